What follows belongs to an exercise in optimizing a design on an open flow for small area and a short achievable clock period; a production flow would make more cautious choices.
RTL that was checked went through simulation tests only; none was proved equivalent to the original.
The runs stand in the order in which they began. Some may have run side by side, so a run need not build on the results above it, and the first need not be the original design.
The series may have gaps, and a smaller design here may also do less where the tests do not look.
For run 1, only the layout was checked, not whether the RTL still works.

File: config.mk
export PLATFORM = sky130hd
export DESIGN_NAME = mips
export DESIGN_NICKNAME = mips
export VERILOG_FILES = /design/flow/design.v
export SDC_FILE = /design/flow/constraint.sdc
export NUM_CORES = 4
export LEC_CHECK = 0
export CAP_MARGIN = 35
export CORE_MARGIN = 2
export CORE_UTILIZATION = 35
export SLEW_MARGIN = 20
File: constraint.sdc
create_clock -name core_clock -period 17.0 [get_ports {clk}]
set_input_delay 3.4000 -clock core_clock [delete_from_list [all_inputs] [get_ports {clk}]]
set_output_delay 3.4000 -clock core_clock [all_outputs]
set_load 0.01 [all_outputs]
File: design.v
`timescale 1ns / 1ps
`timescale 1ns / 1ps
module pc_module(
	input clk,  
	input rst,
    input wire[5:0] control,
    input branch_flag,
    input wire[31:0] branch_target,
	output reg[31:0] pc,
	output reg ce
    );
    always @ (posedge clk) begin
        if (rst == 1)
            ce <= 0;
        else
            ce <= 1;
    end
    always @ (posedge clk) begin
        if (ce == 0)
            pc <= 0;
        else if (branch_flag == 1)
            pc <= branch_target;
        else if (control[0] == 0)
            pc <= pc + 4;
    end
endmodule
`timescale 1ns / 1ps
module insFetch2insDecode(
    input clk,
    input rst,
    input wire[31:0] insFetchPC,
    input wire[31:0] insFetchInst,
    output reg[31:0] insDecodePC,
    output reg[31:0] insDecodeInst,
    input wire[5:0] control
    );
    always @ (posedge clk) begin
        if (rst == 1) begin
            insDecodePC <= 0;
            insDecodeInst <= 0;
        end
        else if(control[1] == 0) begin
            insDecodePC <= insFetchPC;
            insDecodeInst <= insFetchInst;
        end
    end
endmodule
`timescale 1ns / 1ps
 `timescale 1ns / 1ps
module insDecode(
    input rst,
    input wire[31:0] insDecode_pc,
    input wire[31:0] insDecode_ins,
    input wire[31:0] reg1_data_input,
    input wire[31:0] reg2_data_input,
    input execute_WriteOrNot,
    input wire[4:0] execute_DestAddr,
    input wire[31:0] execute_Wdata,
    input memory_WriteOrNot,
    input wire[4:0] memory_DestAddr,
    input wire[31:0] memory_Wdata,
    output reg reg1_read_enabler,
    output reg reg2_read_enabler,
    output reg[4:0] reg1_addr_output,
    output reg[4:0] reg2_addr_output,
    output reg[7:0] aluop_output,
    output reg[2:0] alusel_output,
    output reg[31:0] regOp1,
    output reg[31:0] regOp2,
    output reg[4:0] dest_addr,
    output reg write_or_not,
    input in_delayslot,
    output reg branch_flag_output,
    output reg [31:0] branch_target_output,
    output reg in_delayslot_output,
    output reg next_delay,
    output reg [31:0] ret_addr,
    output wire[31:0] insDecode_ins_output,
    output insDecode_pause_output
    );
    reg [31:0] imm;
    wire[5:0] op1 = insDecode_ins[31:26]; 
    wire[4:0] op2 = insDecode_ins[10:6];  
    wire[5:0] op3 = insDecode_ins[5:0]; 
    wire[4:0] op4 = insDecode_ins[20:16]; 
    wire[31:0] pc_8;
    wire[31:0] pc_4;
    wire[31:0] imm_sll2_signedext;
    assign pc_8 = insDecode_pc + 8;
    assign pc_4 = insDecode_pc + 4;
    assign imm_sll2_signedext = {{14{insDecode_ins[15]}}, insDecode_ins[15:0], 2'b00};
    assign insDecode_ins_output = insDecode_ins;
    assign insDecode_pause_output = 0;
    always @ (*) begin
        if (rst == 1) begin
            aluop_output <= 0;
            alusel_output <= 0;
            dest_addr <= 0;
            write_or_not <= 0;
            reg1_read_enabler <= 0;
            reg2_read_enabler <= 0;
            reg1_addr_output <= 0;
            reg2_addr_output <= 0;
            imm <= 0;
            ret_addr <= 0;
            branch_target_output <= 0;
            branch_flag_output <= 0;            
            next_delay <= 0;
        end else if (in_delayslot == 1) begin
            aluop_output <= 0;
            alusel_output <= 0;
            dest_addr <= 0;
            write_or_not <= 0;
            reg1_read_enabler <= 0;
            reg2_read_enabler <= 0;
            reg1_addr_output <= 0;
            reg2_addr_output <= 0;
            imm <= 0;
            ret_addr <= 0;
            branch_target_output <= 0;
            branch_flag_output <= 0;            
            next_delay <= 0;
        end else begin
            aluop_output <= 0;
            alusel_output <= 0;
            dest_addr <= insDecode_ins[15:11];
            write_or_not <= 0;
            reg1_read_enabler <= 0;
            reg2_read_enabler <= 0;
            reg1_addr_output <= insDecode_ins[25:21];
            reg2_addr_output <= insDecode_ins[20:16];
            imm <= 0;
            ret_addr <= 0;
            branch_target_output <= 0;
            branch_flag_output <= 0;            
            next_delay <= 0;
            case(op1)
                6'b001101: begin
                    write_or_not <= 1;
                    aluop_output <= 8'b0101_1010;
                    alusel_output <= 3'b001;
                    reg1_read_enabler <= 1;
                    reg2_read_enabler <= 0;
                    imm <= {16'b0, insDecode_ins[15:0]};
                    dest_addr <= insDecode_ins[20:16];
                end
                6'b001100: begin
                    write_or_not <= 1;
                    aluop_output <= 8'b0101_1001;
                    alusel_output <= 3'b001;
                    reg1_read_enabler <= 1;
                    reg2_read_enabler <= 0;
                    imm <= {16'b0, insDecode_ins[15:0]};
                    dest_addr <= insDecode_ins[20:16];
                end
                6'b001110: begin
                    write_or_not <= 1;
                    aluop_output <= 8'b0101_1011;
                    alusel_output <= 3'b001;
                    reg1_read_enabler <= 1;
                    reg2_read_enabler <= 0;
                    imm <= {16'b0, insDecode_ins[15:0]};
                    dest_addr <= insDecode_ins[20:16];
                end
                6'b001111: begin
                    write_or_not <= 1;
                    aluop_output <= 8'b0101_1100;
                    alusel_output <= 3'b001;
                    reg1_read_enabler <= 1;
                    reg2_read_enabler <= 0;
                    imm <= {insDecode_ins[15:0], 16'b0};
                    dest_addr <= insDecode_ins[20:16];
                end
                6'b001000: begin
                    write_or_not <= 1;
                    aluop_output <= 8'b01010101;
                    alusel_output <= 3'b100;
                    reg1_read_enabler <= 1;
                    reg2_read_enabler <= 0;
                    if(insDecode_ins[15] == 1'b1)
                        imm <= {16'hffff, insDecode_ins[15:0]};
                    else
                        imm <= {16'b0, insDecode_ins[15:0]};
                    dest_addr <= insDecode_ins[20:16];
                end
                6'b001001: begin
                    write_or_not <= 1;
                    aluop_output <= 8'b01010110;
                    alusel_output <= 3'b100;
                    reg1_read_enabler <= 1;
                    reg2_read_enabler <= 0;
                    if(insDecode_ins[15] == 1'b1)
                        imm <= {16'hffff, insDecode_ins[15:0]};
                    else
                        imm <= {16'b0, insDecode_ins[15:0]};
                    dest_addr <= insDecode_ins[20:16];
                end
                6'b001010: begin
                    write_or_not <= 1;
                    aluop_output <= 8'b00101010;
                    alusel_output <= 3'b100;
                    reg1_read_enabler <= 1;
                    reg2_read_enabler <= 0;
                    if(insDecode_ins[15] == 1'b1)
                        imm <= {16'hffff, insDecode_ins[15:0]};
                    else
                        imm <= {16'b0, insDecode_ins[15:0]};
                    dest_addr <= insDecode_ins[20:16];
                end
                6'b001011: begin
                    write_or_not <= 1;
                    aluop_output <= 8'b00101011;
                    alusel_output <= 3'b100;
                    reg1_read_enabler <= 1;
                    reg2_read_enabler <= 0;
                    if(insDecode_ins[15] == 1'b1)
                        imm <= {16'hffff, insDecode_ins[15:0]};
                    else
                        imm <= {16'b0, insDecode_ins[15:0]};
                    dest_addr <= insDecode_ins[20:16];
                end
                6'b000010: begin
                    write_or_not <= 0;
                    aluop_output <= 8'b01001111;
                    alusel_output <= 3'b110;
                    reg1_read_enabler <= 0;
                    reg2_read_enabler <= 0;
                    ret_addr <= 0;
                    branch_flag_output <= 1;
                    next_delay <= 1;
                    branch_target_output <= {pc_4[31:28], insDecode_ins[25:0], 2'b00};
                end
                6'b000011: begin
                    write_or_not <= 1;
                    dest_addr <= 5'b11111;
                    aluop_output <= 8'b01010000;
                    alusel_output <= 3'b110;
                    reg1_read_enabler <= 0;
                    reg2_read_enabler <= 0;
                    ret_addr <= pc_4;
                    branch_flag_output <= 1;
                    next_delay <= 1;
                    branch_target_output <= {pc_4[31:28], insDecode_ins[25:0], 2'b00};
                end
                6'b000100: begin
                    write_or_not <= 0;
                    aluop_output <= 8'b01010001;
                    alusel_output <= 3'b110;
                    reg1_read_enabler <= 1;
                    reg2_read_enabler <= 1;
                    if(regOp1 == regOp2) begin
                        branch_target_output <= pc_4 + imm_sll2_signedext;
                        branch_flag_output <= 1;
                        next_delay <= 1;
                    end
                end
                6'b000111: begin
                    write_or_not <= 0;
                    aluop_output <= 8'b01010100;
                    alusel_output <= 3'b110;
                    reg1_read_enabler <= 1;
                    reg2_read_enabler <= 0;
                    if(regOp1[31] == 0 && regOp1 != 0) begin
                        branch_target_output <= pc_4 + imm_sll2_signedext;
                        branch_flag_output <= 1;
                        next_delay <= 1;
                    end
                end
                6'b000110: begin
                    write_or_not <= 0;
                    aluop_output <= 8'b01010011;
                    alusel_output <= 3'b110;
                    reg1_read_enabler <= 1;
                    reg2_read_enabler <= 0;
                    if(regOp1[31] == 1 && regOp1 == 0) begin
                        branch_target_output <= pc_4 + imm_sll2_signedext;
                        branch_flag_output <= 1;
                        next_delay <= 1;
                    end
                end
                6'b000101: begin
                    write_or_not <= 0;
                    aluop_output <= 8'b01010011;
                    alusel_output <= 3'b110;
                    reg1_read_enabler <= 1;
                    reg2_read_enabler <= 1;
                    if(regOp1 != regOp2) begin
                        branch_target_output <= pc_4 + imm_sll2_signedext;
                        branch_flag_output <= 1;
                        next_delay <= 1;
                    end
                end
                6'b100000: begin
                    write_or_not <= 1;
                    aluop_output <= 8'b11100000;
                    alusel_output <= 3'b111;
                    reg1_read_enabler <= 1;
                    reg2_read_enabler <= 0;
                    dest_addr <= insDecode_ins[20:16];
                end
                6'b100100: begin
                    write_or_not <= 1;
                    aluop_output <= 8'b11100100;
                    alusel_output <= 3'b111;
                    reg1_read_enabler <= 1;
                    reg2_read_enabler <= 0;
                    dest_addr <= insDecode_ins[20:16];
                end
                6'b100001: begin
                    write_or_not <= 1;
                    aluop_output <= 8'b11100001;
                    alusel_output <= 3'b111;
                    reg1_read_enabler <= 1;
                    reg2_read_enabler <= 0;
                    dest_addr <= insDecode_ins[20:16];
                end
                6'b100101: begin
                    write_or_not <= 1;
                    aluop_output <= 8'b11100101;
                    alusel_output <= 3'b111;
                    reg1_read_enabler <= 1;
                    reg2_read_enabler <= 0;
                    dest_addr <= insDecode_ins[20:16];
                end
                6'b100011: begin
                    write_or_not <= 1;
                    aluop_output <= 8'b11100011;
                    alusel_output <= 3'b111;
                    reg1_read_enabler <= 1;
                    reg2_read_enabler <= 0;
                    dest_addr <= insDecode_ins[20:16];
                end
                6'b100010: begin
                    write_or_not <= 1;
                    aluop_output <= 8'b11100010;
                    alusel_output <= 3'b111;
                    reg1_read_enabler <= 1;
                    reg2_read_enabler <= 1;
                    dest_addr <= insDecode_ins[20:16];
                end
                6'b100110: begin
                    write_or_not <= 1;
                    aluop_output <= 8'b11100110;
                    alusel_output <= 3'b111;
                    reg1_read_enabler <= 1;
                    reg2_read_enabler <= 1;
                    dest_addr <= insDecode_ins[20:16];
                end
                6'b101000: begin
                    write_or_not <= 0;
                    aluop_output <= 8'b11101000;
                    alusel_output <= 3'b111;
                    reg1_read_enabler <= 1;
                    reg2_read_enabler <= 1;
                end
                6'b101001: begin
                    write_or_not <= 0;
                    aluop_output <= 8'b11101001;
                    alusel_output <= 3'b111;
                    reg1_read_enabler <= 1;
                    reg2_read_enabler <= 1;
                end
                6'b101011: begin
                    write_or_not <= 0;
                    aluop_output <= 8'b11101011;
                    alusel_output <= 3'b111;
                    reg1_read_enabler <= 1;
                    reg2_read_enabler <= 1;
                end
                6'b101010: begin
                    write_or_not <= 0;
                    aluop_output <= 8'b11101010;
                    alusel_output <= 3'b111;
                    reg1_read_enabler <= 1;
                    reg2_read_enabler <= 1;
                end
                6'b101110: begin
                    write_or_not <= 0;
                    aluop_output <= 8'b11101110;
                    alusel_output <= 3'b111;
                    reg1_read_enabler <= 1;
                    reg2_read_enabler <= 1;
                end
                6'b000001: begin
                    case(op4)
                        5'b00001: begin
                            write_or_not <= 0;
                            aluop_output <= 8'b01000001;
                            alusel_output <= 3'b110;
                            reg1_read_enabler <= 1;
                            reg2_read_enabler <= 0;
                            if(regOp1[31] == 0) begin
                                branch_target_output <= pc_4 + imm_sll2_signedext;
                                branch_flag_output <= 1;
                                next_delay <= 1;
                            end
                        end
                        5'b10001: begin
                            write_or_not <= 1;
                            dest_addr <= 5'b11111;
                            aluop_output <= 8'b01001011;
                            alusel_output <= 3'b110;
                            reg1_read_enabler <= 1;
                            reg2_read_enabler <= 0;
                            ret_addr <= pc_8;
                            if(regOp1[31] == 0) begin
                                branch_target_output <= pc_4 + imm_sll2_signedext;
                                branch_flag_output <= 1;
                                next_delay <= 1;
                            end
                        end
                        5'b00000 : begin
                            write_or_not <= 0;
                            aluop_output <= 8'b01001011;
                            alusel_output <= 3'b110;
                            reg1_read_enabler <= 1;
                            reg2_read_enabler <= 0;
                            ret_addr <= pc_8;
                            if(regOp1[31] == 1) begin
                                branch_target_output <= pc_4 + imm_sll2_signedext;
                                branch_flag_output <= 1;
                                next_delay <= 1;
                            end
                        end
                        5'b10000 : begin
                            write_or_not <= 1;
                            dest_addr <= 5'b11111;
                            aluop_output <= 8'b01001011;
                            alusel_output <= 3'b110;
                            reg1_read_enabler <= 1;
                            reg2_read_enabler <= 0;
                            ret_addr <= pc_8;
                            if(regOp1[31] == 1) begin
                                branch_target_output <= pc_4 + imm_sll2_signedext;
                                branch_flag_output <= 1;
                                next_delay <= 1;
                            end
                        end
                    endcase
                end
                6'b000000: begin
                    case (op3)
                        6'b100100: begin
                            write_or_not <= 1;
                            aluop_output <= 8'b0010_0100;
                            alusel_output <= 3'b001;
                            reg1_read_enabler <= 1;
                            reg2_read_enabler <= 1;
                            dest_addr <= insDecode_ins[15:11];
                        end
                        6'b100101: begin
                            write_or_not <= 1;
                            aluop_output <= 8'b0010_0101;
                            alusel_output <= 3'b001;
                            reg1_read_enabler <= 1;
                            reg2_read_enabler <= 1;
                            dest_addr <= insDecode_ins[15:11];
                        end
                        6'b100110: begin
                            write_or_not <= 1;
                            aluop_output <= 8'b0010_0110;
                            alusel_output <= 3'b001;
                            reg1_read_enabler <= 1;
                            reg2_read_enabler <= 1;
                            dest_addr <= insDecode_ins[15:11];
                        end
                        6'b100111: begin
                            write_or_not <= 1;
                            aluop_output <= 8'b0010_0111;
                            alusel_output <= 3'b001;
                            reg1_read_enabler <= 1;
                            reg2_read_enabler <= 1;
                            dest_addr <= insDecode_ins[15:11];
                        end
                        6'b000010: begin
                            write_or_not <= 1;
                            aluop_output <= 8'b0000_0010;
                            alusel_output <= 3'b010;
                            reg1_read_enabler <= 0;
                            reg2_read_enabler <= 1;
                            dest_addr <= insDecode_ins[15:11];
                            imm <= op2;
                        end
                        6'b000011: begin
                            write_or_not <= 1;
                            aluop_output <= 8'b0000_0011;
                            alusel_output <= 3'b010;
                            reg1_read_enabler <= 0;
                            reg2_read_enabler <= 1;
                            dest_addr <= insDecode_ins[15:11];
                            imm <= op2;
                        end
                        6'b000100: begin
                            write_or_not <= 1;
                            aluop_output <= 8'b0000_0100;
                            alusel_output <= 3'b010;
                            reg1_read_enabler <= 1;
                            reg2_read_enabler <= 1;
                            dest_addr <= insDecode_ins[15:11];
                        end
                        6'b000110: begin
                            write_or_not <= 1;
                            aluop_output <= 8'b0000_0110;
                            alusel_output <= 3'b010;
                            reg1_read_enabler <= 1;
                            reg2_read_enabler <= 1;
                            imm <= insDecode_ins[15:11];
                        end
                        6'b000111: begin
                            write_or_not <= 1;
                            aluop_output <= 8'b0000_0111;
                            alusel_output <= 3'b010;
                            reg1_read_enabler <= 1;
                            reg2_read_enabler <= 1;
                            imm <= insDecode_ins[15:11];
                        end
                        6'b001111: begin
                            write_or_not <= 1;
                            aluop_output <= 8'b0000_0000;
                            alusel_output <= 3'b000;
                            reg1_read_enabler <= 0;
                            reg2_read_enabler <= 1;
                        end
                        6'b001011: begin
                            aluop_output <= 8'b00001011;
                            alusel_output <=3'b011;
                            reg1_read_enabler <= 1;
                            reg2_read_enabler <= 1;
                            if(regOp2 != 0) begin
                                write_or_not <= 1;
                            end else begin
                                write_or_not <= 0;
                            end
                        end
                        6'b001010: begin
                            aluop_output <= 8'b00001010;
                            alusel_output <=3'b011;
                            reg1_read_enabler <= 1;
                            reg2_read_enabler <= 1;
                            dest_addr <= insDecode_ins[15:11];
                            if(regOp2 == 0) begin
                                write_or_not <= 1;
                            end else begin
                                write_or_not <= 0;
                            end
                        end 
                        6'b010000:begin
                            aluop_output <= 8'b00010000;
                            alusel_output <= 3'b011;
                            reg1_read_enabler <= 0;
                            reg2_read_enabler <= 0;
                            write_or_not <= 1;
                        end
                        6'b010010:begin
                            aluop_output <= 8'b00010010;
                            alusel_output <= 3'b011;
                            reg1_read_enabler <= 0;
                            reg2_read_enabler <= 0;
                            write_or_not <= 1;
                        end
                        6'b010001:begin
                            aluop_output <= 8'b00010001;
                            alusel_output <= 3'b011;
                            reg1_read_enabler <= 1;
                            reg2_read_enabler <= 0;
                            write_or_not <= 0;
                        end
                        6'b010011:begin
                            aluop_output <= 8'b00010011;
                            alusel_output <= 3'b011;
                            reg1_read_enabler <= 1;
                            reg2_read_enabler <= 0;
                            write_or_not <= 0;
                        end
                        6'b100000:begin
                            aluop_output <= 8'b00100000;
                            alusel_output <= 3'b100;
                            reg1_read_enabler <= 1;
                            reg2_read_enabler <= 1;
                            write_or_not <= 1;
                        end
                        6'b100001: begin
                            aluop_output <= 8'b00100001;
                            alusel_output <= 3'b100;
                            reg1_read_enabler <= 1;
                            reg2_read_enabler <= 1;
                            write_or_not <= 1;
                        end 
                        6'b100010: begin
                            aluop_output <= 8'b00100010;
                            alusel_output <= 3'b100;
                            reg1_read_enabler <= 1;
                            reg2_read_enabler <= 1;
                            write_or_not <= 1;
                        end
                        6'b100011: begin
                            aluop_output <= 8'b00100011;
                            alusel_output <= 3'b100;
                            reg1_read_enabler <= 1;
                            reg2_read_enabler <= 1;
                            write_or_not <= 1;
                        end
                        6'b101010: begin
                            aluop_output <= 8'b00101010;
                            alusel_output <= 3'b100;
                            reg1_read_enabler <= 1;
                            reg2_read_enabler <= 1;
                            write_or_not <= 1;
                        end
                        6'b101011: begin
                            aluop_output <= 8'b00101011;
                            alusel_output <= 3'b100;
                            reg1_read_enabler <= 1;
                            reg2_read_enabler <= 1;
                            write_or_not <= 1;
                        end
                        6'b011000: begin
                            write_or_not <= 0;
                            reg1_read_enabler <= 1;
                            reg2_read_enabler <= 1;
                            aluop_output <= 8'b00011000;
                            alusel_output <= 3'b101;
                        end
                        6'b011001: begin
                            write_or_not <= 0;
                            reg1_read_enabler <= 1;
                            reg2_read_enabler <= 1;
                            aluop_output <= 8'b00011000;
                            alusel_output <= 3'b101;
                        end
                        6'b001000: begin
                            write_or_not <= 0;
                            aluop_output <= 8'b00001000;
                            alusel_output <= 3'b110;
                            reg1_read_enabler <= 1;
                            reg2_read_enabler <= 0;
                            ret_addr <= 0;
                            branch_target_output <= regOp1;
                            branch_flag_output <= 1;
                            next_delay <= 1;
                        end
                        6'b001001: begin
                            write_or_not <= 1;
                            aluop_output <= 8'b00001001;
                            alusel_output <= 3'b110;
                            reg1_read_enabler <= 1;
                            reg2_read_enabler <= 0;
                            dest_addr <= insDecode_ins[15:11];
                            ret_addr <= pc_4;
                            branch_target_output <= regOp1;
                            branch_flag_output <= 1;
                            next_delay <= 1;
                        end
                        6'b000000: begin
                            if (op2 == 5'b00000) begin
                                write_or_not <= 0;
                                aluop_output <= 8'b0000_0000;
                                alusel_output <= 3'b000;
                                dest_addr <= insDecode_ins[15:11];
                                reg1_read_enabler <= 0;
                                reg2_read_enabler <= 0;
                            end else begin
                                write_or_not <= 1'b1;
                                aluop_output <= 8'b0111_1100;
                                alusel_output <= 3'b010;
                                reg1_read_enabler <= 0;
                                reg2_read_enabler <= 1;
                                dest_addr <= insDecode_ins[15:11];
                                imm <= op2;
                            end
                        end
                    endcase
                end
                6'b011100: begin
                    case(op3)
                        6'b100000: begin
                            write_or_not <= 1;
                            aluop_output <= 8'b10110000;
                            alusel_output <= 3'b100;
                            reg1_read_enabler <= 1;
                            reg2_read_enabler <= 0;
                        end
                        6'b100001: begin
                            write_or_not <= 1;
                            aluop_output <= 8'b10110001;
                            alusel_output <= 3'b100;
                            reg1_read_enabler <= 1;
                            reg2_read_enabler <= 0;
                        end
                        6'b000010: begin
                            write_or_not <= 1;
                            aluop_output <= 8'b10101001;
                            alusel_output <= 3'b101;
                            reg1_read_enabler <= 1;
                            reg2_read_enabler <= 1;
                        end
                    endcase
                end
            endcase
        end
    end
    always @ (*) begin
        if (rst == 1)
            in_delayslot_output <= 0;
        else
            in_delayslot_output <= in_delayslot;
    end
    always @ (*) begin
        if (rst == 1)
            regOp1 <= 0;
        else if (reg1_read_enabler == 1 && execute_WriteOrNot == 1 && execute_DestAddr == reg1_addr_output)
            regOp1 <= execute_Wdata;
        else if (reg1_read_enabler == 1 && memory_WriteOrNot == 1 && memory_DestAddr == reg1_addr_output)
            regOp1 <= memory_Wdata;
        else if (reg1_read_enabler == 1)
            regOp1 <= reg1_data_input;
        else 
            regOp1 <= imm;
    end
    always @ (*) begin
        if (rst == 1) 
            regOp2 <= 0;
        else if (reg2_read_enabler == 1 && execute_WriteOrNot == 1 && execute_DestAddr == reg2_addr_output)
            regOp2 <= execute_Wdata;
        else if (reg2_read_enabler == 1 && memory_WriteOrNot == 1 && memory_DestAddr == reg2_addr_output)
            regOp2 <= memory_Wdata;
        else if (reg2_read_enabler == 1) 
            regOp2 <= reg2_data_input;
        else 
            regOp2 <= imm;
    end
endmodule
`timescale 1ns / 1ps
module insDecode2execute(
    input clk,
    input rst,
    input wire[7:0] aluop_input,
    input wire[2:0] alusel_input,
    input wire[31:0] regOp1,
    input wire[31:0] regOp2,
    input wire[4:0] dest_addr,
    input write_or_not,
    output reg[7:0] aluop_output,
    output reg[2:0] alusel_output,
    output reg[31:0] regOp1_output,
    output reg[31:0] regOp2_output,
    output reg[4:0] dest_addr_output,
    output reg write_or_not_output,
    input in_delayslot,
    input wire[31:0] ret_addr,
    input next_delay,
    output reg execute_in_delayslot,
    output reg[31:0] ret_addr_output,
    output reg insDecode_in_delayslot,
    input wire[31:0] insDecode_ins,
    output reg[31:0] insDecode2execute_ins,
    input wire[5:0] control
    );
    always @ (posedge clk) begin
        if(rst == 1) begin
            aluop_output <= 0;
            alusel_output <= 0;
            regOp1_output <= 0;
            regOp2_output <= 0;
            dest_addr_output <= 0;
            write_or_not_output <= 0;
            ret_addr_output <= 0;
            execute_in_delayslot <= 0;
            insDecode_in_delayslot <= 0;
            insDecode2execute_ins <= 0;
        end else if(control[2] == 0) begin
            aluop_output <= aluop_input;
            alusel_output <= alusel_input;
            regOp1_output <= regOp1;
            regOp2_output <= regOp2;
            dest_addr_output <= dest_addr;
            write_or_not_output <= write_or_not;
            ret_addr_output <= ret_addr;
            execute_in_delayslot <= in_delayslot;
            insDecode_in_delayslot <= next_delay;
            insDecode2execute_ins <= insDecode_ins;
        end
    end
endmodule
`timescale 1ns / 1ps
 `timescale 1ns / 1ps
module execute(
    input rst,
    input wire[7:0] aluop_input,
    input wire[2:0] alusel_input,
    input wire[31:0] regOp1,
    input wire[31:0] regOp2,
    input wire[4:0] dest_addr,
    input write_or_not,
    input wire memory_HILO_enabler,
    input wire[31:0] memory_HILO_HI,
    input wire[31:0] memory_HILO_LO,
    input wire memory2writeback_HILO_enabler,
    input wire[31:0] memory2writeback_HILO_HI,
    input wire[31:0] memory2writeback_HILO_LO,
    input wire [31:0] hilo0_HILO_HI,
    input wire [31:0] hilo0_HILO_LO,
    input wire[31:0] ret_addr,
    input wire in_delayslot,
    output reg[4:0] dest_addr_output,
    output reg write_or_not_output,
    output reg[31:0] wdata_output,
    output reg execute_HILO_enabler,
    output reg[31:0] execute_HILO_HI,
    output reg[31:0] execute_HILO_LO,
    input wire[31:0] insDecode2execute_ins,
    output wire[7:0] aluop_output,
    output wire[31:0] mem_addr_output,
    output wire[31:0] regOp2_output,
    output execute_pause_output
    );
    reg [31:0] opOut;
    reg [31:0] hi;
    reg [31:0] lo;
    wire overflow;
    wire reg1_eq_reg2;
    wire reg1_lt_reg2;
    reg[31:0] arch_answer;
    wire[31:0] regOp2_mux;
    wire[31:0] regOp1_not;
    wire[31:0] sum_result;
    wire[31:0] mulOp1;
    wire[31:0] mulOp2;
    wire[63:0] mul_temp;
    reg[63:0] mul_result;
    assign regOp2_mux = ((aluop_input == 8'b00100010) || (aluop_input == 8'b00100011) || (aluop_input == 8'b00101010)) ? (~regOp2) + 1 : regOp2;
    assign sum_result = regOp1 + regOp2_mux;
    assign overflow = (!regOp1[31] && !regOp2[31] && sum_result[31]) || (regOp1[31] && regOp2[31] && !sum_result[31]);
    assign reg1_lt_reg2 = (aluop_input == 8'b00101010) ? ((regOp1[31] && !regOp2[31]) || (!regOp1[31] && !regOp2[31] && sum_result[31]) || (regOp1[31] && regOp2[31] && sum_result[31])):(regOp1 < regOp2);
    assign regOp1_not = ~regOp1;
    assign mulOp1 = ((( aluop_input == 8'b10101001) || (aluop_input == 8'b00011000)) && (regOp1[31] == 1)) ? (~regOp1) + 1 : regOp1;
    assign mulOp2 = ((( aluop_input == 8'b10101001) || (aluop_input == 8'b00011000)) && (regOp2[31] == 1)) ? (~regOp2) + 1 : regOp2;
    assign mul_temp = mulOp1 * mulOp2;
    assign aluop_output = aluop_input;
    assign mem_addr_output = regOp1 + {{16{insDecode2execute_ins[15]}}, insDecode2execute_ins[15:0]};
    assign regOp2_output = regOp2;
    assign execute_pause_output = 0;
    always @ (*) begin
        if (rst == 1'b1) begin
            arch_answer <= 0;
        end else begin
            case (aluop_input)
                8'b00101010:
                    arch_answer <= reg1_lt_reg2;
                8'b00101011: 
                    arch_answer <= reg1_lt_reg2;
                8'b00100000:
                    arch_answer <= sum_result;
                8'b00100001:
                    arch_answer <= sum_result;
                8'b01010101:
                    arch_answer <= sum_result;
                8'b01010110:
                    arch_answer <= sum_result;
                8'b00100010:
                    arch_answer <= sum_result;
                8'b00100011:
                    arch_answer <= sum_result;
                8'b10110000: 
                    arch_answer <= regOp1[31] ? 0 : regOp1[30] ? 1 : regOp1[29] ? 2 :
                                                     regOp1[28] ? 3 : regOp1[27] ? 4 : regOp1[26] ? 5 :
                                                     regOp1[25] ? 6 : regOp1[24] ? 7 : regOp1[23] ? 8 : 
                                                     regOp1[22] ? 9 : regOp1[21] ? 10 : regOp1[20] ? 11 :
                                                     regOp1[19] ? 12 : regOp1[18] ? 13 : regOp1[17] ? 14 : 
                                                     regOp1[16] ? 15 : regOp1[15] ? 16 : regOp1[14] ? 17 : 
                                                     regOp1[13] ? 18 : regOp1[12] ? 19 : regOp1[11] ? 20 :
                                                     regOp1[10] ? 21 : regOp1[9] ? 22 : regOp1[8] ? 23 : 
                                                     regOp1[7] ? 24 : regOp1[6] ? 25 : regOp1[5] ? 26 : 
                                                     regOp1[4] ? 27 : regOp1[3] ? 28 : regOp1[2] ? 29 : 
                                                     regOp1[1] ? 30 : regOp1[0] ? 31 : 32 ;
                 8'b10110001:
                    arch_answer <= regOp1_not[31] ? 0 : regOp1_not[30] ? 1 : regOp1_not[29] ? 2 :
                                                     regOp1_not[28] ? 3 : regOp1_not[27] ? 4 : regOp1_not[26] ? 5 :
                                                     regOp1_not[25] ? 6 : regOp1_not[24] ? 7 : regOp1_not[23] ? 8 : 
                                                     regOp1_not[22] ? 9 : regOp1_not[21] ? 10 : regOp1_not[20] ? 11 :
                                                     regOp1_not[19] ? 12 : regOp1_not[18] ? 13 : regOp1_not[17] ? 14 : 
                                                     regOp1_not[16] ? 15 : regOp1_not[15] ? 16 : regOp1_not[14] ? 17 : 
                                                     regOp1_not[13] ? 18 : regOp1_not[12] ? 19 : regOp1_not[11] ? 20 :
                                                     regOp1_not[10] ? 21 : regOp1_not[9] ? 22 : regOp1_not[8] ? 23 : 
                                                     regOp1_not[7] ? 24 : regOp1_not[6] ? 25 : regOp1_not[5] ? 26 : 
                                                     regOp1_not[4] ? 27 : regOp1_not[3] ? 28 : regOp1_not[2] ? 29 : 
                                                     regOp1_not[1] ? 30 : regOp1_not[0] ? 31 : 32 ;
                 default:
                    arch_answer <= 0;
            endcase
        end
    end
    always @ (*) begin
        if (rst == 1) begin
            mul_result <= 0;
        end else if((aluop_input == 8'b00011000) || (aluop_input == 8'b10101001)) begin
            if (regOp1[31] ^ regOp2[31] == 1) begin
                mul_result <= ~mul_temp + 1;
            end else begin
                mul_result <= mul_temp;
            end
        end else begin
            mul_result <= mul_temp;
        end
    end
    always @ (*) begin
        if(rst == 1) begin
            opOut <= 0;
            execute_HILO_enabler <= 0;
            execute_HILO_HI <= 0;
            execute_HILO_LO <= 0;
        end else begin
            opOut <= 0;
            execute_HILO_enabler <= 0;
            execute_HILO_HI <= hi;
            execute_HILO_LO <= lo;
            case (aluop_input)
                8'b0010_0100: begin
                    opOut <= regOp1 & regOp2;
                end
                8'b0010_0101: begin
                    opOut <= regOp1 | regOp2;
                end
                8'b0010_0110: begin
                    opOut <= regOp1 ^ regOp2;
                end
                8'b0010_0111: begin
                    opOut <= ~(regOp1 | regOp2);
                end
                8'b0101_1001: begin
                    opOut <= regOp1 & regOp2;
                end
                8'b0101_1010: begin
                    opOut <= regOp1 | regOp2;
                end
                8'b0101_1011: begin
                    opOut <= regOp1 ^ regOp2;
                end
                8'b0101_1100: begin
                    opOut <= regOp2;
                end
                8'b0111_1100: begin
                    opOut <= regOp2 << regOp1;
                end
                8'b0000_0100: begin
                    opOut <= regOp2 << regOp1;
                end
                8'b0000_0010: begin
                    opOut <= regOp2 >> regOp1;
                end
                8'b0000_0110: begin
                    opOut <= regOp2 >> regOp1;
                end
                8'b0000_0011: begin
                    opOut <= $signed(regOp2) >>> regOp1;
                end
                8'b0000_0111: begin
                    opOut <= $signed(regOp2) >>> regOp1;
                end
                8'b00001011: begin
                    opOut <= regOp1;
                end
                8'b00001010: begin
                    opOut <= regOp1;
                end
                8'b00010000: begin
                    opOut <= hi;
                end
                8'b00010010: begin
                    opOut <= lo;
                end
                8'b00011000, 8'b00011001: begin
                    execute_HILO_enabler <= 1;
                    execute_HILO_HI <= mul_result[63:32];
                    execute_HILO_LO <= mul_result[31:0];
                end
                8'b00010001: begin
                    execute_HILO_enabler <= 1;
                    execute_HILO_HI <= regOp1;
                    execute_HILO_LO <= lo;
                end
                8'b00010011: begin
                    execute_HILO_enabler <= 1;
                    execute_HILO_HI <= hi;
                    execute_HILO_LO <= regOp1;
                end
                default:begin
                    opOut <= 0;
                    execute_HILO_enabler <= 0;
                end
            endcase
        end
    end
    always @ (*) begin
        dest_addr_output <= dest_addr;
        if((aluop_input == 8'b00100000 || aluop_input == 8'b01010101 || aluop_input == 8'b00100010) && overflow == 1) 
            write_or_not_output <= 0;
        else
            write_or_not_output <= write_or_not;
        case (alusel_input)
            3'b001:
                wdata_output <= opOut;
            3'b010:
                wdata_output <= opOut;
            3'b011:
                wdata_output <= opOut;
            3'b100:
                wdata_output <= arch_answer;
            3'b101:
                wdata_output <= mul_result[31:0];
            3'b110:
                wdata_output <= ret_addr;
            default:
                wdata_output <= 0;
        endcase
    end
    always @ (*) begin
        if (memory_HILO_enabler == 1) begin
            hi = memory_HILO_HI;
            lo = memory_HILO_LO;
        end else if (memory2writeback_HILO_enabler == 1) begin
            hi = memory2writeback_HILO_HI;
            lo = memory2writeback_HILO_LO;
        end else begin
            hi = hilo0_HILO_HI;
            lo = hilo0_HILO_LO;
        end
    end
endmodule
`timescale 1ns / 1ps
module execute2memory(
    input rst,
    input clk,
    input wire[4:0] dest_addr,
    input write_or_not,
    input wire[31:0] wdata,
    input execute_HILO_enabler,
    input wire[31:0] execute_HILO_HI,
    input wire[31:0] execute_HILO_LO,
    output reg[4:0] dest_addr_output,
    output reg write_or_not_output,
    output reg[31:0] wdata_output,
    output reg execute2memory_HILO_enabler,
    output reg[31:0] execute2memory_HILO_HI,
    output reg[31:0] execute2memory_HILO_LO,
    input wire[7:0] aluop,
    input wire[31:0] mem_addr,
    input wire[31:0] regOp2,
    output reg[7:0] aluop_output,
    output reg[31:0] mem_addr_output,
    output reg[31:0] regOp2_output,
    input wire[5:0] control
    );
    always @ (posedge clk) begin
        if (rst == 1) begin
            dest_addr_output <= 0;
            write_or_not_output <= 0;
            wdata_output <= 0;
            execute2memory_HILO_enabler <= 0;
            execute2memory_HILO_HI <= 0;
            execute2memory_HILO_LO <= 0;
            aluop_output <= 0;
            mem_addr_output <= 0;
            regOp2_output <= 0;
        end else if(control[3] == 0) begin
            dest_addr_output <= dest_addr;
            write_or_not_output <= write_or_not;
            wdata_output <= wdata;
            execute2memory_HILO_enabler <= execute_HILO_enabler;
            execute2memory_HILO_HI <= execute_HILO_HI;
            execute2memory_HILO_LO <= execute_HILO_LO;
            aluop_output <= aluop;
            mem_addr_output <= mem_addr;
            regOp2_output <= regOp2;
        end
    end
endmodule
`timescale 1ns / 1ps
 `timescale 1ns / 1ps
module memory(
    input rst,
    input wire[4:0] dest_addr,
    input write_or_not,
    input wire[31:0] wdata,
    input execute2memory_HILO_enabler,
    input wire[31:0] execute2memory_HILO_HI,
    input wire[31:0] execute2memory_HILO_LO,
    output reg[4:0] dest_addr_output,
    output reg write_or_not_output,
    output reg[31:0] wdata_output,
    output reg memory_HILO_enabler,
    output reg[31:0] memory_HILO_HI,
    output reg[31:0] memory_HILO_LO,
    input wire[7:0] aluop,
    input wire[31:0] mem_addr,
    input wire[31:0] regOp2,
    input wire[31:0] mem_data,
    output reg[31:0] mem_addr_output,
    output reg[31:0] mem_data_output,
    output reg mem_write_enabler_output,
    output reg[3:0] mem_select_output,
    output reg mem_enabler_output
    );
    always @ (*) begin
        if (rst == 1) begin
            dest_addr_output <= 0;
            write_or_not_output <= 0;
            wdata_output <= 0;
            memory_HILO_enabler <= 0;
            memory_HILO_HI <= 0;
            memory_HILO_LO <= 0;
            mem_write_enabler_output <= 0;
            mem_addr_output <= 0;
            mem_select_output <= 4'b1111;
            mem_enabler_output <= 0;
            mem_data_output <= 0;
        end else begin
            dest_addr_output <= dest_addr;
            write_or_not_output <= write_or_not;
            wdata_output <= wdata;
            memory_HILO_enabler <= execute2memory_HILO_enabler;
            memory_HILO_HI <= execute2memory_HILO_HI;
            memory_HILO_LO <= execute2memory_HILO_LO;
            mem_write_enabler_output <= 0;
            mem_addr_output <= 0;
            mem_select_output <= 4'b1111;
            mem_enabler_output <= 0;
            mem_data_output <= 0;
            case (aluop)
                8'b11100000: begin
                    mem_addr_output <= mem_addr;
                    mem_write_enabler_output <= 0;
                    mem_enabler_output <= 1;
                    case (mem_addr[1:0])
                        2'b00: begin
                            wdata_output <= {{24{mem_data[31]}},mem_data[31:24]};
                            mem_select_output <= 4'b1000;
                        end
                        2'b01: begin
                            wdata_output <= {{24{mem_data[23]}},mem_data[23:16]};
                            mem_select_output <= 4'b0100;
                        end
                        2'b10: begin
                            wdata_output <= {{24{mem_data[15]}},mem_data[15:8]};
                            mem_select_output <= 4'b0010;
                        end
                        2'b11: begin
                            wdata_output <= {{24{mem_data[7]}},mem_data[7:0]};
                            mem_select_output <= 4'b0001;
                        end
                        default: begin
                            wdata_output <= 0;
                        end
                    endcase
                end
                8'b11100100: begin
                    mem_addr_output <= mem_addr;
                    mem_write_enabler_output <= 0;
                    mem_enabler_output <= 1;
                    case (mem_addr[1:0])
                        2'b00: begin
                            wdata_output <= {{24{1'b0}},mem_data[31:24]};
                            mem_select_output <= 4'b1000;
                        end
                        2'b01: begin
                            wdata_output <= {{24{1'b0}},mem_data[23:16]};
                            mem_select_output <= 4'b0100;
                        end
                        2'b10: begin
                            wdata_output <= {{24{1'b0}},mem_data[15:8]};
                            mem_select_output <= 4'b0010;
                        end
                        2'b11: begin
                            wdata_output <= {{24{1'b0}},mem_data[7:0]};
                            mem_select_output <= 4'b0001;
                        end
                        default: begin
                            wdata_output <= 0;
                        end
                    endcase                
                end
                8'b11100001: begin
                    mem_addr_output <= mem_addr;
                    mem_write_enabler_output <= 0;
                    mem_enabler_output <= 1;
                    case (mem_addr[1:0])
                        2'b00: begin
                            wdata_output <= {{16{mem_data[31]}},mem_data[31:16]};
                            mem_select_output <= 4'b1100;
                        end
                        2'b10: begin
                            wdata_output <= {{16{mem_data[15]}},mem_data[15:0]};
                            mem_select_output <= 4'b0011;
                        end
                        default: begin
                            wdata_output <= 0;
                        end
                    endcase                    
                end
                8'b11100101: begin
                    mem_addr_output <= mem_addr;
                    mem_write_enabler_output <= 0;
                    mem_enabler_output <= 1;
                    case (mem_addr[1:0])
                        2'b00: begin
                            wdata_output <= {{16{1'b0}},mem_data[31:16]};
                            mem_select_output <= 4'b1100;
                        end
                        2'b10: begin
                            wdata_output <= {{16{1'b0}},mem_data[15:0]};
                            mem_select_output <= 4'b0011;
                        end
                        default: begin
                            wdata_output <= 0;
                        end
                    endcase                
                end
                8'b11100011: begin
                    mem_addr_output <= mem_addr;
                    mem_write_enabler_output <= 0;
                    wdata_output <= mem_data;
                    mem_select_output <= 4'b1111;
                    mem_enabler_output <= 1;        
                end
                8'b11100010: begin
                    mem_addr_output <= {mem_addr[31:2], 2'b00};
                    mem_write_enabler_output <= 0;
                    mem_select_output <= 4'b1111;
                    mem_enabler_output <= 1;
                    case (mem_addr[1:0])
                        2'b00: begin
                            wdata_output <= mem_data[31:0];
                        end
                        2'b01: begin
                            wdata_output <= {mem_data[23:0],regOp2[7:0]};
                        end
                        2'b10: begin
                            wdata_output <= {mem_data[15:0],regOp2[15:0]};
                        end
                        2'b11: begin
                            wdata_output <= {mem_data[7:0],regOp2[23:0]};    
                        end
                        default: begin
                            wdata_output <= 0;
                        end
                    endcase                
                end
                8'b11100110: begin
                    mem_addr_output <= {mem_addr[31:2], 2'b00};
                    mem_write_enabler_output <= 0;
                    mem_select_output <= 4'b1111;
                    mem_enabler_output <= 1;
                    case (mem_addr[1:0])
                        2'b00: begin
                            wdata_output <= {regOp2[31:8],mem_data[31:24]};
                        end
                        2'b01: begin
                            wdata_output <= {regOp2[31:16],mem_data[31:16]};
                        end
                        2'b10: begin
                            wdata_output <= {regOp2[31:24],mem_data[31:8]};
                        end
                        2'b11: begin
                            wdata_output <= mem_data;    
                        end
                        default: begin
                            wdata_output <= 0;
                        end
                    endcase                    
                end
                8'b11101000: begin
                    mem_addr_output <= mem_addr;
                    mem_write_enabler_output <= 1;
                    mem_data_output <= {regOp2[7:0],regOp2[7:0],regOp2[7:0],regOp2[7:0]};
                    mem_enabler_output <= 1;
                    case (mem_addr[1:0])
                        2'b00: begin
                            mem_select_output <= 4'b1000;
                        end
                        2'b01: begin
                            mem_select_output <= 4'b0100;
                        end
                        2'b10: begin
                            mem_select_output <= 4'b0010;
                        end
                        2'b11: begin
                            mem_select_output <= 4'b0001;    
                        end
                        default: begin
                            mem_select_output <= 4'b0000;
                        end
                    endcase                
                end
                8'b11101001: begin
                    mem_addr_output <= mem_addr;
                    mem_write_enabler_output <= 1;
                    mem_data_output <= {regOp2[15:0],regOp2[15:0]};
                    mem_enabler_output <= 1;
                    case (mem_addr[1:0])
                        2'b00: begin
                            mem_select_output <= 4'b1100;
                        end
                        2'b10: begin
                            mem_select_output <= 4'b0011;
                        end
                        default: begin
                            mem_select_output <= 4'b0000;
                        end
                    endcase                        
                end
                8'b11101011: begin
                    mem_addr_output <= mem_addr;
                    mem_write_enabler_output <= 1;
                    mem_data_output <= regOp2;
                    mem_select_output <= 4'b1111;    
                    mem_enabler_output <= 1;        
                end
                8'b11101010: begin
                    mem_addr_output <= {mem_addr[31:2], 2'b00};
                    mem_write_enabler_output <= 1;
                    mem_enabler_output <= 1;
                    case (mem_addr[1:0])
                        2'b00: begin                          
                            mem_select_output <= 4'b1111;
                            mem_data_output <= regOp2;
                        end
                        2'b01: begin
                            mem_select_output <= 4'b0111;
                            mem_data_output <= {8'b00000000,regOp2[31:8]};
                        end
                        2'b10: begin
                            mem_select_output <= 4'b0011;
                            mem_data_output <= {16'b0000000000000000,regOp2[31:16]};
                        end
                        2'b11: begin
                            mem_select_output <= 4'b0001;    
                            mem_data_output <= {24'b000000000000000000000000,regOp2[31:24]};
                        end
                        default: begin
                            mem_select_output <= 4'b0000;
                        end
                    endcase                            
                end
                8'b11101110: begin
                    mem_addr_output <= {mem_addr[31:2], 2'b00};
                    mem_write_enabler_output <= 1;
                    mem_enabler_output <= 1;
                    case (mem_addr[1:0])
                        2'b00: begin                          
                            mem_select_output <= 4'b1000;
                            mem_data_output <= {regOp2[7:0],24'b000000000000000000000000};
                        end
                        2'b01: begin
                            mem_select_output <= 4'b1100;
                            mem_data_output <= {regOp2[15:0],16'b0000000000000000};
                        end
                        2'b10: begin
                            mem_select_output <= 4'b1110;
                            mem_data_output <= {regOp2[23:0],8'b00000000};
                        end
                        2'b11: begin
                            mem_select_output <= 4'b1111;    
                            mem_data_output <= regOp2[31:0];
                        end
                        default: begin
                            mem_select_output <= 4'b0000;
                        end
                    endcase                                            
                end
            endcase
        end
    end
endmodule
`timescale 1ns / 1ps
module memory2writeback(
    input rst,
    input clk,
    input wire[4:0] dest_addr,
    input write_or_not,
    input wire[31:0] wdata,
    input memory_HILO_enabler,
    input wire[31:0] memory_HILO_HI,
    input wire[31:0] memory_HILO_LO,
    output reg[4:0] dest_addr_output,
    output reg write_or_not_output,
    output reg[31:0] wdata_output,
    output reg memory2writeback_HILO_enabler,
    output reg[31:0] memory2writeback_HILO_HI,
    output reg[31:0] memory2writeback_HILO_LO,
    input wire[5:0] control
    );
    always @ (posedge clk) begin
        if (rst == 1 || (control[4] == 1 && control[5] == 0)) begin
            dest_addr_output <= 0;
            write_or_not_output <= 0;
            wdata_output <= 0;
            memory2writeback_HILO_enabler <= 0; 
            memory2writeback_HILO_HI <= 0; 
            memory2writeback_HILO_LO <= 0;
        end else if(control[4] == 0)begin
            dest_addr_output <= dest_addr;
            write_or_not_output <= write_or_not;
            wdata_output <= wdata;
            memory2writeback_HILO_enabler <= memory_HILO_enabler;
            memory2writeback_HILO_HI <= memory_HILO_HI;
            memory2writeback_HILO_LO <= memory_HILO_LO;
        end
    end
endmodule
`timescale 1ns / 1ps
module regfile(
    input clk,
    input rst,
    input we,
    input wire[4:0] waddr,
    input wire[31:0] wdata,
    input re1,
    input wire[4:0] raddr1,
    output reg[31:0] rdata1,
    input re2,
    input wire[4:0] raddr2,
    output reg[31:0] rdata2
    );
    reg[31:0] regs[0:31];
    integer i;
    always @ (posedge clk) begin
        if(rst == 0 && we == 1 && waddr != 0)
            regs[waddr] <= wdata;
        else if (rst == 1) 
            for(i = 0; i < 32; i = i + 1)
                regs[i] <= wdata;
    end
    always @ (*) begin
        if(rst == 1)
            rdata1 <= 0;
        else if (raddr1 == 0)
            rdata1 <= 0;
        else if (raddr1 == waddr && we == 1 && re1 == 1)
            rdata1 <= wdata;
        else if (re1 == 1)
            rdata1 <= regs[raddr1];
        else
            rdata1 <= 0;
    end
    always @ (*) begin
        if(rst == 1)
            rdata2 <= 0;
        else if (raddr2 == 0)
            rdata2 <= 0;
        else if (raddr2 == waddr && we == 1 && re1 == 1)
            rdata2 <= wdata;
        else if (re2 == 1)
            rdata2 <= regs[raddr2];
        else
            rdata2 <= 0;
    end
endmodule
`timescale 1ns / 1ps
module hilo(
    input clk,
    input rst,
    input enabler,
    input wire[31:0] memory2writeback_HI,
    input wire[31:0] memory2writeback_LO,
    output reg[31:0] hilo_hi,
    output reg[31:0] hilo_lo
    );
    always @ (posedge clk) begin
        if(rst == 1) begin
            hilo_hi <= 0;
            hilo_lo <= 0;
        end else begin
            if (enabler == 1) begin
                hilo_hi <= memory2writeback_HI;
                hilo_lo <= memory2writeback_LO;
            end
        end
    end
endmodule
`timescale 1ns / 1ps
module control(
    input rst,
    input insDecode_pause,
    input execute_pause,
    output reg[5:0] control_output
    );
    always @ (*) begin
        if(rst == 1) begin
            control_output <= 0;
        end else if(execute_pause == 1)
            control_output <= 6'b001111;
        else if(insDecode_pause == 1)
            control_output <= 6'b000111;
        else
            control_output <= 0;
    end
endmodule
`timescale 1ns / 1ps
module mips(
    input rst,
    input clk,
    input wire[31:0] ins_input,
    output wire[31:0] addr_output,
    input wire[31:0] ram_data,
    output wire[31:0] ram_addr_output,
    output wire ram_write_enabler_output,
    output wire[3:0] ram_select_output,
    output wire[31:0] ram_data_output,
    output wire ram_enabler
    );
    wire [31:0] pc;
    wire [31:0] insDecode_PC;
    wire [31:0] insDecode_Inst;
    wire [7:0] insDecode_AluopOutput;
    wire [2:0] insDecode_AluselOutput;
    wire [31:0] insDecode_Reg1;
    wire [31:0] insDecode_Reg2;
    wire [4:0] insDecode_DestAddr;
    wire insDecode_WriteOrNot;
    wire reg1Enabler;
    wire reg2Enabler;
    wire [31:0] reg1Data;
    wire [31:0] reg2Data;
    wire [4:0] reg1Addr;
    wire [4:0] reg2Addr;
    wire [7:0] InsDecode_Aluop;
    wire [2:0] InsDecode_Alusel;
    wire [31:0] InsDecode_Reg1;
    wire [31:0] InsDecode_Reg2;
    wire [4:0]InsDecode_DestAddr;
    wire InsDecode_WriteOrNot;
    wire [7:0] InsDecode2execute_aluop;
    wire [2:0] InsDecode2execute_alusel;
    wire [31:0] InsDecode2execute_Reg1;
    wire [31:0] InsDecode2execute_Reg2;
    wire InsDecode2execute_WriteOrNot;
    wire [4:0] InsDecode2execute_DestAddr;
    wire execute_WriteOrNot;
    wire [4:0] execute_DestAddr;
    wire [31:0] execute_Wdata;
    wire execute_HILO_enabler;
    wire [31:0]execute_HILO_HI;
    wire [31:0]execute_HILO_LO;
    wire execute2memory_WriteOrNot;
    wire [4:0] execute2memory_DestAddr;
    wire [31:0] execute2memory_Wdata;
    wire execute2memory_HILO_enabler;
    wire [31:0] execute2memory_HILO_HI;
    wire [31:0] execute2memory_HILO_LO;
    wire memory_WriteOrNot;
    wire [4:0] memory_DestAddr;
    wire [31:0] memory_Wdata;
    wire memory_HILO_enabler;
    wire [31:0] memory_HILO_HI;
    wire [31:0] memory_HILO_LO;
    wire memory2writeback_WriteOrNot;
    wire [4:0] memory2writeback_DestAddr;
    wire [31:0] memory2writeback_Wdata;
    wire memory2writeback_HILO_enabler;
    wire [31:0] memory2writeback_HILO_HI;
    wire [31:0] memory2writeback_HILO_LO;
    wire [31:0] hilo_HI;
    wire [31:0] hilo_LO;
    wire [31:0] insDecode2pc_branchTargetAddr;
    wire insDecode2pc_branchFlag;
    wire [31:0] insDecode_retAddr;
    wire insDecode_inDelayslot;
    wire insDecode_nextDelay;
    wire insDecode2execute_executeInDelayslot;
    wire [31:0] insDecode2execute_retAddr;
    wire insDecode2execute_insDecodeInDelayslot;
    wire [31:0] insDecode_ins;
    wire [31:0] insDecode2execute_ins;
    wire [7:0] execute_aluop;
    wire [31:0] execute_mem_addr;
    wire [31:0] execute_regOp2;
    wire [7:0] execute2memory_aluop;
    wire [31:0] execute2memory_mem_addr;
    wire [31:0] execute2memory_regOp2;
    wire [5:0] control_output;
    wire insDecode_pause;
    wire execute_pause;
    assign addr_output = pc;
    pc_module pc_module0(
        .clk(clk),
        .rst(rst),
        .branch_flag(insDecode2pc_branchFlag),
        .branch_target(insDecode2pc_branchTargetAddr),
        .pc(pc),
        .ce(enabler_output),
        .control(control_output)
    );
    insFetch2insDecode insFecth2insDecode0(
        .clk(clk),.rst(rst),
        .insFetchPC(pc),.insFetchInst(ins_input),
        .insDecodePC(insDecode_PC), .insDecodeInst(insDecode_Inst),
        .control(control_output)
    );
    insDecode insDecode0(
        .rst(rst),
        .insDecode_pc(insDecode_PC), .insDecode_ins(insDecode_Inst),
        .reg1_data_input(reg1Data), .reg2_data_input(reg2Data),
        .reg1_read_enabler(reg1Enabler), .reg2_read_enabler(reg2Enabler),
        .execute_WriteOrNot(execute_WriteOrNot), .execute_DestAddr(execute_DestAddr), .execute_Wdata(execute_Wdata),
        .memory_WriteOrNot(memory_WriteOrNot), .memory_DestAddr(memory_DestAddr), .memory_Wdata(memory_Wdata),
        .reg1_addr_output(reg1Addr), .reg2_addr_output(reg2Addr),
        .aluop_output(InsDecode_Aluop), .alusel_output(InsDecode_Alusel),
        .regOp1(InsDecode_Reg1), .regOp2(InsDecode_Reg2),
        .dest_addr(InsDecode_DestAddr), .write_or_not(InsDecode_WriteOrNot),
        .in_delayslot(insDecode2execute_insDecodeInDelayslot),
        .branch_flag_output(insDecode2pc_branchFlag),
        .branch_target_output(insDecode2pc_branchTargetAddr),
        .ret_addr(insDecode_retAddr), .next_delay(insDecode_nextDelay),
        .in_delayslot_output(insDecode_inDelayslot),
        .insDecode_ins_output(insDecode_ins),
        .insDecode_pause_output(insDecode_pause)
    );
    insDecode2execute insDecode2execute0(
        .clk(clk), .rst(rst),
        .aluop_input(InsDecode_Aluop), .alusel_input(InsDecode_Alusel),
        .regOp1(InsDecode_Reg1), .regOp2(InsDecode_Reg2),
        .dest_addr(InsDecode_DestAddr), .write_or_not(InsDecode_WriteOrNot),
        .aluop_output(InsDecode2execute_aluop), .alusel_output(InsDecode2execute_alusel),
        .regOp1_output(InsDecode2execute_Reg1), .regOp2_output(InsDecode2execute_Reg2),
        .dest_addr_output(InsDecode2execute_DestAddr), .write_or_not_output(InsDecode2execute_WriteOrNot),
        .in_delayslot(insDecode_inDelayslot), .ret_addr(insDecode_retAddr), .next_delay(insDecode_nextDelay),
        .execute_in_delayslot(insDecode2execute_executeInDelayslot),
        .ret_addr_output(insDecode2execute_retAddr),
        .insDecode_in_delayslot(insDecode2execute_insDecodeInDelayslot),
        .insDecode_ins(insDecode_ins),
        .insDecode2execute_ins(insDecode2execute_ins),
        .control(control_output)
    );
    execute execute0(
        .rst(rst),
        .aluop_input(InsDecode2execute_aluop),
        .alusel_input(InsDecode2execute_alusel),
        .regOp1(InsDecode2execute_Reg1),
        .regOp2(InsDecode2execute_Reg2),
        .dest_addr(InsDecode2execute_DestAddr),
        .write_or_not(InsDecode2execute_WriteOrNot),
        .memory_HILO_enabler(memory_HILO_enabler),
        .memory_HILO_HI(memory_HILO_HI),
        .memory_HILO_LO(memory_HILO_LO),
        .hilo0_HILO_HI(hilo_HI),
        .hilo0_HILO_LO(hilo_LO),
        .dest_addr_output(execute_DestAddr),
        .write_or_not_output(execute_WriteOrNot),
        .wdata_output(execute_Wdata),
        .memory2writeback_HILO_enabler(memory2writeback_HILO_enabler),
        .memory2writeback_HILO_HI(memory2writeback_HILO_HI),
        .memory2writeback_HILO_LO(memory2writeback_HILO_LO),
        .ret_addr(insDecode2execute_retAddr),
        .in_delayslot(insDecode2execute_executeInDelayslot),
        .execute_HILO_enabler(execute_HILO_enabler),
        .execute_HILO_HI(execute_HILO_HI),
        .execute_HILO_LO(execute_HILO_LO),
        .insDecode2execute_ins(insDecode2execute_ins),
        .aluop_output(execute_aluop),
        .mem_addr_output(execute_mem_addr),
        .regOp2_output(execute_regOp2),
        .execute_pause_output(execute_pause)
    );
    execute2memory execute2memory0(
        .rst(rst), .clk(clk),
        .dest_addr(execute_DestAddr), .write_or_not(execute_WriteOrNot),
        .wdata(execute_Wdata),
        .execute_HILO_enabler(execute_HILO_enabler),
        .execute_HILO_HI(execute_HILO_HI),
        .execute_HILO_LO(execute_HILO_LO),
        .dest_addr_output(execute2memory_DestAddr), .write_or_not_output(execute2memory_WriteOrNot),
        .wdata_output(execute2memory_Wdata),
        .execute2memory_HILO_enabler(execute2memory_HILO_enabler),
        .execute2memory_HILO_HI(execute2memory_HILO_HI),
        .execute2memory_HILO_LO(execute2memory_HILO_LO),
        .aluop(execute_aluop),
        .mem_addr(execute_mem_addr),
        .regOp2(execute_regOp2),
        .aluop_output(execute2memory_aluop),
        .mem_addr_output(execute2memory_mem_addr),
        .regOp2_output(execute2memory_regOp2),
        .control(control_output)
    );
    memory memory0(
        .rst(rst),
        .dest_addr(execute2memory_DestAddr),
        .write_or_not(execute2memory_WriteOrNot),
        .wdata(execute2memory_Wdata),
        .execute2memory_HILO_enabler(execute2memory_HILO_enabler),
        .execute2memory_HILO_HI(execute2memory_HILO_HI),
        .execute2memory_HILO_LO(execute2memory_HILO_LO),
        .dest_addr_output(memory_DestAddr), 
        .write_or_not_output(memory_WriteOrNot),
        .wdata_output(memory_Wdata),
        .memory_HILO_enabler(memory_HILO_enabler),
        .memory_HILO_HI(memory_HILO_HI),
        .memory_HILO_LO(memory_HILO_LO),
        .aluop(execute2memory_aluop),
        .mem_addr(execute2memory_mem_addr),
        .regOp2(execute2memory_regOp2),
        .mem_data(ram_data),
        .mem_data_output(ram_data_output),
        .mem_addr_output(ram_addr_output),
        .mem_write_enabler_output(ram_write_enabler_output),
        .mem_select_output(ram_select_output),
        .mem_enabler_output(ram_enabler)
    );
    memory2writeback memory2writeback0(
        .clk(clk), .rst(rst),
        .dest_addr(memory_DestAddr), .write_or_not(memory_WriteOrNot),
        .wdata(memory_Wdata),
        .memory_HILO_enabler(memory_HILO_enabler),
        .memory_HILO_HI(memory_HILO_HI),
        .memory_HILO_LO(memory_HILO_LO),
        .dest_addr_output(memory2writeback_DestAddr), .write_or_not_output(memory2writeback_WriteOrNot),
        .wdata_output(memory2writeback_Wdata),
        .memory2writeback_HILO_enabler(memory2writeback_HILO_enabler),
        .memory2writeback_HILO_HI(memory2writeback_HILO_HI),
        .memory2writeback_HILO_LO(memory2writeback_HILO_LO),
        .control(control_output)
    );
    regfile regfile0(
        .clk(clk), .rst(rst),
        .we(memory2writeback_WriteOrNot), .waddr(memory2writeback_DestAddr), .wdata(memory2writeback_Wdata),
        .re1(reg1Enabler), .re2(reg2Enabler),
        .raddr1(reg1Addr), .raddr2(reg2Addr),
        .rdata1(reg1Data), .rdata2(reg2Data)
    );
    hilo hilo0(
        .clk(clk), .rst(rst),
        .enabler(memory2writeback_HILO_enabler),
        .memory2writeback_HI(memory2writeback_HILO_HI), .memory2writeback_LO(memory2writeback_HILO_LO),
        .hilo_hi(hilo_HI), .hilo_lo(hilo_LO)
    );
    control control0(
        .rst(rst),
        .insDecode_pause(insDecode_pause),
        .execute_pause(execute_pause),
        .control_output(control_output)
    );
endmodule
File: run.sh
#!/bin/bash
# synth_recipe.tcl (not shown) runs the flow's synth.tcl, then flattens the netlist and writes it again
# the make line also repeats each setting of config.mk as NAME=value (left out here)
make -C /OpenROAD-flow-scripts/flow DESIGN_CONFIG=/design/flow/config.mk WORK_HOME=/design/flow/orfs CLKGATE_MAP_FILE= SYNTH_SCRIPT=/design/flow/synth_recipe.tcl finish
==> results.sh, run 1 <==
export IMPL_r2r_start="insDecode2execute0.regOp2_output[1]"
export IMPL_path_max_fanout=32
export IMPL_cts_resized_gates=0
export IMPL_first_iter_violations=16500
export IMPL_synthToLayoutAreaGrowth_pct=12.8
export IMPL_slew_limit_headroom_pct=13.0
export IMPL_tightest_slew_ns=1.31
export IMPL_layout_drive_gt1_share_pct=10.4
export IMPL_fin_crit_sh_pct=91.8
export IMPL_dr_pass1_iters=10
export IMPL_cts_tree="done"
export IMPL_multi_input_area_sq_um=78800
export IMPL_cap_violations=0
export IMPL_vias_per_cell=6.28
export IMPL_final_max_slew_viol_count=0
export IMPL_vias=117000
export IMPL_netlist_top_cells_area="edfxtp_1, fa_1, dfxtp_1"
export IMPL_clockBufferDepth=4
export IMPL_cts_htree_levels=4
export IMPL_synth_top_area_share_pct=24.1
export IMPL_max_freq_mhz=64.1
export IMPL_n_fill_cell=36000
export IMPL_grt_start_max_net_pins=130
export IMPL_final_antenna_net_count=0
export IMPL_ys_seq_area_share_pct=33.0
export IMPL_regMostFlops="regfile0.regs"
export IMPL_clk_pin_slew_ns=0.06
export IMPL_min_from="execute2memory0.execute2memory_HILO_HI[5]"
export IMPL_start_util_pct=35.2
export IMPL_die_area_sq_um=369000
export IMPL_critical_path_slowest_cell="a311oi_1"
export IMPL_grt_pass1_wl_um=890000
export IMPL_hold_class="flip-flop to flip-flop"
export IMPL_syn_inst=13700
export IMPL_dp_hpwl_um=451000
export IMPL_required_ns=17.83
export IMPL_setup_tns_ns=0
export IMPL_crit_top_cell="fa_1"
export IMPL_synth_flop_cell="edfxtp_1"
export IMPL_wl_um=643000
export IMPL_cts_buffers=182
export IMPL_synth_edff_count=1024
export IMPL_track_usage_pct=33.8
export IMPL_antenna_found_initial=55
export IMPL_avgSynthCellArea_sq_um=9.29
export IMPL_seq_area_sq_um=42200
export IMPL_path_class="flip-flop to flip-flop"
export IMPL_rows=221
export IMPL_synth_common_cells="nand2_1, nor2_1, inv_1, edfxtp_1, fa_1"
export IMPL_arrival_ns=16.43
export IMPL_pre_cts_ws_ns=1.96
export IMPL_grt_overflow=0
export IMPL_yosysWarnings=12
export IMPL_report_final_setup_viol=0
export IMPL_portBuffers=167
export IMPL_crit_start="insDecode2execute0.regOp2_output[1]"
export IMPL_grt_pass1_vias=113000
export IMPL_synth_top_area_cell="edfxtp_1"
export IMPL_dieWidth_um=608
export IMPL_final_cells=18700
export IMPL_wl_per_cell_um=34.4
export IMPL_drcViolationCount=0
export IMPL_start_kind="flip-flop"
export IMPL_postCtsSetupBuffers=0
export IMPL_core_sq_um=363000
export IMPL_status="complete, no violations"
export IMPL_hold_viol_final=0
export IMPL_fp_dieH_um=608
export IMPL_clock_sinks=1593
export IMPL_skew_ns=0.0884
export IMPL_synth_nets=15200
export IMPL_largest_register_ffs=1024
export IMPL_fin_nets=15100
export IMPL_place_congestion=1.10
export IMPL_synth_cell_types=111
export IMPL_io_pins=168
export IMPL_synth_area_sq_um=128000
export IMPL_root_buffer="clkbuf_16"
export IMPL_cts_hold_buffers=0
export IMPL_synth_seq_cells=1593
export IMPL_clkLatencyLatePin_ns=0.95
export IMPL_rsz0062_at_grt="false"
export IMPL_synth_most_common_cell="nand2_1"
export IMPL_placed_cells=18300
export IMPL_fin_ws_ns=1.40
export IMPL_async_reset_ff_share_pct=0
export IMPL_period_needed_ns=15.60
export IMPL_cp_end_kind="flip-flop"
export IMPL_critPathMaxStageDelay_ns=0.75
==> placed cells by master (no fill, tap or decap), drive strengths merged, types with 132 or more instances in the layout <==
master	netlist	routed
clkdlybuf4s50	0	166
a211oi	340	340
o21ai	503	503
dfxtp	569	569
clkbuf	774	229
o221ai	132	132
a221oi	150	150
nor2b	398	398
buf	221	596
nor3	180	180
nor2	1296	1296
a31oi	287	287
nand2	1983	1983
nand3	217	217
a21oi	583	583
fa	899	899
edfxtp	1024	1024
ha	461	461
mux4	171	171
xnor2	321	321
inv	1027	1039
mux2i	374	374
==> path summary, 6_finish.rpt <==
path,end,slack [ns],depth (start not counted)
worst max-delay path,execute2memory0.execute2memory_HILO_HI[31],1.40,45
worst min register to register,memory2writeback0.memory2writeback_HILO_HI[5],0.42,1
worst max register to register,execute2memory0.execute2memory_HILO_HI[31],1.40,45
worst min-delay path,memory2writeback0.memory2writeback_HILO_HI[5],0.42,1
==> through the flow <==
step	utilization (%)	hold WS, ns	area, sq um
2_1_floorplan	-	0.403	128000
3_3_place_gp	37.6	0.414	136000
3_5_place_dp	37.9	0.417	137000
4_1_cts	39.6	0.423	143000
5_1_grt	39.7	0.447	144000
6_report	39.7	0.424	144000
==> area by class of cell <==
class                   count  share of cell area (%)
diodes                     34                  0.0592
clock buffers             219                    3.36
clock inverters           112                   0.875
inverters                1030                    2.69
multi-input cells       10100                    54.8
flip-flops and latches   1593                    29.3
well taps                4794                    4.17
repair buffers            773                    4.74
==> per-layer routing <==
layer	share of wire, %	vias to the layer above	track usage (%)
met5	0.041	-	0
met1	35	58100	39.8
li1	-	48400	-
met3	11	2467	9.71
met2	43	8242	50.6
met4	10	40	29.3
==> critical path, delay by kind of cell (launching register included) <==
kind	cells	cell delay [ns]
DFF	1	0.30
xor gates and xnor gates	2	0.75
AOI/OAI and AO/OA	14	4.94
adders and majority gates	10	4.68
buffers and inverters	8	1.25
and+or+nand+nor	11	3.55
==> kinds of logic after synthesis <==
family | synth area share [%]
AO/OA/AOI/OAI | 15.8
XOR/XNOR | 3.00
adder cells (fa/ha/maj) | 18.6
buffers and inverters | 6.05
flip-flops | 33.0
multiplexers | 6.70
AND/OR/NAND/NOR | 16.8
Power of run 1 is not shown: the default activity estimate is doubtful for this run.
==> run 2: too many edits to list; what changed since run 1 <==
design.v: 1741 -> 2864 lines; modules unchanged: 0
  mips_mul32s: new, 2501 lines, shown in part
  mips: edited, 243 -> 361 lines
  removed: pc_module, insFetch2insDecode, insDecode, insDecode2execute, execute, execute2memory, memory, memory2writeback, regfile, hilo, control
  code outside the modules changed too, not shown
==> module mips_mul32s as of run 2, first 166 of 2501 lines <==
module mips_mul32s(input wire [31:0] a, input wire [31:0] b, output wire [63:0] p);
wire s1;
wire c2;
wire s3;
wire c4;
wire s5;
wire c6;
wire s7;
wire c8;
wire s9;
wire c10;
wire s11;
wire c12;
wire s13;
wire c14;
wire s15;
wire c16;
wire s17;
wire c18;
wire s19;
wire c20;
wire s21;
wire c22;
wire s23;
wire c24;
wire s25;
wire c26;
wire s27;
wire c28;
wire s29;
wire c30;
wire s31;
wire c32;
wire s33;
wire c34;
wire s35;
wire c36;
wire s37;
wire c38;
wire s39;
wire c40;
wire s41;
wire c42;
wire s43;
wire c44;
wire s45;
wire c46;
wire s47;
wire c48;
wire s49;
wire c50;
wire s51;
wire c52;
wire s53;
wire c54;
wire s55;
wire c56;
wire s57;
wire c58;
wire s59;
wire c60;
wire s61;
wire c62;
wire s63;
wire c64;
wire s65;
wire c66;
wire s67;
wire c68;
wire s69;
wire c70;
wire s71;
wire c72;
wire s73;
wire c74;
wire s75;
wire c76;
wire s77;
wire c78;
wire s79;
wire c80;
wire s81;
wire c82;
wire s83;
wire c84;
wire s85;
wire c86;
wire s87;
wire c88;
wire s89;
wire c90;
wire s91;
wire c92;
wire s93;
wire c94;
wire s95;
wire c96;
wire s97;
wire c98;
wire s99;
wire c100;
wire s101;
wire c102;
wire s103;
wire c104;
wire s105;
wire c106;
wire s107;
wire c108;
wire s109;
wire c110;
wire s111;
wire c112;
wire s113;
wire c114;
wire s115;
wire c116;
wire s117;
wire c118;
wire s119;
wire c120;
wire s121;
wire c122;
wire s123;
wire c124;
wire s125;
wire c126;
wire s127;
wire c128;
wire s129;
wire c130;
wire s131;
wire c132;
wire s133;
wire c134;
wire s135;
wire c136;
wire s137;
wire c138;
wire s139;
wire c140;
wire s141;
wire c142;
wire s143;
wire c144;
wire s145;
wire c146;
wire s147;
wire c148;
wire s149;
wire c150;
wire s151;
wire c152;
wire s153;
wire c154;
wire s155;
wire c156;
wire s157;
wire c158;
wire s159;
wire c160;
wire s161;
wire c162;
wire s163;
wire c164;
wire s165;
==> module mips as of run 2 <==
module mips(
    input rst,
    input clk,
    input wire[31:0] ins_input,
    output wire[31:0] addr_output,
    input wire[31:0] ram_data,
    output wire[31:0] ram_addr_output,
    output wire ram_write_enabler_output,
    output wire[3:0] ram_select_output,
    output wire[31:0] ram_data_output,
    output wire ram_enabler
    );
    localparam [3:0] M_NONE = 4'b0000,
                     M_LB   = 4'b0001, M_LBU = 4'b0010, M_LH  = 4'b0011,
                     M_LHU  = 4'b0100, M_LW  = 4'b0101, M_LWL = 4'b0110,
                     M_LWR  = 4'b0111,
                     M_SB   = 4'b1001, M_SH  = 4'b1010, M_SW  = 4'b1011,
                     M_SWL  = 4'b1110, M_SWR = 4'b1111;
    reg         ce;
    reg         ce_d;
    reg  [31:0] pc;
    wire [31:0] pc_plus4 = {pc[31:2] + 30'd1, pc[1:0]};
    wire        br_taken;
    wire [31:0] br_target;
    always @(posedge clk) begin
        ce   <= ~rst;
        ce_d <= ce;
        if (!ce)
            pc <= 32'd0;
        else if (br_taken)
            pc <= br_target;
        else
            pc <= pc_plus4;
    end
    assign addr_output = pc;
    reg [31:0] id_ins;
    always @(posedge clk) id_ins <= ins_input;
    reg [31:0] x_a, x_b;
    reg [15:0] x_off;
    reg [4:0]  x_dest;
    reg        x_wr, x_delay, x_ovf, x_sub, x_mem;
    reg [3:0]  x_memop;
    reg        x_and, x_or, x_xor, x_nor, x_passa, x_passb, x_sum, x_slt, x_sltu;
    reg        x_cl, x_clinv, x_mul, x_hi, x_lo, x_sh, x_shl, x_sha;
    reg        x_mult, x_mthi, x_mtlo;
    reg [31:0] m_data, m_st;
    reg [3:0]  m_memop;
    reg [4:0]  m_dest;
    reg        m_wr;
    reg [31:0] w_data;
    reg [4:0]  w_dest;
    reg        w_wr;
    reg [31:0] hi, lo;
    wire [31:0] ex_res;
    wire        ex_wr_f;
    wire [31:0] mem_w;
    wire [31:0] rfv [0:31];
    assign rfv[0] = 32'd0;
    genvar gi;
    generate
        for (gi = 1; gi < 32; gi = gi + 1) begin : R
            reg [31:0] q;
            always @(posedge clk)
                if (rst | (w_wr & (w_dest == gi)))
                    q <= w_data;
            assign rfv[gi] = q;
        end
    endgenerate
    wire kill = rst | ~ce | x_delay;
    wire live = ~kill;
    wire [5:0] op = id_ins[31:26];
    wire [4:0] rs = id_ins[25:21];
    wire [4:0] rt = id_ins[20:16];
    wire [4:0] rd = id_ins[15:11];
    wire [4:0] sa = id_ins[10:6];
    wire [5:0] fn = id_ins[5:0];
    wire [15:0] imm16 = id_ins[15:0];
    wire sp  = live & (op == 6'b000000);
    wire sp2 = live & (op == 6'b011100);
    wire ri  = live & (op == 6'b000001);
    wire i_ori   = live & (op == 6'b001101);
    wire i_andi  = live & (op == 6'b001100);
    wire i_xori  = live & (op == 6'b001110);
    wire i_lui   = live & (op == 6'b001111);
    wire i_addi  = live & (op == 6'b001000);
    wire i_addiu = live & (op == 6'b001001);
    wire i_slti  = live & (op == 6'b001010);
    wire i_sltiu = live & (op == 6'b001011);
    wire i_j     = live & (op == 6'b000010);
    wire i_jal   = live & (op == 6'b000011);
    wire i_beq   = live & (op == 6'b000100);
    wire i_bgtz  = live & (op == 6'b000111);
    wire i_blez  = live & (op == 6'b000110);
    wire i_bne   = live & (op == 6'b000101);
    wire i_lb    = live & (op == 6'b100000);
    wire i_lbu   = live & (op == 6'b100100);
    wire i_lh    = live & (op == 6'b100001);
    wire i_lhu   = live & (op == 6'b100101);
    wire i_lw    = live & (op == 6'b100011);
    wire i_lwl   = live & (op == 6'b100010);
    wire i_lwr   = live & (op == 6'b100110);
    wire i_sb    = live & (op == 6'b101000);
    wire i_sh    = live & (op == 6'b101001);
    wire i_sw    = live & (op == 6'b101011);
    wire i_swl   = live & (op == 6'b101010);
    wire i_swr   = live & (op == 6'b101110);
    wire i_bltz   = ri & (rt == 5'b00000);
    wire i_bltzal = ri & (rt == 5'b10000);
    wire i_bgez   = ri & (rt == 5'b00001);
    wire i_bgezal = ri & (rt == 5'b10001);
    wire i_and   = sp & (fn == 6'b100100);
    wire i_or    = sp & (fn == 6'b100101);
    wire i_xor   = sp & (fn == 6'b100110);
    wire i_nor   = sp & (fn == 6'b100111);
    wire i_srl   = sp & (fn == 6'b000010);
    wire i_sra   = sp & (fn == 6'b000011);
    wire i_sllv  = sp & (fn == 6'b000100);
    wire i_srlv  = sp & (fn == 6'b000110);
    wire i_srav  = sp & (fn == 6'b000111);
    wire i_sync  = sp & (fn == 6'b001111);
    wire i_movn  = sp & (fn == 6'b001011);
    wire i_movz  = sp & (fn == 6'b001010);
    wire i_mfhi  = sp & (fn == 6'b010000);
    wire i_mflo  = sp & (fn == 6'b010010);
    wire i_mthi  = sp & (fn == 6'b010001);
    wire i_mtlo  = sp & (fn == 6'b010011);
    wire i_add   = sp & (fn == 6'b100000);
    wire i_addu  = sp & (fn == 6'b100001);
    wire i_sub   = sp & (fn == 6'b100010);
    wire i_subu  = sp & (fn == 6'b100011);
    wire i_slt   = sp & (fn == 6'b101010);
    wire i_sltu  = sp & (fn == 6'b101011);
    wire i_mult  = sp & (fn == 6'b011000);
    wire i_multu = sp & (fn == 6'b011001);
    wire i_jr    = sp & (fn == 6'b001000);
    wire i_jalr  = sp & (fn == 6'b001001);
    wire i_sll   = sp & (fn == 6'b000000) & (sa != 5'd0);
    wire i_clz   = sp2 & (fn == 6'b100000);
    wire i_clo   = sp2 & (fn == 6'b100001);
    wire i_mul   = sp2 & (fn == 6'b000010);
    wire i_load  = i_lb | i_lbu | i_lh | i_lhu | i_lw | i_lwl | i_lwr;
    wire i_store = i_sb | i_sh | i_sw | i_swl | i_swr;
    wire re1 = i_ori | i_andi | i_xori | i_lui | i_addi | i_addiu | i_slti | i_sltiu |
               i_beq | i_bgtz | i_blez | i_bne | i_load | i_store |
               i_bgez | i_bgezal | i_bltz | i_bltzal |
               i_and | i_or | i_xor | i_nor | i_sllv | i_srlv | i_srav |
               i_movn | i_movz | i_mthi | i_mtlo |
               i_add | i_addu | i_sub | i_subu | i_slt | i_sltu |
               i_mult | i_multu | i_jr | i_jalr | i_clz | i_clo | i_mul;
    wire re2 = i_beq | i_bne | i_lwl | i_lwr | i_store |
               i_and | i_or | i_xor | i_nor | i_srl | i_sra | i_sllv | i_srlv | i_srav |
               i_sync | i_movn | i_movz |
               i_add | i_addu | i_sub | i_subu | i_slt | i_sltu |
               i_mult | i_multu | i_sll | i_mul;
    wire first = ~ce_d;
    wire [31:0] pc4 = {pc[31:3], pc[2] | first, pc[1:0]};
    wire [31:0] pc8 = {pc_plus4[31:4], pc_plus4[3] | first, pc_plus4[2] & ~first, pc_plus4[1:0]};
    wire [31:0] imm1 = {27'd0, sa & {5{i_sll | i_srl | i_sra}}};
    wire [31:0] imm2 = ({32{i_ori | i_andi | i_xori}} & {16'd0, imm16}) |
                       ({32{i_addi | i_addiu | i_slti | i_sltiu}} & {{16{imm16[15]}}, imm16}) |
                       ({32{i_lui}} & {imm16, 16'd0}) |
                       ({32{i_jal | i_jalr}} & pc4) |
                       ({32{i_bgezal | i_bltzal}} & pc8);
    wire ex_load = x_mem & ~x_memop[3];
    wire ex_m1  = ex_wr_f & (x_dest == rs);
    wire ex_m2  = ex_wr_f & (x_dest == rt);
    wire mem_m1 = m_wr & (m_dest == rs);
    wire mem_m2 = m_wr & (m_dest == rt);
    wire wb_m1  = w_wr & (w_dest == rs) & (rs != 5'd0);
    wire wb_m2  = w_wr & (w_dest == rt) & (rt != 5'd0) & re1;
    wire [31:0] base1 = mem_m1 ? mem_w : wb_m1 ? w_data : rfv[rs];
    wire [31:0] base2 = mem_m2 ? mem_w : wb_m2 ? w_data : rfv[rt];
    wire [31:0] fwd1  = ex_m1 ? (ex_load ? 32'd0 : ex_res) : base1;
    wire [31:0] fwd2  = ex_m2 ? (ex_load ? 32'd0 : ex_res) : base2;
    wire [31:0] op1   = re1 ? fwd1 : imm1;
    wire [31:0] op2   = re2 ? fwd2 : imm2;
    wire op_eq  = (op1 == op2);
    wire op1_z  = (op1 == 32'd0);
    assign br_taken = i_j | i_jal | i_jr | i_jalr |
                      (i_beq & op_eq) | (i_bne & ~op_eq) |
                      (i_bgtz & ~op1[31] & ~op1_z) |
                      ((i_bgez | i_bgezal) & ~op1[31]) |
                      ((i_bltz | i_bltzal) & op1[31]);
    wire [31:0] br_off = pc4 + {{14{imm16[15]}}, imm16, 2'b00};
    assign br_target = (i_j | i_jal) ? {pc4[31:28], id_ins[25:0], 2'b00} :
                       (i_jr | i_jalr) ? op1 : br_off;
    wire op2_z = (op2 == 32'd0);
    wire d_wr = i_ori | i_andi | i_xori | i_lui | i_addi | i_addiu | i_slti | i_sltiu |
                i_jal | i_load | i_bgezal | i_bltzal |
                i_and | i_or | i_xor | i_nor | i_srl | i_sra | i_sllv | i_srlv | i_srav |
                i_sync | i_mfhi | i_mflo | i_add | i_addu | i_sub | i_subu | i_slt | i_sltu |
                i_jalr | i_sll | i_clz | i_clo | i_mul |
                (i_movn & ~op2_z) | (i_movz & op2_z);
    wire [4:0] d_dest = (i_ori | i_andi | i_xori | i_lui | i_addi | i_addiu | i_slti | i_sltiu | i_load) ? rt :
                        (i_jal | i_bgezal | i_bltzal) ? 5'd31 : rd;
    wire [3:0] d_memop = i_lb  ? M_LB  : i_lbu ? M_LBU : i_lh  ? M_LH  : i_lhu ? M_LHU :
                         i_lw  ? M_LW  : i_lwl ? M_LWL : i_lwr ? M_LWR :
                         i_sb  ? M_SB  : i_sh  ? M_SH  : i_sw  ? M_SW  :
                         i_swl ? M_SWL : i_swr ? M_SWR : M_NONE;
    always @(posedge clk) begin
        x_a     <= op1;
        x_b     <= op2;
        x_off   <= imm16;
        x_dest  <= d_dest;
        x_wr    <= d_wr;
        x_delay <= br_taken;
        x_ovf   <= i_add | i_addi | i_sub;
        x_sub   <= i_sub | i_subu | i_slt | i_slti | i_sltu | i_sltiu;
        x_mem   <= i_load | i_store;
        x_memop <= d_memop;
        x_and   <= i_and | i_andi;
        x_or    <= i_or | i_ori;
        x_xor   <= i_xor | i_xori;
        x_nor   <= i_nor;
        x_passa <= i_movn | i_movz;
        x_passb <= i_lui | i_jal | i_jalr | i_bgezal | i_bltzal;
        x_sum   <= i_add | i_addu | i_addi | i_addiu | i_sub | i_subu;
        x_slt   <= i_slt | i_slti;
        x_sltu  <= i_sltu | i_sltiu;
        x_cl    <= i_clz | i_clo;
        x_clinv <= i_clo;
        x_mul   <= i_mul;
        x_hi    <= i_mfhi;
        x_lo    <= i_mflo;
        x_sh    <= i_sll | i_srl | i_sra | i_sllv | i_srlv | i_srav;
        x_shl   <= i_sll | i_sllv;
        x_sha   <= i_sra | i_srav;
        x_mult  <= i_mult | i_multu;
        x_mthi  <= i_mthi;
        x_mtlo  <= i_mtlo;
    end
    wire [31:0] a = x_a;
    wire [31:0] b = x_b;
    wire [31:0] add_b = x_mem ? {{16{x_off[15]}}, x_off} : (b ^ {32{x_sub}});
    wire [32:0] add_r = {1'b0, a} + {1'b0, add_b} + {32'd0, x_sub};
    wire [31:0] sum   = add_r[31:0];
    wire ovf   = (~a[31] & ~b[31] & sum[31]) | (a[31] & b[31] & ~sum[31]);
    wire lt_s  = (a[31] & ~b[31]) | (~(a[31] ^ b[31]) & sum[31]);
    wire lt_u  = ~add_r[32];
    function [31:0] rev32(input [31:0] v);
        integer k;
        begin
            for (k = 0; k < 32; k = k + 1) rev32[k] = v[31 - k];
        end
    endfunction
    wire        sh_big  = |a[31:5];
    wire        sh_fill = x_sha & b[31];
    wire [31:0] sh_in   = x_shl ? rev32(b) : b;
    wire [63:0] sh_ext  = {{32{sh_fill}}, sh_in};
    wire [31:0] sh_r    = sh_ext >> a[4:0];
    wire [31:0] sh_res  = sh_big ? {32{sh_fill}} : (x_shl ? rev32(sh_r) : sh_r);
    wire [31:0] cl_in = a ^ {32{x_clinv}};
    reg  [5:0]  cl_res;
    integer ci;
    always @* begin
        cl_res = 6'd32;
        for (ci = 0; ci < 32; ci = ci + 1)
            if (cl_in[ci]) cl_res = 6'd31 - ci;
    end
    wire [63:0] prod;
    mips_mul32s mul0(.a(a), .b(b), .p(prod));
    assign ex_res = ({32{x_and}}   & (a & b)) |
                    ({32{x_or}}    & (a | b)) |
                    ({32{x_xor}}   & (a ^ b)) |
                    ({32{x_nor}}   & ~(a | b)) |
                    ({32{x_passa}} & a) |
                    ({32{x_passb}} & b) |
                    ({32{x_sum | x_mem}} & sum) |
                    {31'd0, (x_slt & lt_s) | (x_sltu & lt_u)} |
                    ({32{x_cl}}    & {26'd0, cl_res}) |
                    ({32{x_mul}}   & prod[31:0]) |
                    ({32{x_hi}}    & hi) |
                    ({32{x_lo}}    & lo) |
                    ({32{x_sh}}    & sh_res);
    assign ex_wr_f = x_wr & ~(x_ovf & ovf);
    always @(posedge clk) begin
        if (rst | x_mult | x_mthi)
            hi <= x_mult ? prod[63:32] : a;
        if (rst | x_mult | x_mtlo)
            lo <= x_mult ? prod[31:0] : a;
    end
    always @(posedge clk) begin
        m_data  <= ex_res;
        m_st    <= b;
        m_memop <= x_memop;
        m_dest  <= x_dest;
        m_wr    <= ex_wr_f;
    end
    wire [1:0] ma = m_data[1:0];
    wire m_store = m_memop[3];
    wire m_load  = ~m_memop[3] & (m_memop != 4'd0);
    wire m_lr    = m_memop[2] & m_memop[1];
    assign ram_enabler = (m_memop != 4'd0);
    assign ram_write_enabler_output = m_store;
    assign ram_addr_output = {m_data[31:2], ma & {2{~m_lr}}};
    wire [31:0] rdw = ram_data;
    reg  [31:0] ld_val;
    reg  [7:0]  ld_byte;
    reg  [15:0] ld_half;
    always @* begin
        case (ma)
            2'd0: ld_byte = rdw[31:24];
            2'd1: ld_byte = rdw[23:16];
            2'd2: ld_byte = rdw[15:8];
            default: ld_byte = rdw[7:0];
        endcase
        ld_half = ma[1] ? rdw[15:0] : rdw[31:16];
        case (m_memop)
            M_LB:  ld_val = {{24{ld_byte[7]}}, ld_byte};
            M_LBU: ld_val = {24'd0, ld_byte};
            M_LH:  ld_val = ma[0] ? 32'd0 : {{16{ld_half[15]}}, ld_half};
            M_LHU: ld_val = ma[0] ? 32'd0 : {16'd0, ld_half};
            M_LWL: case (ma)
                       2'd0: ld_val = rdw;
                       2'd1: ld_val = {rdw[23:0], m_st[7:0]};
                       2'd2: ld_val = {rdw[15:0], m_st[15:0]};
                       default: ld_val = {rdw[7:0], m_st[23:0]};
                   endcase
            M_LWR: case (ma)
                       2'd0: ld_val = {m_st[31:8], rdw[31:24]};
                       2'd1: ld_val = {m_st[31:16], rdw[31:16]};
                       2'd2: ld_val = {m_st[31:24], rdw[31:8]};
                       default: ld_val = rdw;
                   endcase
            default: ld_val = rdw;    
        endcase
    end
    assign mem_w = m_load ? ld_val : m_data;
    reg [3:0]  st_sel;
    reg [31:0] st_data;
    always @* begin
        st_sel = 4'b1111;
        st_data = m_st;
        case (m_memop)
            M_SB: begin
                st_sel = 4'b1000 >> ma;
                st_data = {4{m_st[7:0]}};
            end
            M_SH: begin
                st_sel = ma[0] ? 4'b0000 : (ma[1] ? 4'b0011 : 4'b1100);
                st_data = {2{m_st[15:0]}};
            end
            M_SWL: begin
                st_sel = 4'b1111 >> ma;
                st_data = m_st >> {ma, 3'b000};
            end
            M_SWR: begin
                st_sel = 4'b1111 << (2'd3 - ma);
                st_data = m_st << {2'd3 - ma, 3'b000};
            end
            default: ;
        endcase
    end
    assign ram_select_output = st_sel;
    assign ram_data_output = st_data;
    always @(posedge clk) begin
        w_data <= mem_w;
        w_dest <= m_dest;
        w_wr   <= m_wr;
    end
endmodule
--- a/config.mk
+++ b/config.mk
@@ -6,6 +6,7 @@
 export NUM_CORES = 4
 export LEC_CHECK = 0
+export ABC_AREA = 1
 export CAP_MARGIN = 35
 export CORE_MARGIN = 2
-export CORE_UTILIZATION = 35
+export CORE_UTILIZATION = 50
 export SLEW_MARGIN = 20
==> run 2 against run 1 <==
  * Still clean on timing, DRC and antenna
  * Critical path depth down 1
  * Sequential share of layout area up 6.1 points
  * Fmax up 46%
  * Die area down 48%
  * Core utilization up 17 points
  * Register-to-register slack better by 4.9 ns
  * Synthesized cell count down 21%
==> results.sh, run 2 <==
export IMPL_path_class="flip-flop to flip-flop"
export IMPL_path_max_fanout=33
export IMPL_period_needed_ns=10.69
export IMPL_start_kind="flip-flop"
export IMPL_portBuffers=167
export IMPL_pre_cts_ws_ns=6.70
export IMPL_skew_ns=0.0684
export IMPL_status="complete, no violations"
export IMPL_rsz0062_at_grt="false"
export IMPL_vias_per_cell=6.87
export IMPL_cp_end_kind="flip-flop"
export IMPL_rows=159
export IMPL_critical_path_slowest_cell="dfxtp_2"
export IMPL_grt_overflow=0
export IMPL_arrival_ns=11.38
export IMPL_grt_pass1_vias=87800
export IMPL_cp_num_buf_inv=8
export IMPL_cts_htree_levels=4
export IMPL_crit_family="simple AND/OR/NAND/NOR gates"
export IMPL_final_common_cell="nand2_1"
export IMPL_synth_seq_cells=1348
export IMPL_setup_tns_ns=0
export IMPL_n_fill_cell=16800
export IMPL_hold_viol_final=0
export IMPL_clkLatencyLatePin_ns=0.87
export IMPL_vias=93300
export IMPL_antenna_found_initial=62
export IMPL_synth_common_cells="nand2_1, inv_1, edfxtp_1, o22ai_1, o21ai_0"
export IMPL_start_util_pct=50.3
export IMPL_synth_edff_count=1056
export IMPL_required_ns=17.69
export IMPL_rrSetupSlack_ns=6.31
export IMPL_postCtsSetupBuffers=0
export IMPL_clockBufferDepth=3
export IMPL_fp_dieH_um=439
export IMPL_final_max_slew_viol_count=0
export IMPL_syn_inst=10800
export IMPL_tightest_slew_ns=1.25
export IMPL_netlist_top_cells_area="edfxtp_1, fa_1, nand2_1"
export IMPL_crit_top_cell="nand2_1"
export IMPL_core_sq_um=188000
export IMPL_r2r_start="x_b[1]"
export IMPL_avgSynthCellArea_sq_um=8.74
export IMPL_multi_input_area_sq_um=49500
export IMPL_grt_start_max_net_pins=96
export IMPL_path_depth=44
export IMPL_slew_limit_headroom_pct=16.9
export IMPL_regMostFlops="R.q"
export IMPL_layout_drive_gt1_share_pct=8.58
export IMPL_track_usage_pct=50.3
export IMPL_synth_flop_cell="edfxtp_1"
export IMPL_wl_per_cell_um=36.3
export IMPL_async_reset_ff_share_pct=0
export IMPL_synth_cell_types=77
export IMPL_endpoint="pc[10]"
export IMPL_wl_um=493000
export IMPL_synth_top_area_share_pct=33.6
export IMPL_synth_most_common_cell="nand2_1"
export IMPL_grt_pass1_wl_um=681000
export IMPL_cap_violations=0
export IMPL_fin_ws_ns=6.31
export IMPL_synth_area_sq_um=94400
export IMPL_largest_register_ffs=992
export IMPL_synth_top_area_cell="edfxtp_1"
export IMPL_cts_resized_gates=0
export IMPL_final_cell_mix="nand2_1, inv_1, edfxtp_1"
export IMPL_io_pins=168
export IMPL_drcViolationCount=0
export IMPL_first_iter_violations=14400
export IMPL_critPathMaxStageDelay_ns=0.71
export IMPL_yosysWarnings=1
export IMPL_clock_sinks=1348
export IMPL_fin_crit_sh_pct=62.9
export IMPL_dp_hpwl_um=346000
export IMPL_max_freq_mhz=93.5
export IMPL_synthToLayoutAreaGrowth_pct=12.4
export IMPL_dieWidth_um=439
export IMPL_report_final_setup_viol=0
export IMPL_clk_pin_slew_ns=0.06
export IMPL_final_antenna_net_count=0
export IMPL_place_congestion=1.11
export IMPL_r2r_cells=44
export IMPL_ys_seq_area_share_pct=39.8
export IMPL_die_area_sq_um=192000
export IMPL_fin_nets=11600
export IMPL_whs_ns=0.333
export IMPL_cts_hold_buffers=0
export IMPL_cts_tree="done"
export IMPL_hold_class="flip-flop to flip-flop"
export IMPL_crit_start="x_b[1]"
export IMPL_reg2reg_to="pc[10]"
export IMPL_cts_buffers=152
export IMPL_dr_pass1_iters=26
export IMPL_seq_area_sq_um=37600
export IMPL_root_buffer="clkbuf_16"
export IMPL_synth_nets=11500
==> run 2: cell count changes after synthesis, sizes merged, moves of 235 or more <==
| cell | change |
|---|---|
| xnor2 | -252 |
| dfxtp | -277 |
| xor2 | +476 |
| a31oi | -235 |
| fa | -471 |
| nor2b | -398 |
| mux2i | -347 |
| nor2 | -753 |
| o22ai | +715 |
| clkbuf | -284 |
| a211oi | -302 |
| inv | +349 |
==> run 2: worst min-delay path by stage <==
stage          startpoint         end  slack (ns)  depth (start not counted)
6_report       x_memop[2]  m_memop[2]        0.33                          0
2_1_floorplan  x_memop[0]  m_memop[0]        0.31                          0
3_3_place_gp   x_memop[0]  m_memop[0]        0.32                          0
5_1_grt        x_memop[2]  m_memop[2]        0.35                          0
4_1_cts        x_memop[2]  m_memop[2]        0.34                          0
3_5_place_dp   x_memop[2]  m_memop[2]        0.32                          0
==> run 2: stage by stage <==
stage | cells | instance area, sq um | util (%)
final | 13600 | 106000 | 56.5
after CTS | 13500 | 106000 | 56.3
after global placement | 13200 | 100000 | 53.3
after detailed placement | 13200 | 101000 | 53.5
after global routing | 13500 | 106000 | 56.4
after floorplan | 10800 | 94400 | -
==> run 2: routing by layer <==
| layer | wire [um] | global-route usage (%) |
|---|---|---|
| met1 | 157000 | 56.5 |
| met3 | 65500 | 17.0 |
| met2 | 210000 | 74.3 |
| met4 | 59800 | 48.7 |
| met5 | 234 | 0 |
==> run 2: area by class of cell <==
class	count	area share, %
Antenna cell	52	0.123
Clock buffer	211	4.00
Clock inverter	72	0.887
Inverter	1430	5.06
Multi-Input combinational cell	7339	46.6
Sequential cell	1348	35.4
Tap cell	2495	2.94
Timing Repair Buffer	624	4.94
==> run 2: logic make-up (layout without fill, tap and decap cells) <==
kind of cell | Yosys count | count (layout) | synth area share, %
DFF | 1348 | 1348 | 39.8
AOI/OAI and AO/OA | 2804 | 2804 | 18.8
adders and majority gates | 666 | 666 | 12.2
other | 0 | 52 | 0
muxes | 27 | 27 | 0.286
buffers and inverters | 2113 | 2337 | 8.69
xor gates and xnor gates | 659 | 659 | 6.11
and+or+nand+nor | 3183 | 3183 | 14.1
Power of run 2 is not shown: the default activity estimate is doubtful for this run.
==> run 3: changes to the inputs <==
--- a/design.v
+++ b/design.v
@@ -1,4 +1,5 @@
 `timescale 1ns / 1ps
-module mips_mul32s(input wire [31:0] a, input wire [31:0] b, output wire [63:0] p);
+module mips_mul32s(input wire [31:0] a, input wire [15:0] bone, input wire [15:0] btwo,
+               input wire [15:0] bneg, output wire [63:0] ra, output wire [63:0] rb);
 wire s1;
 wire c2;
@@ -961,7 +962,7 @@
 wire s959;
 wire c960;
-wire one0 = b[0] ^ 1'b0;
-wire two0 = (b[1] ^ b[0]) & ~(b[0] ^ 1'b0);
-wire neg0 = b[1];
+wire one0 = bone[0];
+wire two0 = btwo[0];
+wire neg0 = bneg[0];
 wire pp0_0 = ((one0 & a[0]) | (two0 & 1'b0)) ^ neg0;
 wire pp0_1 = ((one0 & a[1]) | (two0 & a[0])) ^ neg0;
@@ -997,7 +998,7 @@
 wire pp0_31 = ((one0 & a[31]) | (two0 & a[30])) ^ neg0;
 wire pp0_32 = ~(((one0 | two0) & a[31]) ^ neg0);
-wire one1 = b[2] ^ b[1];
-wire two1 = (b[3] ^ b[2]) & ~(b[2] ^ b[1]);
-wire neg1 = b[3];
+wire one1 = bone[1];
+wire two1 = btwo[1];
+wire neg1 = bneg[1];
 wire pp1_0 = ((one1 & a[0]) | (two1 & 1'b0)) ^ neg1;
 wire pp1_1 = ((one1 & a[1]) | (two1 & a[0])) ^ neg1;
@@ -1033,7 +1034,7 @@
 wire pp1_31 = ((one1 & a[31]) | (two1 & a[30])) ^ neg1;
 wire pp1_32 = ~(((one1 | two1) & a[31]) ^ neg1);
-wire one2 = b[4] ^ b[3];
-wire two2 = (b[5] ^ b[4]) & ~(b[4] ^ b[3]);
-wire neg2 = b[5];
+wire one2 = bone[2];
+wire two2 = btwo[2];
+wire neg2 = bneg[2];
 wire pp2_0 = ((one2 & a[0]) | (two2 & 1'b0)) ^ neg2;
 wire pp2_1 = ((one2 & a[1]) | (two2 & a[0])) ^ neg2;
@@ -1069,7 +1070,7 @@
 wire pp2_31 = ((one2 & a[31]) | (two2 & a[30])) ^ neg2;
 wire pp2_32 = ~(((one2 | two2) & a[31]) ^ neg2);
-wire one3 = b[6] ^ b[5];
-wire two3 = (b[7] ^ b[6]) & ~(b[6] ^ b[5]);
-wire neg3 = b[7];
+wire one3 = bone[3];
+wire two3 = btwo[3];
+wire neg3 = bneg[3];
 wire pp3_0 = ((one3 & a[0]) | (two3 & 1'b0)) ^ neg3;
 wire pp3_1 = ((one3 & a[1]) | (two3 & a[0])) ^ neg3;
@@ -1105,7 +1106,7 @@
 wire pp3_31 = ((one3 & a[31]) | (two3 & a[30])) ^ neg3;
 wire pp3_32 = ~(((one3 | two3) & a[31]) ^ neg3);
-wire one4 = b[8] ^ b[7];
-wire two4 = (b[9] ^ b[8]) & ~(b[8] ^ b[7]);
-wire neg4 = b[9];
+wire one4 = bone[4];
+wire two4 = btwo[4];
+wire neg4 = bneg[4];
 wire pp4_0 = ((one4 & a[0]) | (two4 & 1'b0)) ^ neg4;
 wire pp4_1 = ((one4 & a[1]) | (two4 & a[0])) ^ neg4;
@@ -1141,7 +1142,7 @@
 wire pp4_31 = ((one4 & a[31]) | (two4 & a[30])) ^ neg4;
 wire pp4_32 = ~(((one4 | two4) & a[31]) ^ neg4);
-wire one5 = b[10] ^ b[9];
-wire two5 = (b[11] ^ b[10]) & ~(b[10] ^ b[9]);
-wire neg5 = b[11];
+wire one5 = bone[5];
+wire two5 = btwo[5];
+wire neg5 = bneg[5];
 wire pp5_0 = ((one5 & a[0]) | (two5 & 1'b0)) ^ neg5;
 wire pp5_1 = ((one5 & a[1]) | (two5 & a[0])) ^ neg5;
@@ -1177,7 +1178,7 @@
 wire pp5_31 = ((one5 & a[31]) | (two5 & a[30])) ^ neg5;
 wire pp5_32 = ~(((one5 | two5) & a[31]) ^ neg5);
-wire one6 = b[12] ^ b[11];
-wire two6 = (b[13] ^ b[12]) & ~(b[12] ^ b[11]);
-wire neg6 = b[13];
+wire one6 = bone[6];
+wire two6 = btwo[6];
+wire neg6 = bneg[6];
 wire pp6_0 = ((one6 & a[0]) | (two6 & 1'b0)) ^ neg6;
 wire pp6_1 = ((one6 & a[1]) | (two6 & a[0])) ^ neg6;
@@ -1213,7 +1214,7 @@
 wire pp6_31 = ((one6 & a[31]) | (two6 & a[30])) ^ neg6;
 wire pp6_32 = ~(((one6 | two6) & a[31]) ^ neg6);
-wire one7 = b[14] ^ b[13];
-wire two7 = (b[15] ^ b[14]) & ~(b[14] ^ b[13]);
-wire neg7 = b[15];
+wire one7 = bone[7];
+wire two7 = btwo[7];
+wire neg7 = bneg[7];
 wire pp7_0 = ((one7 & a[0]) | (two7 & 1'b0)) ^ neg7;
 wire pp7_1 = ((one7 & a[1]) | (two7 & a[0])) ^ neg7;
@@ -1249,7 +1250,7 @@
 wire pp7_31 = ((one7 & a[31]) | (two7 & a[30])) ^ neg7;
 wire pp7_32 = ~(((one7 | two7) & a[31]) ^ neg7);
-wire one8 = b[16] ^ b[15];
-wire two8 = (b[17] ^ b[16]) & ~(b[16] ^ b[15]);
-wire neg8 = b[17];
+wire one8 = bone[8];
+wire two8 = btwo[8];
+wire neg8 = bneg[8];
 wire pp8_0 = ((one8 & a[0]) | (two8 & 1'b0)) ^ neg8;
 wire pp8_1 = ((one8 & a[1]) | (two8 & a[0])) ^ neg8;
@@ -1285,7 +1286,7 @@
 wire pp8_31 = ((one8 & a[31]) | (two8 & a[30])) ^ neg8;
 wire pp8_32 = ~(((one8 | two8) & a[31]) ^ neg8);
-wire one9 = b[18] ^ b[17];
-wire two9 = (b[19] ^ b[18]) & ~(b[18] ^ b[17]);
-wire neg9 = b[19];
+wire one9 = bone[9];
+wire two9 = btwo[9];
+wire neg9 = bneg[9];
 wire pp9_0 = ((one9 & a[0]) | (two9 & 1'b0)) ^ neg9;
 wire pp9_1 = ((one9 & a[1]) | (two9 & a[0])) ^ neg9;
@@ -1321,7 +1322,7 @@
 wire pp9_31 = ((one9 & a[31]) | (two9 & a[30])) ^ neg9;
 wire pp9_32 = ~(((one9 | two9) & a[31]) ^ neg9);
-wire one10 = b[20] ^ b[19];
-wire two10 = (b[21] ^ b[20]) & ~(b[20] ^ b[19]);
-wire neg10 = b[21];
+wire one10 = bone[10];
+wire two10 = btwo[10];
+wire neg10 = bneg[10];
 wire pp10_0 = ((one10 & a[0]) | (two10 & 1'b0)) ^ neg10;
 wire pp10_1 = ((one10 & a[1]) | (two10 & a[0])) ^ neg10;
@@ -1357,7 +1358,7 @@
 wire pp10_31 = ((one10 & a[31]) | (two10 & a[30])) ^ neg10;
 wire pp10_32 = ~(((one10 | two10) & a[31]) ^ neg10);
-wire one11 = b[22] ^ b[21];
-wire two11 = (b[23] ^ b[22]) & ~(b[22] ^ b[21]);
-wire neg11 = b[23];
+wire one11 = bone[11];
+wire two11 = btwo[11];
+wire neg11 = bneg[11];
 wire pp11_0 = ((one11 & a[0]) | (two11 & 1'b0)) ^ neg11;
 wire pp11_1 = ((one11 & a[1]) | (two11 & a[0])) ^ neg11;
@@ -1393,7 +1394,7 @@
 wire pp11_31 = ((one11 & a[31]) | (two11 & a[30])) ^ neg11;
 wire pp11_32 = ~(((one11 | two11) & a[31]) ^ neg11);
-wire one12 = b[24] ^ b[23];
-wire two12 = (b[25] ^ b[24]) & ~(b[24] ^ b[23]);
-wire neg12 = b[25];
+wire one12 = bone[12];
+wire two12 = btwo[12];
+wire neg12 = bneg[12];
 wire pp12_0 = ((one12 & a[0]) | (two12 & 1'b0)) ^ neg12;
 wire pp12_1 = ((one12 & a[1]) | (two12 & a[0])) ^ neg12;
@@ -1429,7 +1430,7 @@
 wire pp12_31 = ((one12 & a[31]) | (two12 & a[30])) ^ neg12;
 wire pp12_32 = ~(((one12 | two12) & a[31]) ^ neg12);
-wire one13 = b[26] ^ b[25];
-wire two13 = (b[27] ^ b[26]) & ~(b[26] ^ b[25]);
-wire neg13 = b[27];
+wire one13 = bone[13];
+wire two13 = btwo[13];
+wire neg13 = bneg[13];
 wire pp13_0 = ((one13 & a[0]) | (two13 & 1'b0)) ^ neg13;
 wire pp13_1 = ((one13 & a[1]) | (two13 & a[0])) ^ neg13;
@@ -1465,7 +1466,7 @@
 wire pp13_31 = ((one13 & a[31]) | (two13 & a[30])) ^ neg13;
 wire pp13_32 = ~(((one13 | two13) & a[31]) ^ neg13);
-wire one14 = b[28] ^ b[27];
-wire two14 = (b[29] ^ b[28]) & ~(b[28] ^ b[27]);
-wire neg14 = b[29];
+wire one14 = bone[14];
+wire two14 = btwo[14];
+wire neg14 = bneg[14];
 wire pp14_0 = ((one14 & a[0]) | (two14 & 1'b0)) ^ neg14;
 wire pp14_1 = ((one14 & a[1]) | (two14 & a[0])) ^ neg14;
@@ -1501,7 +1502,7 @@
 wire pp14_31 = ((one14 & a[31]) | (two14 & a[30])) ^ neg14;
 wire pp14_32 = ~(((one14 | two14) & a[31]) ^ neg14);
-wire one15 = b[30] ^ b[29];
-wire two15 = (b[31] ^ b[30]) & ~(b[30] ^ b[29]);
-wire neg15 = b[31];
+wire one15 = bone[15];
+wire two15 = btwo[15];
+wire neg15 = bneg[15];
 wire pp15_0 = ((one15 & a[0]) | (two15 & 1'b0)) ^ neg15;
 wire pp15_1 = ((one15 & a[1]) | (two15 & a[0])) ^ neg15;
@@ -2497,7 +2498,6 @@
 assign s959 = 1'b1 ^ pp15_31;
 assign c960 = 1'b1 & pp15_31;
-wire [63:0] ra = {1'b1, pp15_32, s959, s957, s955, s953, s951, s949, s947, s945, s943, s941, s939, s937, s935, s933, s931, s929, s927, s925, s923, s921, s919, s917, s915, s913, s911, s909, s907, s905, s903, s901, s899, s897, s895, s893, s891, s889, s887, s885, s883, s881, s879, s877, s875, s873, s871, s869, s867, s865, s863, s861, s859, s857, s855, s853, s851, s849, s847, s845, s843, pp1_0, pp0_1, neg0};
-wire [63:0] rb = {1'b0, c960, c958, c956, c954, c952, c950, c948, c946, c944, c942, c940, c938, c936, c934, c932, c930, c928, c926, c924, c922, c920, c918, c916, c914, c912, c910, c908, c906, c904, c902, c900, c898, c896, c894, c892, c890, c888, c886, c884, c882, c880, c878, c876, c874, c872, c870, c868, c866, c864, c862, c860, c858, c856, c854, c852, c850, c848, c846, c844, c842, s841, 1'b0, pp0_0};
-assign p = ra + rb;
+assign ra = {1'b1, pp15_32, s959, s957, s955, s953, s951, s949, s947, s945, s943, s941, s939, s937, s935, s933, s931, s929, s927, s925, s923, s921, s919, s917, s915, s913, s911, s909, s907, s905, s903, s901, s899, s897, s895, s893, s891, s889, s887, s885, s883, s881, s879, s877, s875, s873, s871, s869, s867, s865, s863, s861, s859, s857, s855, s853, s851, s849, s847, s845, s843, pp1_0, pp0_1, neg0};
+assign rb = {1'b0, c960, c958, c956, c954, c952, c950, c948, c946, c944, c942, c940, c938, c936, c934, c932, c930, c928, c926, c924, c922, c920, c918, c916, c914, c912, c910, c908, c906, c904, c902, c900, c898, c896, c894, c892, c890, c888, c886, c884, c882, c880, c878, c876, c874, c872, c870, c868, c866, c864, c862, c860, c858, c856, c854, c852, c850, c848, c846, c844, c842, s841, 1'b0, pp0_0};
 endmodule
 `timescale 1ns / 1ps
@@ -2547,4 +2547,5 @@
     reg        x_cl, x_clinv, x_mul, x_hi, x_lo, x_sh, x_shl, x_sha;
     reg        x_mult, x_mthi, x_mtlo;
+    reg [15:0] x_bone, x_btwo;
     reg [31:0] m_data, m_st;
     reg [3:0]  m_memop;
@@ -2556,4 +2557,6 @@
     reg [31:0] hi, lo;
     wire [31:0] ex_res;
+    wire [31:0] ex_nm;
+    wire [63:0] mul_ra, mul_rb;
     wire        ex_wr_f;
     wire [31:0] mem_w;
@@ -2570,5 +2573,5 @@
         end
     endgenerate
-    wire kill = rst | ~ce | x_delay;
+    wire kill = ~ce | x_delay;
     wire live = ~kill;
     wire [5:0] op = id_ins[31:26];
@@ -2666,17 +2669,28 @@
                        ({32{i_bgezal | i_bltzal}} & pc8);
     wire ex_load = x_mem & ~x_memop[3];
-    wire ex_m1  = ex_wr_f & (x_dest == rs);
-    wire ex_m2  = ex_wr_f & (x_dest == rt);
+    wire ex_eq1 = (x_dest == rs);
+    wire ex_eq2 = (x_dest == rt);
+    wire f1_ex  = ex_wr_f & ~ex_load & ex_eq1;
+    wire f2_ex  = ex_wr_f & ~ex_load & ex_eq2;
+    wire f1_z   = ex_wr_f & ex_load & ex_eq1;
+    wire f2_z   = ex_wr_f & ex_load & ex_eq2;
     wire mem_m1 = m_wr & (m_dest == rs);
     wire mem_m2 = m_wr & (m_dest == rt);
     wire wb_m1  = w_wr & (w_dest == rs) & (rs != 5'd0);
     wire wb_m2  = w_wr & (w_dest == rt) & (rt != 5'd0) & re1;
-    wire [31:0] base1 = mem_m1 ? mem_w : wb_m1 ? w_data : rfv[rs];
-    wire [31:0] base2 = mem_m2 ? mem_w : wb_m2 ? w_data : rfv[rt];
-    wire [31:0] fwd1  = ex_m1 ? (ex_load ? 32'd0 : ex_res) : base1;
-    wire [31:0] fwd2  = ex_m2 ? (ex_load ? 32'd0 : ex_res) : base2;
+    wire [31:0] e1 = f1_z ? 32'd0 : mem_m1 ? mem_w : wb_m1 ? w_data : rfv[rs];
+    wire [31:0] e2 = f2_z ? 32'd0 : mem_m2 ? mem_w : wb_m2 ? w_data : rfv[rt];
+    wire [31:0] fwd1  = f1_ex ? ex_res : e1;
+    wire [31:0] fwd2  = f2_ex ? ex_res : e2;
     wire [31:0] op1   = re1 ? fwd1 : imm1;
     wire [31:0] op2   = re2 ? fwd2 : imm2;
-    wire op_eq  = (op1 == op2);
+    wire [31:0] cmp_y = f1_ex ? e2 : e1;
+    wire [31:0] cs_a  = mul_ra[31:0];
+    wire [31:0] cs_b  = mul_rb[31:0];
+    wire [31:0] cs_c  = {(cs_a[30:0] & cs_b[30:0]) | ((cs_a[30:0] | cs_b[30:0]) & ~cmp_y[30:0]), 1'b0};
+    wire cs_eq  = ~|(cs_a ^ cs_b ^ cmp_y ^ cs_c);
+    wire nm_eq  = (ex_nm == cmp_y);
+    wire ex_eq  = x_mul ? cs_eq : nm_eq;
+    wire op_eq  = (f1_ex & f2_ex) ? 1'b1 : (f1_ex | f2_ex) ? ex_eq : (e1 == e2);
     wire op1_z  = (op1 == 32'd0);
     assign br_taken = i_j | i_jal | i_jr | i_jalr |
@@ -2701,4 +2715,13 @@
                          i_sb  ? M_SB  : i_sh  ? M_SH  : i_sw  ? M_SW  :
                          i_swl ? M_SWL : i_swr ? M_SWR : M_NONE;
+    wire [32:0] bx = {op2, 1'b0};
+    wire [15:0] b_one, b_two;
+    genvar bi;
+    generate
+        for (bi = 0; bi < 16; bi = bi + 1) begin : BE
+            assign b_one[bi] = bx[2*bi+1] ^ bx[2*bi];
+            assign b_two[bi] = (bx[2*bi+2] ^ bx[2*bi+1]) & ~(bx[2*bi+1] ^ bx[2*bi]);
+        end
+    endgenerate
     always @(posedge clk) begin
         x_a     <= op1;
@@ -2732,4 +2755,6 @@
         x_mthi  <= i_mthi;
         x_mtlo  <= i_mtlo;
+        x_bone  <= b_one;
+        x_btwo  <= b_two;
     end
     wire [31:0] a = x_a;
@@ -2761,7 +2786,13 @@
             if (cl_in[ci]) cl_res = 6'd31 - ci;
     end
-    wire [63:0] prod;
-    mips_mul32s mul0(.a(a), .b(b), .p(prod));
-    assign ex_res = ({32{x_and}}   & (a & b)) |
+    wire [15:0] b_neg;
+    generate
+        for (bi = 0; bi < 16; bi = bi + 1) begin : BN
+            assign b_neg[bi] = b[2*bi+1];
+        end
+    endgenerate
+    wire [63:0] prod = mul_ra + mul_rb;
+    mips_mul32s mul0(.a(a), .bone(x_bone), .btwo(x_btwo), .bneg(b_neg), .ra(mul_ra), .rb(mul_rb));
+    assign ex_nm = ({32{x_and}}   & (a & b)) |
                     ({32{x_or}}    & (a | b)) |
                     ({32{x_xor}}   & (a ^ b)) |
@@ -2772,8 +2803,8 @@
                     {31'd0, (x_slt & lt_s) | (x_sltu & lt_u)} |
                     ({32{x_cl}}    & {26'd0, cl_res}) |
-                    ({32{x_mul}}   & prod[31:0]) |
                     ({32{x_hi}}    & hi) |
                     ({32{x_lo}}    & lo) |
                     ({32{x_sh}}    & sh_res);
+    assign ex_res = ex_nm | ({32{x_mul}} & prod[31:0]);
     assign ex_wr_f = x_wr & ~(x_ovf & ovf);
     always @(posedge clk) begin
==> run 3 against run 2 <==
  * Sequential cell count grew 31
  * Global-route usage shrank 0.41 points
  * Worst hold slack gained 0.028 ns
  * First-iteration DRC count grew 29%
  * Count of clock-buffer cells in the layout shrank 9
  * Non-clock buffer count grew 18
  * Via count grew 6.8%
  * Critical path depth shrank 7
  * Highest routed layer unchanged
  * Sequential share of layout area shrank 0.76 points
  * Area after synthesis grew 4.7%
  * Fmax grew 3.0%
==> results.sh, run 3 <==
export IMPL_grt_start_max_net_pins=60
export IMPL_first_iter_violations=18600
export IMPL_largest_register_ffs=992
export IMPL_synth_simple_area_share_pct=16.7
export IMPL_cts_tree="done"
export IMPL_hold_class="flip-flop to flip-flop"
export IMPL_critical_path_slowest_cell="nand3_2"
export IMPL_critPathMaxStageDelay_ns=0.79
export IMPL_dp_hpwl_um=367000
export IMPL_avgSynthCellArea_sq_um=8.49
export IMPL_synth_area_sq_um=98800
export IMPL_cts_buffers=153
export IMPL_wl_um=520000
export IMPL_cts_resized_gates=0
export IMPL_synth_compound_area_share_pct=16.3
export IMPL_final_max_slew_viol_count=0
export IMPL_hold_viol_final=0
export IMPL_fin_nets=12500
export IMPL_rows=163
export IMPL_netlist_top_cells_area="edfxtp_1, fa_1, nand2_1"
export IMPL_final_common_cell="nand2_1"
export IMPL_synthAdderAreaFrac_pct=12.5
export IMPL_cp_end_kind="flip-flop"
export IMPL_place_congestion=1.08
export IMPL_clockBufferDepth=3
export IMPL_skew_ns=0.115
export IMPL_async_reset_ff_share_pct=0
export IMPL_core_sq_um=197000
export IMPL_cp_num_buf_inv=7
export IMPL_synth_xor_area_share_pct=6.27
export IMPL_clk_pin_slew_ns=0.07
export IMPL_rrSetupSlack_ns=6.62
export IMPL_clkLatencyLatePin_ns=0.87
export IMPL_synth_seq_cells=1379
export IMPL_track_usage_pct=49.9
export IMPL_fin_crit_sh_pct=61.1
export IMPL_r2r_cells=37
export IMPL_period_needed_ns=10.38
export IMPL_vias=99600
export IMPL_required_ns=17.69
export IMPL_synth_cell_types=79
export IMPL_grt_overflow=0
export IMPL_crit_family="simple AND/OR/NAND/NOR gates"
export IMPL_synth_top_area_cell="edfxtp_1"
export IMPL_synthMuxAreaShare_pct=0.233
export IMPL_setup_tns_ns=0
export IMPL_cap_violations=0
export IMPL_antenna_found_initial=60
export IMPL_dieWidth_um=449
export IMPL_final_cell_mix="nand2_1, inv_1, edfxtp_1"
export IMPL_holdPathEnd="w_dest[3]"
export IMPL_synth_edff_count=1056
export IMPL_report_final_setup_viol=0
export IMPL_cts_hold_buffers=0
export IMPL_dr_pass1_iters=9
export IMPL_path_max_fanout=45
export IMPL_min_from="m_dest[3]"
export IMPL_start_util_pct=50.2
export IMPL_synth_top_family_by_area="simple AND/OR/NAND/NOR gates"
export IMPL_ys_seq_area_share_pct=38.6
export IMPL_reg2reg_to="pc[24]"
export IMPL_die_area_sq_um=201000
export IMPL_final_antenna_net_count=0
export IMPL_root_buffer="clkbuf_16"
export IMPL_drcViolationCount=0
export IMPL_io_pins=168
export IMPL_cts_htree_levels=4
export IMPL_regMostFlops="R.q"
export IMPL_vias_per_cell=6.86
export IMPL_grt_pass1_wl_um=712000
export IMPL_rsz0062_at_grt="false"
export IMPL_synthToLayoutAreaGrowth_pct=11.5
export IMPL_synth_flop_cell="edfxtp_1"
export IMPL_path_class="flip-flop to flip-flop"
export IMPL_status="complete, no violations"
export IMPL_postCtsSetupBuffers=0
export IMPL_syn_inst=11600
export IMPL_synth_nets=12400
export IMPL_layout_drive_gt1_share_pct=7.96
export IMPL_arrival_ns=11.07
export IMPL_synth_common_cells="nand2_1, inv_1, edfxtp_1, o22ai_1, xor2_1"
export IMPL_wl_per_cell_um=35.8
export IMPL_synth_top_area_share_pct=32.1
export IMPL_start_kind="flip-flop"
export IMPL_tightest_slew_ns=1.24
export IMPL_max_freq_mhz=96.3
export IMPL_grt_pass1_vias=92200
export IMPL_r2r_start="x_b[17]"
export IMPL_yosysWarnings=1
export IMPL_holdPathStages=0
export IMPL_portBuffers=167
export IMPL_clock_sinks=1379
export IMPL_slew_limit_headroom_pct=17.1
export IMPL_fp_dieH_um=449
export IMPL_synth_most_common_cell="nand2_1"
## run 3: cell types whose count changed in the layout (fill, tap and decap cells not counted), sizes merged, moves of 42 or more
cell / previous run / this run
a221oi: 218 / 121
nand4: 150 / 253
inv: 1387 / 1635
nand2: 2010 / 2337
o22ai: 811 / 895
o21ai: 703 / 635
xor2: 590 / 641
nand3: 287 / 457
nor3: 59 / 144
or2: 27 / 69
a21oi: 473 / 404
## run 3: layout make-up
class / count / area [sq um]
Multi-Input combinational cell: 7885 / 51900
Fill cell: 17900 / 86600
Clock inverter: 77 / 915
Timing Repair Buffer: 642 / 5380
Tap cell: 2640 / 3300
Antenna cell: 33 / 82.6
Clock buffer: 202 / 4170
Sequential cell: 1379 / 38200
Inverter: 1670 / 6270
## run 3: worst max path at each step
stage / startpoint / to / slack [ns] / cells after the start
floorplan: x_a[4] / hi[27] / 9.60 / 35
global placement: ram_data[23] / pc[28] / 6.52 / 34
detailed placement: ram_data[23] / pc[24] / 6.58 / 32
finish: x_b[17] / pc[24] / 6.62 / 37
CTS: x_a[16] / pc[24] / 7.39 / 27
global route: ram_data[23] / pc[22] / 6.65 / 33
## run 3: logic make-up after synthesis
group / after synthesis
and+or+nand+nor: 3871
AOI/OAI and AO/OA: 2573
DFF: 1379
xor gates and xnor gates: 707
adders and majority gates: 711
muxes: 23
buffers and inverters: 2377
## run 3: metal layers
layer  GRT usage (%)  wire length [um]
met1            66.2            190000
met2            64.2            194000
met3            26.6             99800
met4            27.2             36100
met5               0               550
## run 3: worst reg2reg max path: cells and delay by family, from the launching register on
| family | cells | cell delay [ns] |
|---|---|---|
| fa+ha+maj | 2 | 0.74 |
| buf+inv | 7 | 2.24 |
| flops | 1 | 0.30 |
| xor+xnor | 1 | 0.14 |
| compound gates | 6 | 1.24 |
| simple gates | 21 | 5.55 |
## run 3: through the flow
step / worst slack, ns / instance area [sq um] / std cells / utilization (%) / hold slack, ns
floorplan: 9.60 / 98800 / 11600 / - / 0.310
global placement: 6.52 / 104000 / 14100 / 53.0 / 0.349
detailed placement: 6.58 / 105000 / 14200 / 53.2 / 0.350
CTS: 7.39 / 110000 / 14500 / 55.8 / 0.359
global route: 6.65 / 110000 / 14500 / 56.0 / 0.372
finish: 6.62 / 110000 / 14500 / 56.0 / 0.360
Power of run 3 is not shown: the default activity estimate is doubtful for this run.
==> run 4: changes to the inputs <==
--- a/design.v
+++ b/design.v
@@ -2501,4 +2501,207 @@
 assign rb = {1'b0, c960, c958, c956, c954, c952, c950, c948, c946, c944, c942, c940, c938, c936, c934, c932, c930, c928, c926, c924, c922, c920, c918, c916, c914, c912, c910, c908, c906, c904, c902, c900, c898, c896, c894, c892, c890, c888, c886, c884, c882, c880, c878, c876, c874, c872, c870, c868, c866, c864, c862, c860, c858, c856, c854, c852, c850, c848, c846, c844, c842, s841, 1'b0, pp0_0};
 endmodule
+module mips_bk30(input wire [29:0] a, input wire [29:0] b, input wire ci,
+        output wire [29:0] s, output wire co);
+wire [29:0] p0 = a ^ b;
+wire [29:0] g0 = a & b;
+wire gg1 = g0[1] | (p0[1] & (g0[0] | (p0[0] & ci)));
+wire gg2 = g0[3] | (p0[3] & g0[2]);
+wire pp2 = p0[3] & p0[2];
+wire gg3 = g0[5] | (p0[5] & g0[4]);
+wire pp3 = p0[5] & p0[4];
+wire gg4 = g0[7] | (p0[7] & g0[6]);
+wire pp4 = p0[7] & p0[6];
+wire gg5 = g0[9] | (p0[9] & g0[8]);
+wire pp5 = p0[9] & p0[8];
+wire gg6 = g0[11] | (p0[11] & g0[10]);
+wire pp6 = p0[11] & p0[10];
+wire gg7 = g0[13] | (p0[13] & g0[12]);
+wire pp7 = p0[13] & p0[12];
+wire gg8 = g0[15] | (p0[15] & g0[14]);
+wire pp8 = p0[15] & p0[14];
+wire gg9 = g0[17] | (p0[17] & g0[16]);
+wire pp9 = p0[17] & p0[16];
+wire gg10 = g0[19] | (p0[19] & g0[18]);
+wire pp10 = p0[19] & p0[18];
+wire gg11 = g0[21] | (p0[21] & g0[20]);
+wire pp11 = p0[21] & p0[20];
+wire gg12 = g0[23] | (p0[23] & g0[22]);
+wire pp12 = p0[23] & p0[22];
+wire gg13 = g0[25] | (p0[25] & g0[24]);
+wire pp13 = p0[25] & p0[24];
+wire gg14 = g0[27] | (p0[27] & g0[26]);
+wire pp14 = p0[27] & p0[26];
+wire gg15 = g0[29] | (p0[29] & g0[28]);
+wire pp15 = p0[29] & p0[28];
+wire gg16 = gg2 | (pp2 & gg1);
+wire gg17 = gg4 | (pp4 & gg3);
+wire pp17 = pp4 & pp3;
+wire gg18 = gg6 | (pp6 & gg5);
+wire pp18 = pp6 & pp5;
+wire gg19 = gg8 | (pp8 & gg7);
+wire pp19 = pp8 & pp7;
+wire gg20 = gg10 | (pp10 & gg9);
+wire pp20 = pp10 & pp9;
+wire gg21 = gg12 | (pp12 & gg11);
+wire pp21 = pp12 & pp11;
+wire gg22 = gg14 | (pp14 & gg13);
+wire pp22 = pp14 & pp13;
+wire gg23 = gg17 | (pp17 & gg16);
+wire gg24 = gg19 | (pp19 & gg18);
+wire pp24 = pp19 & pp18;
+wire gg25 = gg21 | (pp21 & gg20);
+wire pp25 = pp21 & pp20;
+wire gg26 = gg24 | (pp24 & gg23);
+wire gg27 = gg25 | (pp25 & gg26);
+wire gg28 = gg18 | (pp18 & gg23);
+wire gg29 = gg20 | (pp20 & gg26);
+wire gg30 = gg22 | (pp22 & gg27);
+wire gg31 = gg3 | (pp3 & gg16);
+wire gg32 = gg5 | (pp5 & gg23);
+wire gg33 = gg7 | (pp7 & gg28);
+wire gg34 = gg9 | (pp9 & gg26);
+wire gg35 = gg11 | (pp11 & gg29);
+wire gg36 = gg13 | (pp13 & gg27);
+wire gg37 = gg15 | (pp15 & gg30);
+wire gg38 = g0[2] | (p0[2] & gg1);
+wire gg39 = g0[4] | (p0[4] & gg16);
+wire gg40 = g0[6] | (p0[6] & gg31);
+wire gg41 = g0[8] | (p0[8] & gg23);
+wire gg42 = g0[10] | (p0[10] & gg32);
+wire gg43 = g0[12] | (p0[12] & gg28);
+wire gg44 = g0[14] | (p0[14] & gg33);
+wire gg45 = g0[16] | (p0[16] & gg26);
+wire gg46 = g0[18] | (p0[18] & gg34);
+wire gg47 = g0[20] | (p0[20] & gg29);
+wire gg48 = g0[22] | (p0[22] & gg35);
+wire gg49 = g0[24] | (p0[24] & gg27);
+wire gg50 = g0[26] | (p0[26] & gg36);
+wire gg51 = g0[28] | (p0[28] & gg30);
+wire [29:0] cc = {gg51, gg30, gg50, gg36, gg49, gg27, gg48, gg35, gg47, gg29, gg46, gg34, gg45, gg26, gg44, gg33, gg43, gg28, gg42, gg32, gg41, gg23, gg40, gg31, gg39, gg16, gg38, gg1, (g0[0] | (p0[0] & ci)), ci};
+assign s = p0 ^ cc;
+assign co = gg37;
+endmodule
+module mips_bk32l(input wire [31:0] a, input wire [31:0] b, input wire ci,
+        output wire [31:0] s, output wire co);
+wire [31:0] p0 = a ^ b;
+wire [31:0] g0 = a & b;
+wire gg1 = g0[1] | (p0[1] & g0[0]);
+wire pp1 = p0[1] & p0[0];
+wire gg2 = g0[3] | (p0[3] & g0[2]);
+wire pp2 = p0[3] & p0[2];
+wire gg3 = g0[5] | (p0[5] & g0[4]);
+wire pp3 = p0[5] & p0[4];
+wire gg4 = g0[7] | (p0[7] & g0[6]);
+wire pp4 = p0[7] & p0[6];
+wire gg5 = g0[9] | (p0[9] & g0[8]);
+wire pp5 = p0[9] & p0[8];
+wire gg6 = g0[11] | (p0[11] & g0[10]);
+wire pp6 = p0[11] & p0[10];
+wire gg7 = g0[13] | (p0[13] & g0[12]);
+wire pp7 = p0[13] & p0[12];
+wire gg8 = g0[15] | (p0[15] & g0[14]);
+wire pp8 = p0[15] & p0[14];
+wire gg9 = g0[17] | (p0[17] & g0[16]);
+wire pp9 = p0[17] & p0[16];
+wire gg10 = g0[19] | (p0[19] & g0[18]);
+wire pp10 = p0[19] & p0[18];
+wire gg11 = g0[21] | (p0[21] & g0[20]);
+wire pp11 = p0[21] & p0[20];
+wire gg12 = g0[23] | (p0[23] & g0[22]);
+wire pp12 = p0[23] & p0[22];
+wire gg13 = g0[25] | (p0[25] & g0[24]);
+wire pp13 = p0[25] & p0[24];
+wire gg14 = g0[27] | (p0[27] & g0[26]);
+wire pp14 = p0[27] & p0[26];
+wire gg15 = g0[29] | (p0[29] & g0[28]);
+wire pp15 = p0[29] & p0[28];
+wire gg16 = g0[31] | (p0[31] & g0[30]);
+wire pp16 = p0[31] & p0[30];
+wire gg17 = gg2 | (pp2 & gg1);
+wire pp17 = pp2 & pp1;
+wire gg18 = gg4 | (pp4 & gg3);
+wire pp18 = pp4 & pp3;
+wire gg19 = gg6 | (pp6 & gg5);
+wire pp19 = pp6 & pp5;
+wire gg20 = gg8 | (pp8 & gg7);
+wire pp20 = pp8 & pp7;
+wire gg21 = gg10 | (pp10 & gg9);
+wire pp21 = pp10 & pp9;
+wire gg22 = gg12 | (pp12 & gg11);
+wire pp22 = pp12 & pp11;
+wire gg23 = gg14 | (pp14 & gg13);
+wire pp23 = pp14 & pp13;
+wire gg24 = gg16 | (pp16 & gg15);
+wire pp24 = pp16 & pp15;
+wire gg25 = gg18 | (pp18 & gg17);
+wire pp25 = pp18 & pp17;
+wire gg26 = gg20 | (pp20 & gg19);
+wire pp26 = pp20 & pp19;
+wire gg27 = gg22 | (pp22 & gg21);
+wire pp27 = pp22 & pp21;
+wire gg28 = gg24 | (pp24 & gg23);
+wire pp28 = pp24 & pp23;
+wire gg29 = gg26 | (pp26 & gg25);
+wire pp29 = pp26 & pp25;
+wire gg30 = gg28 | (pp28 & gg27);
+wire pp30 = pp28 & pp27;
+wire gg31 = gg30 | (pp30 & gg29);
+wire pp31 = pp30 & pp29;
+wire gg32 = gg27 | (pp27 & gg29);
+wire pp32 = pp27 & pp29;
+wire gg33 = gg19 | (pp19 & gg25);
+wire pp33 = pp19 & pp25;
+wire gg34 = gg21 | (pp21 & gg29);
+wire pp34 = pp21 & pp29;
+wire gg35 = gg23 | (pp23 & gg32);
+wire pp35 = pp23 & pp32;
+wire gg36 = gg3 | (pp3 & gg17);
+wire pp36 = pp3 & pp17;
+wire gg37 = gg5 | (pp5 & gg25);
+wire pp37 = pp5 & pp25;
+wire gg38 = gg7 | (pp7 & gg33);
+wire pp38 = pp7 & pp33;
+wire gg39 = gg9 | (pp9 & gg29);
+wire pp39 = pp9 & pp29;
+wire gg40 = gg11 | (pp11 & gg34);
+wire pp40 = pp11 & pp34;
+wire gg41 = gg13 | (pp13 & gg32);
+wire pp41 = pp13 & pp32;
+wire gg42 = gg15 | (pp15 & gg35);
+wire pp42 = pp15 & pp35;
+wire gg43 = g0[2] | (p0[2] & gg1);
+wire pp43 = p0[2] & pp1;
+wire gg44 = g0[4] | (p0[4] & gg17);
+wire pp44 = p0[4] & pp17;
+wire gg45 = g0[6] | (p0[6] & gg36);
+wire pp45 = p0[6] & pp36;
+wire gg46 = g0[8] | (p0[8] & gg25);
+wire pp46 = p0[8] & pp25;
+wire gg47 = g0[10] | (p0[10] & gg37);
+wire pp47 = p0[10] & pp37;
+wire gg48 = g0[12] | (p0[12] & gg33);
+wire pp48 = p0[12] & pp33;
+wire gg49 = g0[14] | (p0[14] & gg38);
+wire pp49 = p0[14] & pp38;
+wire gg50 = g0[16] | (p0[16] & gg29);
+wire pp50 = p0[16] & pp29;
+wire gg51 = g0[18] | (p0[18] & gg39);
+wire pp51 = p0[18] & pp39;
+wire gg52 = g0[20] | (p0[20] & gg34);
+wire pp52 = p0[20] & pp34;
+wire gg53 = g0[22] | (p0[22] & gg40);
+wire pp53 = p0[22] & pp40;
+wire gg54 = g0[24] | (p0[24] & gg32);
+wire pp54 = p0[24] & pp32;
+wire gg55 = g0[26] | (p0[26] & gg41);
+wire pp55 = p0[26] & pp41;
+wire gg56 = g0[28] | (p0[28] & gg35);
+wire pp56 = p0[28] & pp35;
+wire gg57 = g0[30] | (p0[30] & gg42);
+wire pp57 = p0[30] & pp42;
+wire [31:0] cc = {(gg57 | (pp57 & ci)), (gg42 | (pp42 & ci)), (gg56 | (pp56 & ci)), (gg35 | (pp35 & ci)), (gg55 | (pp55 & ci)), (gg41 | (pp41 & ci)), (gg54 | (pp54 & ci)), (gg32 | (pp32 & ci)), (gg53 | (pp53 & ci)), (gg40 | (pp40 & ci)), (gg52 | (pp52 & ci)), (gg34 | (pp34 & ci)), (gg51 | (pp51 & ci)), (gg39 | (pp39 & ci)), (gg50 | (pp50 & ci)), (gg29 | (pp29 & ci)), (gg49 | (pp49 & ci)), (gg38 | (pp38 & ci)), (gg48 | (pp48 & ci)), (gg33 | (pp33 & ci)), (gg47 | (pp47 & ci)), (gg37 | (pp37 & ci)), (gg46 | (pp46 & ci)), (gg25 | (pp25 & ci)), (gg45 | (pp45 & ci)), (gg36 | (pp36 & ci)), (gg44 | (pp44 & ci)), (gg17 | (pp17 & ci)), (gg43 | (pp43 & ci)), (gg1 | (pp1 & ci)), (g0[0] | (p0[0] & ci)), ci};
+assign s = p0 ^ cc;
+assign co = (gg31 | (pp31 & ci));
+endmodule
 `timescale 1ns / 1ps
 module mips(
@@ -2523,5 +2726,8 @@
     reg         ce_d;
     reg  [31:0] pc;
-    wire [31:0] pc_plus4 = {pc[31:2] + 30'd1, pc[1:0]};
+    wire [29:0] pc_inc;
+    wire        pc_inc_co;
+    mips_bk30 pcinc0(.a(pc[31:2]), .b(30'd0), .ci(1'b1), .s(pc_inc), .co(pc_inc_co));
+    wire [31:0] pc_plus4 = {pc_inc, pc[1:0]};
     wire        br_taken;
     wire [31:0] br_target;
@@ -2566,9 +2772,9 @@
     generate
         for (gi = 1; gi < 32; gi = gi + 1) begin : R
-            reg [31:0] q;
+            reg [31:0] qn;    
             always @(posedge clk)
                 if (rst | (w_wr & (w_dest == gi)))
-                    q <= w_data;
-            assign rfv[gi] = q;
+                    qn <= ~w_data;
+            assign rfv[gi] = ~qn;
         end
     endgenerate
@@ -2699,5 +2905,8 @@
                       ((i_bgez | i_bgezal) & ~op1[31]) |
                       ((i_bltz | i_bltzal) & op1[31]);
-    wire [31:0] br_off = pc4 + {{14{imm16[15]}}, imm16, 2'b00};
+    wire [29:0] br_sum;
+    wire        br_co;
+    mips_bk30 bradd0(.a(pc4[31:2]), .b({{14{imm16[15]}}, imm16}), .ci(1'b0), .s(br_sum), .co(br_co));
+    wire [31:0] br_off = {br_sum, pc4[1:0]};
     assign br_target = (i_j | i_jal) ? {pc4[31:28], id_ins[25:0], 2'b00} :
                        (i_jr | i_jalr) ? op1 : br_off;
@@ -2763,7 +2972,8 @@
     wire [32:0] add_r = {1'b0, a} + {1'b0, add_b} + {32'd0, x_sub};
     wire [31:0] sum   = add_r[31:0];
+    wire        add_co = add_r[32];
     wire ovf   = (~a[31] & ~b[31] & sum[31]) | (a[31] & b[31] & ~sum[31]);
     wire lt_s  = (a[31] & ~b[31]) | (~(a[31] ^ b[31]) & sum[31]);
-    wire lt_u  = ~add_r[32];
+    wire lt_u  = ~add_co;
     function [31:0] rev32(input [31:0] v);
         integer k;
@@ -2792,5 +3002,9 @@
         end
     endgenerate
-    wire [63:0] prod = mul_ra + mul_rb;
+    wire [32:0] prod_lo = {1'b0, mul_ra[31:0]} + {1'b0, mul_rb[31:0]};
+    wire [31:0] prod_hi;
+    wire        prod_co;
+    mips_bk32l mulhi0(.a(mul_ra[63:32]), .b(mul_rb[63:32]), .ci(prod_lo[32]), .s(prod_hi), .co(prod_co));
+    wire [63:0] prod = {prod_hi, prod_lo[31:0]};
     mips_mul32s mul0(.a(a), .bone(x_bone), .btwo(x_btwo), .bneg(b_neg), .ra(mul_ra), .rb(mul_rb));
     assign ex_nm = ({32{x_and}}   & (a & b)) |
--- a/config.mk
+++ b/config.mk
@@ -9,4 +9,6 @@
 export CAP_MARGIN = 35
 export CORE_MARGIN = 2
-export CORE_UTILIZATION = 50
+export CORE_UTILIZATION = 45
+export CTS_CLUSTER_DIAMETER = 60
+export CTS_CLUSTER_SIZE = 20
 export SLEW_MARGIN = 20
==> run 4 against run 3 <==
  * Non-clock buffer count fell by 23
  * Via count fell by 7.5%
  * Area after synthesis fell by 3.3%
  * Register-to-register slack improved by 0.28 ns
  * Wire length rose by 3.5%
  * Global-route usage fell by 1.5 points
  * Final cell count fell by 7.0%
  * Synthesized cell count fell by 9.3%
  * Critical path type unchanged
  * Highest routed layer unchanged
==> results.sh, run 4 <==
export IMPL_fin_nets=11400
export IMPL_synth_nets=11400
export IMPL_start_util_pct=45.2
export IMPL_crit_start="x_a[20]"
export IMPL_fp_dieH_um=465
export IMPL_endpoint="pc[31]"
export IMPL_final_antenna_net_count=0
export IMPL_critical_path_slowest_cell="clkinv_1"
export IMPL_final_max_slew_viol_count=0
export IMPL_clk_pin_slew_ns=0.06
export IMPL_antenna_found_initial=31
export IMPL_clockBufferDepth=3
export IMPL_yosysWarnings=1
export IMPL_synth_edff_count=1056
export IMPL_grt_start_max_net_pins=61
export IMPL_cts_buffers=135
export IMPL_synth_area_sq_um=95500
export IMPL_setup_tns_ns=0
export IMPL_max_freq_mhz=99.0
export IMPL_hold_class="flip-flop to flip-flop"
export IMPL_synthToLayoutAreaGrowth_pct=11.9
export IMPL_die_area_sq_um=216000
export IMPL_skew_ns=0.0795
export IMPL_netlist_top_cells_area="edfxtp_1, fa_1, o22ai_1"
export IMPL_r2r_start="x_a[20]"
export IMPL_async_reset_ff_share_pct=0
export IMPL_grt_pass1_vias=87000
export IMPL_final_cell_mix="nand2_1, o22ai_1, inv_1"
export IMPL_first_iter_violations=15400
export IMPL_portBuffers=167
export IMPL_status="complete, no violations"
export IMPL_wl_um=538000
export IMPL_vias=92100
export IMPL_clkLatencyLatePin_ns=0.87
export IMPL_start_kind="flip-flop"
export IMPL_synth_top_area_cell="edfxtp_1"
export IMPL_vias_per_cell=6.82
export IMPL_path_max_fanout=30
export IMPL_root_buffer="clkbuf_16"
export IMPL_path_class="flip-flop to flip-flop"
export IMPL_cts_resized_gates=0
export IMPL_slew_limit_headroom_pct=16.0
export IMPL_final_common_cell="nand2_1"
export IMPL_rsz0062_at_grt="false"
export IMPL_cts_tree="done"
export IMPL_r2r_cells=38
export IMPL_cts_hold_buffers=0
export IMPL_period_needed_ns=10.10
export IMPL_grt_pass1_wl_um=725000
export IMPL_avgSynthCellArea_sq_um=9.05
export IMPL_io_pins=168
export IMPL_report_final_setup_viol=0
export IMPL_dr_pass1_iters=9
export IMPL_synth_cell_types=80
export IMPL_regMostFlops="R.qn"
export IMPL_n_fill_cell=19800
export IMPL_fin_crit_sh_pct=59.4
export IMPL_synth_common_cells="nand2_1, o22ai_1, inv_1, edfxtp_1, xor2_1"
export IMPL_hold_viol_final=0
export IMPL_tightest_slew_ns=1.26
export IMPL_cts_htree_levels=4
export IMPL_clock_sinks=1379
export IMPL_synth_most_common_cell="nand2_1"
export IMPL_syn_inst=10600
export IMPL_track_usage_pct=48.4
export IMPL_place_congestion=1.12
export IMPL_synth_seq_cells=1379
export IMPL_rrSetupSlack_ns=6.90
export IMPL_dieWidth_um=465
export IMPL_cp_end_kind="flip-flop"
export IMPL_ys_seq_area_share_pct=40.0
export IMPL_drcViolationCount=0
export IMPL_largest_register_ffs=992
export IMPL_rows=169
export IMPL_critPathMaxStageDelay_ns=0.72
export IMPL_layout_drive_gt1_share_pct=9.67
export IMPL_synth_flop_cell="edfxtp_1"
export IMPL_wl_per_cell_um=39.8
export IMPL_core_sq_um=211000
export IMPL_grt_overflow=0
export IMPL_dp_hpwl_um=381000
export IMPL_reg2reg_to="pc[31]"
export IMPL_arrival_ns=10.82
export IMPL_required_ns=17.72
export IMPL_postCtsSetupBuffers=0
export IMPL_cap_violations=0
export IMPL_synth_top_area_share_pct=33.2
## run 4: cells by family (layout without fill, tap and decap cells)
| group | count (synthesis) | count (layout) | share of synthesized area, % |
|---|---|---|---|
| mux | 25 | 25 | 0.262 |
| simple gates | 2914 | 2914 | 13.6 |
| flops | 1379 | 1379 | 40.0 |
| compound gates | 2764 | 2764 | 18.0 |
| fa+ha+maj | 740 | 740 | 13.4 |
| other cells | 0 | 14 | 0 |
| xor+xnor | 706 | 706 | 6.47 |
| buf+inv | 2030 | 2147 | 8.36 |
## run 4: area by class of cell
class                   count  area, sq um  share of cell area (%)
clock buffers             145         3470                    3.24
repair buffers            619         5370                    5.03
well taps                2821         3530                    3.30
diodes                     14         35.0                  0.0328
inverters                1292         4850                    4.54
multi-input cells        7149        50200                    47.0
flip-flops and latches   1379        38200                    35.7
clock inverters            91         1260                    1.18
## run 4: layer usage
layer / GRT usage, % / wire [um]
met2: 71.6 / 228000
met1: 58.9 / 187000
met5: 0 / 124
met3: 12.8 / 65300
met4: 40.4 / 57200
## run 4: how the worst min path moves through the flow
| stage | from | end | slack, ns | cells after the start |
|---|---|---|---|---|
| final | x_memop[2] | m_memop[2] | 0.34 | 0 |
| after global routing | x_memop[2] | m_memop[2] | 0.34 | 0 |
| after CTS | x_memop[2] | m_memop[2] | 0.34 | 0 |
| after detailed placement | x_memop[2] | m_memop[2] | 0.32 | 0 |
| after global placement | x_memop[0] | m_memop[0] | 0.32 | 0 |
| after floorplan | x_memop[0] | m_memop[0] | 0.31 | 0 |
## run 4: metrics by stage
step | hold slack, ns | std cells | instance area (sq um) | worst slack, ns | util [%]
floorplan | 0.310 | 10600 | 95500 | 9.59 | -
global placement | 0.324 | 13200 | 101000 | 6.02 | 47.9
detailed placement | 0.321 | 13200 | 102000 | 6.47 | 48.2
CTS | 0.335 | 13500 | 107000 | 6.96 | 50.5
global route | 0.342 | 13500 | 107000 | 6.45 | 50.6
finish | 0.335 | 13500 | 107000 | 6.90 | 50.6
## run 4: worst max-delay path, delay by kind of cell (launching register included)
family / cells / cell delay, ns
and+or+nand+nor: 13 / 1.60
adders and majority gates: 7 / 3.63
xor gates and xnor gates: 2 / 0.66
DFF: 1 / 0.44
buffers and inverters: 9 / 1.92
AOI/OAI and AO/OA: 7 / 1.70
Power of run 4 is not shown: the default activity estimate is doubtful for this run.
==> run 5: changes to the inputs <==
--- a/design.v
+++ b/design.v
@@ -2731,14 +2731,9 @@
     wire [31:0] pc_plus4 = {pc_inc, pc[1:0]};
     wire        br_taken;
-    wire [31:0] br_target;
+    wire [31:0] pc_next;
     always @(posedge clk) begin
         ce   <= ~rst;
         ce_d <= ce;
-        if (!ce)
-            pc <= 32'd0;
-        else if (br_taken)
-            pc <= br_target;
-        else
-            pc <= pc_plus4;
+        pc <= pc_next;
     end
     assign addr_output = pc;
@@ -2891,5 +2886,8 @@
     wire [31:0] op1   = re1 ? fwd1 : imm1;
     wire [31:0] op2   = re2 ? fwd2 : imm2;
-    wire [31:0] cmp_y = f1_ex ? e2 : e1;
+    wire br_ex_cmp = (i_beq | i_bne) & (f1_ex ^ f2_ex);
+    wire br_ex_sgn = (i_bgtz | i_bgez | i_bgezal | i_bltz | i_bltzal) & f1_ex;
+    wire br_ex     = br_ex_cmp | br_ex_sgn;
+    wire [31:0] cmp_y = f1_ex ? (e2 & {32{~i_bgtz}}) : e1;
     wire [31:0] cs_a  = mul_ra[31:0];
     wire [31:0] cs_b  = mul_rb[31:0];
@@ -2898,17 +2896,26 @@
     wire nm_eq  = (ex_nm == cmp_y);
     wire ex_eq  = x_mul ? cs_eq : nm_eq;
-    wire op_eq  = (f1_ex & f2_ex) ? 1'b1 : (f1_ex | f2_ex) ? ex_eq : (e1 == e2);
-    wire op1_z  = (op1 == 32'd0);
-    assign br_taken = i_j | i_jal | i_jr | i_jalr |
-                      (i_beq & op_eq) | (i_bne & ~op_eq) |
-                      (i_bgtz & ~op1[31] & ~op1_z) |
-                      ((i_bgez | i_bgezal) & ~op1[31]) |
-                      ((i_bltz | i_bltzal) & op1[31]);
+    wire ex_s   = ex_res[31];
+    wire ex_tk  = (br_ex_cmp & (ex_eq ^ i_bne)) |
+                  (br_ex_sgn & (((i_bgez | i_bgezal) & ~ex_s) | ((i_bltz | i_bltzal) & ex_s) |
+                                (i_bgtz & ~ex_s & ~ex_eq)));
+    wire eq_e   = (f1_ex & f2_ex) | (e1 == e2);
+    wire e1_s   = e1[31];
+    wire e1_z   = (e1 == 32'd0);
+    wire tk_e   = i_j | i_jal | i_jr | i_jalr |
+                  (i_beq & eq_e) | (i_bne & ~eq_e) |
+                  (i_bgtz & ~e1_s & ~e1_z) |
+                  ((i_bgez | i_bgezal) & ~e1_s) |
+                  ((i_bltz | i_bltzal) & e1_s);
+    assign br_taken = br_ex ? ex_tk : tk_e;
     wire [29:0] br_sum;
     wire        br_co;
     mips_bk30 bradd0(.a(pc4[31:2]), .b({{14{imm16[15]}}, imm16}), .ci(1'b0), .s(br_sum), .co(br_co));
     wire [31:0] br_off = {br_sum, pc4[1:0]};
-    assign br_target = (i_j | i_jal) ? {pc4[31:28], id_ins[25:0], 2'b00} :
-                       (i_jr | i_jalr) ? op1 : br_off;
+    wire [31:0] br_target = (i_j | i_jal) ? {pc4[31:28], id_ins[25:0], 2'b00} :
+                            (i_jr | i_jalr) ? op1 : br_off;
+    wire [31:0] nxt_e  = tk_e ? br_target : pc_plus4;
+    wire [31:0] nxt_x  = ex_tk ? br_off : pc_plus4;
+    assign pc_next = {32{ce}} & (br_ex ? nxt_x : nxt_e);
     wire op2_z = (op2 == 32'd0);
     wire d_wr = i_ori | i_andi | i_xori | i_lui | i_addi | i_addiu | i_slti | i_sltiu |
==> run 5 against run 4 <==
  * Synthesized cell count up 1.7%
  * Still clean on timing, DRC and antenna
  * First-iteration DRC count rose by 13%
  * Worst setup slack improved by 0.54 ns
  * Final cell count increased by 1.7%
  * Area after synthesis increased by 0.22%
  * Fmax rose by 5.6%
  * Sequential cell count unchanged
  * Die area is 0.22% higher
  * Core utilization is essentially flat
  * Critical endpoint is now pc[27]
  * Highest routed layer unchanged
  * Count of clock-buffer cells in the layout is 6 lower
  * Via count grew 1.7%
  * Global-route usage fell by 2.8 points
==> results.sh, run 5 <==
export IMPL_fin_nets=11600
export IMPL_grt_overflow=0
export IMPL_synth_flop_cell="edfxtp_1"
export IMPL_whs_ns=0.354
export IMPL_min_from="m_dest[0]"
export IMPL_synth_cell_types=65
export IMPL_antenna_found_initial=70
export IMPL_ys_seq_area_share_pct=39.9
export IMPL_rows=169
export IMPL_synth_nets=11500
export IMPL_final_cell_mix="nand2_1, o22ai_1, inv_1"
export IMPL_use_met2_pct=59.0
export IMPL_largest_register_ffs=992
export IMPL_wl_um=510000
export IMPL_vias=93700
export IMPL_syn_inst=10700
export IMPL_synth_most_common_cell="nand2_1"
export IMPL_r2r_start="x_a[17]"
export IMPL_final_max_slew_viol_count=0
export IMPL_synth_common_cells="nand2_1, o22ai_1, inv_1, edfxtp_1, xor2_1"
export IMPL_cts_buffers=120
export IMPL_rrSetupSlack_ns=7.44
export IMPL_dp_hpwl_um=363000
export IMPL_core_sq_um=212000
export IMPL_cts_tree="done"
export IMPL_synthToLayoutAreaGrowth_pct=11.8
export IMPL_cts_hold_buffers=0
export IMPL_drcViolationCount=0
export IMPL_crit_start="x_a[17]"
export IMPL_clk_pin_slew_ns=0.08
export IMPL_synth_top_area_share_pct=33.1
export IMPL_gr_usage_met1_pct=62.1
export IMPL_setup_tns_ns=0
export IMPL_cp_num_buf_inv=9
export IMPL_required_ns=17.80
export IMPL_cts_resized_gates=0
export IMPL_clockBufferDepth=3
export IMPL_cts_htree_levels=3
export IMPL_hold_viol_final=0
export IMPL_synth_area_sq_um=95700
export IMPL_wl_per_cell_um=37.1
export IMPL_hold_class="flip-flop to flip-flop"
export IMPL_die_area_sq_um=216000
export IMPL_skew_ns=0.101
export IMPL_cap_violations=0
export IMPL_dr_pass1_iters=11
export IMPL_fin_crit_sh_pct=56.3
export IMPL_final_common_cell="nand2_1"
export IMPL_report_final_setup_viol=0
export IMPL_final_antenna_net_count=0
export IMPL_path_max_fanout=31
export IMPL_place_congestion=1.10
export IMPL_status="complete, no violations"
export IMPL_first_iter_violations=17400
export IMPL_slew_limit_headroom_pct=19.6
export IMPL_cp_end_kind="flip-flop"
export IMPL_crit_family="adder cells"
export IMPL_synth_edff_count=1056
export IMPL_grt_pass1_vias=85700
export IMPL_synth_seq_cells=1379
export IMPL_arrival_ns=10.36
export IMPL_grt_busiest_layer="met1"
export IMPL_netlist_top_cells_area="edfxtp_1, fa_1, o22ai_1"
export IMPL_start_util_pct=45.2
export IMPL_clkLatencyLatePin_ns=0.87
export IMPL_synth_top_area_cell="edfxtp_1"
export IMPL_postCtsSetupBuffers=0
export IMPL_track_usage_pct=45.6
export IMPL_regMostFlops="R.qn"
export IMPL_fp_dieH_um=465
export IMPL_portBuffers=167
export IMPL_io_pins=168
export IMPL_root_buffer="clkbuf_16"
export IMPL_critical_path_slowest_cell="clkinv_1"
export IMPL_layout_drive_gt1_share_pct=8.78
export IMPL_tightest_slew_ns=1.20
export IMPL_max_freq_mhz=105
export IMPL_crit_top_cell="fa_1"
export IMPL_start_kind="flip-flop"
export IMPL_dieWidth_um=465
export IMPL_async_reset_ff_share_pct=0
export IMPL_rsz0062_at_grt="false"
export IMPL_yosysWarnings=1
export IMPL_grt_start_max_net_pins=81
export IMPL_clock_sinks=1379
export IMPL_avgSynthCellArea_sq_um=8.91
export IMPL_path_class="flip-flop to flip-flop"
export IMPL_use_met3_pct=23.9
export IMPL_grt_pass1_wl_um=692000
export IMPL_vias_per_cell=6.82
export IMPL_critPathMaxStageDelay_ns=0.81
export IMPL_period_needed_ns=9.56
[run 5: worst paths after layout]
| kind | to | depth (start not counted) |
|---|---|---|
| setup / recovery | pc[27] | 31 |
| hold / removal | w_dest[0] | 0 |
| setup reg to reg | pc[27] | 31 |
| hold reg to reg | w_dest[0] | 0 |
[run 5: through the flow]
stage               cells  setup WS [ns]  instance area, sq um  utilization (%)
global placement    13400           7.22                101000             47.9
floorplan           10700           9.79                 95700                -
detailed placement  13400           7.13                102000             48.3
CTS                 13700           7.87                107000             50.3
global route        13700           7.39                107000             50.5
finish              13700           7.44                107000             50.5
[run 5: kinds of logic (layout without fill, tap and decap cells)]
family,Yosys count,after routing,share of synthesized area [%]
simple gates,3091,3091,14.1
compound gates,2779,2779,17.8
buf+inv,2018,2164,8.14
flops,1379,1379,39.9
fa+ha+maj,741,741,13.4
xor+xnor,713,713,6.52
mux,20,20,0.209
other cells,0,31,0
[run 5: routing by layer]
| layer | wire, um | up-vias | share of wire (%) |
|---|---|---|---|
| li1 | - | 38000 | - |
| met5 | 852 | - | 0.17 |
| met4 | 28500 | 66 | 5.6 |
| met2 | 192000 | 8622 | 38 |
| met1 | 194000 | 45600 | 38 |
| met3 | 94300 | 1480 | 19 |
[run 5: final cells by class]
class | instances | area (sq um)
inverter | 1266 | 4750
timing repair buffer | 675 | 5770
antenna | 31 | 77.6
tap | 2821 | 3530
multi-input combinational | 7344 | 50400
clock buffer | 139 | 3140
sequential | 1379 | 38200
clock inverter | 84 | 1160
fill | 19600 | 105000
Power of run 5 is not shown: the default activity estimate is doubtful for this run.
==> run 6: changes to the inputs <==
--- a/design.v
+++ b/design.v
@@ -2723,7 +2723,11 @@
                      M_SB   = 4'b1001, M_SH  = 4'b1010, M_SW  = 4'b1011,
                      M_SWL  = 4'b1110, M_SWR = 4'b1111;
+    reg [31:0] m_data;    
     reg         ce;
     reg         ce_d;
-    reg  [31:0] pc;
+    reg  [31:0] pc_a, pc_b;
+    reg         pc_sel;
+    reg         pc_msel;    
+    wire [31:0] pc = pc_msel ? m_data : pc_sel ? pc_a : pc_b;
     wire [29:0] pc_inc;
     wire        pc_inc_co;
@@ -2731,9 +2735,14 @@
     wire [31:0] pc_plus4 = {pc_inc, pc[1:0]};
     wire        br_taken;
-    wire [31:0] pc_next;
+    wire [31:0] pc_next_a, pc_next_b;
+    wire        pc_next_sel;
+    wire        pc_next_msel;
     always @(posedge clk) begin
         ce   <= ~rst;
         ce_d <= ce;
-        pc <= pc_next;
+        pc_a   <= pc_next_a;
+        pc_b   <= pc_next_b;
+        pc_sel <= pc_next_sel;
+        pc_msel <= pc_next_msel;
     end
     assign addr_output = pc;
@@ -2743,5 +2752,5 @@
     reg [15:0] x_off;
     reg [4:0]  x_dest;
-    reg        x_wr, x_delay, x_ovf, x_sub, x_mem;
+    reg        x_wr, x_delay, x_ovf, x_sub, x_mem, x_movn, x_movz;
     reg [3:0]  x_memop;
     reg        x_and, x_or, x_xor, x_nor, x_passa, x_passb, x_sum, x_slt, x_sltu;
@@ -2749,5 +2758,5 @@
     reg        x_mult, x_mthi, x_mtlo;
     reg [15:0] x_bone, x_btwo;
-    reg [31:0] m_data, m_st;
+    reg [31:0] m_st;
     reg [3:0]  m_memop;
     reg [4:0]  m_dest;
@@ -2756,6 +2765,9 @@
     reg [4:0]  w_dest;
     reg        w_wr;
-    reg [31:0] hi, lo;
+    reg [31:0] hi_a, hi_b, lo;    
+    reg        hi_c;
     wire [31:0] ex_res;
+    wire b_z = (x_b == 32'd0);
+    wire x_wr_e = x_wr | (x_movn & ~b_z) | (x_movz & b_z);
     wire [31:0] ex_nm;
     wire [63:0] mul_ra, mul_rb;
@@ -2880,14 +2892,18 @@
     wire wb_m1  = w_wr & (w_dest == rs) & (rs != 5'd0);
     wire wb_m2  = w_wr & (w_dest == rt) & (rt != 5'd0) & re1;
-    wire [31:0] e1 = f1_z ? 32'd0 : mem_m1 ? mem_w : wb_m1 ? w_data : rfv[rs];
-    wire [31:0] e2 = f2_z ? 32'd0 : mem_m2 ? mem_w : wb_m2 ? w_data : rfv[rt];
+    wire [31:0] e1 = (mem_m1 & ~f1_z) ? mem_w : f1_z ? 32'd0 : wb_m1 ? w_data : rfv[rs];
+    wire [31:0] e2 = (mem_m2 & ~f2_z) ? mem_w : f2_z ? 32'd0 : wb_m2 ? w_data : rfv[rt];
     wire [31:0] fwd1  = f1_ex ? ex_res : e1;
     wire [31:0] fwd2  = f2_ex ? ex_res : e2;
     wire [31:0] op1   = re1 ? fwd1 : imm1;
     wire [31:0] op2   = re2 ? fwd2 : imm2;
+    wire f1_exn = x_wr_e & ~ex_load & ex_eq1;
+    wire f2_exn = x_wr_e & ~ex_load & ex_eq2;
     wire br_ex_cmp = (i_beq | i_bne) & (f1_ex ^ f2_ex);
     wire br_ex_sgn = (i_bgtz | i_bgez | i_bgezal | i_bltz | i_bltzal) & f1_ex;
     wire br_ex     = br_ex_cmp | br_ex_sgn;
-    wire [31:0] cmp_y = f1_ex ? (e2 & {32{~i_bgtz}}) : e1;
+    wire br_ex_cmpn = (i_beq | i_bne) & (f1_exn ^ f2_exn);
+    wire br_ex_sgnn = (i_bgtz | i_bgez | i_bgezal | i_bltz | i_bltzal) & f1_exn;
+    wire [31:0] cmp_y = f1_exn ? (e2 & {32{~i_bgtz}}) : e1;
     wire [31:0] cs_a  = mul_ra[31:0];
     wire [31:0] cs_b  = mul_rb[31:0];
@@ -2897,6 +2913,6 @@
     wire ex_eq  = x_mul ? cs_eq : nm_eq;
     wire ex_s   = ex_res[31];
-    wire ex_tk  = (br_ex_cmp & (ex_eq ^ i_bne)) |
-                  (br_ex_sgn & (((i_bgez | i_bgezal) & ~ex_s) | ((i_bltz | i_bltzal) & ex_s) |
+    wire ex_tk  = (br_ex_cmpn & (ex_eq ^ i_bne)) |
+                  (br_ex_sgnn & (((i_bgez | i_bgezal) & ~ex_s) | ((i_bltz | i_bltzal) & ex_s) |
                                 (i_bgtz & ~ex_s & ~ex_eq)));
     wire eq_e   = (f1_ex & f2_ex) | (e1 == e2);
@@ -2914,15 +2930,14 @@
     wire [31:0] br_off = {br_sum, pc4[1:0]};
     wire [31:0] br_target = (i_j | i_jal) ? {pc4[31:28], id_ins[25:0], 2'b00} :
-                            (i_jr | i_jalr) ? op1 : br_off;
-    wire [31:0] nxt_e  = tk_e ? br_target : pc_plus4;
-    wire [31:0] nxt_x  = ex_tk ? br_off : pc_plus4;
-    assign pc_next = {32{ce}} & (br_ex ? nxt_x : nxt_e);
-    wire op2_z = (op2 == 32'd0);
+                            (i_jr | i_jalr) ? e1 : br_off;
+    assign pc_next_a   = {32{ce}} & br_target;
+    assign pc_next_b   = {32{ce}} & pc_plus4;
+    assign pc_next_sel = br_taken;
+    assign pc_next_msel = (i_jr | i_jalr) & f1_ex;
     wire d_wr = i_ori | i_andi | i_xori | i_lui | i_addi | i_addiu | i_slti | i_sltiu |
                 i_jal | i_load | i_bgezal | i_bltzal |
                 i_and | i_or | i_xor | i_nor | i_srl | i_sra | i_sllv | i_srlv | i_srav |
                 i_sync | i_mfhi | i_mflo | i_add | i_addu | i_sub | i_subu | i_slt | i_sltu |
-                i_jalr | i_sll | i_clz | i_clo | i_mul |
-                (i_movn & ~op2_z) | (i_movz & op2_z);
+                i_jalr | i_sll | i_clz | i_clo | i_mul;
     wire [4:0] d_dest = (i_ori | i_andi | i_xori | i_lui | i_addi | i_addiu | i_slti | i_sltiu | i_load) ? rt :
                         (i_jal | i_bgezal | i_bltzal) ? 5'd31 : rd;
@@ -2946,4 +2961,6 @@
         x_dest  <= d_dest;
         x_wr    <= d_wr;
+        x_movn  <= i_movn;
+        x_movz  <= i_movz;
         x_delay <= br_taken;
         x_ovf   <= i_add | i_addi | i_sub;
@@ -3010,8 +3027,7 @@
     endgenerate
     wire [32:0] prod_lo = {1'b0, mul_ra[31:0]} + {1'b0, mul_rb[31:0]};
-    wire [31:0] prod_hi;
-    wire        prod_co;
-    mips_bk32l mulhi0(.a(mul_ra[63:32]), .b(mul_rb[63:32]), .ci(prod_lo[32]), .s(prod_hi), .co(prod_co));
-    wire [63:0] prod = {prod_hi, prod_lo[31:0]};
+    wire [31:0] hi;
+    wire        hi_co;
+    mips_bk32l hiadd0(.a(hi_a), .b(hi_b), .ci(hi_c), .s(hi), .co(hi_co));
     mips_mul32s mul0(.a(a), .bone(x_bone), .btwo(x_btwo), .bneg(b_neg), .ra(mul_ra), .rb(mul_rb));
     assign ex_nm = ({32{x_and}}   & (a & b)) |
@@ -3027,11 +3043,14 @@
                     ({32{x_lo}}    & lo) |
                     ({32{x_sh}}    & sh_res);
-    assign ex_res = ex_nm | ({32{x_mul}} & prod[31:0]);
-    assign ex_wr_f = x_wr & ~(x_ovf & ovf);
+    assign ex_res = ex_nm | ({32{x_mul}} & prod_lo[31:0]);
+    assign ex_wr_f = x_wr_e & ~(x_ovf & ovf);
     always @(posedge clk) begin
-        if (rst | x_mult | x_mthi)
-            hi <= x_mult ? prod[63:32] : a;
+        if (rst | x_mult | x_mthi) begin
+            hi_a <= x_mult ? mul_ra[63:32] : a;
+            hi_b <= {32{x_mult}} & mul_rb[63:32];
+            hi_c <= x_mult & prod_lo[32];
+        end
         if (rst | x_mult | x_mtlo)
-            lo <= x_mult ? prod[31:0] : a;
+            lo <= x_mult ? prod_lo[31:0] : a;
     end
     always @(posedge clk) begin
==> run 6 against run 5 <==
  * First-iteration DRC count decreased by 15%
  * Global-route usage increased by 0.81 points
  * Sequential cell count increased by 67
  * Wire length increased by 1.9%
  * Clock skew decreased by 0.032 ns
  * Fmax increased by 17%
  * Final area increased by 1.5%
  * Final cell count decreased by 1.4%
  * Non-clock buffer count decreased by 21
  * Worst setup slack improved by 1.4 ns
==> results.sh, run 6 <==
export IMPL_final_max_slew_viol_count=0
export IMPL_dp_hpwl_um=366000
export IMPL_yosysWarnings=1
export IMPL_cts_htree_levels=4
export IMPL_clockBufferDepth=3
export IMPL_final_cell_mix="o22ai_1, nand2_1, inv_1"
export IMPL_synth_seq_cells=1446
export IMPL_cts_buffers=136
export IMPL_cts_tree="done"
export IMPL_synth_top_area_cell="edfxtp_1"
export IMPL_vias=92000
export IMPL_period_needed_ns=8.20
export IMPL_fin_ws_ns=8.80
export IMPL_wl_per_cell_um=38.3
export IMPL_skew_ns=0.0689
export IMPL_start_kind="flip-flop"
export IMPL_largest_register_ffs=992
export IMPL_rows=170
export IMPL_die_area_sq_um=219000
export IMPL_fin_crit_sh_pct=48.2
export IMPL_vias_per_cell=6.79
export IMPL_postCtsSetupBuffers=0
export IMPL_seq_area_sq_um=39900
export IMPL_synth_cell_types=83
export IMPL_drcViolationCount=0
export IMPL_hold_viol_final=0
export IMPL_cp_end_kind="flip-flop"
export IMPL_multi_input_area_sq_um=50300
export IMPL_clkLatencyLatePin_ns=0.88
export IMPL_io_pins=168
export IMPL_async_reset_ff_share_pct=0
export IMPL_setup_tns_ns=0
export IMPL_core_sq_um=214000
export IMPL_hold_class="flip-flop to flip-flop"
export IMPL_synth_flop_cell="edfxtp_1"
export IMPL_ys_seq_area_share_pct=41.1
export IMPL_slew_limit_headroom_pct=26.2
export IMPL_rsz0062_at_grt="false"
export IMPL_netlist_top_cells_area="edfxtp_1, fa_1, o22ai_1"
export IMPL_synth_top_area_share_pct=33.7
export IMPL_r2r_start="x_a[19]"
export IMPL_crit_start="x_a[19]"
export IMPL_n_fill_cell=19900
export IMPL_grt_overflow=0
export IMPL_final_antenna_net_count=0
export IMPL_path_class="flip-flop to flip-flop"
export IMPL_place_congestion=1.06
export IMPL_synthToLayoutAreaGrowth_pct=12.0
export IMPL_cts_resized_gates=0
export IMPL_portBuffers=167
export IMPL_grt_pass1_wl_um=705000
export IMPL_synth_area_sq_um=96900
export IMPL_synth_common_cells="o22ai_1, nand2_1, inv_1, edfxtp_1, o21ai_0"
export IMPL_status="complete, no violations"
export IMPL_fp_dieH_um=468
export IMPL_required_ns=17.73
export IMPL_fin_nets=11400
export IMPL_dr_pass1_iters=9
export IMPL_arrival_ns=8.93
export IMPL_layout_drive_gt1_share_pct=9.94
export IMPL_min_from="x_memop[0]"
export IMPL_dieWidth_um=468
export IMPL_avgSynthCellArea_sq_um=9.20
export IMPL_start_util_pct=45.2
export IMPL_synth_most_common_cell="o22ai_1"
export IMPL_antenna_found_initial=42
export IMPL_clk_pin_slew_ns=0.08
export IMPL_regMostFlops="R.qn"
export IMPL_report_final_setup_viol=0
export IMPL_track_usage_pct=46.4
export IMPL_synth_nets=11300
export IMPL_root_buffer="clkbuf_16"
export IMPL_path_max_fanout=19
export IMPL_cts_hold_buffers=0
export IMPL_clock_sinks=1446
export IMPL_grt_start_max_net_pins=65
export IMPL_synth_edff_count=1088
export IMPL_wl_um=519000
export IMPL_max_freq_mhz=122
export IMPL_pre_cts_ws_ns=8.59
export IMPL_final_common_cell="o22ai_1"
export IMPL_grt_pass1_vias=86200
export IMPL_syn_inst=10500
export IMPL_tightest_slew_ns=1.10
export IMPL_first_iter_violations=14800
export IMPL_cap_violations=0
-- run 6: worst paths after layout --
| kind | to | slack (ns) | cells after the start |
|---|---|---|---|
| worst max register to register | x_btwo[15] | 8.80 | 25 |
| worst max-delay path | x_btwo[15] | 8.80 | 25 |
| worst min register to register | m_memop[0] | 0.33 | 0 |
| worst min-delay path | m_memop[0] | 0.33 | 0 |
-- run 6: cells by family after synthesis --
| kind of cell | synth area share (%) |
|---|---|
| fa+ha+maj | 13.0 |
| simple gates | 12.5 |
| compound gates | 18.9 |
| xor+xnor | 6.27 |
| buf+inv | 7.96 |
| flops | 41.1 |
| mux | 0.279 |
-- run 6: layout make-up --
cell class / count / area share (%)
Tap cell: 2838 / 3.27
Inverter: 1202 / 4.16
Sequential cell: 1446 / 36.7
Antenna cell: 27 / 0.0622
Clock inverter: 97 / 1.23
Multi-Input combinational cell: 7140 / 46.3
Timing Repair Buffer: 654 / 5.11
Clock buffer: 147 / 3.22
-- run 6: worst max-delay path, stage by stage (launching register included) --
cell      delay [ns]
dfxtp_1         0.31
buf_4           0.33
clkinv_1        0.81
o22ai_1         0.43
xor2_1          0.25
fa_1            0.45
fa_1            0.56
inv_1           0.06
fa_1            0.51
fa_1            0.53
inv_1           0.06
fa_1            0.52
fa_1            0.80
ha_1            0.38
a21oi_1         0.23
o21bai_1        0.09
a21oi_1         0.14
o21ai_1         0.10
xor2_1          0.41
a21oi_1         0.23
inv_2           0.18
nand2_1         0.07
o211ai_1        0.09
nand2_1         0.31
nand2_1         0.16
o21ai_1         0.07
-- run 6: stage by stage --
stage	instance area [sq um]	hold slack (ns)	util [%]	instances
after global routing	109000	0.345	50.6	13500
after floorplan	96900	0.310	-	10500
after detailed placement	103000	0.315	48.3	13300
after global placement	103000	0.318	47.9	13200
final	109000	0.333	50.7	13600
after CTS	108000	0.339	50.5	13500
-- run 6: per-layer routing --
layer  vias to the layer above  GRT usage [%]  share of wire, %
met5                         -              0             0.044
met4                        32           36.8                10
met3                      1901           13.0                12
met2                      7503           68.0                42
met1                     45000           57.3                35
li1                      37600              -                 -
Power of run 6 is not shown: the default activity estimate is doubtful for this run.
==> run 7: changes to the inputs <==
==> flow/run.sh (new file) <==
#!/bin/bash
# Own flow: the standard layout (standard.sh, unchanged synthesis and steps), with one
# change to clock tree synthesis: no dummy loads are inserted to balance the leaf buffers
# (they only add cell area here). Sink clustering and repair are as in the standard flow,
# with the cluster size/diameter of config.mk. All tool output goes to flow.log here;
# ORFS's per-step logs stay under orfs/logs.
set -euo pipefail
export CTS_ARGS="-sink_clustering_enable -repair_clock_nets -sink_clustering_size 28 -sink_clustering_max_diameter 70 -dont_use_dummy_load"
bash standard.sh finish > flow.log 2>&1
==> standard.sh (new file) <==
#!/bin/bash
# synth_recipe.tcl (not shown) runs the flow's synth.tcl, then flattens the netlist and writes it again
# the make line also repeats each setting of config.mk as NAME=value (left out here)
make -C /OpenROAD-flow-scripts/flow DESIGN_CONFIG=/design/flow/config.mk WORK_HOME=/design/flow/orfs CLKGATE_MAP_FILE= SYNTH_SCRIPT=/design/flow/synth_recipe.tcl "${@:-finish}"
--- a/config.mk
+++ b/config.mk
@@ -10,5 +10,5 @@
 export CORE_MARGIN = 2
 export CORE_UTILIZATION = 45
-export CTS_CLUSTER_DIAMETER = 60
-export CTS_CLUSTER_SIZE = 20
+export CTS_CLUSTER_DIAMETER = 70
+export CTS_CLUSTER_SIZE = 28
 export SLEW_MARGIN = 20
removed: run.sh
==> run 7 against run 6 <==
  * Non-clock buffer count grew 2
  * Sequential cell count is the same
  * Via count decreased by 0.48%
  * Global-route usage is 0.16 points lower
  * Sequential share of layout area rose by 0.76 points
==> results.sh, run 7 <==
export IMPL_cap_violations=0
export IMPL_synth_most_common_cell="o22ai_1"
export IMPL_path_class="flip-flop to flip-flop"
export IMPL_grt_start_max_net_pins=65
export IMPL_cts_buffers=103
export IMPL_arrival_ns=8.87
export IMPL_wl_per_cell_um=38.6
export IMPL_wl_met3_um=63300
export IMPL_synth_top_area_cell="edfxtp_1"
export IMPL_layout_drive_gt1_share_pct=8.86
export IMPL_synth_cell_types=83
export IMPL_first_iter_violations=14700
export IMPL_start_kind="flip-flop"
export IMPL_min_from="x_memop[0]"
export IMPL_dr_wl_met2_um=218000
export IMPL_synth_edff_count=1088
export IMPL_path_max_fanout=19
export IMPL_io_pins=168
export IMPL_n_fill_cell=20100
export IMPL_synth_seq_cells=1446
export IMPL_wl_met1_um=183000
export IMPL_regMostFlops="R.qn"
export IMPL_postCtsSetupBuffers=0
export IMPL_wl_um=518000
export IMPL_hold_viol_final=0
export IMPL_clkLatencyLatePin_ns=0.87
export IMPL_final_cell_mix="o22ai_1, nand2_1, inv_1"
export IMPL_seq_area_sq_um=39900
export IMPL_rows=170
export IMPL_cts_tree="done"
export IMPL_dieWidth_um=468
export IMPL_root_buffer="clkbuf_16"
export IMPL_async_reset_ff_share_pct=0
export IMPL_synth_area_sq_um=96900
export IMPL_place_congestion=1.06
export IMPL_report_final_setup_viol=0
export IMPL_cts_resized_gates=0
export IMPL_rsz0062_at_grt="false"
export IMPL_syn_inst=10500
export IMPL_hold_class="flip-flop to flip-flop"
export IMPL_critPathMaxStageDelay_ns=0.80
export IMPL_cts_htree_levels=3
export IMPL_largest_register_ffs=992
export IMPL_die_area_sq_um=219000
export IMPL_drcViolationCount=0
export IMPL_avgSynthCellArea_sq_um=9.20
export IMPL_crit_start="x_a[19]"
export IMPL_netlist_top_cells_area="edfxtp_1, fa_1, o22ai_1"
export IMPL_track_usage_pct=46.2
export IMPL_final_max_slew_viol_count=0
export IMPL_clockBufferDepth=3
export IMPL_dp_hpwl_um=366000
export IMPL_critical_path_slowest_cell="fa_1"
export IMPL_portBuffers=167
export IMPL_final_antenna_net_count=0
export IMPL_clk_pin_slew_ns=0.07
export IMPL_crit_family="adder cells"
export IMPL_fin_nets=11300
export IMPL_multi_input_area_sq_um=50200
export IMPL_max_freq_mhz=121
export IMPL_grt_pass1_wl_um=703000
export IMPL_crit_top_cell="fa_1"
export IMPL_synthToLayoutAreaGrowth_pct=9.76
export IMPL_required_ns=17.61
export IMPL_grt_pass1_vias=85400
export IMPL_slew_limit_headroom_pct=25.1
export IMPL_synth_flop_cell="edfxtp_1"
export IMPL_dr_pass1_iters=10
export IMPL_final_common_cell="o22ai_1"
export IMPL_status="complete, no violations"
export IMPL_vias=91600
export IMPL_setup_tns_ns=0
export IMPL_routed_top_layer="met5"
export IMPL_cts_hold_buffers=0
export IMPL_synth_nets=11300
export IMPL_synth_common_cells="o22ai_1, nand2_1, inv_1, edfxtp_1, o21ai_0"
export IMPL_start_util_pct=45.2
export IMPL_cp_num_buf_inv=5
export IMPL_antenna_found_initial=44
export IMPL_grt_overflow=0
export IMPL_synth_top_area_share_pct=33.7
export IMPL_ys_seq_area_share_pct=41.1
export IMPL_vias_per_cell=6.83
export IMPL_cp_end_kind="flip-flop"
export IMPL_core_sq_um=214000
export IMPL_skew_ns=0.174
export IMPL_fin_crit_sh_pct=48.6
export IMPL_period_needed_ns=8.26
export IMPL_fp_dieH_um=468
export IMPL_clock_sinks=1446
export IMPL_r2r_start="x_a[19]"
export IMPL_yosysWarnings=1
export IMPL_tightest_slew_ns=1.12
run 7: final timing paths:
check,end,cells past startpoint,slack [ns]
max,x_btwo[15],25,8.74
min,m_memop[0],0,0.33
max reg2reg,x_btwo[15],25,8.74
min reg2reg,m_memop[0],0,0.33
run 7: routing by layer:
metal | global-route usage [%] | vias to the layer above
met3 | 12.7 | 1831
met2 | 67.9 | 7464
met4 | 36.3 | 28
li1 | - | 37500
met5 | 0 | -
met1 | 57.3 | 44800
run 7: per-stage QoR:
stage | utilization [%] | cells | hold slack (ns) | setup WS [ns] | instance area, sq um
finish | 49.6 | 13400 | 0.335 | 8.74 | 106000
detailed placement | 48.3 | 13300 | 0.315 | 8.59 | 103000
floorplan | - | 10500 | 0.310 | 10.33 | 96900
global placement | 47.9 | 13200 | 0.318 | 8.56 | 103000
global route | 49.6 | 13400 | 0.345 | 8.44 | 106000
CTS | 49.5 | 13400 | 0.338 | 8.92 | 106000
run 7: cells by family (layout without fill, tap and decap cells):
logic type / count (synthesis) / after routing / share of synthesized area (%)
compound gates: 2978 / 2978 / 18.9
simple gates: 2715 / 2715 / 12.5
buf+inv: 1953 / 1961 / 7.96
flops: 1446 / 1446 / 41.1
fa+ha+maj: 726 / 726 / 13.0
xor+xnor: 694 / 694 / 6.27
mux: 27 / 27 / 0.279
other cells: 0 / 33 / 0
run 7: cell type report:
| class | instances | share of cell area, % |
|---|---|---|
| diodes | 33 | 0.0776 |
| flip-flops and latches | 1446 | 37.5 |
| multi-input cells | 7140 | 47.2 |
| well taps | 2838 | 3.34 |
| clock buffers | 103 | 2.42 |
| inverters | 1202 | 4.24 |
| repair buffers | 656 | 5.25 |
run 7: worst register-to-register path: stages (launching register included):
cell      delay, ns
dfxtp_1        0.30
buf_4          0.33
clkinv_1       0.79
o22ai_1        0.46
xor2_1         0.25
fa_1           0.45
fa_1           0.55
inv_1          0.06
fa_1           0.51
fa_1           0.53
inv_1          0.06
fa_1           0.52
fa_1           0.80
ha_1           0.38
a21oi_1        0.23
o21bai_1       0.09
a21oi_1        0.14
o21ai_1        0.10
xor2_1         0.42
a21oi_1        0.25
inv_2          0.18
nand2_1        0.07
o211ai_1       0.09
nand2_1        0.32
nand2_1        0.16
o21ai_1        0.07
Power of run 7 is not shown: the default activity estimate is doubtful for this run.

-- what the ideal ports hide --
In the flow no input, the clock included, has a driving cell. The finished layouts below were timed again as built, in two steps. Step 1 assumes that a clkbuf_16 drives the clock port and a buf_2 every other input. Step 2 times the ports against the registers' clock, not the clock port: input delays grow and output delays shrink by t, the midpoint of the rising clock arrivals with the driver on. Three values: ideal ports, drivers, drivers and shift; two values: the first two.
| run | shift t [ns] | setup WS [ns] | hold WS [ns] |
|---|---|---|---|
| run 1 | 1.008 | 1.399 / 1.399 / 1.399 | 0.424 / 0.424 / 0.424 |
| run 2 | 0.931 | 6.310 / 6.310 / 6.310 | 0.333 / 0.333 / 0.333 |
| run 3 | 0.911 | 6.617 / 6.617 / 6.152 | 0.360 / 0.360 / 0.360 |
| run 4 | 0.927 | 6.898 / 6.898 / 6.041 | 0.335 / 0.335 / 0.335 |
| run 5 | 0.920 | 7.436 / 7.436 / 6.690 | 0.354 / 0.354 / 0.354 |
| run 6 | 0.945 | 8.800 / 8.800 / 8.282 | 0.333 / 0.333 / 0.333 |
| run 7 | 0.899 | 8.740 / 8.740 / 8.223 | 0.335 / 0.335 / 0.335 |
After both steps setup and hold are still met in every run listed. The setup slack of run 4, which loses most, moves by 0.000 ns with the drivers and by -0.857 ns with both steps.
